Context: an optimization exercise on an open-source flow, tuned for a short achievable clock period and few clock cycles. The choices shown serve that exercise and are no tape-out recipe.
In this exercise RTL edits were held to simulation tests only and were not proved equivalent to the original.
The runs stand in the order in which they began. Some may have run side by side, so a run need not build on the results above it, and the first need not be the original design.
The series may have gaps, and a smaller design here may also do less where the tests do not look.

## flow/config.mk

```make
export PLATFORM = sky130hd
export DESIGN_NAME = cpu
export DESIGN_NICKNAME = cpu
export VERILOG_FILES = /design/flow/design.v
export SDC_FILE = /design/flow/constraint.sdc
export NUM_CORES = 4
export LEC_CHECK = 0
export CAP_MARGIN = 20
export CORE_MARGIN = 2
export CORE_UTILIZATION = 40
export SLEW_MARGIN = 20
```

## flow/constraint.sdc

```tcl
create_clock -name core_clock -period 13.0 [get_ports {clk}]
set_input_delay 2.6000 -clock core_clock [delete_from_list [all_inputs] [get_ports {clk}]]
set_output_delay 2.6000 -clock core_clock [all_outputs]
set_load 0.01 [all_outputs]
```

## flow/design.v

```verilog
package rv32i_types;
  typedef enum logic [6:0] {
    op_lui       = 7'b0110111,  
    op_auipc     = 7'b0010111,  
    op_jal       = 7'b1101111,  
    op_jalr      = 7'b1100111,  
    op_br        = 7'b1100011,  
    op_load      = 7'b0000011,  
    op_store     = 7'b0100011,  
    op_imm       = 7'b0010011,  
    op_reg       = 7'b0110011   
  } rv32i_opcode;
  typedef enum logic [2:0] {
    beq  = 3'b000,
    bne  = 3'b001,
    blt  = 3'b100,
    bge  = 3'b101,
    bltu = 3'b110,
    bgeu = 3'b111
  } branch_funct3_t;
  typedef enum logic [2:0] {
    lb  = 3'b000,
    lh  = 3'b001,
    lw  = 3'b010,
    lbu = 3'b100,
    lhu = 3'b101
  } load_funct3_t;
  typedef enum logic [2:0] {
    sb = 3'b000,
    sh = 3'b001,
    sw = 3'b010
  } store_funct3_t;
  typedef enum logic [2:0] {
    add  = 3'b000,  
    sll  = 3'b001,
    slt  = 3'b010,
    sltu = 3'b011,
    axor = 3'b100,
    sr   = 3'b101,  
    aor  = 3'b110,
    aand = 3'b111
  } arith_funct3_t;
  typedef enum logic [2:0] {
    alu_add = 3'b000,
    alu_sll = 3'b001,
    alu_sra = 3'b010,
    alu_sub = 3'b011,
    alu_xor = 3'b100,
    alu_srl = 3'b101,
    alu_or  = 3'b110,
    alu_and = 3'b111
  } alu_ops;
  typedef enum logic {
    rs1_out = 1'b0,
    pc_out  = 1'b1
  } alu_m1_sel_t;
  typedef struct packed {
    logic valid;
    logic [31:0] pc;
    logic [31:0] pc_next;
    logic [31:0] inst;
  } if_id_t;
  typedef struct packed {
    logic valid;
    logic regf_we;        
    logic mem_we;        
    logic mem_rd;        
    logic [31:0] pc;
    logic  [31:0] pc_next;
    logic  [6:0]  opcode;
    logic  [2:0]  funct3;
    logic  [4:0]  rd_s;
    logic  [6:0]  funct7;
    logic  [31:0] i_imm;
    logic  [31:0] s_imm;
    logic  [31:0] b_imm;
    logic  [31:0] u_imm;
    logic  [31:0] j_imm;
    logic  [31:0] rs1_v, rs2_v;
    logic [4:0]  rs1_s, rs2_s;
    logic [31:0] inst;
  } id_ex_t;
  typedef struct packed {
    logic valid;
    logic [31:0] rd_v;
    logic [2:0] funct3;
    logic [4:0]  rd_s;
    logic regf_we;        
    logic mem_we;        
    logic mem_rd;        
    logic [31:0] inst;
    logic [31:0] pc;
    logic [31:0] pc_next;
    logic  [31:0] rs1_v, rs2_v;
    logic [4:0]  rs1_s, rs2_s;
    logic [3:0] load_mask;  
    logic load_half_s;  
    logic load_byte_s;
    logic load_half_u;
    logic load_byte_u;
    logic [3:0] dmem_wmask;
    logic [3:0] dmem_rmask;
    logic [31:0] dmem_wdata;
    logic [31:0] dmem_addr;
  } ex_mem_t;
  typedef struct packed {
    logic valid;
    logic [4:0]  rd_s;
    logic [31:0] rd_v;
    logic regf_we;       
    logic [31:0] inst;
    logic [31:0] pc;
    logic [31:0] pc_next;
    logic  [31:0] rs1_v, rs2_v;
    logic [4:0]  rs1_s, rs2_s;
    logic [3:0] dmem_wmask;
    logic [3:0] dmem_rmask;
    logic [31:0] dmem_rdata;
    logic [31:0] dmem_wdata;
    logic [31:0] dmem_addr;
  } mem_wb_t;
  typedef struct packed {
    logic [4:0] rd_s;
    logic [31:0] rd_v;
    logic regf_we;
  } fwd_t;
endpackage
import rv32i_types::*;
module alu
(
  input logic [2:0]   aluop,
  input logic [31:0]  a, b,
  output logic [31:0] aluout
);
  logic signed   [31:0] as;
  logic signed   [31:0] bs;
  logic unsigned [31:0] au;
  logic unsigned [31:0] bu;
  assign as =   signed'(a);
  assign bs =   signed'(b);
  assign au = unsigned'(a);
  assign bu = unsigned'(b);
  always_comb begin
    unique case (aluop)
      alu_add: aluout = au +   bu;
      alu_sll: aluout = au <<  bu[4:0];
      alu_sra: aluout = unsigned'(as >>> bu[4:0]);
      alu_sub: aluout = au -   bu;
      alu_xor: aluout = au ^   bu;
      alu_srl: aluout = au >>  bu[4:0];
      alu_or:  aluout = au |   bu;
      alu_and: aluout = au &   bu;
      default: aluout = 'x;
    endcase
  end
endmodule
import rv32i_types::*;
module cmp
(
  input logic [2:0]  cmpop,
  input logic [31:0] a,
  input logic [31:0] b,
  output logic       cmpout
);
  logic signed   [31:0] as;
  logic signed   [31:0] bs;
  logic unsigned [31:0] au;
  logic unsigned [31:0] bu;
  assign as =   signed'(a);
  assign bs =   signed'(b);
  assign au = unsigned'(a);
  assign bu = unsigned'(b);
  always_comb begin
    unique case (cmpop)
      beq:  cmpout = (au == bu);
      bne:  cmpout = (au != bu);
      blt:  cmpout = (as <  bs);
      bge:  cmpout = (as >=  bs);
      bltu: cmpout = (au <  bu);
      bgeu: cmpout = (au >=  bu);
      default: cmpout = 1'bx;
    endcase
  end
endmodule
module regfile
(
  input logic         clk,
  input logic         rst,
  input logic         regf_we,
  input logic [31:0]  rd_v,
  input logic [4:0]   rs1_s, rs2_s, rd_s,
  output logic [31:0] rs1_v, rs2_v
);
  logic   [31:0]  data [32];
  always_ff @(posedge clk) begin
      if (rst) begin
          for (int i = 0; i < 32; i++) begin
              data[i] <= '0;
          end
      end else if (regf_we && (rd_s != 5'd0)) begin
          data[rd_s] <= rd_v;
      end
  end
  always_comb begin
      if (rst) begin
          rs1_v = '0;
      end
      else begin
          if (rs1_s == 0) begin
            rs1_v = '0;
          end else if (rd_s == rs1_s && regf_we) begin
            rs1_v = rd_v;
          end else begin
            rs1_v = data[rs1_s];
          end
      end
      if (rst) begin
          rs2_v = '0;
      end
      else begin
          if (rs2_s == 0) begin
            rs2_v = '0;
          end else if (rd_s == rs2_s && regf_we) begin
            rs2_v = rd_v;
          end else begin
            rs2_v = data[rs2_s];
          end
      end
  end
endmodule
import rv32i_types::*;
module if_stage
(
  input   logic   [31:0]  pc, pc_next,
  input   logic           imem_resp,
  input   logic   [31:0]  imem_rdata,
  input   logic   load_hazard,
  input   logic   global_stall,
  output  logic   [31:0]  imem_addr,
  output  logic   [3:0]   imem_mask,
  output  logic           imem_stall,
  output  rv32i_types::if_id_t         if_id_reg_next
);
  always_comb begin
      if_id_reg_next = '0;
      imem_stall = ~imem_resp;
      imem_mask       = 4'b1111;  
      if (~global_stall && ~load_hazard) begin
        imem_addr = pc_next;
      end else begin
        imem_addr = pc;
      end
      if_id_reg_next = '0;
      if (imem_resp) begin
        if_id_reg_next.pc       = pc;
        if_id_reg_next.pc_next  = pc_next;
        if_id_reg_next.valid = '1;
        if_id_reg_next.inst = imem_rdata;
      end else begin
        if_id_reg_next.valid = '0;
      end
  end
endmodule
import rv32i_types::*;
module id_stage
(
  output logic [4:0] rs1_s,
  output logic [4:0] rs2_s,
  input logic [31:0] rs1_v,
  input logic [31:0] rs2_v,
  input rv32i_types::if_id_t      if_id_reg,
  output rv32i_types::id_ex_t     id_ex_reg_next
);
  logic   [6:0]   opcode;
  assign opcode = if_id_reg.inst[6:0];
  logic [31:0] i_imm, j_imm, s_imm, u_imm, b_imm;
  assign i_imm = {{21{if_id_reg.inst[31]}}, if_id_reg.inst[30:20]};
  assign j_imm = {{12{if_id_reg.inst[31]}}, if_id_reg.inst[19:12], if_id_reg.inst[20], if_id_reg.inst[30:21], 1'b0};
  assign s_imm = {{21{if_id_reg.inst[31]}}, if_id_reg.inst[30:25], if_id_reg.inst[11:7]};
  assign u_imm = {if_id_reg.inst[31:12], 12'h000};
  assign b_imm = {{20{if_id_reg.inst[31]}}, if_id_reg.inst[7], if_id_reg.inst[30:25], if_id_reg.inst[11:8], 1'b0};
  always_comb begin
    id_ex_reg_next = '0;
    id_ex_reg_next.mem_rd = 1'b0;
    id_ex_reg_next.mem_we = 1'b0;
    id_ex_reg_next.regf_we = 1'b0;
    id_ex_reg_next.funct3 = if_id_reg.inst[14:12];
    id_ex_reg_next.funct7 = if_id_reg.inst[31:25];
    id_ex_reg_next.opcode = opcode;
    id_ex_reg_next.rd_s   = if_id_reg.inst[11:7];
    id_ex_reg_next.i_imm  = i_imm;
    id_ex_reg_next.s_imm  = s_imm;
    id_ex_reg_next.b_imm  = b_imm;
    id_ex_reg_next.u_imm  = u_imm;
    id_ex_reg_next.j_imm  = j_imm;
    rs1_s  = if_id_reg.inst[19:15];
    rs2_s  = if_id_reg.inst[24:20];
    id_ex_reg_next.pc = if_id_reg.pc;
    id_ex_reg_next.pc_next = if_id_reg.pc_next;
    id_ex_reg_next.inst = if_id_reg.inst;
    id_ex_reg_next.valid = if_id_reg.valid;
    id_ex_reg_next.rs1_v = rs1_v;
    id_ex_reg_next.rs2_v = rs2_v;
    case(opcode)
      op_lui: begin  
        id_ex_reg_next.regf_we = 1'b1;
        rs1_s = '0;
        rs2_s = '0;
      end
      op_auipc: begin  
        id_ex_reg_next.regf_we = 1'b1;
        rs1_s = '0;
        rs2_s = '0;
      end
      op_jal: begin  
        id_ex_reg_next.regf_we = 1'b1;
        rs1_s = '0;
        rs2_s = '0;
      end
      op_jalr: begin  
        id_ex_reg_next.regf_we = 1'b1;
        rs2_s = '0;
      end
      op_br: begin  
        id_ex_reg_next.regf_we = 1'b0;
        rs2_s = rs2_s;
      end
      op_load: begin  
        id_ex_reg_next.regf_we = 1'b1;
        id_ex_reg_next.mem_rd = 1'b1;
        rs2_s = '0;
      end
      op_store: begin  
        id_ex_reg_next.mem_we = 1'b1;
      end
      op_imm: begin  
        id_ex_reg_next.regf_we = 1'b1;
        rs2_s = '0;
      end
      op_reg: begin  
        id_ex_reg_next.regf_we = 1'b1;
      end
      default: begin
        id_ex_reg_next.valid      = 1'b0;
      end
    endcase
    id_ex_reg_next.rs1_s = rs1_s;
    id_ex_reg_next.rs2_s = rs2_s;
  end
endmodule
import rv32i_types::*;
module ex_stage
(
  input   rv32i_types::id_ex_t         id_ex_reg,
  output  rv32i_types::ex_mem_t        ex_mem_reg_next,
  output  logic   [3:0]   dmem_rmask,
  output  logic   [3:0]   dmem_wmask,
  output  logic   [31:0]  dmem_wdata,
  output  logic   [31:0]  dmem_addr,   
  output logic [31:0] pc_next,
  output logic jmp,
  output logic br_taken,
  output logic br_not_taken,
  input rv32i_types::fwd_t mem_fwd, wb_fwd
);
  logic   [31:0]  a;
  logic   [31:0]  b;
  logic   [2:0]   aluop;
  logic   [2:0]   cmpop;
  logic   [31:0]  aluout;
  logic           cmpout;
  cmp cmp_i (
    .a      (a),
    .b      (b),
    .cmpop  (cmpop),
    .cmpout (cmpout)
  );
  alu alu(
    .a      (a),
    .b      (b),
    .aluop  (aluop),
    .aluout (aluout)
  );
  logic [1:0] byte_align;
  logic [31:0] fwd_rs1, fwd_rs2;
  always_comb begin
    ex_mem_reg_next = '0;
    a = id_ex_reg.rs1_v;
    b = id_ex_reg.rs2_v;
    if(id_ex_reg.rs1_s != 0 && id_ex_reg.rs1_s == mem_fwd.rd_s && mem_fwd.regf_we) begin
      fwd_rs1 = mem_fwd.rd_v;
    end else if (id_ex_reg.rs1_s != 0 && id_ex_reg.rs1_s == wb_fwd.rd_s && wb_fwd.regf_we) begin
      fwd_rs1 = wb_fwd.rd_v;
    end else begin
      fwd_rs1 = id_ex_reg.rs1_v;
    end
    if(id_ex_reg.rs2_s != 0 && id_ex_reg.rs2_s == mem_fwd.rd_s && mem_fwd.regf_we) begin
      fwd_rs2 = mem_fwd.rd_v;
    end else if (id_ex_reg.rs2_s != 0 && id_ex_reg.rs2_s == wb_fwd.rd_s && wb_fwd.regf_we) begin
      fwd_rs2 = wb_fwd.rd_v;
    end else begin
      fwd_rs2 = id_ex_reg.rs2_v;
    end
    ex_mem_reg_next.mem_rd = id_ex_reg.mem_rd;
    ex_mem_reg_next.mem_we = id_ex_reg.mem_we;
    ex_mem_reg_next.rd_s     = id_ex_reg.rd_s;
    ex_mem_reg_next.regf_we = id_ex_reg.regf_we;
    ex_mem_reg_next.rd_v = 32'd0;
    aluop = alu_add;  
    cmpop = beq;  
    ex_mem_reg_next.valid = id_ex_reg.valid;
    byte_align = 2'b0;
    ex_mem_reg_next.pc = id_ex_reg.pc;
    ex_mem_reg_next.pc_next = id_ex_reg.pc_next;
    ex_mem_reg_next.inst = id_ex_reg.inst;
    ex_mem_reg_next.rs1_v = fwd_rs1;
    ex_mem_reg_next.rs2_v = fwd_rs2;
    ex_mem_reg_next.rs1_s = id_ex_reg.rs1_s;
    ex_mem_reg_next.rs2_s = id_ex_reg.rs2_s;
    ex_mem_reg_next.load_mask = 4'h0;
    ex_mem_reg_next.funct3 = id_ex_reg.funct3;
    dmem_rmask = 4'b0000;
    dmem_wmask = 4'b0000;
    dmem_addr  = 32'd0;
    dmem_wdata = 32'd0;
    ex_mem_reg_next.dmem_addr = dmem_addr;
    ex_mem_reg_next.dmem_rmask = dmem_rmask;
    jmp = '0;
    br_taken = '0;
    br_not_taken = '0;
    pc_next = id_ex_reg.pc_next;
    ex_mem_reg_next.dmem_wdata = dmem_wdata;  
    ex_mem_reg_next.dmem_wmask = dmem_wmask;
    case(id_ex_reg.opcode)
      op_imm: begin
        a = fwd_rs1;
        b = id_ex_reg.i_imm;
        ex_mem_reg_next.rs1_v = fwd_rs1;
        ex_mem_reg_next.rs2_v = '0;
        ex_mem_reg_next.rs2_s = '0;
        case(id_ex_reg.funct3)
          3'b000: begin  
            case(id_ex_reg.funct7[5])
              1'b0: begin
                aluop = alu_add;
              end
              1'b1: begin
                aluop = alu_add;  
              end
            endcase
            ex_mem_reg_next.rd_v = aluout;
          end
          3'b010: begin  
            cmpop = blt;
            case(cmpout)
              1'b1: begin
                ex_mem_reg_next.rd_v = 32'd1;
              end
              1'b0: begin
                ex_mem_reg_next.rd_v = 32'd0;
              end
            endcase
          end
          3'b011: begin  
            cmpop = bltu;
            case(cmpout)
              1'b1: begin
                ex_mem_reg_next.rd_v = 32'd1;
              end
              1'b0: begin
                ex_mem_reg_next.rd_v = 32'd0;
              end
            endcase
          end
          3'b100: begin  
            aluop = alu_xor;
            ex_mem_reg_next.rd_v = aluout;
          end
          3'b110: begin  
            aluop = alu_or;
            ex_mem_reg_next.rd_v = aluout;
          end
          3'b111: begin  
            aluop = alu_and;
            ex_mem_reg_next.rd_v = aluout;
          end
          3'b001: begin  
            aluop = alu_sll;
            ex_mem_reg_next.rd_v = aluout;
          end
          3'b101: begin  
            if (id_ex_reg.funct7[5]) begin  
              aluop = alu_sra;
            end else begin  
              aluop = alu_srl;
            end
            ex_mem_reg_next.rd_v = aluout;
          end
          default: begin
            aluop = alu_add;  
            b     = 0;
            ex_mem_reg_next.rd_v = aluout;
            ex_mem_reg_next.valid = 1'b0;
          end
        endcase
      end
      op_reg: begin
        a = fwd_rs1;
        b = fwd_rs2;
        ex_mem_reg_next.rs1_v = fwd_rs1;
        ex_mem_reg_next.rs2_v = fwd_rs2;
        case(id_ex_reg.funct3)
          3'b000: begin  
            if (id_ex_reg.funct7[5]) begin  
              aluop = alu_sub;
            end else begin  
              aluop = alu_add;
            end
            ex_mem_reg_next.rd_v = aluout;
          end
          3'b001: begin  
            aluop = alu_sll;
            ex_mem_reg_next.rd_v = aluout;
          end
          3'b010: begin  
            cmpop = blt;
            case(cmpout)
              1'b1: begin
                ex_mem_reg_next.rd_v = 32'd1;
              end
              1'b0: begin
                ex_mem_reg_next.rd_v = 32'd0;
              end
            endcase
          end
          3'b011: begin  
            cmpop = bltu;
            case(cmpout)
              1'b1: begin
                ex_mem_reg_next.rd_v = 32'd1;
              end
              1'b0: begin
                ex_mem_reg_next.rd_v = 32'd0;
              end
            endcase
          end
          3'b100: begin  
            aluop = alu_xor;
            ex_mem_reg_next.rd_v = aluout;
          end
          3'b110: begin  
            aluop = alu_or;
            ex_mem_reg_next.rd_v = aluout;
          end
          3'b111: begin  
            aluop = alu_and;
            ex_mem_reg_next.rd_v = aluout;
          end
          3'b101: begin  
            if (id_ex_reg.funct7[5]) begin  
              aluop = alu_sra;
            end else begin  
              aluop = alu_srl;
            end
            ex_mem_reg_next.rd_v = aluout;
          end
          default: begin
            aluop = alu_add;  
            b     = 0;
            ex_mem_reg_next.rd_v = aluout;
            ex_mem_reg_next.valid = 1'b0;
          end
        endcase
      end
      op_load: begin
        a = fwd_rs1;
        ex_mem_reg_next.rs1_v = fwd_rs1;
        ex_mem_reg_next.rs2_s = '0;
        ex_mem_reg_next.dmem_wmask = '0;
        aluop = alu_add;  
        b     = id_ex_reg.i_imm;
        ex_mem_reg_next.rd_v = {aluout[31:2], 2'b00};
        dmem_addr = {aluout[31:2], 2'b00};  
        ex_mem_reg_next.dmem_addr = {aluout[31:2], 2'b00};
        byte_align = aluout[1:0];
        case(id_ex_reg.funct3)
          lb: begin
            dmem_rmask = 4'b0001 << byte_align;
            ex_mem_reg_next.load_mask[0] = 1'b1;
            ex_mem_reg_next.dmem_rmask = 4'b0001 << byte_align;
          end
          lh: begin
            dmem_rmask = 4'b0011 << {byte_align[1], 1'b0};
            ex_mem_reg_next.load_mask[1] = 1'b1;
            ex_mem_reg_next.dmem_rmask = 4'b0011 << {byte_align[1], 1'b0};
          end
          lw: begin
            dmem_rmask = 4'b1111;
            ex_mem_reg_next.dmem_rmask = 4'b1111;
          end
          lbu: begin
            dmem_rmask = 4'b0001 << byte_align;
            ex_mem_reg_next.load_mask[2] = 1'b1;
            ex_mem_reg_next.dmem_rmask = 4'b0001 << byte_align;
          end
          lhu: begin
            dmem_rmask = 4'b0011 << {byte_align[1], 1'b0};
            ex_mem_reg_next.load_mask[3] = 1'b1;
            ex_mem_reg_next.dmem_rmask = 4'b0011 << {byte_align[1], 1'b0};
          end
          default: begin
            dmem_rmask = 4'b0000;
            ex_mem_reg_next.valid = 1'b0;
            ex_mem_reg_next.dmem_rmask =  4'b0000;
          end
        endcase
      end
      op_store: begin
        a = fwd_rs1;
        ex_mem_reg_next.rs1_v = fwd_rs1;
        ex_mem_reg_next.dmem_rmask = '0;
        ex_mem_reg_next.rd_s = '0;
        aluop = alu_add;  
        b     = id_ex_reg.s_imm;
        ex_mem_reg_next.rs2_v = fwd_rs2;
        ex_mem_reg_next.rd_v = aluout;
        dmem_addr = {aluout[31:2], 2'b00};  
        ex_mem_reg_next.dmem_addr = {aluout[31:2], 2'b00};
        byte_align = aluout[1:0];
        dmem_wdata = fwd_rs2;
        case(id_ex_reg.funct3)
          sb: begin
            case (byte_align)
            2'b00: begin 
              dmem_wmask = 4'b0001; 
              dmem_wdata = {24'h000000, dmem_wdata[7:0]};
              ex_mem_reg_next.dmem_wmask = dmem_wmask;
              ex_mem_reg_next.dmem_wdata = dmem_wdata;
            end
            2'b01: begin 
              dmem_wmask = 4'b0010; 
              dmem_wdata = {16'h0000, dmem_wdata[7:0], 8'h00};
              ex_mem_reg_next.dmem_wmask = dmem_wmask;
              ex_mem_reg_next.dmem_wdata = dmem_wdata;
            end
            2'b10: begin 
              dmem_wmask = 4'b0100; 
              dmem_wdata = {8'h00, dmem_wdata[7:0], 16'h0000};
              ex_mem_reg_next.dmem_wmask = dmem_wmask;
              ex_mem_reg_next.dmem_wdata = dmem_wdata;
            end
            2'b11: begin 
              dmem_wmask = 4'b1000; 
              dmem_wdata = {dmem_wdata[7:0], 24'h000000};
              ex_mem_reg_next.dmem_wmask = dmem_wmask;
              ex_mem_reg_next.dmem_wdata = dmem_wdata;
            end
            endcase
          end
          sh: begin
            case(byte_align)
            2'b00: begin
              dmem_wmask = 4'b0011;
              dmem_wdata = {16'h0, dmem_wdata[15:0]};
              ex_mem_reg_next.dmem_wmask = dmem_wmask;
              ex_mem_reg_next.dmem_wdata = dmem_wdata;
            end
            2'b10: begin
              dmem_wmask = 4'b1100;
              dmem_wdata = {dmem_wdata[15:0], 16'h0};
              ex_mem_reg_next.dmem_wmask = dmem_wmask;
              ex_mem_reg_next.dmem_wdata = dmem_wdata;
            end
            default:begin
              dmem_wmask = 4'b0000;
              ex_mem_reg_next.dmem_wmask = 4'h0;
              ex_mem_reg_next.valid = 1'b0;
            end
            endcase
          end
          sw: begin
            dmem_wmask = 4'b1111;
            ex_mem_reg_next.dmem_wmask = dmem_wmask;
            ex_mem_reg_next.dmem_wdata = dmem_wdata;
          end
          default: begin
            dmem_wmask = 4'b0000;
            ex_mem_reg_next.dmem_wmask = 4'h0;
            ex_mem_reg_next.valid = 1'b0;
          end
        endcase
      end
      op_lui: begin
        ex_mem_reg_next.rd_v = id_ex_reg.u_imm;
        ex_mem_reg_next.rs2_v = '0;
        ex_mem_reg_next.rs2_s = '0;
        ex_mem_reg_next.rs1_v = '0;
        ex_mem_reg_next.rs1_s = '0;
      end
      op_auipc: begin
        aluop = alu_add;
        a     = id_ex_reg.pc;
        b     = id_ex_reg.u_imm;
        ex_mem_reg_next.rd_v = aluout;
        ex_mem_reg_next.rs1_v = '0;
        ex_mem_reg_next.rs1_s = '0;
        ex_mem_reg_next.rs2_v = '0;
        ex_mem_reg_next.rs2_s = '0;
      end
      op_jal: begin
        aluop = alu_add;
        a = id_ex_reg.pc;
        b     = id_ex_reg.j_imm;
        pc_next = aluout;  
        ex_mem_reg_next.pc_next = pc_next;
        ex_mem_reg_next.rd_v = id_ex_reg.pc + 'd4;  
        ex_mem_reg_next.rs2_v = '0;
        ex_mem_reg_next.rs2_s = '0;
        jmp = '1 & id_ex_reg.valid;
      end
      op_jalr: begin
        a = fwd_rs1;
        ex_mem_reg_next.rs1_v = fwd_rs1;
        ex_mem_reg_next.rs2_v = '0;
        ex_mem_reg_next.rs2_s = '0;
        aluop = alu_add;
        b     = id_ex_reg.i_imm;
        pc_next = aluout & ~32'd1;  
        ex_mem_reg_next.pc_next = pc_next;
        ex_mem_reg_next.rd_v = id_ex_reg.pc + 'd4;  
        jmp = '1 & id_ex_reg.valid;
      end
      op_br: begin
        a = fwd_rs1;
        b = fwd_rs2;
        ex_mem_reg_next.rs1_v = fwd_rs1;
        ex_mem_reg_next.rs2_v = fwd_rs2;
        ex_mem_reg_next.rd_s = '0;
        case(id_ex_reg.funct3)
          beq: begin  
            cmpop = beq;
          end
          bne: begin  
            cmpop = bne;
          end
          blt: begin  
            cmpop = blt;
          end
          bge: begin  
            cmpop = bge;
          end
          bltu: begin  
            cmpop = bltu;
          end
          bgeu: begin  
            cmpop = bgeu;
          end
          default: begin
            cmpop = beq;  
            b     = 0;
            ex_mem_reg_next.valid = 1'b0;
          end
        endcase
        if (cmpout) begin
          pc_next = id_ex_reg.pc + id_ex_reg.b_imm;  
          br_taken = '1 & id_ex_reg.valid;
          jmp = '1 & id_ex_reg.valid;
        end else begin
          ex_mem_reg_next.pc_next = id_ex_reg.pc_next;  
          br_not_taken = '1 & id_ex_reg.valid;
        end
        ex_mem_reg_next.pc_next = pc_next;
      end
      default: begin
        ex_mem_reg_next.rs2_v = '0;
        ex_mem_reg_next.rs2_s = '0;
        aluop = alu_add;  
        b     = 0;
        ex_mem_reg_next.rd_v = aluout;
        ex_mem_reg_next.valid = 1'b0;
      end
    endcase
  end
endmodule
import rv32i_types::*;
module mem_stage
(
  input rv32i_types::ex_mem_t      ex_mem_reg,
  output rv32i_types::mem_wb_t     mem_wb_reg_next,
  input logic [31:0]  dmem_rdata
);
  logic read_req;
  logic write_req;
  logic request;
  assign read_req = |ex_mem_reg.dmem_rmask;
  assign write_req = |ex_mem_reg.dmem_wmask;
  assign request = read_req | write_req;
  always_comb begin
    mem_wb_reg_next = '0;
    mem_wb_reg_next.valid     = ex_mem_reg.valid;
    mem_wb_reg_next.rd_v = ex_mem_reg.rd_v;
    mem_wb_reg_next.rd_s         = ex_mem_reg.rd_s;
    mem_wb_reg_next.regf_we    = ex_mem_reg.regf_we;
    mem_wb_reg_next.valid      = ex_mem_reg.valid;
    mem_wb_reg_next.pc_next    = ex_mem_reg.pc_next;
    mem_wb_reg_next.pc         = ex_mem_reg.pc;
    mem_wb_reg_next.inst       = ex_mem_reg.inst;
    mem_wb_reg_next.rs1_v     = ex_mem_reg.rs1_v;
    mem_wb_reg_next.rs2_v     = ex_mem_reg.rs2_v;
    mem_wb_reg_next.rs1_s     = ex_mem_reg.rs1_s;
    mem_wb_reg_next.rs2_s     = ex_mem_reg.rs2_s;
    mem_wb_reg_next.dmem_wdata = ex_mem_reg.dmem_wdata;
    mem_wb_reg_next.dmem_addr  = ex_mem_reg.dmem_addr;
    mem_wb_reg_next.dmem_wmask = ex_mem_reg.dmem_wmask;
    mem_wb_reg_next.dmem_rmask = ex_mem_reg.dmem_rmask;
    mem_wb_reg_next.dmem_rdata = '0;  
    if (ex_mem_reg.mem_rd & ex_mem_reg.valid) begin  
      mem_wb_reg_next.rd_v = dmem_rdata;  
      mem_wb_reg_next.dmem_rdata = dmem_rdata;
      if(ex_mem_reg.load_mask[0]) begin  
        case(ex_mem_reg.dmem_rmask)
          4'b0001: mem_wb_reg_next.rd_v = {{24{dmem_rdata[7]}}, dmem_rdata[7:0]};
          4'b0010: mem_wb_reg_next.rd_v = {{24{dmem_rdata[15]}}, dmem_rdata[15:8]};
          4'b0100: mem_wb_reg_next.rd_v = {{24{dmem_rdata[23]}}, dmem_rdata[23:16]};
          4'b1000: mem_wb_reg_next.rd_v = {{24{dmem_rdata[31]}}, dmem_rdata[31:24]};
          default: mem_wb_reg_next.valid = 1'b0;
        endcase
      end else if(ex_mem_reg.load_mask[1]) begin  
        case (ex_mem_reg.dmem_rmask)
          4'b0011: mem_wb_reg_next.rd_v = {{16{dmem_rdata[15]}}, dmem_rdata[15:0]};
          4'b1100: mem_wb_reg_next.rd_v = {{16{dmem_rdata[31]}}, dmem_rdata[31:16]};
          default: mem_wb_reg_next.valid = 1'b0;
        endcase
      end else if(ex_mem_reg.load_mask[2]) begin  
        case(ex_mem_reg.dmem_rmask)
          4'b0001: mem_wb_reg_next.rd_v = {{24'h0}, dmem_rdata[7:0]};
          4'b0010: mem_wb_reg_next.rd_v = {{24'h0}, dmem_rdata[15:8]};
          4'b0100: mem_wb_reg_next.rd_v = {{24'h0}, dmem_rdata[23:16]};
          4'b1000: mem_wb_reg_next.rd_v = {{24'h0}, dmem_rdata[31:24]};
          default: mem_wb_reg_next.valid = 1'b0;
        endcase
      end else if(ex_mem_reg.load_mask[3]) begin  
        case (ex_mem_reg.dmem_rmask)
          4'b0011: mem_wb_reg_next.rd_v = {{16'h0}, dmem_rdata[15:0]};
          4'b1100: mem_wb_reg_next.rd_v = {{16'h0}, dmem_rdata[31:16]};
          default: mem_wb_reg_next.valid = 1'b0;
        endcase
      end
    end else if (ex_mem_reg.regf_we & ex_mem_reg.valid) begin
      mem_wb_reg_next.rd_v = ex_mem_reg.rd_v;  
    end else begin
      mem_wb_reg_next.rd_v = '0; 
    end
    if (ex_mem_reg.mem_we & ex_mem_reg.valid) begin
      mem_wb_reg_next.rd_v = '0;  
    end
  end
endmodule
import rv32i_types::*;
module wb_stage
(
  input rv32i_types::mem_wb_t      mem_wb_reg,
  output logic [31:0] wb_rd_v,
  output logic [4:0]  wb_rd_s,
  output logic        wb_regf_we
);
  logic [4:0] rd_addr;
  assign rd_addr = wb_rd_s;
  always_comb begin
    if (mem_wb_reg.regf_we & mem_wb_reg.valid) begin
      wb_rd_v     = mem_wb_reg.rd_v;
      wb_rd_s     = mem_wb_reg.rd_s;
      wb_regf_we  = 1'b1;
    end else begin
      wb_rd_v     = 32'b0;
      wb_rd_s     = 5'b0;
      wb_regf_we  = 1'b0;
    end
  end
endmodule
import rv32i_types::*;
module cpu
(
    input logic         clk,
    input logic         rst,
    output logic [31:0] imem_addr,
    output logic [3:0]  imem_rmask,
    input logic [31:0]  imem_rdata,
    input logic         imem_resp,
    output logic [31:0] dmem_addr,
    output logic [3:0]  dmem_rmask,
    output logic [3:0]  dmem_wmask,
    input logic [31:0]  dmem_rdata,
    output logic [31:0] dmem_wdata,
    input logic         dmem_resp
);
  logic           global_stall;
  logic           imem_stall;
  logic           dmem_stall;
  logic rvfi_valid;
  logic [31:0]    pc, pc_next, pc_jmp;
  logic [4:0]     rs1_s, rs2_s, wb_rd_s;
  logic           wb_regf_we;
  logic [31:0]    rs1_v, rs2_v, wb_rd_v;
  rv32i_types::if_id_t  if_id_reg,  if_id_reg_next;
  rv32i_types::id_ex_t  id_ex_reg,  id_ex_reg_next;
  rv32i_types::ex_mem_t ex_mem_reg, ex_mem_reg_next;
  rv32i_types::mem_wb_t mem_wb_reg, mem_wb_reg_next;
  rv32i_types::fwd_t mem_fwd, wb_fwd;
  assign mem_fwd.rd_v = ex_mem_reg.rd_v; 
  assign mem_fwd.rd_s = ex_mem_reg.rd_s;
  assign mem_fwd.regf_we = ex_mem_reg.valid & ex_mem_reg.regf_we & (~ex_mem_reg.mem_rd);
  assign wb_fwd.rd_v = mem_wb_reg.rd_v;
  assign wb_fwd.rd_s = mem_wb_reg.rd_s;
  assign wb_fwd.regf_we = mem_wb_reg.valid & mem_wb_reg.regf_we;
  logic load_hazard;
  assign load_hazard = (id_ex_reg.mem_rd & ((rs1_s == id_ex_reg.rd_s) | (rs2_s == id_ex_reg.rd_s)) & (|id_ex_reg.rd_s));
  logic inst_latched;
  logic jmp, br_taken, br_not_taken;
  logic [31:0] inst_latch;
  logic if_id_st, pc_st, id_ex_st;
  logic if_id_clr, id_ex_clr;
  always_comb begin
    if_id_st = '0;
    if_id_clr = '0;
    id_ex_clr = '0;
    id_ex_st = '0;
    pc_st = '0;
    if (jmp) begin
      if_id_clr = '1;
      id_ex_clr = '1;
    end 
    if (load_hazard) begin
      id_ex_clr = '1;
      if_id_st = '1;
      pc_st = '1;
    end
  end
  logic [63:0] rvfi_order;
  logic dmem_req;
  assign dmem_req = (|ex_mem_reg.dmem_rmask) | (|ex_mem_reg.dmem_wmask);
  logic [3:0] dmem_rmask_ex;
  logic [3:0] dmem_wmask_ex;
  logic [31:0] dmem_addr_ex, dmem_wdata_ex;
  assign dmem_stall = ex_mem_reg.valid & dmem_req & ~dmem_resp;
  always_comb begin
    if (!global_stall) begin
      dmem_rmask = dmem_rmask_ex;
      dmem_wmask = dmem_wmask_ex;
      dmem_wdata = dmem_wdata_ex;
      dmem_addr = dmem_addr_ex;
    end else begin
      dmem_rmask = ex_mem_reg.dmem_rmask;
      dmem_wmask = ex_mem_reg.dmem_wmask;
      dmem_wdata = ex_mem_reg.dmem_wdata;
      dmem_addr = ex_mem_reg.dmem_addr;
    end
  end
  assign global_stall = imem_stall || dmem_stall;
  assign pc_next = jmp ? pc_jmp : pc + 'd4;
  always_ff @(posedge clk) begin
    if (rst) begin
      pc <= 32'haaaa_a000;
      if_id_reg <= '0;
      id_ex_reg <= '0;
      ex_mem_reg <= '0;
      mem_wb_reg <= '0;
    end else if (!global_stall) begin
      ex_mem_reg <= ex_mem_reg_next;
      mem_wb_reg <= mem_wb_reg_next;
      if(if_id_clr) begin
        if_id_reg <= '0;
      end else if(if_id_st) begin 
        if_id_reg <= if_id_reg;
      end else begin
        if_id_reg <= if_id_reg_next;
      end
      if (id_ex_clr) begin 
        id_ex_reg <= '0;
      end else if (id_ex_st) begin
        id_ex_reg <= id_ex_reg;
      end else begin
        id_ex_reg <= id_ex_reg_next;
      end
      if(pc_st) begin 
        pc <= pc;
      end else begin
        pc        <= pc_next;
      end
    end else begin
      pc        <= pc;
      if_id_reg  <= if_id_reg;
      id_ex_reg  <= id_ex_reg;
      ex_mem_reg <= ex_mem_reg;
      mem_wb_reg <= mem_wb_reg;
    end
  end
  regfile regfile_i (
    .clk     (clk),
    .rst     (rst),
    .regf_we (wb_regf_we),
    .rd_s    (wb_rd_s),
    .rd_v    (wb_rd_v),
    .rs1_s   (rs1_s),
    .rs2_s   (rs2_s),
    .rs1_v   (rs1_v),
    .rs2_v   (rs2_v)
  );
  if_stage if_stage_i (
    .imem_addr      (imem_addr),
    .imem_mask      (imem_rmask),
    .imem_stall     (imem_stall),
    .imem_resp      (imem_resp),
    .pc             (pc),
    .pc_next        (pc_next),
    .if_id_reg_next (if_id_reg_next),
    .imem_rdata     (imem_rdata),
    .load_hazard    (load_hazard),
    .global_stall   (global_stall)
  );
  id_stage id_stage_i (
    .if_id_reg      (if_id_reg),
    .id_ex_reg_next (id_ex_reg_next),
    .rs1_s          (rs1_s),
    .rs2_s          (rs2_s),
    .rs1_v          (rs1_v),
    .rs2_v          (rs2_v)
  );
  ex_stage ex_stage_i (
    .id_ex_reg       (id_ex_reg),
    .ex_mem_reg_next (ex_mem_reg_next),
    .dmem_rmask      (dmem_rmask_ex),
    .dmem_wmask      (dmem_wmask_ex),
    .dmem_wdata      (dmem_wdata_ex),
    .dmem_addr       (dmem_addr_ex),
    .pc_next        (pc_jmp),
    .jmp            (jmp),
    .br_taken       (br_taken),
    .br_not_taken   (br_not_taken),
    .mem_fwd         (mem_fwd),
    .wb_fwd          (wb_fwd)
  );
  mem_stage mem_stage_i (
    .ex_mem_reg      (ex_mem_reg),
    .mem_wb_reg_next (mem_wb_reg_next),
    .dmem_rdata      (dmem_rdata)
  );
  wb_stage wb_stage_i (
    .mem_wb_reg     (mem_wb_reg),
    .wb_rd_v        (wb_rd_v),
    .wb_rd_s        (wb_rd_s),
    .wb_regf_we     (wb_regf_we)
  );
  logic [31:0] rvfi_pc;
  logic [31:0] rvfi_pc_next;
  logic [31:0] rvfi_inst;
  logic [3:0] rvfi_dmem_rmask;
  logic [3:0]  rvfi_dmem_wmask;
  logic [31:0] rvfi_dmem_addr;
  logic [31:0] rvfi_dmem_wdata;
  logic [31:0] rvfi_dmem_rdata;
  assign rvfi_dmem_rmask = mem_wb_reg.dmem_rmask;
  assign rvfi_dmem_wmask = mem_wb_reg.dmem_wmask;
  assign rvfi_dmem_addr  = mem_wb_reg.dmem_addr;
  assign rvfi_dmem_wdata = mem_wb_reg.dmem_wdata;
  assign rvfi_dmem_rdata = mem_wb_reg.dmem_rdata;
  assign rvfi_pc = mem_wb_reg.pc;
  assign rvfi_pc_next = mem_wb_reg.pc_next;
  assign rvfi_inst = mem_wb_reg.inst;
  assign rvfi_valid = mem_wb_reg.valid & !global_stall;
  always_ff @ (posedge clk) begin
    if (rst) begin
      rvfi_order <= 64'd0;
    end else if (rvfi_valid) begin
      rvfi_order <= rvfi_order + 64'd1;
    end
  end
endmodule
```

## flow/run.sh

```bash
#!/bin/bash
# synth_recipe.tcl (not shown) runs the flow's synth.tcl, then flattens the netlist and writes it again
# the make line also repeats each setting of config.mk as NAME=value (left out here)
make -C /OpenROAD-flow-scripts/flow DESIGN_CONFIG=/design/flow/config.mk WORK_HOME=/design/flow/orfs CLKGATE_MAP_FILE= SYNTH_SCRIPT=/design/flow/synth_recipe.tcl finish
```

==> results of run 1 <==
==> cells by family (layout without fill, tap and decap cells) <==
| kind of cell | Yosys count | after routing | synth area share, % |
|---|---|---|---|
| AOI/OAI and AO/OA | 2660 | 2660 | 21.4 |
| xor gates and xnor gates | 135 | 135 | 1.33 |
| adders and majority gates | 132 | 132 | 1.88 |
| buffers and inverters | 1167 | 979 | 5.20 |
| DFF | 1473 | 1473 | 44.7 |
| muxes | 421 | 421 | 4.89 |
| other | 2 | 60 | 0.00845 |
| and+or+nand+nor | 4349 | 4349 | 20.6 |
==> area by class of cell <==
| type | instances | area, µm² | area share (%) |
|---|---|---|---|
| tap | 2975 | 3720 | 3.74 |
| sequential | 1473 | 39800 | 40.0 |
| clock inverter | 91 | 1060 | 1.07 |
| multi-input combinational | 7735 | 45200 | 45.5 |
| inverter | 150 | 571 | 0.573 |
| timing repair buffer | 514 | 4460 | 4.48 |
| antenna | 22 | 55.1 | 0.0553 |
| clock buffer | 224 | 4620 | 4.64 |
==> worst reg2reg max path: stages (launching register included) <==
cell and delay [ns]:
dfxtp_1 0.72, xor2_1 0.21, nor4_1 0.50, and3_1 0.59
buf_4 0.34, mux2i_1 0.13, o21ai_0 0.47, a21boi_0 0.36
ha_1 0.56, nand3_1 0.37, nor4_1 0.88, nand3_1 0.34
o22ai_1 0.24, a21oi_1 0.09, mux2_2 0.32, a21boi_4 0.30
buf_4 0.32, a21oi_2 0.11, buf_4 0.23, nor2_4 0.43
buf_4 0.66, buf_4 0.81, a22oi_1 0.24, nor2_1 0.13
==> worst max-delay path by stage <==
stage	from	endpoint	slack [ns]	depth (start not counted)
floorplan	mem_wb_reg[309]	imem_addr[3]	3.69	25
global placement	mem_wb_reg[307]	imem_addr[22]	1.83	22
detailed placement	mem_wb_reg[307]	imem_addr[25]	1.92	23
CTS	mem_wb_reg[307]	imem_addr[25]	0.98	23
global route	mem_wb_reg[307]	imem_addr[22]	0.44	22
finish	mem_wb_reg[307]	dmem_addr[25]	0.79	21
==> routing by layer <==
layer,routed length [µm],vias up,global-route usage [%]
met1,172000,43140,50.2
met3,51900,1407,9.36
li1,-,37012,-
met2,199000,6406,59.6
met5,117,-,0.0426
met4,41800,18,29.5
==> per-stage QoR <==
step           instance area, µm²  instances  hold slack (ns)  utilization, %
4_1_cts                     99400      13161            0.442            44.8
3_5_place_dp                93700      12846            0.443            42.3
6_report                    99500      13184            0.450            44.9
3_3_place_gp                93600      12845            0.433            42.2
2_1_floorplan               89000      10375            0.425               -
5_1_grt                     99400      13165            0.462            44.9
==> layout by cell type (no fill, tap or decap), types with 214 or more instances in the layout <==
master,instances
nand2_1,1629
nor2_1,1610
edfxtp_1,1024
a21oi_1,639
nand3_1,497
dfxtp_1,445
o21ai_0,380
mux2i_1,331
buf_4,330
a22oi_1,316
a221oi_1,214
==> synthesized netlist by cell type, drive strengths merged, types with 38 or more instances <==
| library cell | count |
|---|---|
| nand3 | 505 |
| mux2 | 88 |
| o21ai | 402 |
| a311o | 69 |
| a221o | 92 |
| o211ai | 72 |
| a21o | 41 |
| a311oi | 141 |
| and2 | 60 |
| a22oi | 318 |
| a21oi | 648 |
| nor3 | 74 |
| and3 | 200 |
| xnor2 | 90 |
| mux2i | 333 |
| xor2 | 45 |
| ha | 129 |
| inv | 149 |
| a31oi | 66 |
| o21a | 55 |
| a211oi | 111 |
| dfxtp | 449 |
| a22o | 73 |
| o311ai | 38 |
| clkbuf | 871 |
| nand2 | 1687 |
| nor4 | 48 |
| buf | 146 |
| edfxtp | 1024 |
| nor2 | 1622 |
| a221oi | 243 |
==> summary.md, run 1 <==
| Metric | Value |
|---|---|
| All-layer global routing usage | 39.9% |
| Register area share after synthesis | 44.7% |
| Post-synthesis cell count | 10,339 |
| CTS buffer count | 170 |
| Post-Route Skew | 0.0832 ns |
| Synth Register Bits | 1,473 |
| Final setup margin | 0.790 ns |
| Setup TNS | 0 ns |
| Crit-path cells | xor2_1 -> nor4_1 -> and3_1 -> buf_4 -> mux2i_1 -> o21ai_0 -> a21boi_0 -> inv_1 -> ha_1 -> nor3_1 -> buf_4 -> nand2_1 -> o21ai_0 -> o21ai_0 -> a311o_1 -> a311oi_1 -> o21ai_0 -> a311oi_2 -> nand2_1 -> o21ai_0 -> clkdlybuf4s50_1 |
| H-tree Lvls | 4 |
| Via Count | 87,983 |
| Share of layout cells above drive strength 1 | 8.87% |
| Reg2reg path depth | 23 |
| Nets@finish | 10,244 |
| Antenna-violating nets left | 0 |
| # fillers | 21,497 |
| Area growth, synth to finish | 11.9% |
| IO Port Bufs | 169 |
| Wire length per cell | 35.3 µm |
| Global route total overflow | 0 |
| Insertion delay to the later sink of the worst-skew pair | 0.88 ns |
| Number of synthesis warnings | 9 |
| Die area | 0.226 mm² |
| Reg2Reg Setup Slack | 3.52 ns |
| Vias/cell | 6.67 |
| Synthesized area | 0.0889 mm² |
| Tmin final | 12.21 ns |
| Post-CTS sizing | 0 |
| Number of antenna violations at the first check in global routing | 36 |
| RePlAce Congestion | 1.05 |
| Critical Path Fanout Max | 13 |
| WHS Endpoint | ex_mem_reg[251] |
| Unrepaired setup endpoints after global routing | false |
| Height of the die | 475 µm |
| Arr. time, crit path | 9.61 ns |
| Hold buffers post-CTS | 0 |
| Max_slew headroom | 13.7% |
| Terminus of the critical flop-to-flop path | if_id_reg[20] |
| DRT iter0 DRCs | 13,532 |
| Outcome | timing/DRC/antenna clean |
| Min-delay src | id_ex_reg[353] |
| CTS tree | built |
| Top cell type's share of synthesized area | 34.6% |
| Slew Viols, Final | 0 |
| Hold Crit Class | reg -> reg |
| CP endpoint kind | primary output |
| Max Cap Viol | 0 |
| Post-CTS setup buffers | 0 |
| Buf/Inv on CP | 4 |
| Sink Count | 1,473 |
| Slowest CP cell | a311oi_2 |
| Fmax | 0.0819 GHz |
| Largest net degree at the start of global routing | 155 |
| Final Hold Viols | 0 |
| Post-synthesis area per instance | 8.60 µm² |
| First-pass GRT wire length | 641,000 µm |
| EDFF count, synth | 1,024 |
| Synth async-reset ratio | 0% |
| Yosys cell types | 111 |
| Drt total wl | 465,000 µm |
| Critical path's largest stage delay | 1.14 ns |
| DRC viols | 0 |
| Count of final setup violators | 0 |
| Pre-CTS setup slack | 1.92 ns |
| Worst Setup Path Type | reg -> out |
| DP HPWL | 313,000 µm |
| RR Startpoint | mem_wb_reg[307] |
| Num ports | 176 |
| Vias in the first global route | 80,512 |
| CTS clk-pin slew, worst paths | 0.07 ns |
| Synth Flop Type | edfxtp_1 |
| CTS max path bufs | 3 |
| Worst hold stages | 2 |
| Synth area leaders | edfxtp_1 (35%), dfxtp_1 (10%), nand2_1 (7.1%) |
| CP Launch Type | flip-flop |
| Most frequent CP cell | o21ai_0 |
| Tightest Pin Transition | 1.28 ns |
| Router iterations before antenna repair | 7 |
| Cell family with most CP delay | compound AO/OA/AOI/OAI gates |
| Root buffer cell | clkbuf_16 |
| Max reg flops | 1,024 |
| Cell Rows | 173 |
| Die span in x | 475 µm |
| Core footprint | 0.222 mm² |
| Leading area contributor after synthesis | edfxtp_1 |
| Final period utilization | 93.9% |
| Initial Util | 40.1% |
| Critical Path RT | 10.40 ns |
Testbench counts, summed over its fixed seeds: cycles 76,797.
Power of run 1 is not shown: the default activity estimate is doubtful for this run.
==> run 2, diff against run 1 <==
==> flow/design.v (replaced) <==
module cpu
(
    input logic         clk,
    input logic         rst,
    output logic [31:0] imem_addr,
    output logic [3:0]  imem_rmask,
    input logic [31:0]  imem_rdata,
    input logic         imem_resp,
    output logic [31:0] dmem_addr,
    output logic [3:0]  dmem_rmask,
    output logic [3:0]  dmem_wmask,
    input logic [31:0]  dmem_rdata,
    output logic [31:0] dmem_wdata,
    input logic         dmem_resp
);
  localparam logic [31:0] RESET_PC = 32'haaaa_a000;
  logic        global_stall;
  logic        redir_e, redir_m, redir;
  logic [31:0] redir_tgt;
  logic [31:0] fpc;
  logic        can_issue, ibusy, ikill;
  logic [31:0] opc, opnpc;
  logic        optk;
  logic [31:0] q_inst [4];
  logic [31:0] q_pc   [4];
  logic [31:0] q_pnpc [4];
  logic        q_ptk  [4];
  logic [1:0]  q_rptr, q_wptr;
  logic [2:0]  q_cnt;
  logic        btb_v   [16];
  logic [7:0]  btb_tag [16];
  logic [29:0] btb_tgt [16];
  logic [1:0]  btb_ctr [16];
  logic [31:0] rf [32];
  logic        e_valid, e_redone;
  logic [31:0] e_pc, e_a, e_b, e_sd, e_pre, e_tgt, e_pc4, e_pnpc;
  logic        e_fa_m, e_fa_w, e_fa_x, e_fb_m, e_fb_w, e_fb_x, e_fs_m, e_fs_w, e_fs_x;
  logic        e_add, e_sub, e_sll, e_srl, e_sra, e_slt, e_sltu, e_xor, e_or, e_and, e_pres;
  logic        e_br, e_jal, e_jalr, e_load, e_store, e_wr;
  logic [2:0]  e_f3;
  logic [4:0]  e_rd;
  logic        e_ptk, e_tok;
  logic        m_valid, m_redone, m_upd;
  logic [31:0] m_res, m_addr, m_pnpc, m_pc, m_tgt, m_wdata;
  logic [3:0]  m_rmask, m_wmask;
  logic        m_load, m_wr, m_jalr, m_ctrl, m_taken, m_isbr;
  logic [2:0]  m_f3;
  logic [4:0]  m_rd;
  logic        w_valid, w_load, w_wr;
  logic [31:0] w_res;
  logic [2:0]  w_f3;
  logic [1:0]  w_off;
  logic [4:0]  w_rd;
  logic        x_valid, x_wr;
  logic [31:0] x_res;
  logic [4:0]  x_rd;
  logic        dbusy;
  assign imem_addr  = fpc;
  assign imem_rmask = can_issue ? 4'hf : 4'h0;
  logic        ifree, iacc, ipush;
  assign ifree = ~ibusy | imem_resp;
  assign iacc  = can_issue & ifree;
  assign ipush = imem_resp & ibusy & ~ikill;
  logic [3:0]  bidx;
  logic        bhit, bptk;
  logic [31:0] fpc4, pnpc;
  assign bidx = fpc[5:2];
  assign bhit = btb_v[bidx] & (btb_tag[bidx] == fpc[13:6]);
  assign bptk = bhit & btb_ctr[bidx][1];
  assign fpc4 = fpc + 32'd4;
  assign pnpc = bptk ? {btb_tgt[bidx], 2'b00} : fpc4;
  logic        d_valid, d_fire, d_stall;
  logic        qpush, qpop;
  logic [2:0]  q_cnt_n;
  logic        ibusy_n;
  assign qpush = ipush & ~redir;
  assign qpop  = d_fire;
  assign q_cnt_n = redir ? 3'd0 : (q_cnt + {2'b0, qpush} - {2'b0, qpop});
  assign ibusy_n = iacc | (ibusy & ~imem_resp);
  always_ff @(posedge clk) begin
    if (rst) begin
      fpc       <= RESET_PC;
      can_issue <= 1'b1;
      ibusy     <= 1'b0;
      ikill     <= 1'b0;
      q_rptr    <= '0;
      q_wptr    <= '0;
      q_cnt     <= '0;
    end else begin
      ibusy     <= ibusy_n;
      can_issue <= ({1'b0, q_cnt_n} + {3'b0, ibusy_n}) <= 4'd3;
      if (redir)                 ikill <= ibusy_n;
      else if (iacc | imem_resp) ikill <= 1'b0;
      if (redir)     fpc <= redir_tgt;
      else if (iacc) fpc <= pnpc;
      q_cnt <= q_cnt_n;
      if (redir) begin
        q_rptr <= q_wptr;
      end else begin
        if (qpush) q_wptr <= q_wptr + 2'd1;
        if (qpop)  q_rptr <= q_rptr + 2'd1;
      end
    end
  end
  always_ff @(posedge clk) begin
    if (iacc) begin
      opc   <= fpc;
      opnpc <= pnpc;
      optk  <= bptk;
    end
    if (q_cnt != 3'd4) begin
      q_inst[q_wptr] <= imem_rdata;
      q_pc[q_wptr]   <= opc;
      q_pnpc[q_wptr] <= opnpc;
      q_ptk[q_wptr]  <= optk;
    end
  end
  logic [31:0] d_inst, d_pc, d_pnpc;
  logic        d_ptk;
  assign d_valid = (q_cnt != 3'd0);
  assign d_inst  = q_inst[q_rptr];
  assign d_pc    = q_pc[q_rptr];
  assign d_pnpc  = q_pnpc[q_rptr];
  assign d_ptk   = q_ptk[q_rptr];
  logic [6:0] op;
  logic [2:0] f3;
  logic [4:0] rs1, rs2, rd;
  assign op  = d_inst[6:0];
  assign f3  = d_inst[14:12];
  assign rd  = d_inst[11:7];
  assign rs1 = d_inst[19:15];
  assign rs2 = d_inst[24:20];
  logic is_lui, is_auipc, is_jal, is_jalr, is_br, is_load, is_store, is_opimm, is_op;
  assign is_lui   = (op == 7'b0110111);
  assign is_auipc = (op == 7'b0010111);
  assign is_jal   = (op == 7'b1101111);
  assign is_jalr  = (op == 7'b1100111);
  assign is_br    = (op == 7'b1100011);
  assign is_load  = (op == 7'b0000011);
  assign is_store = (op == 7'b0100011);
  assign is_opimm = (op == 7'b0010011);
  assign is_op    = (op == 7'b0110011);
  logic use1, use2, d_wr, alu_rr;
  assign use1   = (is_jalr | is_br | is_load | is_store | is_opimm | is_op) & (rs1 != 5'd0);
  assign use2   = (is_br | is_store | is_op) & (rs2 != 5'd0);
  assign d_wr   = (is_lui | is_auipc | is_jal | is_jalr | is_load | is_opimm | is_op) & (rd != 5'd0);
  assign alu_rr = is_op | is_br;
  logic [31:0] imm_i, imm_s, imm_b, imm_u, imm_j;
  assign imm_i = {{20{d_inst[31]}}, d_inst[31:20]};
  assign imm_s = {{20{d_inst[31]}}, d_inst[31:25], d_inst[11:7]};
  assign imm_b = {{19{d_inst[31]}}, d_inst[31], d_inst[7], d_inst[30:25], d_inst[11:8], 1'b0};
  assign imm_u = {d_inst[31:12], 12'h000};
  assign imm_j = {{11{d_inst[31]}}, d_inst[31], d_inst[19:12], d_inst[20], d_inst[30:21], 1'b0};
  logic [31:0] d_imm, d_tgt, d_pc4, d_pre;
  assign d_imm = is_store ? imm_s : imm_i;
  assign d_tgt = d_pc + (is_auipc ? imm_u : is_jal ? imm_j : imm_b);
  assign d_pc4 = d_pc + 32'd4;
  assign d_pre = is_lui ? imm_u : is_auipc ? d_tgt : d_pc4;
  logic [31:0] rv1, rv2;
  assign rv1 = (x_valid & x_wr & (x_rd == rs1)) ? x_res : rf[rs1];
  assign rv2 = (x_valid & x_wr & (x_rd == rs2)) ? x_res : rf[rs2];
  logic s1m, s1w, s1x, s2m, s2w, s2x;
  assign s1m = use1 & e_valid & e_wr & (e_rd == rs1);
  assign s1w = use1 & ~s1m & m_valid & m_wr & (m_rd == rs1);
  assign s1x = use1 & ~s1m & ~s1w & w_valid & w_wr & (w_rd == rs1);
  assign s2m = use2 & e_valid & e_wr & (e_rd == rs2);
  assign s2w = use2 & ~s2m & m_valid & m_wr & (m_rd == rs2);
  assign s2x = use2 & ~s2m & ~s2w & w_valid & w_wr & (w_rd == rs2);
  assign d_stall = (e_valid & e_load & e_wr & ((use1 & (e_rd == rs1)) | (use2 & (e_rd == rs2)))) |
                   (m_valid & m_load & m_wr & ((use1 & (m_rd == rs1)) | (use2 & (m_rd == rs2))));
  assign d_fire = d_valid & ~d_stall & ~global_stall & ~redir;
  always_ff @(posedge clk) begin
    if (rst) begin
      e_valid  <= 1'b0;
      e_redone <= 1'b0;
    end else begin
      if (redir_m)            e_valid <= 1'b0;
      else if (!global_stall) e_valid <= d_fire;
      e_redone <= global_stall & (redir_e | e_redone);
    end
  end
  always_ff @(posedge clk) begin
    if (!global_stall) begin
      e_pc   <= d_pc;
      e_a    <= rv1;
      e_b    <= alu_rr ? rv2 : d_imm;
      e_sd   <= rv2;
      e_pre  <= d_pre;
      e_tgt  <= d_tgt;
      e_pc4  <= d_pc4;
      e_pnpc <= d_pnpc;
      e_fa_m <= s1m; e_fa_w <= s1w; e_fa_x <= s1x;
      e_fb_m <= s2m & alu_rr; e_fb_w <= s2w & alu_rr; e_fb_x <= s2x & alu_rr;
      e_fs_m <= s2m; e_fs_w <= s2w; e_fs_x <= s2x;
      e_add  <= ((is_opimm | is_op) & (f3 == 3'd0) & ~(is_op & d_inst[30])) | is_load | is_store;
      e_sub  <= is_op & (f3 == 3'd0) & d_inst[30];
      e_sll  <= (is_opimm | is_op) & (f3 == 3'd1);
      e_slt  <= (is_opimm | is_op) & (f3 == 3'd2);
      e_sltu <= (is_opimm | is_op) & (f3 == 3'd3);
      e_xor  <= (is_opimm | is_op) & (f3 == 3'd4);
      e_srl  <= (is_opimm | is_op) & (f3 == 3'd5) & ~d_inst[30];
      e_sra  <= (is_opimm | is_op) & (f3 == 3'd5) & d_inst[30];
      e_or   <= (is_opimm | is_op) & (f3 == 3'd6);
      e_and  <= (is_opimm | is_op) & (f3 == 3'd7);
      e_pres <= is_lui | is_auipc | is_jal | is_jalr;
      e_br   <= is_br;
      e_jal  <= is_jal;
      e_jalr <= is_jalr;
      e_load <= is_load;
      e_store <= is_store;
      e_wr   <= d_wr;
      e_f3   <= f3;
      e_rd   <= rd;
      e_ptk  <= d_ptk;
      e_tok  <= d_ptk & (d_pnpc == d_tgt);
    end
  end
  logic [31:0] fa, fb, fs;
  assign fa = ({32{e_fa_m}} & m_res) | ({32{e_fa_w}} & w_res) | ({32{e_fa_x}} & x_res) |
              ({32{~(e_fa_m | e_fa_w | e_fa_x)}} & e_a);
  assign fb = ({32{e_fb_m}} & m_res) | ({32{e_fb_w}} & w_res) | ({32{e_fb_x}} & x_res) |
              ({32{~(e_fb_m | e_fb_w | e_fb_x)}} & e_b);
  assign fs = ({32{e_fs_m}} & m_res) | ({32{e_fs_w}} & w_res) | ({32{e_fs_x}} & x_res) |
              ({32{~(e_fs_m | e_fs_w | e_fs_x)}} & e_sd);
  logic [31:0] sum, dif, shl, shr, res;
  logic        lt, ltu, eq;
  assign sum = fa + fb;
  assign dif = fa - fb;
  assign shl = fa << fb[4:0];
  assign shr = 32'(signed'({e_sra & fa[31], fa}) >>> fb[4:0]);
  assign lt  = signed'(fa) < signed'(fb);
  assign ltu = fa < fb;
  assign eq  = fa == fb;
  assign res = ({32{e_add}} & sum) | ({32{e_sub}} & dif) | ({32{e_sll}} & shl) |
               ({32{e_srl | e_sra}} & shr) | ({32{e_xor}} & (fa ^ fb)) |
               ({32{e_or}} & (fa | fb)) | ({32{e_and}} & (fa & fb)) |
               {31'b0, (e_slt & lt) | (e_sltu & ltu)} | ({32{e_pres}} & e_pre);
  logic taken;
  always_comb begin
    case (e_f3)
      3'b000:  taken = eq;
      3'b001:  taken = ~eq;
      3'b100:  taken = lt;
      3'b101:  taken = ~lt;
      3'b110:  taken = ltu;
      default: taken = ~ltu;
    endcase
  end
  logic e_mis;
  logic [31:0] e_rtgt;
  always_comb begin
    if (e_br) begin
      e_mis  = taken ? ~e_tok : e_ptk;
      e_rtgt = taken ? e_tgt : e_pc4;
    end else if (e_jal) begin
      e_mis  = ~e_tok;
      e_rtgt = e_tgt;
    end else begin
      e_mis  = e_ptk & ~e_jalr;
      e_rtgt = e_pc4;
    end
  end
  assign redir_e = e_valid & ~e_redone & e_mis;
  logic [3:0] rmask_e, wmask_e;
  logic [31:0] wdata_e;
  always_comb begin
    case (e_f3[1:0])
      2'b00:   rmask_e = 4'b0001 << sum[1:0];
      2'b01:   rmask_e = sum[1] ? 4'b1100 : 4'b0011;
      default: rmask_e = 4'b1111;
    endcase
    wmask_e = rmask_e;
    case (e_f3[1:0])
      2'b00:   wdata_e = {4{fs[7:0]}};
      2'b01:   wdata_e = {2{fs[15:0]}};
      default: wdata_e = fs;
    endcase
  end
  logic e_go;
  assign e_go = e_valid & ~redir_m;
  always_ff @(posedge clk) begin
    if (rst) begin
      m_valid  <= 1'b0;
      m_rmask  <= 4'b0;
      m_wmask  <= 4'b0;
      m_redone <= 1'b0;
      m_upd    <= 1'b0;
    end else begin
      if (!global_stall) begin
        m_valid <= e_go;
        m_rmask <= (e_go & e_load) ? rmask_e : 4'b0;
        m_wmask <= (e_go & e_store) ? wmask_e : 4'b0;
      end
      m_upd    <= ~global_stall & e_go & (e_br | e_jal | e_jalr);
      m_redone <= global_stall & (redir_m | m_redone);
    end
  end
  always_ff @(posedge clk) begin
    if (!global_stall) begin
      m_res   <= res;
      m_addr  <= sum;
      m_wdata <= wdata_e;
      m_pnpc  <= e_pnpc;
      m_pc    <= e_pc;
      m_tgt   <= e_jalr ? {sum[31:1], 1'b0} : e_tgt;
      m_taken <= e_jal | e_jalr | (e_br & taken);
      m_isbr  <= e_br;
      m_load  <= e_load;
      m_wr    <= e_wr;
      m_jalr  <= e_jalr;
      m_f3    <= e_f3;
      m_rd    <= e_rd;
    end
  end
  assign dmem_addr  = m_addr;
  assign dmem_rmask = m_rmask;
  assign dmem_wmask = m_wmask;
  assign dmem_wdata = m_wdata;
  logic m_req, dfree, stall_m, stall_w;
  assign m_req   = (m_rmask != 4'b0) | (m_wmask != 4'b0);
  assign dfree   = ~dbusy | dmem_resp;
  assign stall_m = m_req & ~dfree;
  assign stall_w = w_valid & w_load & ~dmem_resp;
  assign global_stall = stall_m | stall_w;
  always_ff @(posedge clk) begin
    if (rst) dbusy <= 1'b0;
    else     dbusy <= (m_req & dfree) | (dbusy & ~dmem_resp);
  end
  assign redir_m = m_valid & ~m_redone & m_jalr & (m_tgt != m_pnpc);
  assign redir     = redir_m | redir_e;
  assign redir_tgt = redir_m ? m_tgt : e_rtgt;
  logic [3:0] uidx;
  logic       uhit;
  assign uidx = m_pc[5:2];
  assign uhit = btb_v[uidx] & (btb_tag[uidx] == m_pc[13:6]);
  always_ff @(posedge clk) begin
    if (rst) begin
      for (int i = 0; i < 16; i++) begin
        btb_v[i]   <= 1'b0;
        btb_ctr[i] <= 2'b0;
      end
    end else if (m_upd) begin
      if (!m_isbr) begin
        btb_v[uidx]   <= 1'b1;
        btb_tag[uidx] <= m_pc[13:6];
        btb_tgt[uidx] <= m_tgt[31:2];
        btb_ctr[uidx] <= 2'b11;
      end else if (uhit) begin
        if (m_taken) begin
          btb_tgt[uidx] <= m_tgt[31:2];
          if (btb_ctr[uidx] != 2'b11) btb_ctr[uidx] <= btb_ctr[uidx] + 2'b01;
        end else begin
          if (btb_ctr[uidx] != 2'b00) btb_ctr[uidx] <= btb_ctr[uidx] - 2'b01;
        end
      end else if (m_taken) begin
        btb_v[uidx]   <= 1'b1;
        btb_tag[uidx] <= m_pc[13:6];
        btb_tgt[uidx] <= m_tgt[31:2];
        btb_ctr[uidx] <= 2'b10;
      end
    end
  end
  always_ff @(posedge clk) begin
    if (rst) begin
      w_valid <= 1'b0;
    end else if (!global_stall) begin
      w_valid <= m_valid;
    end
  end
  always_ff @(posedge clk) begin
    if (!global_stall) begin
      w_res  <= m_res;
      w_load <= m_rmask != 4'b0;
      w_wr   <= m_wr;
      w_f3   <= m_f3;
      w_off  <= m_addr[1:0];
      w_rd   <= m_rd;
    end
  end
  logic [31:0] lshift, ldata;
  assign lshift = dmem_rdata >> {w_off, 3'b000};
  always_comb begin
    case (w_f3)
      3'b000:  ldata = {{24{lshift[7]}}, lshift[7:0]};
      3'b001:  ldata = {{16{lshift[15]}}, lshift[15:0]};
      3'b100:  ldata = {24'b0, lshift[7:0]};
      3'b101:  ldata = {16'b0, lshift[15:0]};
      default: ldata = dmem_rdata;
    endcase
  end
  always_ff @(posedge clk) begin
    if (rst) begin
      x_valid <= 1'b0;
    end else if (!global_stall) begin
      x_valid <= w_valid;
    end
  end
  always_ff @(posedge clk) begin
    if (!global_stall) begin
      x_res <= w_load ? ldata : w_res;
      x_wr  <= w_wr;
      x_rd  <= w_rd;
    end
  end
  always_ff @(posedge clk) begin
    if (rst) begin
      for (int i = 0; i < 32; i++) rf[i] <= 32'b0;
    end else if (x_valid & x_wr) begin
      rf[x_rd] <= x_res;
    end
  end
endmodule
==> summary.md, run 2 <==
| Metric | Value |
|---|---|
| Outcome | timing/DRC/antenna clean |
| Most frequent cells in the layout | edfxtp_1 (2,655), and2_1 (1,054), mux4_2 (751), nand2_1 (609), mux2i_1 (431) |
| Most frequent cell after synthesis | edfxtp_1 |
| Post-CTS setup buffers | 0 |
| Insertion delay to the later sink of the worst-skew pair | 0.95 ns |
| Arr. time, crit path | 8.38 ns |
| Number of antenna violations at the first check in global routing | 52 |
| Reg with most FFs | rf |
| Yosys cell types | 95 |
| Critical Path RT | 13.80 ns |
| Reg2reg path depth | 23 |
| Post-synthesis cell count | 9,483 |
| CTS clk-pin slew, worst paths | 0.06 ns |
| Area growth, synth to finish | 12.3% |
| Share of layout cells above drive strength 1 | 17.4% |
| Post-CTS sizing | 0 |
| Synth Flop Type | edfxtp_1 |
| Max reg flops | 1,024 |
| Critical Path Fanout Max | 33 |
| Buf/Inv on CP | 4 |
| CP Launch Type | flip-flop |
| Slew Viols, Final | 0 |
| Core footprint | 0.337 mm² |
| Area of the multi-input gates | 0.0507 mm² |
| Die span in x | 586 µm |
| Initial Util | 40.2% |
| Critical path's largest stage delay | 0.78 ns |
| Synth Register Bits | 2,739 |
| Max_slew headroom | 19.0% |
| Count of final setup violators | 0 |
| Crit-path cells | buf_4 -> nor3_2 -> buf_4 -> a221o_1 -> ha_1 -> nor2b_1 -> o311ai_1 -> a31o_1 -> a31o_1 -> and3_1 -> a21boi_1 -> or3_1 -> nor4b_2 -> o31a_1 -> buf_4 -> nand2_1 -> ha_1 -> inv_1 -> ha_1 -> fa_1 -> xnor2_1 -> o21ai_0 -> nand2_1 |
| Top cell type's share of synthesized area | 58.8% |
| Wire length per cell | 34.0 µm |
| Cell family with most CP delay | simple AND/OR/NAND/NOR gates |
| Number of synthesis warnings | 1 |
| Terminus of the critical flop-to-flop path | can_issue |
| IO Port Bufs | 175 |
| Synth area leaders | edfxtp_1 (59%), mux4_2 (13%), and2_1 (4.9%) |
| Max Cap Viol | 0 |
| CTS buffer count | 304 |
| Post-synthesis area per instance | 14.3 µm² |
| Fmax | 0.132 GHz |
| Synthesized area | 0.136 mm² |
| First-pass GRT wire length | 669,000 µm |
| Final period utilization | 58.3% |
| Tightest Pin Transition | 1.20 ns |
| Drt total wl | 484,000 µm |
| Reg2Reg Setup Slack | 5.42 ns |
| Die area | 0.344 mm² |
| Pre-CTS setup slack | 5.67 ns |
| CTS max path bufs | 4 |
| RePlAce Congestion | 0.971 |
| DRC viols | 0 |
| Most frequent cells after synthesis | edfxtp_1 (2,655), and2_1 (1,057), mux4_2 (753), nand2_1 (610), clkbuf_1 (600) |
| Num ports | 176 |
| Vias/cell | 6.23 |
| Worst Setup Path Type | reg -> reg |
| Synth async-reset ratio | 0% |
| Sink Count | 2,739 |
| Tmin final | 7.58 ns |
| # fillers | 29,651 |
| Min-delay src | e_pnpc[30] |
| All-layer global routing usage | 27.6% |
| Global route total overflow | 0 |
| H-tree Lvls | 5 |
| Final setup margin | 5.42 ns |
| RR Startpoint | e_fa_m |
| WHS Endpoint | m_pnpc[30] |
| Final Hold Viols | 0 |
| Final design utilization | 45.2% |
| Vias in the first global route | 85,888 |
| Hold Worst Slack | 0.408 ns |
| FF/Latch Area | 0.0814 mm² |
| CP endpoint kind | flip-flop |
| Height of the die | 586 µm |
| CTS tree | built |
| Setup TNS | 0 ns |
| Unrepaired setup endpoints after global routing | false |
| Cell Rows | 213 |
| Root buffer cell | clkbuf_16 |
| Slowest CP cell | nor4b_2 |
| Post-Route Skew | 0.0922 ns |
| Router iterations before antenna repair | 9 |
| DP HPWL | 311,000 µm |
| EDFF count, synth | 2,655 |
| Hold Crit Class | reg -> reg |
| Nets@finish | 9,655 |
| Hold buffers post-CTS | 0 |
| Register area share after synthesis | 60.1% |
| Antenna-violating nets left | 0 |
| Leading area contributor after synthesis | edfxtp_1 |
| DRT iter0 DRCs | 13,045 |
| Commonest non-fill, non-tap cell in the layout | edfxtp_1 |
| Via Count | 88,661 |
| Worst hold stages | 0 |
| Largest net degree at the start of global routing | 183 |
==> run 2: area by class of cell <==
cell class / instances / share of cell area, %
flip-flops and latches: 2739 / 53.5
multi-input cells: 5772 / 33.3
clock buffers: 383 / 5.31
well taps: 4515 / 3.71
repair buffers: 448 / 2.57
clock inverters: 170 / 1.16
inverters: 181 / 0.449
diodes: 15 / 0.0247
==> run 2: worst max path at each step <==
stage / start / to / slack, ns / depth (start not counted)
final: e_fa_m / can_issue / 5.42 / 23
after global routing: e_fa_m / can_issue / 5.08 / 24
after floorplan: dmem_resp / can_issue / 0.22 / 11
after detailed placement: e_fa_m / can_issue / 5.67 / 22
after global placement: e_fa_m / can_issue / 5.66 / 22
after CTS: e_fa_m / can_issue / 5.66 / 22
==> run 2: metal layers <==
metal	wire length, µm	GRT usage (%)	up-vias
met2	217000	41.9	5226
met1	193000	38.5	45830
met3	48100	4.98	923
li1	-	-	36662
met4	25100	12.8	20
met5	126	0	-
==> run 2: logic make-up after synthesis <==
group           Yosys count  share of synthesized area, %
flops                  2739                          60.1
simple gates           2598                          9.91
compound gates         1518                          7.63
mux                    1257                          16.5
buf+inv                 972                          2.88
xor+xnor                258                          1.68
fa+ha+maj               141                          1.32
==> run 2: stage by stage <==
stage                     instances  cell area [µm²]
after floorplan                9483           136000
after global placement        13648           142000
after detailed placement      13652           142000
after CTS                     14205           152000
after global routing          14215           152000
final                         14223           152000
Testbench counts for the RTL of run 2, summed over its fixed seeds: cycles 64,227.
Power of run 2 is not shown: the default activity estimate is doubtful for this run.
==> run 3, diff against run 2 <==
--- a/flow/design.v
+++ b/flow/design.v
@@ -15,7 +15,7 @@
 );
   localparam logic [31:0] RESET_PC = 32'haaaa_a000;
   logic        global_stall;
-  logic        redir_e, redir_m, redir;
+  logic        redir;
   logic [31:0] redir_tgt;
   logic [31:0] fpc;
   logic        can_issue, ibusy, ikill;
@@ -32,18 +32,19 @@
   logic [29:0] btb_tgt [16];
   logic [1:0]  btb_ctr [16];
   logic [31:0] rf [32];
-  logic        e_valid, e_redone;
+  logic        e_valid;
   logic [31:0] e_pc, e_a, e_b, e_sd, e_pre, e_tgt, e_pc4, e_pnpc;
   logic        e_fa_m, e_fa_w, e_fa_x, e_fb_m, e_fb_w, e_fb_x, e_fs_m, e_fs_w, e_fs_x;
   logic        e_add, e_sub, e_sll, e_srl, e_sra, e_slt, e_sltu, e_xor, e_or, e_and, e_pres;
   logic        e_br, e_jal, e_jalr, e_load, e_store, e_wr;
   logic [2:0]  e_f3;
   logic [4:0]  e_rd;
-  logic        e_ptk, e_tok;
+  logic        e_ptk;
   logic        m_valid, m_redone, m_upd;
   logic [31:0] m_res, m_addr, m_pnpc, m_pc, m_tgt, m_wdata;
   logic [3:0]  m_rmask, m_wmask;
-  logic        m_load, m_wr, m_jalr, m_ctrl, m_taken, m_isbr;
+  logic        m_load, m_wr, m_jalr, m_taken, m_isbr, m_mis;
+  logic [31:0] m_rtgt;
   logic [2:0]  m_f3;
   logic [4:0]  m_rd;
   logic        w_valid, w_load, w_wr;
@@ -88,7 +89,7 @@
       q_cnt     <= '0;
     end else begin
       ibusy     <= ibusy_n;
-      can_issue <= ({1'b0, q_cnt_n} + {3'b0, ibusy_n}) <= 4'd3;
+      can_issue <= redir | (({1'b0, q_cnt} + {3'b0, ipush} + {3'b0, ibusy_n}) <= 4'd3);
       if (redir)                 ikill <= ibusy_n;
       else if (iacc | imem_resp) ikill <= 1'b0;
       if (redir)     fpc <= redir_tgt;
@@ -172,11 +173,9 @@
   always_ff @(posedge clk) begin
     if (rst) begin
       e_valid  <= 1'b0;
-      e_redone <= 1'b0;
     end else begin
-      if (redir_m)            e_valid <= 1'b0;
+      if (redir)              e_valid <= 1'b0;
       else if (!global_stall) e_valid <= d_fire;
-      e_redone <= global_stall & (redir_e | e_redone);
     end
   end
   always_ff @(posedge clk) begin
@@ -212,7 +211,6 @@
       e_f3   <= f3;
       e_rd   <= rd;
       e_ptk  <= d_ptk;
-      e_tok  <= d_ptk & (d_pnpc == d_tgt);
     end
   end
   logic [31:0] fa, fb, fs;
@@ -246,8 +244,9 @@
       default: taken = ~ltu;
     endcase
   end
-  logic e_mis;
+  logic e_mis, e_tok;
   logic [31:0] e_rtgt;
+  assign e_tok = e_ptk & (e_pnpc == e_tgt);
   always_comb begin
     if (e_br) begin
       e_mis  = taken ? ~e_tok : e_ptk;
@@ -255,12 +254,14 @@
     end else if (e_jal) begin
       e_mis  = ~e_tok;
       e_rtgt = e_tgt;
+    end else if (e_jalr) begin
+      e_mis  = 1'b0;
+      e_rtgt = {sum[31:1], 1'b0};
     end else begin
-      e_mis  = e_ptk & ~e_jalr;
+      e_mis  = e_ptk;
       e_rtgt = e_pc4;
     end
   end
-  assign redir_e = e_valid & ~e_redone & e_mis;
   logic [3:0] rmask_e, wmask_e;
   logic [31:0] wdata_e;
   always_comb begin
@@ -277,7 +278,7 @@
     endcase
   end
   logic e_go;
-  assign e_go = e_valid & ~redir_m;
+  assign e_go = e_valid & ~redir;
   always_ff @(posedge clk) begin
     if (rst) begin
       m_valid  <= 1'b0;
@@ -292,7 +293,7 @@
         m_wmask <= (e_go & e_store) ? wmask_e : 4'b0;
       end
       m_upd    <= ~global_stall & e_go & (e_br | e_jal | e_jalr);
-      m_redone <= global_stall & (redir_m | m_redone);
+      m_redone <= global_stall & (redir | m_redone);
     end
   end
   always_ff @(posedge clk) begin
@@ -305,6 +306,8 @@
       m_tgt   <= e_jalr ? {sum[31:1], 1'b0} : e_tgt;
       m_taken <= e_jal | e_jalr | (e_br & taken);
       m_isbr  <= e_br;
+      m_mis   <= e_mis;
+      m_rtgt  <= e_rtgt;
       m_load  <= e_load;
       m_wr    <= e_wr;
       m_jalr  <= e_jalr;
@@ -326,9 +329,8 @@
     if (rst) dbusy <= 1'b0;
     else     dbusy <= (m_req & dfree) | (dbusy & ~dmem_resp);
   end
-  assign redir_m = m_valid & ~m_redone & m_jalr & (m_tgt != m_pnpc);
-  assign redir     = redir_m | redir_e;
-  assign redir_tgt = redir_m ? m_tgt : e_rtgt;
+  assign redir     = m_valid & ~m_redone & (m_mis | (m_jalr & (m_rtgt[31:1] != m_pnpc[31:1])));
+  assign redir_tgt = m_rtgt;
   logic [3:0] uidx;
   logic       uhit;
   assign uidx = m_pc[5:2];
==> flow/flow/run.sh (new file) <==
#!/bin/bash
# The standard layout (standard synthesis, floorplan, placement, CTS, routing), with the
# timing repair steps asked to leave extra setup slack so that the layout runs faster than the
# clock period requires. The SDC (clock period, I/O delays, loads) is the design's, unchanged.
set -euo pipefail
export SETUP_SLACK_MARGIN=${REPAIR_MARGIN:-8.5}
export TNS_END_PERCENT=100
bash standard.sh > standard_flow.log 2>&1
==> flow/standard.sh (new file) <==
#!/bin/bash
# synth_recipe.tcl (not shown) runs the flow's synth.tcl, then flattens the netlist and writes it again
# the make line also repeats each setting of config.mk as NAME=value (left out here)
make -C /OpenROAD-flow-scripts/flow DESIGN_CONFIG=/design/flow/config.mk WORK_HOME=/design/flow/orfs CLKGATE_MAP_FILE= SYNTH_SCRIPT=/design/flow/synth_recipe.tcl "${@:-finish}"
--- a/flow/config.mk
+++ b/flow/config.mk
@@ -5,6 +5,7 @@
 export SDC_FILE = /design/flow/constraint.sdc
 export NUM_CORES = 4
 export LEC_CHECK = 0
+export ABC_CLOCK_PERIOD_IN_PS = 3000
 export CAP_MARGIN = 20
 export CORE_MARGIN = 2
 export CORE_UTILIZATION = 40
removed: flow/run.sh
==> summary.md, run 3 <==
| Metric | Value |
|---|---|
| Outcome | timing/DRC/antenna clean |
| Post-synthesis area per instance | 15.2 µm² |
| Commonest non-fill, non-tap cell in the layout | edfxtp_1 |
| CP endpoint kind | flip-flop |
| EDFF count, synth | 2,684 |
| Vias/cell | 6.34 |
| Most frequent cells in the layout | edfxtp_1 (2,684), and2_1 (1,053), mux4_2 (971), nand2_1 (538), buf_4 (371) |
| Worst Setup Path Type | reg -> reg |
| CTS clk-pin slew, worst paths | 0.06 ns |
| RePlAce Congestion | 0.973 |
| Share of layout cells above drive strength 1 | 26.2% |
| Vias in the first global route | 85,334 |
| DRT iter0 DRCs | 14,622 |
| Max Cap Viol | 0 |
| Worst hold stages | 0 |
| Synthesized area | 0.136 mm² |
| DRC viols | 0 |
| Tightest Pin Transition | 1.23 ns |
| Root buffer cell | clkbuf_16 |
| Reg2reg path depth | 18 |
| Hold Crit Class | reg -> reg |
| Initial Util | 40.3% |
| Die area | 0.344 mm² |
| # fillers | 28,772 |
| Fmax | 0.214 GHz |
| Insertion delay to the later sink of the worst-skew pair | 0.95 ns |
| Number of synthesis warnings | 1 |
| CTS buffer count | 304 |
| Synth Flop Type | edfxtp_1 |
| Drt total wl | 490,000 µm |
| DP HPWL | 308,000 µm |
| Global route total overflow | 0 |
| Critical Path Fanout Max | 10 |
| Post-Route Skew | 0.0909 ns |
| Leading area contributor after synthesis | edfxtp_1 |
| Synth Register Bits | 2,767 |
| Wire length per cell | 35.1 µm |
| Number of antenna violations at the first check in global routing | 62 |
| Die span in x | 587 µm |
| Core footprint | 0.337 mm² |
| Max_slew headroom | 15.8% |
| H-tree Lvls | 5 |
| Register area share after synthesis | 60.6% |
| Arr. time, crit path | 5.29 ns |
| Antenna-violating nets left | 0 |
| Tmin final | 4.68 ns |
| IO Port Bufs | 175 |
| Max reg flops | 1,024 |
| FF/Latch Area | 0.0824 mm² |
| Yosys cell types | 99 |
| All-layer global routing usage | 27.6% |
| Nets@finish | 9,408 |
| Area growth, synth to finish | 16.8% |
| Synth async-reset ratio | 0% |
| Reg with most FFs | rf |
| Final period utilization | 36.0% |
| Num ports | 176 |
| Most frequent cell after synthesis | edfxtp_1 |
| CP Launch Type | flip-flop |
| Router iterations before antenna repair | 12 |
| Unrepaired setup endpoints after global routing | true |
| Height of the die | 587 µm |
| Cell Rows | 213 |
| CTS tree | built |
| Most frequent cells after synthesis | edfxtp_1 (2,684), and2_1 (1,055), mux4_2 (976), nand2_1 (566), clkbuf_1 (519) |
| Sink Count | 2,767 |
| Top cell type's share of synthesized area | 59.3% |
| Hold buffers post-CTS | 0 |
| First-pass GRT wire length | 675,000 µm |
| Largest net degree at the start of global routing | 174 |
| Count of final setup violators | 0 |
| Post-synthesis cell count | 8,929 |
| Synth area leaders | edfxtp_1 (59%), mux4_2 (16%), and2_1 (4.9%) |
| Area of the multi-input gates | 0.0528 mm² |
| CTS max path bufs | 4 |
| Setup TNS | 0 ns |
| Critical Path RT | 13.61 ns |
| Final Hold Viols | 0 |
| Slew Viols, Final | 0 |
| Via Count | 88,668 |
==> run 3: cell count changes in the layout (fill, tap and decap cells not counted), sizes merged, moves of 37 or more <==
cell / before / now
clkdlybuf4s50: 174 / 91
nor3: 105 / 54
nand2: 611 / 567
nor2: 453 / 409
mux4: 772 / 982
o221ai: 150 / 22
buf: 273 / 501
a21oi: 389 / 257
dlygate4sd2: 0 / 79
o22ai: 110 / 12
inv: 194 / 157
mux2i: 433 / 249
==> run 3: area by class of cell <==
type                       count  area share (%)
timing repair inverter         2         0.00631
timing repair buffer         695            4.47
inverter                     155           0.392
sequential                  2767            51.9
clock inverter               166            1.20
multi-input combinational   5271            33.3
antenna                       27          0.0426
tap                         4515            3.56
clock buffer                 379            5.12
==> run 3: layer usage <==
layer	vias to the layer above	GRT usage (%)	routed length [µm]
li1	35464	-	-
met3	984	7.96	61000
met4	46	10.9	22600
met5	-	0	277
met2	5920	40.2	212000
met1	46254	39.0	194000
==> run 3: worst paths after layout <==
check | start | end | slack, ns
max | e_fa_x | m_rtgt[30] | 8.32
max reg2reg | e_fa_x | m_rtgt[30] | 8.32
min reg2reg | m_f3[1] | w_f3[1] | 0.42
min | m_f3[1] | w_f3[1] | 0.42
==> run 3: worst max-delay path: stages, from the launching register on <==
cell and delay (ns):
edfxtp_1 0.42, buf_6 0.15, buf_12 0.14, nor3_4 0.25, buf_6 0.15, buf_4 0.11
buf_4 0.11, a221o_1 0.55, ha_4 0.36, nor4_2 0.59, nand4_1 0.25, nor3_1 0.19
o31ai_1 0.12, o21ai_2 0.11, nor3_4 0.08, buf_6 0.15, buf_16 0.14, and3_1 0.18
o32a_4 0.35
==> run 3: per-stage QoR <==
step / setup WS [ns] / hold slack (ns) / util (%) / instance area [µm²] / cells
3_5_place_dp: 5.53 / 0.406 / 42.3 / 143000 / 13125
6_report: 8.32 / 0.419 / 47.0 / 159000 / 13977
4_1_cts: 8.38 / 0.420 / 46.5 / 157000 / 13873
3_3_place_gp: 5.60 / 0.405 / 42.3 / 143000 / 13125
2_1_floorplan: 0.923 / 0.400 / - / 136000 / 8929
5_1_grt: 8.18 / 0.433 / 47.0 / 159000 / 13963
==> run 3: repair_timing <==
item	in CTS	in global routing
endpoints found under the setup margin	1961	418
pin swaps	105	73
gates resized for setup	585	173
buffers inserted	174	68
gates cloned	29	7
==> run 3: logic make-up after synthesis <==
group | Yosys count | synth area share [%]
AO/OA/AOI/OAI | 1155 | 5.85
XOR/XNOR | 251 | 1.62
adder cells (fa/ha/maj) | 144 | 1.34
buffers and inverters | 898 | 2.66
flip-flops | 2767 | 60.6
multiplexers | 1299 | 18.6
AND/OR/NAND/NOR | 2415 | 9.31
Testbench counts for the RTL of run 3, summed over its fixed seeds: cycles 65,921.
Power of run 3 is not shown: the default activity estimate is doubtful for this run.
==> run 4, diff against run 3 <==
--- a/flow/design.v
+++ b/flow/design.v
@@ -27,24 +27,31 @@
   logic        q_ptk  [4];
   logic [1:0]  q_rptr, q_wptr;
   logic [2:0]  q_cnt;
-  logic        btb_v   [16];
-  logic [7:0]  btb_tag [16];
-  logic [29:0] btb_tgt [16];
-  logic [1:0]  btb_ctr [16];
+  logic        dv, d_redone;
+  logic [31:0] d_inst, d_pc, d_pnpc;
+  logic        d_ptk;
+  logic        ras_v;
+  logic [31:0] ras;
+  localparam int NB = 16;
+  localparam int BI = 4;
+  logic        btb_v   [NB];
+  logic [7:0]  btb_tag [NB];
+  logic [29:0] btb_tgt [NB];
+  logic [1:0]  btb_ctr [NB];
   logic [31:0] rf [32];
   logic        e_valid;
   logic [31:0] e_pc, e_a, e_b, e_sd, e_pre, e_tgt, e_pc4, e_pnpc;
   logic        e_fa_m, e_fa_w, e_fa_x, e_fb_m, e_fb_w, e_fb_x, e_fs_m, e_fs_w, e_fs_x;
   logic        e_add, e_sub, e_sll, e_srl, e_sra, e_slt, e_sltu, e_xor, e_or, e_and, e_pres;
-  logic        e_br, e_jal, e_jalr, e_load, e_store, e_wr;
+  logic        e_br, e_jal, e_jalr, e_ret, e_load, e_store, e_wr;
   logic [2:0]  e_f3;
   logic [4:0]  e_rd;
   logic        e_ptk;
   logic        m_valid, m_redone, m_upd;
   logic [31:0] m_res, m_addr, m_pnpc, m_pc, m_tgt, m_wdata;
   logic [3:0]  m_rmask, m_wmask;
-  logic        m_load, m_wr, m_jalr, m_taken, m_isbr, m_mis;
-  logic [31:0] m_rtgt;
+  logic        m_load, m_wr, m_jalr, m_taken, m_isbr, m_mis, m_ret;
+  logic [31:0] m_pc4;
   logic [2:0]  m_f3;
   logic [4:0]  m_rd;
   logic        w_valid, w_load, w_wr;
@@ -62,22 +69,33 @@
   assign ifree = ~ibusy | imem_resp;
   assign iacc  = can_issue & ifree;
   assign ipush = imem_resp & ibusy & ~ikill;
-  logic [3:0]  bidx;
+  logic [BI-1:0] bidx;
   logic        bhit, bptk;
   logic [31:0] fpc4, pnpc;
-  assign bidx = fpc[5:2];
-  assign bhit = btb_v[bidx] & (btb_tag[bidx] == fpc[13:6]);
+  assign bidx = fpc[BI+1:2];
+  assign bhit = btb_v[bidx] & (btb_tag[bidx] == fpc[BI+9:BI+2]);
   assign bptk = bhit & btb_ctr[bidx][1];
   assign fpc4 = fpc + 32'd4;
   assign pnpc = bptk ? {btb_tgt[bidx], 2'b00} : fpc4;
-  logic        d_valid, d_fire, d_stall;
-  logic        qpush, qpop;
-  logic [2:0]  q_cnt_n;
+  logic [6:0] op;
+  logic [2:0] f3;
+  logic [4:0] rs1, rs2, rd;
+  assign op  = d_inst[6:0];
+  assign f3  = d_inst[14:12];
+  assign rd  = d_inst[11:7];
+  assign rs1 = d_inst[19:15];
+  assign rs2 = d_inst[24:20];
+  logic        d_fire, d_stall, dpred, dredir, flush;
+  logic [31:0] dtgt, d_tgt, d_pc4;
+  logic        qpush, qpop, d_take, d_from_q, d_from_in;
   logic        ibusy_n;
-  assign qpush = ipush & ~redir;
-  assign qpop  = d_fire;
-  assign q_cnt_n = redir ? 3'd0 : (q_cnt + {2'b0, qpush} - {2'b0, qpop});
   assign ibusy_n = iacc | (ibusy & ~imem_resp);
+  assign flush   = redir | dredir;
+  assign d_take  = ~dv | d_fire;
+  assign d_from_q  = d_take & (q_cnt != 3'd0);
+  assign d_from_in = d_take & (q_cnt == 3'd0) & ipush;
+  assign qpop  = d_from_q;
+  assign qpush = ipush & ~d_from_in;
   always_ff @(posedge clk) begin
     if (rst) begin
       fpc       <= RESET_PC;
@@ -87,20 +105,34 @@
       q_rptr    <= '0;
       q_wptr    <= '0;
       q_cnt     <= '0;
+      dv        <= 1'b0;
+      d_redone  <= 1'b0;
+      ras_v     <= 1'b0;
     end else begin
       ibusy     <= ibusy_n;
-      can_issue <= redir | (({1'b0, q_cnt} + {3'b0, ipush} + {3'b0, ibusy_n}) <= 4'd3);
-      if (redir)                 ikill <= ibusy_n;
+      can_issue <= flush | (({1'b0, q_cnt} + {3'b0, dv} + {3'b0, ipush} + {3'b0, ibusy_n}) <= 4'd4);
+      if (flush)                 ikill <= ibusy_n;
       else if (iacc | imem_resp) ikill <= 1'b0;
-      if (redir)     fpc <= redir_tgt;
-      else if (iacc) fpc <= pnpc;
-      q_cnt <= q_cnt_n;
-      if (redir) begin
+      if (redir)       fpc <= redir_tgt;
+      else if (dredir) fpc <= dtgt;
+      else if (iacc)   fpc <= pnpc;
+      if (flush) begin
+        q_cnt  <= '0;
         q_rptr <= q_wptr;
       end else begin
+        q_cnt <= q_cnt + {2'b0, qpush} - {2'b0, qpop};
         if (qpush) q_wptr <= q_wptr + 2'd1;
         if (qpop)  q_rptr <= q_rptr + 2'd1;
       end
+      if (redir)                  dv <= 1'b0;
+      else if (dredir)            dv <= ~d_fire;
+      else if (d_take)            dv <= d_from_q | d_from_in;
+      if (redir | d_take)         d_redone <= 1'b0;
+      else if (dredir)            d_redone <= 1'b1;
+      if (d_fire && (op == 7'b1101111 || op == 7'b1100111) && rd != 5'd0) begin
+        ras_v <= 1'b1;
+        ras   <= d_pc4;
+      end
     end
   end
   always_ff @(posedge clk) begin
@@ -115,22 +147,18 @@
       q_pnpc[q_wptr] <= opnpc;
       q_ptk[q_wptr]  <= optk;
     end
+    if (d_from_q) begin
+      d_inst <= q_inst[q_rptr];
+      d_pc   <= q_pc[q_rptr];
+      d_pnpc <= q_pnpc[q_rptr];
+      d_ptk  <= q_ptk[q_rptr];
+    end else if (d_from_in) begin
+      d_inst <= imem_rdata;
+      d_pc   <= opc;
+      d_pnpc <= opnpc;
+      d_ptk  <= optk;
+    end
   end
-  logic [31:0] d_inst, d_pc, d_pnpc;
-  logic        d_ptk;
-  assign d_valid = (q_cnt != 3'd0);
-  assign d_inst  = q_inst[q_rptr];
-  assign d_pc    = q_pc[q_rptr];
-  assign d_pnpc  = q_pnpc[q_rptr];
-  assign d_ptk   = q_ptk[q_rptr];
-  logic [6:0] op;
-  logic [2:0] f3;
-  logic [4:0] rs1, rs2, rd;
-  assign op  = d_inst[6:0];
-  assign f3  = d_inst[14:12];
-  assign rd  = d_inst[11:7];
-  assign rs1 = d_inst[19:15];
-  assign rs2 = d_inst[24:20];
   logic is_lui, is_auipc, is_jal, is_jalr, is_br, is_load, is_store, is_opimm, is_op;
   assign is_lui   = (op == 7'b0110111);
   assign is_auipc = (op == 7'b0010111);
@@ -152,7 +180,9 @@
   assign imm_b = {{19{d_inst[31]}}, d_inst[31], d_inst[7], d_inst[30:25], d_inst[11:8], 1'b0};
   assign imm_u = {d_inst[31:12], 12'h000};
   assign imm_j = {{11{d_inst[31]}}, d_inst[31], d_inst[19:12], d_inst[20], d_inst[30:21], 1'b0};
-  logic [31:0] d_imm, d_tgt, d_pc4, d_pre;
+  logic [31:0] d_imm, d_pre;
+  logic        is_ret;
+  assign is_ret = is_jalr & (rd == 5'd0) & (d_inst[31:20] == 12'd0);
   assign d_imm = is_store ? imm_s : imm_i;
   assign d_tgt = d_pc + (is_auipc ? imm_u : is_jal ? imm_j : imm_b);
   assign d_pc4 = d_pc + 32'd4;
@@ -169,7 +199,10 @@
   assign s2x = use2 & ~s2m & ~s2w & w_valid & w_wr & (w_rd == rs2);
   assign d_stall = (e_valid & e_load & e_wr & ((use1 & (e_rd == rs1)) | (use2 & (e_rd == rs2)))) |
                    (m_valid & m_load & m_wr & ((use1 & (m_rd == rs1)) | (use2 & (m_rd == rs2))));
-  assign d_fire = d_valid & ~d_stall & ~global_stall & ~redir;
+  assign d_fire = dv & ~d_stall & ~global_stall & ~redir;
+  assign dpred  = dv & ~d_ptk & (is_jal | (is_br & d_inst[31]) | (is_ret & ras_v));
+  assign dredir = dpred & ~d_redone & ~redir;
+  assign dtgt   = is_ret ? ras : d_tgt;
   always_ff @(posedge clk) begin
     if (rst) begin
       e_valid  <= 1'b0;
@@ -187,7 +220,7 @@
       e_pre  <= d_pre;
       e_tgt  <= d_tgt;
       e_pc4  <= d_pc4;
-      e_pnpc <= d_pnpc;
+      e_pnpc <= dpred ? dtgt : d_pnpc;
       e_fa_m <= s1m; e_fa_w <= s1w; e_fa_x <= s1x;
       e_fb_m <= s2m & alu_rr; e_fb_w <= s2w & alu_rr; e_fb_x <= s2x & alu_rr;
       e_fs_m <= s2m; e_fs_w <= s2w; e_fs_x <= s2x;
@@ -205,12 +238,13 @@
       e_br   <= is_br;
       e_jal  <= is_jal;
       e_jalr <= is_jalr;
+      e_ret  <= is_ret;
       e_load <= is_load;
       e_store <= is_store;
       e_wr   <= d_wr;
       e_f3   <= f3;
       e_rd   <= rd;
-      e_ptk  <= d_ptk;
+      e_ptk  <= d_ptk | dpred;
     end
   end
   logic [31:0] fa, fb, fs;
@@ -245,22 +279,12 @@
     endcase
   end
   logic e_mis, e_tok;
-  logic [31:0] e_rtgt;
   assign e_tok = e_ptk & (e_pnpc == e_tgt);
   always_comb begin
-    if (e_br) begin
-      e_mis  = taken ? ~e_tok : e_ptk;
-      e_rtgt = taken ? e_tgt : e_pc4;
-    end else if (e_jal) begin
-      e_mis  = ~e_tok;
-      e_rtgt = e_tgt;
-    end else if (e_jalr) begin
-      e_mis  = 1'b0;
-      e_rtgt = {sum[31:1], 1'b0};
-    end else begin
-      e_mis  = e_ptk;
-      e_rtgt = e_pc4;
-    end
+    if (e_br)        e_mis = taken ? ~e_tok : e_ptk;
+    else if (e_jal)  e_mis = ~e_tok;
+    else if (e_jalr) e_mis = 1'b0;
+    else             e_mis = e_ptk;
   end
   logic [3:0] rmask_e, wmask_e;
   logic [31:0] wdata_e;
@@ -307,7 +331,8 @@
       m_taken <= e_jal | e_jalr | (e_br & taken);
       m_isbr  <= e_br;
       m_mis   <= e_mis;
-      m_rtgt  <= e_rtgt;
+      m_pc4   <= e_pc4;
+      m_ret   <= e_ret;
       m_load  <= e_load;
       m_wr    <= e_wr;
       m_jalr  <= e_jalr;
@@ -329,22 +354,24 @@
     if (rst) dbusy <= 1'b0;
     else     dbusy <= (m_req & dfree) | (dbusy & ~dmem_resp);
   end
-  assign redir     = m_valid & ~m_redone & (m_mis | (m_jalr & (m_rtgt[31:1] != m_pnpc[31:1])));
-  assign redir_tgt = m_rtgt;
-  logic [3:0] uidx;
-  logic       uhit;
-  assign uidx = m_pc[5:2];
-  assign uhit = btb_v[uidx] & (btb_tag[uidx] == m_pc[13:6]);
+  assign redir     = m_valid & ~m_redone & (m_mis | (m_jalr & (m_tgt[31:1] != m_pnpc[31:1])));
+  assign redir_tgt = m_taken ? m_tgt : m_pc4;
+  logic [BI-1:0] uidx;
+  logic [7:0]    utag;
+  logic          uhit;
+  assign uidx = m_pc[BI+1:2];
+  assign utag = m_pc[BI+9:BI+2];
+  assign uhit = btb_v[uidx] & (btb_tag[uidx] == utag);
   always_ff @(posedge clk) begin
     if (rst) begin
-      for (int i = 0; i < 16; i++) begin
+      for (int i = 0; i < NB; i++) begin
         btb_v[i]   <= 1'b0;
         btb_ctr[i] <= 2'b0;
       end
-    end else if (m_upd) begin
+    end else if (m_upd & ~m_ret) begin
       if (!m_isbr) begin
         btb_v[uidx]   <= 1'b1;
-        btb_tag[uidx] <= m_pc[13:6];
+        btb_tag[uidx] <= utag;
         btb_tgt[uidx] <= m_tgt[31:2];
         btb_ctr[uidx] <= 2'b11;
       end else if (uhit) begin
@@ -356,7 +383,7 @@
         end
       end else if (m_taken) begin
         btb_v[uidx]   <= 1'b1;
-        btb_tag[uidx] <= m_pc[13:6];
+        btb_tag[uidx] <= utag;
         btb_tgt[uidx] <= m_tgt[31:2];
         btb_ctr[uidx] <= 2'b10;
       end
==> summary.md, run 4 <==
| Metric | Value |
|---|---|
| Outcome | timing/DRC/antenna clean |
| CTS max path bufs | 4 |
| Reg2Reg Setup Slack | 8.42 ns |
| Worst Setup Path Type | reg -> reg |
| Vias/cell | 6.14 |
| Die area | 0.359 mm² |
| Core footprint | 0.353 mm² |
| Most frequent cells in the layout | edfxtp_1 (2,817), and2_1 (1,039), mux4_2 (967), nor2_1 (448), nand2_1 (422) |
| CTS clk-pin slew, worst paths | 0.06 ns |
| Reg with most FFs | rf |
| Post-synthesis cell count | 9,320 |
| Router iterations before antenna repair | 14 |
| Most frequent cell after synthesis | edfxtp_1 |
| Min-delay src | e_pc4[13] |
| Slew Viols, Final | 0 |
| DP HPWL | 319,000 µm |
| WHS Endpoint | m_pc4[13] |
| Leading area contributor after synthesis | edfxtp_1 |
| Arr. time, crit path | 5.22 ns |
| CTS tree | built |
| CP Launch Type | flip-flop |
| Max reg flops | 1,024 |
| Nets@finish | 9,732 |
| Post-synthesis area per instance | 15.2 µm² |
| Most frequent cells after synthesis | edfxtp_1 (2,817), and2_1 (1,042), mux4_2 (967), clkbuf_1 (590), nor2_1 (512) |
| DRT iter0 DRCs | 13,625 |
| EDFF count, synth | 2,817 |
| Placed Cells | 13,744 |
| Sink Count | 2,913 |
| Register area share after synthesis | 61.0% |
| Initial Util | 40.2% |
| Unrepaired setup endpoints after global routing | true |
| Number of antenna violations at the first check in global routing | 53 |
| Tmin final | 4.58 ns |
| Num ports | 176 |
| Max_slew headroom | 23.7% |
| Tightest Pin Transition | 1.13 ns |
| DRC viols | 0 |
| Post-Route Skew | 0.101 ns |
| Vias in the first global route | 87,893 |
| Global route total overflow | 0 |
| Final period utilization | 35.2% |
| Critical Path RT | 13.65 ns |
| Synth Flop Type | edfxtp_1 |
| Share of layout cells above drive strength 1 | 25.6% |
| Number of synthesis warnings | 1 |
| First-pass GRT wire length | 684,000 µm |
| Synthesized area | 0.142 mm² |
| CTS buffer count | 323 |
| Height of the die | 599 µm |
| Hold Crit Class | reg -> reg |
| Final Hold Viols | 0 |
| Die span in x | 599 µm |
| Max Cap Viol | 0 |
| Cell Rows | 218 |
| Root buffer cell | clkbuf_16 |
| Wire length per cell | 33.9 µm |
| Count of final setup violators | 0 |
| Fin cells | 14,530 |
| Via Count | 89,262 |
| Synth area leaders | edfxtp_1 (60%), mux4_2 (15%), and2_1 (4.6%) |
| Area growth, synth to finish | 15.6% |
| Reg2reg path depth | 15 |
| H-tree Lvls | 5 |
| Terminus of the critical flop-to-flop path | m_res[28] |
| Top cell type's share of synthesized area | 59.7% |
| Fmax | 0.218 GHz |
| Largest net degree at the start of global routing | 92 |
| Critical Path Fanout Max | 6 |
| Antenna-violating nets left | 0 |
| Synth async-reset ratio | 0% |
| Final design utilization | 46.5% |
| Drt total wl | 493,000 µm |
| Commonest non-fill, non-tap cell in the layout | edfxtp_1 |
| RR Startpoint | e_fa_w |
| All-layer global routing usage | 26.9% |
| CP endpoint kind | flip-flop |
| IO Port Bufs | 175 |
| Worst hold stages | 0 |
| Hold Worst Slack | 0.388 ns |
| Yosys cell types | 102 |
| Insertion delay to the later sink of the worst-skew pair | 0.95 ns |
| RePlAce Congestion | 0.984 |
| Synth Register Bits | 2,913 |
-- run 4: changes by cell type in the layout (fill, tap and decap cells not counted), sizes merged, moves of 23 or more --
cell	before	now
mux2	74	196
inv	157	210
a21oi	257	361
clkbuf	386	423
nor2	409	513
edfxtp	2684	2817
xnor2	162	185
buf	501	444
nand2	567	444
-- run 4: critical path, stage by stage (launching register included) --
cell      delay, ns
edfxtp_1       0.37
buf_6          0.16
buf_4          0.16
a222oi_1       0.51
nand2_4        0.16
ha_4           0.26
or4_4          0.54
nor3_4         0.25
nand3_2        0.11
buf_4          0.15
buf_6          0.12
or4_4          0.50
o211ai_1       0.22
a211oi_2       0.18
a221o_1        0.33
a221o_1        0.33
-- run 4: timing repair --
item	in CTS	in global routing
gates resized for setup	367	172
setup buffers	89	70
pin swaps	29	63
setup endpoints to repair	1318	254
hold buffers	0	0
gates cloned	14	8
-- run 4: area by class of cell --
| class | count | area [µm²] |
|---|---|---|
| fillers | 30430 | 189000 |
| flip-flops and latches | 2913 | 86600 |
| multi-input cells | 5447 | 53700 |
| clock buffers | 415 | 8660 |
| repair buffers | 636 | 6330 |
| well taps | 4730 | 5920 |
| clock inverters | 178 | 1900 |
| inverters | 200 | 801 |
| diodes | 11 | 27.5 |
-- run 4: how the worst max path moves through the flow --
stage / cells past startpoint / from / endpoint
4_1_cts: 16 / e_fb_x / m_tgt[30]
3_3_place_gp: 10 / dmem_resp / d_pc[2]
5_1_grt: 15 / e_fa_w / m_res[30]
2_1_floorplan: 15 / dmem_resp / q_cnt[2]
6_report: 15 / e_fa_w / m_res[28]
3_5_place_dp: 10 / dmem_resp / d_pc[2]
-- run 4: kinds of logic after synthesis --
| kind of cell | after synthesis | synth area share, % |
|---|---|---|
| fa+ha+maj | 143 | 1.28 |
| flops | 2913 | 61.0 |
| xor+xnor | 260 | 1.61 |
| mux | 1412 | 18.7 |
| simple gates | 2412 | 8.93 |
| compound gates | 1219 | 5.75 |
| buf+inv | 961 | 2.67 |
-- run 4: through the flow --
| stage | setup WS [ns] | area, µm² | setup TNS, ns |
|---|---|---|---|
| CTS | 8.43 | 162000 | 0 |
| global placement | 6.34 | 149000 | 0 |
| global route | 8.33 | 164000 | 0 |
| finish | 8.42 | 164000 | 0 |
| detailed placement | 6.33 | 150000 | 0 |
| floorplan | -0.142 | 142000 | -0.155 |
-- run 4: layer usage --
metal	routed length, µm	share of wire, %	track usage, %	vias up
met4	28000	5.7	12.6	10
met5	71	0.014	0	-
met2	237000	48	44.3	4786
li1	-	-	-	36727
met3	41400	8.4	4.01	994
met1	187000	38	35.1	46745
Testbench counts for the RTL of run 4, summed over its fixed seeds: cycles 63,886.
Power of run 4 is not shown: the default activity estimate is doubtful for this run.
==> run 5, diff against run 4 <==
--- a/flow/design.v
+++ b/flow/design.v
@@ -39,9 +39,11 @@
   logic [29:0] btb_tgt [NB];
   logic [1:0]  btb_ctr [NB];
   logic [31:0] rf [32];
+  logic [31:0] rf_v;       
   logic        e_valid;
   logic [31:0] e_pc, e_a, e_b, e_sd, e_pre, e_tgt, e_pc4, e_pnpc;
   logic        e_fa_m, e_fa_w, e_fa_x, e_fb_m, e_fb_w, e_fb_x, e_fs_m, e_fs_w, e_fs_x;
+  logic        e_fa_r, e_fb_r, e_fs_r;
   logic        e_add, e_sub, e_sll, e_srl, e_sra, e_slt, e_sltu, e_xor, e_or, e_and, e_pres;
   logic        e_br, e_jal, e_jalr, e_ret, e_load, e_store, e_wr;
   logic [2:0]  e_f3;
@@ -184,12 +186,12 @@
   logic        is_ret;
   assign is_ret = is_jalr & (rd == 5'd0) & (d_inst[31:20] == 12'd0);
   assign d_imm = is_store ? imm_s : imm_i;
-  assign d_tgt = d_pc + (is_auipc ? imm_u : is_jal ? imm_j : imm_b);
+  assign d_tgt = d_pc + (d_inst[3] ? imm_j : imm_b);
   assign d_pc4 = d_pc + 32'd4;
-  assign d_pre = is_lui ? imm_u : is_auipc ? d_tgt : d_pc4;
+  assign d_pre = is_lui ? imm_u : is_auipc ? {d_pc[31:12] + d_inst[31:12], d_pc[11:0]} : d_pc4;
   logic [31:0] rv1, rv2;
-  assign rv1 = (x_valid & x_wr & (x_rd == rs1)) ? x_res : rf[rs1];
-  assign rv2 = (x_valid & x_wr & (x_rd == rs2)) ? x_res : rf[rs2];
+  assign rv1 = (x_valid & x_wr & (x_rd == rs1)) ? x_res : (rf[rs1] & {32{rf_v[rs1]}});
+  assign rv2 = (x_valid & x_wr & (x_rd == rs2)) ? x_res : (rf[rs2] & {32{rf_v[rs2]}});
   logic s1m, s1w, s1x, s2m, s2w, s2x;
   assign s1m = use1 & e_valid & e_wr & (e_rd == rs1);
   assign s1w = use1 & ~s1m & m_valid & m_wr & (m_rd == rs1);
@@ -200,7 +202,13 @@
   assign d_stall = (e_valid & e_load & e_wr & ((use1 & (e_rd == rs1)) | (use2 & (e_rd == rs2)))) |
                    (m_valid & m_load & m_wr & ((use1 & (m_rd == rs1)) | (use2 & (m_rd == rs2))));
   assign d_fire = dv & ~d_stall & ~global_stall & ~redir;
-  assign dpred  = dv & ~d_ptk & (is_jal | (is_br & d_inst[31]) | (is_ret & ras_v));
+  logic br_guess;
+  always_comb begin
+    if (d_inst[31])       br_guess = 1'b1;
+    else if (rs1 == rs2)  br_guess = (f3 == 3'b000) | (f3 == 3'b101) | (f3 == 3'b111);
+    else                  br_guess = 1'b0;
+  end
+  assign dpred  = dv & ~d_ptk & (is_jal | (is_br & br_guess) | (is_ret & ras_v));
   assign dredir = dpred & ~d_redone & ~redir;
   assign dtgt   = is_ret ? ras : d_tgt;
   always_ff @(posedge clk) begin
@@ -224,6 +232,9 @@
       e_fa_m <= s1m; e_fa_w <= s1w; e_fa_x <= s1x;
       e_fb_m <= s2m & alu_rr; e_fb_w <= s2w & alu_rr; e_fb_x <= s2x & alu_rr;
       e_fs_m <= s2m; e_fs_w <= s2w; e_fs_x <= s2x;
+      e_fa_r <= ~(s1m | s1w | s1x);
+      e_fb_r <= ~((s2m | s2w | s2x) & alu_rr);
+      e_fs_r <= ~(s2m | s2w | s2x);
       e_add  <= ((is_opimm | is_op) & (f3 == 3'd0) & ~(is_op & d_inst[30])) | is_load | is_store;
       e_sub  <= is_op & (f3 == 3'd0) & d_inst[30];
       e_sll  <= (is_opimm | is_op) & (f3 == 3'd1);
@@ -249,11 +260,11 @@
   end
   logic [31:0] fa, fb, fs;
   assign fa = ({32{e_fa_m}} & m_res) | ({32{e_fa_w}} & w_res) | ({32{e_fa_x}} & x_res) |
-              ({32{~(e_fa_m | e_fa_w | e_fa_x)}} & e_a);
+              ({32{e_fa_r}} & e_a);
   assign fb = ({32{e_fb_m}} & m_res) | ({32{e_fb_w}} & w_res) | ({32{e_fb_x}} & x_res) |
-              ({32{~(e_fb_m | e_fb_w | e_fb_x)}} & e_b);
+              ({32{e_fb_r}} & e_b);
   assign fs = ({32{e_fs_m}} & m_res) | ({32{e_fs_w}} & w_res) | ({32{e_fs_x}} & x_res) |
-              ({32{~(e_fs_m | e_fs_w | e_fs_x)}} & e_sd);
+              ({32{e_fs_r}} & e_sd);
   logic [31:0] sum, dif, shl, shr, res;
   logic        lt, ltu, eq;
   assign sum = fa + fb;
@@ -433,9 +444,12 @@
   end
   always_ff @(posedge clk) begin
     if (rst) begin
-      for (int i = 0; i < 32; i++) rf[i] <= 32'b0;
+      rf_v <= 32'b0;
     end else if (x_valid & x_wr) begin
-      rf[x_rd] <= x_res;
+      rf_v[x_rd] <= 1'b1;
     end
   end
+  always_ff @(posedge clk) begin
+    if (x_valid & x_wr) rf[x_rd] <= x_res;
+  end
 endmodule
==> flow/flow/run.sh (replaced) <==
#!/bin/bash
# The standard layout (standard synthesis, floorplan, placement, CTS, routing), with
#  - the timing repair steps asked to leave extra setup slack, so that the layout runs faster
#    than the clock period requires;
#  - port buffers of a plain buffer cell (buf_4) rather than the delay cell buffer_ports picks.
# The SDC (clock period, I/O delays, loads) is the design's, unchanged.
set -euo pipefail
export SETUP_SLACK_MARGIN=${REPAIR_MARGIN:-9.0}
export TNS_END_PERCENT=100
export BUFFER_PORTS_ARGS="-buffer_cell sky130_fd_sc_hd__buf_4"
bash standard.sh > standard_flow.log 2>&1
==> summary.md, run 5 <==
| Metric | Value |
|---|---|
| Die span in x | 588 µm |
| Critical path's largest stage delay | 0.35 ns |
| CTS max path bufs | 4 |
| Critical Path RT | 13.79 ns |
| Max reg flops | 1,024 |
| H-tree Lvls | 5 |
| Core footprint | 0.340 mm² |
| Wire length per cell | 34.3 µm |
| DRC viols | 0 |
| CP endpoint kind | flip-flop |
| Global route total overflow | 0 |
| Unrepaired setup endpoints after global routing | true |
| FF/Latch Area | 0.0874 mm² |
| Tmin final | 4.29 ns |
| Final period utilization | 33.0% |
| Register area share after synthesis | 63.8% |
| Hold buffers post-CTS | 0 |
| Cell Rows | 214 |
| Synth async-reset ratio | 0% |
| Vias in the first global route | 82,804 |
| Synth area leaders | edfxtp_1 (62%), mux4_2 (16%), mux2i_1 (2.2%) |
| Critical Path Fanout Max | 3 |
| Largest net degree at the start of global routing | 84 |
| Final Hold Viols | 0 |
| Drt total wl | 467,000 µm |
| Tightest Pin Transition | 1.26 ns |
| First-pass GRT wire length | 643,000 µm |
| Max_slew headroom | 15.1% |
| EDFF count, synth | 2,820 |
| Fin cells | 13,601 |
| Synth Flop Type | edfxtp_1 |
| RePlAce Congestion | 0.966 |
| Yosys cell types | 89 |
| CP Launch Type | input port |
| DRT iter0 DRCs | 10,724 |
| CTS buffer count | 318 |
| Most frequent cells in the layout | edfxtp_1 (2,820), mux4_2 (984), buf_4 (463), nand2_1 (461), nor2_1 (406) |
| Post-Route Skew | 0.0917 ns |
| Commonest non-fill, non-tap cell in the layout | edfxtp_1 |
| Leading area contributor after synthesis | edfxtp_1 |
| CTS clk-pin slew, worst paths | 0.06 ns |
| Fmax | 0.233 GHz |
| RR Startpoint | e_fa_x |
| DP HPWL | 289,000 µm |
| All-layer global routing usage | 26.2% |
| Crit path launch | dmem_resp |
| Height of the die | 588 µm |
| Synthesized area | 0.137 mm² |
| Initial Util | 40.2% |
| Cell family with most CP delay | compound AO/OA/AOI/OAI gates |
| Nets@finish | 9,036 |
| Placed Cells | 12,676 |
| Min-delay src | e_pc4[4] |
| Top cell type's share of synthesized area | 62.0% |
| Most frequent cells after synthesis | edfxtp_1 (2,820), mux4_2 (984), nand2_1 (517), nor2_1 (479), clkbuf_1 (364) |
| Max Cap Viol | 0 |
| Outcome | timing/DRC/antenna clean |
| Number of antenna violations at the first check in global routing | 41 |
| Hold Worst Slack | 0.402 ns |
| Area of the multi-input gates | 0.0493 mm² |
| Reg with most FFs | rf |
| Area growth, synth to finish | 17.9% |
| Synth Register Bits | 2,948 |
| Number of synthesis warnings | 1 |
| Most frequent cell after synthesis | edfxtp_1 |
| Post-synthesis area per instance | 16.5 µm² |
| Buf/Inv on CP | 5 |
| IO Port Bufs | 175 |
| Vias/cell | 6.23 |
| Arr. time, crit path | 5.08 ns |
| Router iterations before antenna repair | 9 |
| Count of final setup violators | 0 |
| Setup TNS | 0 ns |
| # fillers | 28,580 |
| Insertion delay to the later sink of the worst-skew pair | 0.94 ns |
| Final design utilization | 47.4% |
| Die area | 0.346 mm² |
| Num ports | 176 |
| Slowest CP cell | fa_2 |
| Share of layout cells above drive strength 1 | 31.2% |
| CTS tree | built |
| Via Count | 84,753 |
| Post-synthesis cell count | 8,274 |
| Root buffer cell | clkbuf_16 |
| Hold Crit Class | reg -> reg |
| Worst Setup Path Type | in -> reg |
| Slew Viols, Final | 0 |
| Crit-path cells | buf_12 -> a21oi_4 -> buf_12 -> clkinv_16 -> nand2_4 -> a211o_4 -> o21a_4 -> o41ai_4 -> ha_4 -> inv_2 -> ha_4 -> inv_2 -> fa_2 -> xor2_2 -> xnor2_1 -> nor2_1 |
| Sink Count | 2,948 |
| Antenna-violating nets left | 0 |
[run 5: final cells by class]
cell class,count,area share (%)
Sequential cell,2948,54.3
Multi-Input combinational cell,4617,30.6
Clock buffer,392,5.23
Timing Repair Buffer,730,4.74
Tap cell,4536,3.52
Clock inverter,180,1.12
Inverter,182,0.492
Timing Repair inverter,4,0.0404
Antenna cell,12,0.0186
[run 5: routing by layer]
layer	wire, µm	GRT usage, %	vias to the layer above
met4	28200	13.4	22
met3	41400	5.09	999
met5	151	0	-
met2	221000	42.0	4653
met1	176000	33.9	44508
li1	-	-	34571
[run 5: timing repair]
item                       4_1_cts  5_1_grt
gates cloned                    24       11
setup endpoints to repair     1337      588
pin swaps                       63      121
gates resized for setup        592      242
buffers inserted               187      119
[run 5: cells by family after synthesis]
family | count (synthesis) | synth area share [%]
AOI/OAI and AO/OA | 1299 | 6.17
adders and majority gates | 167 | 1.56
buffers and inverters | 709 | 2.03
muxes | 1479 | 20.1
DFF | 2948 | 63.8
xor gates and xnor gates | 269 | 1.72
and+or+nand+nor | 1403 | 4.53
[run 5: worst reg2reg max path: cells and delay by family (launching register included)]
kind / cells / cell delay [ns]
AO/OA/AOI/OAI: 8 / 2.04
buffers and inverters: 3 / 0.49
flip-flops: 1 / 0.47
AND/OR/NAND/NOR: 3 / 0.39
adder cells (fa/ha/maj): 1 / 0.30
XOR/XNOR: 1 / 0.20
[run 5: path summary, 6_finish.rpt]
path / to / slack (ns) / cells after the start
max: q_cnt[2] / 8.71 / 16
min: m_pc4[4] / 0.40 / 0
max reg2reg: m_res[17] / 8.88 / 16
min reg2reg: m_pc4[4] / 0.40 / 0
[run 5: stage by stage]
stage / worst slack (ns) / cell area, µm²
finish: 8.71 / 161000
CTS: 8.69 / 159000
floorplan: 6.93 / 137000
global placement: 5.78 / 144000
global route: 8.63 / 161000
detailed placement: 5.65 / 144000
Testbench counts for the RTL of run 5, summed over its fixed seeds: cycles 63,724.
Power of run 5 is not shown: the default activity estimate is doubtful for this run.
==> run 6, diff against run 5 <==
--- a/flow/design.v
+++ b/flow/design.v
@@ -92,6 +92,9 @@
   logic        qpush, qpop, d_take, d_from_q, d_from_in;
   logic        ibusy_n;
   assign ibusy_n = iacc | (ibusy & ~imem_resp);
+  logic [2:0]  q_cnt_inc, q_cnt_dec;
+  assign q_cnt_inc = q_cnt + 3'd1;
+  assign q_cnt_dec = q_cnt - 3'd1;
   assign flush   = redir | dredir;
   assign d_take  = ~dv | d_fire;
   assign d_from_q  = d_take & (q_cnt != 3'd0);
@@ -122,7 +125,8 @@
         q_cnt  <= '0;
         q_rptr <= q_wptr;
       end else begin
-        q_cnt <= q_cnt + {2'b0, qpush} - {2'b0, qpop};
+        if (qpush & ~qpop)      q_cnt <= q_cnt_inc;
+        else if (qpop & ~qpush) q_cnt <= q_cnt_dec;
         if (qpush) q_wptr <= q_wptr + 2'd1;
         if (qpop)  q_rptr <= q_rptr + 2'd1;
       end
@@ -319,6 +323,8 @@
       m_valid  <= 1'b0;
       m_rmask  <= 4'b0;
       m_wmask  <= 4'b0;
+      m_addr   <= 32'b0;
+      m_wdata  <= 32'b0;
       m_redone <= 1'b0;
       m_upd    <= 1'b0;
     end else begin
@@ -326,6 +332,8 @@
         m_valid <= e_go;
         m_rmask <= (e_go & e_load) ? rmask_e : 4'b0;
         m_wmask <= (e_go & e_store) ? wmask_e : 4'b0;
+        m_addr  <= sum;
+        m_wdata <= wdata_e;
       end
       m_upd    <= ~global_stall & e_go & (e_br | e_jal | e_jalr);
       m_redone <= global_stall & (redir | m_redone);
@@ -334,8 +342,6 @@
   always_ff @(posedge clk) begin
     if (!global_stall) begin
       m_res   <= res;
-      m_addr  <= sum;
-      m_wdata <= wdata_e;
       m_pnpc  <= e_pnpc;
       m_pc    <= e_pc;
       m_tgt   <= e_jalr ? {sum[31:1], 1'b0} : e_tgt;
--- a/flow/flow/run.sh
+++ b/flow/flow/run.sh
@@ -5,7 +5,7 @@
 #  - port buffers of a plain buffer cell (buf_4) rather than the delay cell buffer_ports picks.
 # The SDC (clock period, I/O delays, loads) is the design's, unchanged.
 set -euo pipefail
-export SETUP_SLACK_MARGIN=${REPAIR_MARGIN:-9.0}
+export SETUP_SLACK_MARGIN=${REPAIR_MARGIN:-9.5}
 export TNS_END_PERCENT=100
 export BUFFER_PORTS_ARGS="-buffer_cell sky130_fd_sc_hd__buf_4"
 bash standard.sh > standard_flow.log 2>&1
==> summary.md, run 6 <==
| Metric | Value |
|---|---|
| Root buffer cell | clkbuf_16 |
| DP HPWL | 297,000 µm |
| Die span in x | 589 µm |
| Leading area contributor after synthesis | edfxtp_1 |
| DRT iter0 DRCs | 11,649 |
| Crit-path cells | buf_6 -> buf_16 -> a22oi_2 -> nand2_4 -> ha_4 -> or3_4 -> a211o_1 -> a211oi_4 -> o31a_1 -> a21o_1 -> a211oi_2 -> or4_4 -> nand4b_1 -> buf_6 -> mux2i_1 -> a21oi_1 |
| Most frequent cell after synthesis | edfxtp_1 |
| Global route total overflow | 0 |
| Router iterations before antenna repair | 6 |
| Slowest CP cell | or4_4 |
| Via Count | 88,693 |
| CTS clk-pin slew, worst paths | 0.06 ns |
| DRC viols | 0 |
| Cell Rows | 214 |
| Max_slew headroom | 16.4% |
| Final period utilization | 32.7% |
| Reg with most FFs | rf |
| Number of synthesis warnings | 1 |
| Nets@finish | 9,516 |
| Count of final setup violators | 0 |
| Register area share after synthesis | 63.2% |
| Cell family with most CP delay | compound AO/OA/AOI/OAI gates |
| Synthesized area | 0.137 mm² |
| Hold Worst Slack | 0.413 ns |
| Core footprint | 0.341 mm² |
| IO Port Bufs | 175 |
| Share of layout cells above drive strength 1 | 35.7% |
| Synth Flop Type | edfxtp_1 |
| Height of the die | 589 µm |
| CP endpoint kind | flip-flop |
| Sink Count | 2,948 |
| Post-Route Skew | 0.0723 ns |
| Die area | 0.347 mm² |
| Post-synthesis cell count | 8,545 |
| Drt total wl | 496,000 µm |
| Setup TNS | 0 ns |
| Tightest Pin Transition | 1.25 ns |
| H-tree Lvls | 5 |
| Post-synthesis area per instance | 16.0 µm² |
| CP Launch Type | flip-flop |
| Outcome | timing/DRC/antenna clean |
| # fillers | 28,182 |
| Top cell type's share of synthesized area | 60.4% |
| Max reg flops | 1,024 |
| Tmin final | 4.26 ns |
| Insertion delay to the later sink of the worst-skew pair | 0.94 ns |
| RePlAce Congestion | 0.964 |
| Most frequent CP cell | buf_6 |
| Worst Setup Path Type | reg -> reg |
| First-pass GRT wire length | 678,000 µm |
| Hold Crit Class | reg -> reg |
| CTS max path bufs | 4 |
| Wire length per cell | 35.2 µm |
| Final Hold Viols | 0 |
| Most frequent cells after synthesis | edfxtp_1 (2,756), mux4_2 (987), nand2_1 (619), nor2_1 (543), clkbuf_1 (390) |
| Area post-placement | 0.144 mm² |
| Critical Path RT | 13.65 ns |
| Most frequent cells in the layout | edfxtp_1 (2,756), mux4_2 (987), nand2_1 (567), buf_4 (561), nor2_1 (452) |
| Fmax | 0.235 GHz |
| Critical Path Fanout Max | 4 |
| Commonest non-fill, non-tap cell in the layout | edfxtp_1 |
| Antenna-violating nets left | 0 |
| Critical path's largest stage delay | 0.53 ns |
| Largest net degree at the start of global routing | 86 |
| Cell area after layout | 0.167 mm² |
| Buf/Inv on CP | 3 |
| Area growth, synth to finish | 22.0% |
| Vias/cell | 6.29 |
| Synth async-reset ratio | 0% |
| Unrepaired setup endpoints after global routing | true |
| Initial Util | 40.3% |
| Vias in the first global route | 86,471 |
| Number of antenna violations at the first check in global routing | 41 |
| Synth area leaders | edfxtp_1 (60%), mux4_2 (16%), dfxtp_1 (2.8%) |
| All-layer global routing usage | 27.6% |
| Num ports | 176 |
| Hold buffers post-CTS | 0 |
| Yosys cell types | 85 |
| Synth Register Bits | 2,948 |
| Max Cap Viol | 0 |
| CTS tree | built |
| EDFF count, synth | 2,756 |
| Slew Viols, Final | 0 |
| Arr. time, crit path | 4.90 ns |
| CTS buffer count | 319 |
==> run 6: cell count changes after synthesis, moves of 20 or more <==
cell / change
nand2_1: +102
dfxtp_1: +64
edfxtp_1: -64
nor2_1: +64
o21ai_0: +35
a211oi_1: +34
mux2i_1: -30
clkbuf_1: +26
nand3_1: +26
xnor2_1: +26
xor2_1: -23
inv_1: -20
==> run 6: kinds of logic after synthesis <==
family	after synthesis	share of synthesized area [%]
AOI/OAI and AO/OA	1374	6.52
muxes	1452	19.8
DFF	2948	63.2
buffers and inverters	709	2.02
xor gates and xnor gates	272	1.74
and+or+nand+nor	1624	5.22
adders and majority gates	166	1.54
==> run 6: what timing repair did <==
action | 4_1_cts | 5_1_grt
setup buffers | 367 | 115
gates resized for setup | 1222 | 377
endpoints found under the setup margin | 2162 | 1291
pin swaps | 154 | 161
cloned | 59 | 24
==> run 6: cell type report <==
type	count	area, µm²	area share [%]
Inverter	157	698	0.417
Tap cell	4536	5680	3.39
Clock buffer	403	8500	5.09
Timing Repair Buffer	942	10600	6.35
Antenna cell	11	27.5	0.0165
Multi-Input combinational cell	4907	52800	31.6
Clock inverter	184	1850	1.11
Timing Repair inverter	7	61.3	0.0367
Sequential cell	2948	87000	52.0
==> run 6: worst register-to-register path, stage by stage (launching register included) <==
cell and delay [ns]:
edfxtp_1 0.41, buf_6 0.17, buf_16 0.15, a22oi_2 0.24
nand2_4 0.14, ha_4 0.27, or3_4 0.40, a211o_1 0.28
a211oi_4 0.36, o31a_1 0.26, a21o_1 0.20, a211oi_2 0.08
or4_4 0.53, nand4b_1 0.12, buf_6 0.13, mux2i_1 0.18
a21oi_1 0.10
==> run 6: path summary, 6_finish.rpt <==
path | from | to | slack (ns) | cells past startpoint
max | e_fa_x | m_mis | 8.74 | 16
min | e_pc4[28] | m_pc4[28] | 0.41 | 0
max reg2reg | e_fa_x | m_mis | 8.74 | 16
min reg2reg | e_pc4[28] | m_pc4[28] | 0.41 | 0
==> run 6: metal layers <==
metal  up-vias  global-route usage [%]  routed length (µm)
li1      35906                       -                   -
met4        14                    14.6               32800
met3      1131                    4.93               44800
met5         -                       0                 100
met2      5131                    44.2              233000
met1     46511                    35.9              185000
==> run 6: stage by stage <==
step                      std cells  setup WS, ns  util, %
after floorplan                8545          8.26        -
after global placement        12929          6.17     42.3
after global routing          14085          8.68     49.1
final                         14095          8.74     49.1
after CTS                     13945          8.81     48.2
after detailed placement      12932          6.08     42.4
Testbench counts for the RTL of run 6, summed over its fixed seeds: cycles 63,724.
Power of run 6 is not shown: the default activity estimate is doubtful for this run.
==> run 7, diff against run 6 <==
--- a/flow/design.v
+++ b/flow/design.v
@@ -32,11 +32,11 @@
   logic        d_ptk;
   logic        ras_v;
   logic [31:0] ras;
-  localparam int NB = 16;
-  localparam int BI = 4;
+  localparam int NB = 32;
+  localparam int BI = 5;
   logic        btb_v   [NB];
   logic [7:0]  btb_tag [NB];
-  logic [29:0] btb_tgt [NB];
+  logic [13:0] btb_tgt [NB];    
   logic [1:0]  btb_ctr [NB];
   logic [31:0] rf [32];
   logic [31:0] rf_v;       
@@ -78,7 +78,7 @@
   assign bhit = btb_v[bidx] & (btb_tag[bidx] == fpc[BI+9:BI+2]);
   assign bptk = bhit & btb_ctr[bidx][1];
   assign fpc4 = fpc + 32'd4;
-  assign pnpc = bptk ? {btb_tgt[bidx], 2'b00} : fpc4;
+  assign pnpc = bptk ? {fpc[31:16], btb_tgt[bidx], 2'b00} : fpc4;
   logic [6:0] op;
   logic [2:0] f3;
   logic [4:0] rs1, rs2, rd;
@@ -389,11 +389,11 @@
       if (!m_isbr) begin
         btb_v[uidx]   <= 1'b1;
         btb_tag[uidx] <= utag;
-        btb_tgt[uidx] <= m_tgt[31:2];
+        btb_tgt[uidx] <= m_tgt[15:2];
         btb_ctr[uidx] <= 2'b11;
       end else if (uhit) begin
         if (m_taken) begin
-          btb_tgt[uidx] <= m_tgt[31:2];
+          btb_tgt[uidx] <= m_tgt[15:2];
           if (btb_ctr[uidx] != 2'b11) btb_ctr[uidx] <= btb_ctr[uidx] + 2'b01;
         end else begin
           if (btb_ctr[uidx] != 2'b00) btb_ctr[uidx] <= btb_ctr[uidx] - 2'b01;
@@ -401,7 +401,7 @@
       end else if (m_taken) begin
         btb_v[uidx]   <= 1'b1;
         btb_tag[uidx] <= utag;
-        btb_tgt[uidx] <= m_tgt[31:2];
+        btb_tgt[uidx] <= m_tgt[15:2];
         btb_ctr[uidx] <= 2'b10;
       end
     end
==> summary.md, run 7 <==
| Metric | Value |
|---|---|
| Post-synthesis area per instance | 16.1 µm² |
| Num ports | 176 |
| Tightest Pin Transition | 1.36 ns |
| CTS buffer count | 336 |
| Tmin final | 4.43 ns |
| Reg2Reg Setup Slack | 8.57 ns |
| Critical Path Fanout Max | 32 |
| Leading area contributor after synthesis | edfxtp_1 |
| IO Port Bufs | 175 |
| Critical Path RT | 13.78 ns |
| Most frequent cells after synthesis | edfxtp_1 (2,886), mux4_2 (1,056), nand2_1 (659), nor2_1 (533), clkbuf_1 (425) |
| Die area | 0.365 mm² |
| Cell area after layout | 0.178 mm² |
| Count of final setup violators | 0 |
| DRC viols | 0 |
| Synth area leaders | edfxtp_1 (60%), mux4_2 (16%), dfxtp_1 (2.9%) |
| Met3 WL | 54,800 µm |
| Max Cap Viol | 0 |
| Outcome | timing/DRC/antenna clean |
| Final period utilization | 34.0% |
| Terminus of the critical flop-to-flop path | m_mis |
| Placed Cells | 13,577 |
| Max_slew headroom | 8.71% |
| First-pass GRT wire length | 726,000 µm |
| Largest net degree at the start of global routing | 113 |
| Router iterations before antenna repair | 8 |
| Register area share after synthesis | 63.0% |
| All-layer global routing usage | 28.1% |
| DP HPWL | 315,000 µm |
| Nets@finish | 10,052 |
| Core footprint | 0.359 mm² |
| Fmax | 0.226 GHz |
| Vias in the first global route | 92,838 |
| Wire length per cell | 35.5 µm |
| Unrepaired setup endpoints after global routing | true |
| CTS tree | built |
| Top cell type's share of synthesized area | 60.1% |
| CP endpoint kind | flip-flop |
| Hold Crit Class | reg -> reg |
| Synth Register Bits | 3,096 |
| Synth async-reset ratio | 0% |
| Synth Flop Type | edfxtp_1 |
| DRT iter0 DRCs | 14,273 |
| H-tree Lvls | 5 |
| Crit path launch | e_fb_x |
| RR Startpoint | e_fb_x |
| Fin cells | 14,895 |
| Antenna-violating nets left | 0 |
| FF/Latch Area | 0.0912 mm² |
| Height of the die | 605 µm |
| Via Count | 94,771 |
| Pre-CTS setup slack | 6.27 ns |
| Share of layout cells above drive strength 1 | 37.1% |
| Setup TNS | 0 ns |
| Drt total wl | 528,000 µm |
| Reg2reg path depth | 15 |
| Yosys cell types | 88 |
| Vias/cell | 6.36 |
| CP Launch Type | flip-flop |
| Root buffer cell | clkbuf_16 |
| Final Hold Viols | 0 |
| CTS clk-pin slew, worst paths | 0.07 ns |
| DR top layer | met5 |
| Post-Route Skew | 0.113 ns |
| Worst Setup Path Type | reg -> reg |
| Cell Rows | 220 |
| Max reg flops | 1,024 |
| Most frequent cell after synthesis | edfxtp_1 |
| Post-synthesis cell count | 8,976 |
| Number of antenna violations at the first check in global routing | 52 |
| Area growth, synth to finish | 23.6% |
| Arr. time, crit path | 5.20 ns |
| Die span in x | 605 µm |
| Slew Viols, Final | 0 |
| RePlAce Congestion | 0.977 |
| # fillers | 29,476 |
| Global route total overflow | 0 |
| WL met1 | 202,000 µm |
| Area of the multi-input gates | 0.0568 mm² |
| Insertion delay to the later sink of the worst-skew pair | 0.98 ns |
| Sink Count | 3,096 |
| Reg with most FFs | rf |
| Commonest non-fill, non-tap cell in the layout | edfxtp_1 |
| Number of synthesis warnings | 1 |
| DR WL met2 | 238,000 µm |
| EDFF count, synth | 2,886 |
| Synthesized area | 0.144 mm² |
| Initial Util | 40.2% |
| Most frequent cells in the layout | edfxtp_1 (2,886), mux4_2 (1,056), nand2_1 (572), buf_4 (539), nor2_1 (367) |
| CTS max path bufs | 4 |
| CP endpoint | m_mis |
| Final setup margin | 8.57 ns |
| Area post-placement | 0.152 mm² |
run 7: worst max-delay path, stage by stage, from the launching register on:
cell and delay [ns]:
edfxtp_1 0.42, buf_12 0.21, a22oi_1 0.27, nand2_2 0.18
ha_4 0.28, nor4_4 0.34, a21oi_2 0.14, a2111oi_4 0.46
buf_4 0.19, a211oi_2 0.05, o31a_1 0.35, or4_4 0.44
a21oi_4 0.27, o211ai_1 0.22, or3_1 0.39, o211ai_1 0.10
run 7: cell type report:
class | instances | area share [%]
antenna | 32 | 0.0449
clock buffer | 417 | 5.00
clock inverter | 195 | 1.06
inverter | 166 | 0.391
multi-input combinational | 5160 | 31.8
sequential | 3096 | 51.1
tap | 4773 | 3.35
timing repair buffer | 1053 | 7.17
timing repair inverter | 3 | 0.0147
run 7: logic make-up after synthesis:
group                      synth area share [%]
DFF                                        63.0
and+or+nand+nor                            5.33
muxes                                      20.2
AOI/OAI and AO/OA                          6.29
buffers and inverters                      2.08
xor gates and xnor gates                   1.64
adders and majority gates                  1.48
run 7: repair_timing:
action	CTS	global route
setup buffers	390	162
hold buffers	0	0
gates cloned	113	8
setup endpoints to repair	2219	1231
gates resized for setup	1399	445
pin swaps	253	228
run 7: routing by layer:
metal	GRT usage [%]	vias to the layer above
li1	-	37927
met1	38.2	49635
met2	42.9	6005
met3	5.45	1196
met4	14.7	8
met5	0	-
run 7: worst min path at each step:
stage / start / slack (ns) / to / cells past startpoint
2_1_floorplan: e_pc4[10] / 0.40 / m_pc4[10] / 0
3_3_place_gp: e_pc4[25] / 0.40 / m_pc4[25] / 0
3_5_place_dp: e_pc4[12] / 0.41 / m_pc4[12] / 0
4_1_cts: e_pc[13] / 0.34 / m_pc[13] / 0
5_1_grt: e_pc[13] / 0.34 / m_pc[13] / 0
6_report: e_pc4[28] / 0.34 / m_pc4[28] / 0
run 7: through the flow:
stage	util [%]	hold slack, ns
after floorplan	-	0.400
after global placement	42.3	0.403
after detailed placement	42.3	0.405
after CTS	48.6	0.341
after global routing	49.7	0.343
final	49.7	0.336
Testbench counts for the RTL of run 7, summed over its fixed seeds: cycles 63,028.
Power of run 7 is not shown: the default activity estimate is doubtful for this run.
==> run 8, diff against run 7 <==
--- a/flow/design.v
+++ b/flow/design.v
@@ -21,12 +21,12 @@
   logic        can_issue, ibusy, ikill;
   logic [31:0] opc, opnpc;
   logic        optk;
-  logic [31:0] q_inst [4];
-  logic [31:0] q_pc   [4];
-  logic [31:0] q_pnpc [4];
-  logic        q_ptk  [4];
-  logic [1:0]  q_rptr, q_wptr;
-  logic [2:0]  q_cnt;
+  logic [31:0] q_inst [8];
+  logic [31:0] q_pc   [8];
+  logic [31:0] q_pnpc [8];
+  logic        q_ptk  [8];
+  logic [2:0]  q_rptr, q_wptr;
+  logic [3:0]  q_cnt;
   logic        dv, d_redone;
   logic [31:0] d_inst, d_pc, d_pnpc;
   logic        d_ptk;
@@ -52,7 +52,10 @@
   logic        m_valid, m_redone, m_upd;
   logic [31:0] m_res, m_addr, m_pnpc, m_pc, m_tgt, m_wdata;
   logic [3:0]  m_rmask, m_wmask;
-  logic        m_load, m_wr, m_jalr, m_taken, m_isbr, m_mis, m_ret;
+  logic        m_load, m_wr, m_jalr, m_isbr, m_mis_nb, m_ret, m_uncond, m_tok, m_ptk;
+  logic        m_eq, m_lt, m_ltu;
+  logic [2:0]  m_bf3;
+  logic        m_taken;
   logic [31:0] m_pc4;
   logic [2:0]  m_f3;
   logic [4:0]  m_rd;
@@ -92,13 +95,13 @@
   logic        qpush, qpop, d_take, d_from_q, d_from_in;
   logic        ibusy_n;
   assign ibusy_n = iacc | (ibusy & ~imem_resp);
-  logic [2:0]  q_cnt_inc, q_cnt_dec;
-  assign q_cnt_inc = q_cnt + 3'd1;
-  assign q_cnt_dec = q_cnt - 3'd1;
+  logic [3:0]  q_cnt_inc, q_cnt_dec;
+  assign q_cnt_inc = q_cnt + 4'd1;
+  assign q_cnt_dec = q_cnt - 4'd1;
   assign flush   = redir | dredir;
   assign d_take  = ~dv | d_fire;
-  assign d_from_q  = d_take & (q_cnt != 3'd0);
-  assign d_from_in = d_take & (q_cnt == 3'd0) & ipush;
+  assign d_from_q  = d_take & (q_cnt != 4'd0);
+  assign d_from_in = d_take & (q_cnt == 4'd0) & ipush;
   assign qpop  = d_from_q;
   assign qpush = ipush & ~d_from_in;
   always_ff @(posedge clk) begin
@@ -115,7 +118,7 @@
       ras_v     <= 1'b0;
     end else begin
       ibusy     <= ibusy_n;
-      can_issue <= flush | (({1'b0, q_cnt} + {3'b0, dv} + {3'b0, ipush} + {3'b0, ibusy_n}) <= 4'd4);
+      can_issue <= flush | (({1'b0, q_cnt} + {4'b0, dv} + {4'b0, ipush} + {4'b0, ibusy_n}) <= 5'd8);
       if (flush)                 ikill <= ibusy_n;
       else if (iacc | imem_resp) ikill <= 1'b0;
       if (redir)       fpc <= redir_tgt;
@@ -127,8 +130,8 @@
       end else begin
         if (qpush & ~qpop)      q_cnt <= q_cnt_inc;
         else if (qpop & ~qpush) q_cnt <= q_cnt_dec;
-        if (qpush) q_wptr <= q_wptr + 2'd1;
-        if (qpop)  q_rptr <= q_rptr + 2'd1;
+        if (qpush) q_wptr <= q_wptr + 3'd1;
+        if (qpop)  q_rptr <= q_rptr + 3'd1;
       end
       if (redir)                  dv <= 1'b0;
       else if (dredir)            dv <= ~d_fire;
@@ -147,7 +150,7 @@
       opnpc <= pnpc;
       optk  <= bptk;
     end
-    if (q_cnt != 3'd4) begin
+    if (q_cnt != 4'd8) begin
       q_inst[q_wptr] <= imem_rdata;
       q_pc[q_wptr]   <= opc;
       q_pnpc[q_wptr] <= opnpc;
@@ -282,25 +285,8 @@
                ({32{e_srl | e_sra}} & shr) | ({32{e_xor}} & (fa ^ fb)) |
                ({32{e_or}} & (fa | fb)) | ({32{e_and}} & (fa & fb)) |
                {31'b0, (e_slt & lt) | (e_sltu & ltu)} | ({32{e_pres}} & e_pre);
-  logic taken;
-  always_comb begin
-    case (e_f3)
-      3'b000:  taken = eq;
-      3'b001:  taken = ~eq;
-      3'b100:  taken = lt;
-      3'b101:  taken = ~lt;
-      3'b110:  taken = ltu;
-      default: taken = ~ltu;
-    endcase
-  end
-  logic e_mis, e_tok;
+  logic e_tok;
   assign e_tok = e_ptk & (e_pnpc == e_tgt);
-  always_comb begin
-    if (e_br)        e_mis = taken ? ~e_tok : e_ptk;
-    else if (e_jal)  e_mis = ~e_tok;
-    else if (e_jalr) e_mis = 1'b0;
-    else             e_mis = e_ptk;
-  end
   logic [3:0] rmask_e, wmask_e;
   logic [31:0] wdata_e;
   always_comb begin
@@ -345,9 +331,15 @@
       m_pnpc  <= e_pnpc;
       m_pc    <= e_pc;
       m_tgt   <= e_jalr ? {sum[31:1], 1'b0} : e_tgt;
-      m_taken <= e_jal | e_jalr | (e_br & taken);
+      m_uncond <= e_jal | e_jalr;
+      m_eq    <= eq;
+      m_lt    <= lt;
+      m_ltu   <= ltu;
+      m_bf3   <= e_f3;
+      m_tok   <= e_tok;
+      m_ptk   <= e_ptk;
       m_isbr  <= e_br;
-      m_mis   <= e_mis;
+      m_mis_nb <= e_jal ? ~e_tok : (~e_br & ~e_jalr & e_ptk);
       m_pc4   <= e_pc4;
       m_ret   <= e_ret;
       m_load  <= e_load;
@@ -371,6 +363,19 @@
     if (rst) dbusy <= 1'b0;
     else     dbusy <= (m_req & dfree) | (dbusy & ~dmem_resp);
   end
+  logic m_brt, m_mis;
+  always_comb begin
+    case (m_bf3)
+      3'b000:  m_brt = m_eq;
+      3'b001:  m_brt = ~m_eq;
+      3'b100:  m_brt = m_lt;
+      3'b101:  m_brt = ~m_lt;
+      3'b110:  m_brt = m_ltu;
+      default: m_brt = ~m_ltu;
+    endcase
+  end
+  assign m_taken = m_uncond | (m_isbr & m_brt);
+  assign m_mis   = m_mis_nb | (m_isbr & (m_brt ? ~m_tok : m_ptk));
   assign redir     = m_valid & ~m_redone & (m_mis | (m_jalr & (m_tgt[31:1] != m_pnpc[31:1])));
   assign redir_tgt = m_taken ? m_tgt : m_pc4;
   logic [BI-1:0] uidx;
==> summary.md, run 8 <==
| Metric | Value |
|---|---|
| Register area share after synthesis | 64.4% |
| Number of antenna violations at the first check in global routing | 35 |
| Number of synthesis warnings | 1 |
| Leading area contributor after synthesis | edfxtp_1 |
| Synth async-reset ratio | 0% |
| Arr. time, crit path | 1.58 ns |
| Critical Path Fanout Max | 2 |
| Max Cap Viol | 0 |
| Critical Path RT | 10.40 ns |
| Die span in x | 635 µm |
| Cell family with most CP delay | flip-flops |
| Synthesized area | 0.159 mm² |
| CTS buffer count | 372 |
| Critical path's largest stage delay | 0.50 ns |
| Area growth, synth to finish | 24.6% |
| Drt total wl | 570,000 µm |
| Most frequent cell after synthesis | edfxtp_1 |
| Slowest CP cell | dfxtp_4 |
| Fmax | 0.239 GHz |
| Hold Crit Class | reg -> reg |
| CP Launch Type | flip-flop |
| Top cell type's share of synthesized area | 61.7% |
| Global route total overflow | 0 |
| CP endpoint kind | primary output |
| Most frequent cells after synthesis | edfxtp_1 (3,279), mux4_2 (1,167), nor2_1 (652), nand2_1 (603), mux2i_1 (457) |
| DRC viols | 0 |
| Synth Register Bits | 3,493 |
| Hold buffers post-CTS | 0 |
| Post-synthesis cell count | 9,673 |
| Tmin final | 4.18 ns |
| RePlAce Congestion | 1.02 |
| Cell Rows | 231 |
| Synth area leaders | edfxtp_1 (62%), mux4_2 (16%), mux2i_1 (2.9%) |
| Die area | 0.404 mm² |
| Wire length per cell | 35.1 µm |
| All-layer global routing usage | 27.0% |
| Most frequent cells in the layout | edfxtp_1 (3,279), mux4_2 (1,167), buf_4 (610), nand2_1 (530), clkbuf_16 (396) |
| Unrepaired setup endpoints after global routing | true |
| Crit-path cells | buf_6 |
| Root buffer cell | clkbuf_16 |
| Vias/cell | 6.30 |
| CTS max path bufs | 4 |
| Router iterations before antenna repair | 8 |
| Setup TNS | 0 ns |
| Share of layout cells above drive strength 1 | 39.0% |
| DRT iter0 DRCs | 13,477 |
| WHS Endpoint | m_pc4[20] |
| DP HPWL | 332,000 µm |
| CTS clk-pin slew, worst paths | 0.06 ns |
| Vias in the first global route | 100,007 |
| Height of the die | 635 µm |
| Worst Setup Path Type | reg -> out |
| Core footprint | 0.397 mm² |
| RR Startpoint | e_fb_r |
| Slew Viols, Final | 0 |
| Final period utilization | 32.1% |
| Outcome | timing/DRC/antenna clean |
| Nets@finish | 10,912 |
| Largest net degree at the start of global routing | 140 |
| Reg with most FFs | rf |
| Commonest non-fill, non-tap cell in the layout | edfxtp_1 |
| Via Count | 102,292 |
| CTS tree | built |
| Num ports | 176 |
| Post-Route Skew | 0.121 ns |
| Initial Util | 40.2% |
| Reg2reg path depth | 17 |
| H-tree Lvls | 5 |
| Tightest Pin Transition | 1.22 ns |
| EDFF count, synth | 3,279 |
| Synth Flop Type | edfxtp_1 |
| Terminus of the critical flop-to-flop path | m_res[30] |
| Min-delay src | e_pc4[20] |
| Max reg flops | 1,024 |
| IO Port Bufs | 175 |
| Buf/Inv on CP | 1 |
| Post-synthesis area per instance | 16.5 µm² |
| First-pass GRT wire length | 780,000 µm |
| Worst hold stages | 0 |
| Count of final setup violators | 0 |
| Yosys cell types | 84 |
| Insertion delay to the later sink of the worst-skew pair | 1.01 ns |
| Max_slew headroom | 18.3% |
| Reg2Reg Setup Slack | 8.83 ns |
| Antenna-violating nets left | 0 |
| Sink Count | 3,493 |
| Final Hold Viols | 0 |
[run 8: changes by cell type in the layout (fill, tap and decap cells not counted), sizes merged, moves of 47 or more]
cell	previous run	this run
edfxtp	2886	3279
nand2	667	603
nor2	566	683
a21oi	348	450
mux4	1056	1167
nand3	154	107
mux2i	336	457
buf	1025	1170
mux2	177	113
clkbuf	425	503
[run 8: how the worst max path moves through the flow]
stage	from	endpoint	slack [ns]	cells after the start
2_1_floorplan	dmem_resp	q_cnt[3]	8.39	11
3_3_place_gp	dmem_resp	flip-flop	6.86	9
3_5_place_dp	dmem_resp	flip-flop	6.79	9
4_1_cts	m_addr[29]	dmem_addr[29]	8.79	1
5_1_grt	m_addr[23]	dmem_addr[23]	8.77	1
6_report	m_addr[23]	dmem_addr[23]	8.82	1
[run 8: layer usage]
metal  vias up  track usage, %  part of all wire [%]
li1      41151               -                     -
met1     53267            33.2                    35
met2      6273            44.0                    48
met3      1597            4.63                   8.6
met4         4            18.1                   8.1
met5         -               0                0.0039
[run 8: cells by family after synthesis]
family | after synthesis | synth area share (%)
xor+xnor | 268 | 1.47
compound gates | 1449 | 5.80
simple gates | 1751 | 4.81
buf+inv | 808 | 2.01
fa+ha+maj | 167 | 1.34
mux | 1737 | 20.1
flops | 3493 | 64.4
[run 8: metrics by stage]
step	utilization (%)	cells	cell area (µm²)	hold WS, ns	worst slack [ns]
2_1_floorplan	-	9673	160000	0.400	8.39
3_3_place_gp	42.2	14711	167000	0.401	6.86
3_5_place_dp	42.2	14714	168000	0.405	6.79
4_1_cts	48.6	15969	193000	0.399	8.79
5_1_grt	50.1	16228	199000	0.401	8.77
6_report	50.1	16239	199000	0.387	8.82
[run 8: cell type report]
class,count,area [µm²]
multi-input combinational,5417,61500
clock buffer,481,9980
clock inverter,201,2120
antenna,12,30.0
fill,31970,198000
sequential,3493,103000
inverter,174,772
tap,5242,6560
timing repair inverter,7,126
timing repair buffer,1212,14500
[run 8: what timing repair did]
item,CTS,global route
gates cloned,95,41
endpoints found under the setup margin,1796,1280
setup buffers,478,216
resized for setup,1610,775
pin swaps,218,310
Testbench counts for the RTL of run 8, summed over its fixed seeds: cycles 62,198.
Power of run 8 is not shown: the default activity estimate is doubtful for this run.
==> run 9, diff against run 8 <==
--- a/flow/design.v
+++ b/flow/design.v
@@ -68,6 +68,11 @@
   logic [31:0] x_res;
   logic [4:0]  x_rd;
   logic        dbusy;
+  logic        p_valid, p_ready, p_wr;
+  logic [4:0]  p_rd;
+  logic [2:0]  p_f3;
+  logic [1:0]  p_off;
+  logic [31:0] p_data;
   assign imem_addr  = fpc;
   assign imem_rmask = can_issue ? 4'hf : 4'h0;
   logic        ifree, iacc, ipush;
@@ -196,9 +201,26 @@
   assign d_tgt = d_pc + (d_inst[3] ? imm_j : imm_b);
   assign d_pc4 = d_pc + 32'd4;
   assign d_pre = is_lui ? imm_u : is_auipc ? {d_pc[31:12] + d_inst[31:12], d_pc[11:0]} : d_pc4;
+  logic [31:0] pshift, pdata_n;
+  assign pshift = dmem_rdata >> {p_off, 3'b000};
+  always_comb begin
+    case (p_f3)
+      3'b000:  pdata_n = {{24{pshift[7]}}, pshift[7:0]};
+      3'b001:  pdata_n = {{16{pshift[15]}}, pshift[15:0]};
+      3'b100:  pdata_n = {24'b0, pshift[7:0]};
+      3'b101:  pdata_n = {16'b0, pshift[15:0]};
+      default: pdata_n = dmem_rdata;
+    endcase
+  end
   logic [31:0] rv1, rv2;
-  assign rv1 = (x_valid & x_wr & (x_rd == rs1)) ? x_res : (rf[rs1] & {32{rf_v[rs1]}});
-  assign rv2 = (x_valid & x_wr & (x_rd == rs2)) ? x_res : (rf[rs2] & {32{rf_v[rs2]}});
+  logic [31:0] pv;
+  logic        p_byp;
+  assign pv    = p_ready ? p_data : pdata_n;
+  assign p_byp = p_valid & p_wr;
+  assign rv1 = (x_valid & x_wr & (x_rd == rs1)) ? x_res :
+               (p_byp & (p_rd == rs1)) ? pv : (rf[rs1] & {32{rf_v[rs1]}});
+  assign rv2 = (x_valid & x_wr & (x_rd == rs2)) ? x_res :
+               (p_byp & (p_rd == rs2)) ? pv : (rf[rs2] & {32{rf_v[rs2]}});
   logic s1m, s1w, s1x, s2m, s2w, s2x;
   assign s1m = use1 & e_valid & e_wr & (e_rd == rs1);
   assign s1w = use1 & ~s1m & m_valid & m_wr & (m_rd == rs1);
@@ -207,7 +229,11 @@
   assign s2w = use2 & ~s2m & m_valid & m_wr & (m_rd == rs2);
   assign s2x = use2 & ~s2m & ~s2w & w_valid & w_wr & (w_rd == rs2);
   assign d_stall = (e_valid & e_load & e_wr & ((use1 & (e_rd == rs1)) | (use2 & (e_rd == rs2)))) |
-                   (m_valid & m_load & m_wr & ((use1 & (m_rd == rs1)) | (use2 & (m_rd == rs2))));
+                   (m_valid & m_load & m_wr & ((use1 & (m_rd == rs1)) | (use2 & (m_rd == rs2)))) |
+                   (w_valid & w_load & w_wr & ~dmem_resp &
+                    ((use1 & (w_rd == rs1)) | (use2 & (w_rd == rs2)))) |
+                   (p_valid & p_wr & ~p_ready & ~dmem_resp &
+                    ((use1 & (p_rd == rs1)) | (use2 & (p_rd == rs2))));
   assign d_fire = dv & ~d_stall & ~global_stall & ~redir;
   logic br_guess;
   always_comb begin
@@ -357,7 +383,9 @@
   assign m_req   = (m_rmask != 4'b0) | (m_wmask != 4'b0);
   assign dfree   = ~dbusy | dmem_resp;
   assign stall_m = m_req & ~dfree;
-  assign stall_w = w_valid & w_load & ~dmem_resp;
+  logic w_late;    
+  assign w_late  = w_valid & w_load & ~dmem_resp;
+  assign stall_w = w_late & p_valid & ~p_ready;
   assign global_stall = stall_m | stall_w;
   always_ff @(posedge clk) begin
     if (rst) dbusy <= 1'b0;
@@ -443,7 +471,32 @@
     if (rst) begin
       x_valid <= 1'b0;
     end else if (!global_stall) begin
-      x_valid <= w_valid;
+      x_valid <= w_valid & ~w_late;
+    end
+  end
+  always_ff @(posedge clk) begin
+    if (rst) begin
+      p_valid <= 1'b0;
+      p_ready <= 1'b0;
+      p_wr    <= 1'b0;
+    end else begin
+      if (w_late & ~stall_w) begin
+        p_valid <= 1'b1;
+        p_ready <= 1'b0;
+        p_wr    <= w_wr;
+        p_rd    <= w_rd;
+        p_f3    <= w_f3;
+        p_off   <= w_off;
+      end else if (p_valid & p_ready) begin
+        p_valid <= 1'b0;
+        p_ready <= 1'b0;
+      end else if (p_valid & dmem_resp) begin
+        p_ready <= 1'b1;
+        p_data  <= pdata_n;
+        if (x_valid & x_wr & (x_rd == p_rd)) p_wr <= 1'b0;
+      end else if (p_valid & x_valid & x_wr & (x_rd == p_rd)) begin
+        p_wr <= 1'b0;
+      end
     end
   end
   always_ff @(posedge clk) begin
@@ -456,11 +509,13 @@
   always_ff @(posedge clk) begin
     if (rst) begin
       rf_v <= 32'b0;
-    end else if (x_valid & x_wr) begin
-      rf_v[x_rd] <= 1'b1;
+    end else begin
+      if (p_valid & p_ready & p_wr) rf_v[p_rd] <= 1'b1;
+      if (x_valid & x_wr)           rf_v[x_rd] <= 1'b1;
     end
   end
   always_ff @(posedge clk) begin
-    if (x_valid & x_wr) rf[x_rd] <= x_res;
+    if (p_valid & p_ready & p_wr) rf[p_rd] <= p_data;
+    if (x_valid & x_wr)           rf[x_rd] <= x_res;
   end
 endmodule
==> summary.md, run 9 <==
| Metric | Value |
|---|---|
| DRC viols | 0 |
| IO Port Bufs | 175 |
| Yosys cell types | 94 |
| CP endpoint kind | primary output |
| Vias/cell | 6.55 |
| Core footprint | 0.437 mm² |
| First-pass GRT wire length | 920,000 µm |
| Largest net degree at the start of global routing | 125 |
| Count of final setup violators | 0 |
| Synth async-reset ratio | 0% |
| Most frequent cells in the layout | edfxtp_1 (3,321), mux4_2 (1,162), mux2_2 (1,056), buf_4 (665), nand2_1 (528) |
| Post-synthesis xor/xnor area fraction | 1.51% |
| Post-Route Skew | 0.122 ns |
| Vias in the first global route | 116,112 |
| Mux contribution to synthesized area | 24.6% |
| EDFF count, synth | 3,321 |
| Main combinational cell family by area after synthesis | multiplexers |
| Sink Count | 3,538 |
| Global route total overflow | 0 |
| Nets@finish | 12,308 |
| Synth area leaders | edfxtp_1 (57%), mux4_2 (15%), mux2_2 (7.1%) |
| Area growth, synth to finish | 23.9% |
| Post-synthesis simple-gate area fraction | 4.24% |
| Critical Path RT | 10.40 ns |
| Most frequent cells after synthesis | edfxtp_1 (3,321), mux4_2 (1,162), mux2_2 (1,100), clkbuf_1 (728), nand2_1 (669) |
| Wire length per cell | 37.3 µm |
| Synth Register Bits | 3,538 |
| Leading area contributor after synthesis | edfxtp_1 |
| Synth Flop Type | edfxtp_1 |
| Number of synthesis warnings | 1 |
| Arr. time, crit path | 1.69 ns |
| DRT iter0 DRCs | 17,087 |
| CP Launch Type | flip-flop |
| Max reg flops | 1,024 |
| Initial Util | 40.1% |
| Synth Area in Compound Gates | 6.48% |
| DP HPWL | 380,000 µm |
| Outcome | timing/DRC/antenna clean |
| Tightest Pin Transition | 1.39 ns |
| CTS clk-pin slew, worst paths | 0.06 ns |
| Post-synthesis cell count | 11,271 |
| CTS tree | built |
| Drt total wl | 677,000 µm |
| Final period utilization | 33.0% |
| Synthesized area | 0.175 mm² |
| Reg with most FFs | rf |
| Die area | 0.444 mm² |
| Via Count | 119,040 |
| Share of layout cells above drive strength 1 | 44.0% |
| Post-synthesis area per instance | 15.6 µm² |
| Most frequent cell after synthesis | edfxtp_1 |
| Slew Viols, Final | 0 |
| Die span in x | 666 µm |
| Max_slew headroom | 7.20% |
| Unrepaired setup endpoints after global routing | true |
| Top cell type's share of synthesized area | 56.9% |
| H-tree Lvls | 5 |
| CTS buffer count | 383 |
| Number of antenna violations at the first check in global routing | 44 |
| Num ports | 176 |
| Adder-cell share of the synthesized area | 1.23% |
| Worst Setup Path Type | reg -> out |
| Register area share after synthesis | 59.3% |
| Antenna-violating nets left | 0 |
| All-layer global routing usage | 29.3% |
| Max Cap Viol | 0 |
| Fmax | 0.233 GHz |
| Commonest non-fill, non-tap cell in the layout | edfxtp_1 |
| Cell Rows | 243 |
| # fillers | 35,732 |
| Root buffer cell | clkbuf_16 |
| Hold Crit Class | reg -> reg |
| Insertion delay to the later sink of the worst-skew pair | 1.07 ns |
| Tmin final | 4.29 ns |
| Setup TNS | 0 ns |
| RePlAce Congestion | 0.943 |
| Final Hold Viols | 0 |
| Critical Path Fanout Max | 2 |
| Height of the die | 666 µm |
| CTS max path bufs | 4 |
| Router iterations before antenna repair | 9 |
run 9: changes by cell type in the layout (fill, tap and decap cells not counted), moves of 35 or more:
| cell | before | now |
|---|---|---|
| a21oi_2 | 132 | 57 |
| a221oi_1 | 9 | 44 |
| buf_4 | 610 | 665 |
| buf_6 | 299 | 347 |
| edfxtp_1 | 3279 | 3321 |
| mux2_2 | 80 | 1056 |
| nand2_2 | 39 | 85 |
| nor2_2 | 82 | 20 |
| nor2_4 | 220 | 161 |
| o21a_1 | 20 | 65 |
| o21ai_2 | 24 | 94 |
| xor2_1 | 70 | 109 |
run 9: path summary, 6_finish.rpt:
path / endpoint / depth (start not counted) / slack (ns) / startpoint
max: imem_addr[9] / 2 / 8.71 / fpc[9]
min: m_pc4[24] / 0 / 0.42 / e_pc4[24]
max reg2reg: m_res[27] / 18 / 8.75 / e_fb_x
min reg2reg: m_pc4[24] / 0 / 0.42 / e_pc4[24]
run 9: logic make-up after synthesis:
family,count (synthesis)
flip-flops,3538
buffers and inverters,1155
XOR/XNOR,303
AO/OA/AOI/OAI,1698
AND/OR/NAND/NOR,1683
adder cells (fa/ha/maj),169
multiplexers,2725
run 9: cell type report:
cell class / instances / area [µm²] / area share (%)
repair buffers: 1367 / 16900 / 7.78
multi-input cells: 6607 / 75300 / 34.6
repair inverters: 8 / 148 / 0.0679
inverters: 166 / 739 / 0.340
clock buffers: 488 / 10400 / 4.78
diodes: 28 / 70.1 / 0.0322
clock inverters: 210 / 2210 / 1.02
flip-flops and latches: 3538 / 104000 / 48.0
well taps: 5757 / 7200 / 3.31
run 9: critical path: stages (launching register included):
cell and delay [ns]:
dfxtp_4 0.36, buf_12 0.14, buf_6 0.12
run 9: per-layer routing:
layer | GRT usage [%] | vias to the layer above | share of wire (%)
met5 | 0.304 | - | 0.032
met4 | 16.7 | 24 | 7.1
met3 | 5.76 | 2034 | 10
met2 | 46.3 | 7968 | 46
met1 | 37.9 | 62128 | 37
li1 | - | 46886 | -
run 9: what timing repair did:
action                                  in CTS  in global routing
endpoints found under the setup margin    1884               1709
pin swaps                                  387                317
hold buffers                                 0                  0
gates resized for setup                   1876                682
gates cloned                               142                 18
buffers inserted                           547                183
run 9: metrics by stage:
step                utilization, %  instance area [µm²]  cells  setup slack, ns  hold WS [ns]
finish                        49.7               217000  18169             8.71         0.419
detailed placement            42.0               184000  16540             6.06         0.405
floorplan                        -               176000  11271             7.89         0.400
global placement              42.0               183000  16537             6.03         0.402
global route                  49.7               217000  18148             8.69         0.424
CTS                           48.5               212000  17927             8.68         0.419
Testbench counts for the RTL of run 9, summed over its fixed seeds: cycles 61,982.
Power of run 9 is not shown: the default activity estimate is doubtful for this run.
==> run 10, diff against run 9 <==
--- a/flow/design.v
+++ b/flow/design.v
@@ -255,30 +255,10 @@
   always_ff @(posedge clk) begin
     if (!global_stall) begin
       e_pc   <= d_pc;
-      e_a    <= rv1;
-      e_b    <= alu_rr ? rv2 : d_imm;
-      e_sd   <= rv2;
       e_pre  <= d_pre;
       e_tgt  <= d_tgt;
       e_pc4  <= d_pc4;
       e_pnpc <= dpred ? dtgt : d_pnpc;
-      e_fa_m <= s1m; e_fa_w <= s1w; e_fa_x <= s1x;
-      e_fb_m <= s2m & alu_rr; e_fb_w <= s2w & alu_rr; e_fb_x <= s2x & alu_rr;
-      e_fs_m <= s2m; e_fs_w <= s2w; e_fs_x <= s2x;
-      e_fa_r <= ~(s1m | s1w | s1x);
-      e_fb_r <= ~((s2m | s2w | s2x) & alu_rr);
-      e_fs_r <= ~(s2m | s2w | s2x);
-      e_add  <= ((is_opimm | is_op) & (f3 == 3'd0) & ~(is_op & d_inst[30])) | is_load | is_store;
-      e_sub  <= is_op & (f3 == 3'd0) & d_inst[30];
-      e_sll  <= (is_opimm | is_op) & (f3 == 3'd1);
-      e_slt  <= (is_opimm | is_op) & (f3 == 3'd2);
-      e_sltu <= (is_opimm | is_op) & (f3 == 3'd3);
-      e_xor  <= (is_opimm | is_op) & (f3 == 3'd4);
-      e_srl  <= (is_opimm | is_op) & (f3 == 3'd5) & ~d_inst[30];
-      e_sra  <= (is_opimm | is_op) & (f3 == 3'd5) & d_inst[30];
-      e_or   <= (is_opimm | is_op) & (f3 == 3'd6);
-      e_and  <= (is_opimm | is_op) & (f3 == 3'd7);
-      e_pres <= is_lui | is_auipc | is_jal | is_jalr;
       e_br   <= is_br;
       e_jal  <= is_jal;
       e_jalr <= is_jalr;
@@ -291,6 +271,57 @@
       e_ptk  <= d_ptk | dpred;
     end
   end
+  always_ff @(posedge clk) begin
+    if (rst) begin
+      e_a <= '0;
+      e_b <= '0;
+      e_sd <= '0;
+      e_fa_m <= '0;
+      e_fa_w <= '0;
+      e_fa_x <= '0;
+      e_fb_m <= '0;
+      e_fb_w <= '0;
+      e_fb_x <= '0;
+      e_fs_m <= '0;
+      e_fs_w <= '0;
+      e_fs_x <= '0;
+      e_fa_r <= '0;
+      e_fb_r <= '0;
+      e_fs_r <= '0;
+      e_add <= '0;
+      e_sub <= '0;
+      e_sll <= '0;
+      e_slt <= '0;
+      e_sltu <= '0;
+      e_xor <= '0;
+      e_srl <= '0;
+      e_sra <= '0;
+      e_or <= '0;
+      e_and <= '0;
+      e_pres <= '0;
+    end else if (!global_stall) begin
+        e_a    <= rv1;
+        e_b    <= alu_rr ? rv2 : d_imm;
+        e_sd   <= rv2;
+        e_fa_m <= s1m; e_fa_w <= s1w; e_fa_x <= s1x;
+        e_fb_m <= s2m & alu_rr; e_fb_w <= s2w & alu_rr; e_fb_x <= s2x & alu_rr;
+        e_fs_m <= s2m; e_fs_w <= s2w; e_fs_x <= s2x;
+        e_fa_r <= ~(s1m | s1w | s1x);
+        e_fb_r <= ~((s2m | s2w | s2x) & alu_rr);
+        e_fs_r <= ~(s2m | s2w | s2x);
+        e_add  <= ((is_opimm | is_op) & (f3 == 3'd0) & ~(is_op & d_inst[30])) | is_load | is_store;
+        e_sub  <= is_op & (f3 == 3'd0) & d_inst[30];
+        e_sll  <= (is_opimm | is_op) & (f3 == 3'd1);
+        e_slt  <= (is_opimm | is_op) & (f3 == 3'd2);
+        e_sltu <= (is_opimm | is_op) & (f3 == 3'd3);
+        e_xor  <= (is_opimm | is_op) & (f3 == 3'd4);
+        e_srl  <= (is_opimm | is_op) & (f3 == 3'd5) & ~d_inst[30];
+        e_sra  <= (is_opimm | is_op) & (f3 == 3'd5) & d_inst[30];
+        e_or   <= (is_opimm | is_op) & (f3 == 3'd6);
+        e_and  <= (is_opimm | is_op) & (f3 == 3'd7);
+        e_pres <= is_lui | is_auipc | is_jal | is_jalr;
+    end
+  end
   logic [31:0] fa, fb, fs;
   assign fa = ({32{e_fa_m}} & m_res) | ({32{e_fa_w}} & w_res) | ({32{e_fa_x}} & x_res) |
               ({32{e_fa_r}} & e_a);
==> summary.md, run 10 <==
| Metric | Value |
|---|---|
| Final period utilization | 33.0% |
| H-tree Lvls | 5 |
| Cell family with most CP delay | buffers and inverters |
| Final Hold Viols | 0 |
| Final setup margin | 8.71 ns |
| Area growth, synth to finish | 24.2% |
| Wire length per cell | 37.9 µm |
| Die area | 0.445 mm² |
| Initial Util | 40.2% |
| Synth area leaders | edfxtp_1 (55%), mux4_2 (15%), mux2_2 (7.0%) |
| Number of antenna violations at the first check in global routing | 42 |
| Vias/cell | 6.55 |
| CTS buffer count | 387 |
| Unrepaired setup endpoints after global routing | true |
| Number of synthesis warnings | 1 |
| Cell Rows | 243 |
| Root buffer cell | clkbuf_16 |
| Antenna-violating nets left | 0 |
| Post-synthesis area per instance | 15.0 µm² |
| Synth Flop Type | edfxtp_1 |
| Drt total wl | 709,000 µm |
| Leading area contributor after synthesis | edfxtp_1 |
| CP Launch Type | flip-flop |
| Outcome | timing/DRC/antenna clean |
| Num ports | 176 |
| Via Count | 122,618 |
| Max Cap Viol | 0 |
| Worst Setup Path Type | reg -> reg |
| Max_slew headroom | 12.4% |
| Reg with most FFs | rf |
| Commonest non-fill, non-tap cell in the layout | edfxtp_1 |
| IO Port Bufs | 175 |
| Hold Crit Class | reg -> reg |
| Most frequent CP cell | buf_6 |
| Die span in x | 667 µm |
| Count of final setup violators | 0 |
| Yosys cell types | 86 |
| Sink Count | 3,538 |
| Synth Register Bits | 3,538 |
| Synthesized area | 0.176 mm² |
| Core footprint | 0.438 mm² |
| Buf/Inv on CP | 11 |
| Synth async-reset ratio | 0% |
| DRT iter0 DRCs | 18,942 |
| Nets@finish | 12,740 |
| DRC viols | 0 |
| Tmin final | 4.29 ns |
| Crit-path cells | buf_12 -> buf_12 -> mux4_2 -> mux4_2 -> mux2i_1 -> nor4_2 -> nand4_1 -> buf_6 -> o21bai_4 -> buf_6 -> buf_6 -> buf_6 -> buf_6 -> buf_6 -> buf_16 -> buf_6 -> buf_6 -> nor2_4 |
| Pre-CTS setup slack | 5.80 ns |
| CP endpoint kind | flip-flop |
| Share of layout cells above drive strength 1 | 43.2% |
| Critical Path Fanout Max | 13 |
| Global route total overflow | 0 |
| Top cell type's share of synthesized area | 54.7% |
| Most frequent cell after synthesis | edfxtp_1 |
| Post-Route Skew | 0.104 ns |
| CTS max path bufs | 4 |
| Arr. time, crit path | 4.93 ns |
| DP HPWL | 403,000 µm |
| Most frequent cells in the layout | edfxtp_1 (3,202), mux4_2 (1,162), mux2_2 (1,065), buf_4 (652), nand2_1 (616) |
| Fmax | 0.233 GHz |
| Hold buffers post-CTS | 0 |
| Slowest CP cell | mux4_2 |
| Post-synthesis cell count | 11,698 |
| Register area share after synthesis | 58.5% |
| All-layer global routing usage | 30.7% |
| Tightest Pin Transition | 1.31 ns |
| CTS clk-pin slew, worst paths | 0.07 ns |
| Router iterations before antenna repair | 7 |
| CTS tree | built |
| Most frequent cells after synthesis | edfxtp_1 (3,202), mux4_2 (1,162), mux2_2 (1,096), nand2_1 (787), clkbuf_1 (780) |
| Largest net degree at the start of global routing | 119 |
| Max reg flops | 1,024 |
| First-pass GRT wire length | 959,000 µm |
| Height of the die | 667 µm |
| Critical Path RT | 13.64 ns |
| RePlAce Congestion | 0.961 |
| Vias in the first global route | 118,934 |
| Setup TNS | 0 ns |
| Slew Viols, Final | 0 |
| Critical path's largest stage delay | 0.61 ns |
| Insertion delay to the later sink of the worst-skew pair | 1.04 ns |
| EDFF count, synth | 3,202 |
==> run 10: cells by family after synthesis <==
family	count (synthesis)	share of synthesized area, %
AOI/OAI and AO/OA	1788	6.71
and+or+nand+nor	2006	5.06
adders and majority gates	169	1.22
xor gates and xnor gates	299	1.49
DFF	3538	58.5
buffers and inverters	1200	2.64
muxes	2698	24.4
==> run 10: layout make-up <==
| type | count | area (µm²) |
|---|---|---|
| well taps | 5880 | 7360 |
| clock inverters | 211 | 2010 |
| repair inverters | 10 | 161 |
| diodes | 12 | 30.0 |
| flip-flops and latches | 3538 | 103000 |
| repair buffers | 1402 | 17700 |
| inverters | 164 | 693 |
| multi-input cells | 7000 | 76800 |
| fillers | 35880 | 220000 |
| clock buffers | 511 | 10500 |
==> run 10: path summary, 6_finish.rpt <==
kind                            depth (start not counted)        endpoint  slack, ns  startpoint
worst min-delay path                                    0       m_pc4[12]       0.41   e_pc4[12]
worst max register to register                         18  btb_tag[13][5]       8.71   flip-flop
worst max-delay path                                   18  btb_tag[13][5]       8.71   flip-flop
worst min register to register                          0       m_pc4[12]       0.41   e_pc4[12]
==> run 10: what timing repair did <==
action / in CTS / in global routing
gates cloned: 161 / 19
endpoints found under the setup margin: 2803 / 1539
pin swaps: 405 / 311
buffers inserted: 565 / 158
gates resized for setup: 2056 / 728
==> run 10: metal layers <==
metal / share of wire (%) / vias up / track usage, %
met4: 7.3 / 33 / 17.8
li1: - / 48236 / -
met2: 44 / 8531 / 46.5
met5: 0.11 / - / 0.0543
met3: 12 / 2070 / 7.83
met1: 37 / 63748 / 39.9
==> run 10: through the flow <==
step | util (%) | std cells | hold slack, ns | instance area [µm²]
floorplan | - | 11698 | 0.400 | 176000
global placement | 42.1 | 17069 | 0.402 | 184000
detailed placement | 42.1 | 17077 | 0.405 | 185000
CTS | 48.7 | 18525 | 0.414 | 213000
global route | 49.9 | 18719 | 0.422 | 219000
finish | 49.9 | 18728 | 0.411 | 219000
Testbench counts for the RTL of run 10, summed over its fixed seeds: cycles 61,982.
Power of run 10 is not shown: the default activity estimate is doubtful for this run.
==> run 11, diff against run 10 <==
--- a/flow/design.v
+++ b/flow/design.v
@@ -1,3 +1,35 @@
+module add32
+(
+  input  logic [31:0] a,
+  input  logic [31:0] b,
+  input  logic        cin,
+  output logic [31:0] s,
+  output logic        cout
+);
+  logic [31:0] g [6];
+  logic [31:0] p [6];
+  logic [32:0] c;
+  assign g[0] = a & b;
+  assign p[0] = a ^ b;
+  genvar l, i;
+  generate
+    for (l = 1; l < 6; l++) begin : lvl
+      for (i = 0; i < 32; i++) begin : bit_
+        if (i >= (1 << (l - 1))) begin : op
+          assign g[l][i] = g[l-1][i] | (p[l-1][i] & g[l-1][i - (1 << (l - 1))]);
+          assign p[l][i] = p[l-1][i] & p[l-1][i - (1 << (l - 1))];
+        end else begin : pass
+          assign g[l][i] = g[l-1][i];
+          assign p[l][i] = p[l-1][i];
+        end
+      end
+    end
+  endgenerate
+  assign c[0]    = cin;
+  assign c[32:1] = g[5] | (p[5] & {32{cin}});
+  assign s       = p[0] ^ c[31:0];
+  assign cout    = c[32];
+endmodule
 module cpu
 (
     input logic         clk,
@@ -42,8 +74,7 @@
   logic [31:0] rf_v;       
   logic        e_valid;
   logic [31:0] e_pc, e_a, e_b, e_sd, e_pre, e_tgt, e_pc4, e_pnpc;
-  logic        e_fa_m, e_fa_w, e_fa_x, e_fb_m, e_fb_w, e_fb_x, e_fs_m, e_fs_w, e_fs_x;
-  logic        e_fa_r, e_fb_r, e_fs_r;
+  logic        e_fa_m, e_fb_m, e_fs_m;    
   logic        e_add, e_sub, e_sll, e_srl, e_sra, e_slt, e_sltu, e_xor, e_or, e_and, e_pres;
   logic        e_br, e_jal, e_jalr, e_ret, e_load, e_store, e_wr;
   logic [2:0]  e_f3;
@@ -73,7 +104,8 @@
   logic [2:0]  p_f3;
   logic [1:0]  p_off;
   logic [31:0] p_data;
-  assign imem_addr  = fpc;
+  logic [31:0] fpc_o;
+  assign imem_addr  = fpc_o;
   assign imem_rmask = can_issue ? 4'hf : 4'h0;
   logic        ifree, iacc, ipush;
   assign ifree = ~ibusy | imem_resp;
@@ -112,6 +144,7 @@
   always_ff @(posedge clk) begin
     if (rst) begin
       fpc       <= RESET_PC;
+      fpc_o     <= RESET_PC;
       can_issue <= 1'b1;
       ibusy     <= 1'b0;
       ikill     <= 1'b0;
@@ -129,6 +162,10 @@
       if (redir)       fpc <= redir_tgt;
       else if (dredir) fpc <= dtgt;
       else if (iacc)   fpc <= pnpc;
+      if (redir)       fpc_o <= redir_tgt;
+      else if (dredir) fpc_o <= dtgt;
+      else if (iacc)   fpc_o <= pnpc;
+      else             fpc_o <= fpc;
       if (flush) begin
         q_cnt  <= '0;
         q_rptr <= q_wptr;
@@ -212,6 +249,17 @@
       default: pdata_n = dmem_rdata;
     endcase
   end
+  logic [31:0] lshift, ldata;
+  assign lshift = dmem_rdata >> {w_off, 3'b000};
+  always_comb begin
+    case (w_f3)
+      3'b000:  ldata = {{24{lshift[7]}}, lshift[7:0]};
+      3'b001:  ldata = {{16{lshift[15]}}, lshift[15:0]};
+      3'b100:  ldata = {24'b0, lshift[7:0]};
+      3'b101:  ldata = {16'b0, lshift[15:0]};
+      default: ldata = dmem_rdata;
+    endcase
+  end
   logic [31:0] rv1, rv2;
   logic [31:0] pv;
   logic        p_byp;
@@ -228,6 +276,10 @@
   assign s2m = use2 & e_valid & e_wr & (e_rd == rs2);
   assign s2w = use2 & ~s2m & m_valid & m_wr & (m_rd == rs2);
   assign s2x = use2 & ~s2m & ~s2w & w_valid & w_wr & (w_rd == rs2);
+  logic [31:0] wv, op1, op2;
+  assign wv  = w_load ? ldata : w_res;
+  assign op1 = s1w ? m_res : s1x ? wv : rv1;
+  assign op2 = s2w ? m_res : s2x ? wv : rv2;
   assign d_stall = (e_valid & e_load & e_wr & ((use1 & (e_rd == rs1)) | (use2 & (e_rd == rs2)))) |
                    (m_valid & m_load & m_wr & ((use1 & (m_rd == rs1)) | (use2 & (m_rd == rs2)))) |
                    (w_valid & w_load & w_wr & ~dmem_resp &
@@ -277,17 +329,8 @@
       e_b <= '0;
       e_sd <= '0;
       e_fa_m <= '0;
-      e_fa_w <= '0;
-      e_fa_x <= '0;
       e_fb_m <= '0;
-      e_fb_w <= '0;
-      e_fb_x <= '0;
       e_fs_m <= '0;
-      e_fs_w <= '0;
-      e_fs_x <= '0;
-      e_fa_r <= '0;
-      e_fb_r <= '0;
-      e_fs_r <= '0;
       e_add <= '0;
       e_sub <= '0;
       e_sll <= '0;
@@ -300,15 +343,12 @@
       e_and <= '0;
       e_pres <= '0;
     end else if (!global_stall) begin
-        e_a    <= rv1;
-        e_b    <= alu_rr ? rv2 : d_imm;
-        e_sd   <= rv2;
-        e_fa_m <= s1m; e_fa_w <= s1w; e_fa_x <= s1x;
-        e_fb_m <= s2m & alu_rr; e_fb_w <= s2w & alu_rr; e_fb_x <= s2x & alu_rr;
-        e_fs_m <= s2m; e_fs_w <= s2w; e_fs_x <= s2x;
-        e_fa_r <= ~(s1m | s1w | s1x);
-        e_fb_r <= ~((s2m | s2w | s2x) & alu_rr);
-        e_fs_r <= ~(s2m | s2w | s2x);
+        e_a    <= op1;
+        e_b    <= alu_rr ? op2 : d_imm;
+        e_sd   <= op2;
+        e_fa_m <= s1m;
+        e_fb_m <= s2m & alu_rr;
+        e_fs_m <= s2m;
         e_add  <= ((is_opimm | is_op) & (f3 == 3'd0) & ~(is_op & d_inst[30])) | is_load | is_store;
         e_sub  <= is_op & (f3 == 3'd0) & d_inst[30];
         e_sll  <= (is_opimm | is_op) & (f3 == 3'd1);
@@ -323,20 +363,18 @@
     end
   end
   logic [31:0] fa, fb, fs;
-  assign fa = ({32{e_fa_m}} & m_res) | ({32{e_fa_w}} & w_res) | ({32{e_fa_x}} & x_res) |
-              ({32{e_fa_r}} & e_a);
-  assign fb = ({32{e_fb_m}} & m_res) | ({32{e_fb_w}} & w_res) | ({32{e_fb_x}} & x_res) |
-              ({32{e_fb_r}} & e_b);
-  assign fs = ({32{e_fs_m}} & m_res) | ({32{e_fs_w}} & w_res) | ({32{e_fs_x}} & x_res) |
-              ({32{e_fs_r}} & e_sd);
+  assign fa = e_fa_m ? m_res : e_a;
+  assign fb = e_fb_m ? m_res : e_b;
+  assign fs = e_fs_m ? m_res : e_sd;
   logic [31:0] sum, dif, shl, shr, res;
   logic        lt, ltu, eq;
-  assign sum = fa + fb;
-  assign dif = fa - fb;
+  logic        sum_co, dif_co;
+  add32 add_i (.a(fa), .b(fb),  .cin(1'b0), .s(sum), .cout(sum_co));
+  add32 sub_i (.a(fa), .b(~fb), .cin(1'b1), .s(dif), .cout(dif_co));
   assign shl = fa << fb[4:0];
   assign shr = 32'(signed'({e_sra & fa[31], fa}) >>> fb[4:0]);
-  assign lt  = signed'(fa) < signed'(fb);
-  assign ltu = fa < fb;
+  assign ltu = ~dif_co;
+  assign lt  = (fa[31] ^ fb[31]) ? fa[31] : ltu;
   assign eq  = fa == fb;
   assign res = ({32{e_add}} & sum) | ({32{e_sub}} & dif) | ({32{e_sll}} & shl) |
                ({32{e_srl | e_sra}} & shr) | ({32{e_xor}} & (fa ^ fb)) |
@@ -487,17 +525,6 @@
       w_rd   <= m_rd;
     end
   end
-  logic [31:0] lshift, ldata;
-  assign lshift = dmem_rdata >> {w_off, 3'b000};
-  always_comb begin
-    case (w_f3)
-      3'b000:  ldata = {{24{lshift[7]}}, lshift[7:0]};
-      3'b001:  ldata = {{16{lshift[15]}}, lshift[15:0]};
-      3'b100:  ldata = {24'b0, lshift[7:0]};
-      3'b101:  ldata = {16'b0, lshift[15:0]};
-      default: ldata = dmem_rdata;
-    endcase
-  end
   always_ff @(posedge clk) begin
     if (rst) begin
       x_valid <= 1'b0;
==> summary.md, run 11 <==
| Metric | Value |
|---|---|
| Outcome | timing/DRC/antenna clean |
| Vias/cell | 6.62 |
| Synth async-reset ratio | 0% |
| All-layer global routing usage | 29.8% |
| Most frequent cells in the layout | edfxtp_1 (3,202), mux4_2 (1,191), mux2_2 (1,070), buf_4 (674), nand2_1 (452) |
| Initial Util | 40.2% |
| Most frequent CP cell | buf_6 |
| Router iterations before antenna repair | 8 |
| Largest net degree at the start of global routing | 98 |
| CP endpoint kind | flip-flop |
| Die span in x | 664 µm |
| Synthesized area | 0.174 mm² |
| Critical Path Fanout Max | 8 |
| DRC viols | 0 |
| Unrepaired setup endpoints after global routing | true |
| Via Count | 122,013 |
| H-tree Lvls | 5 |
| Final period utilization | 32.8% |
| Post-synthesis cell count | 11,370 |
| CTS max path bufs | 4 |
| Arr. time, crit path | 5.19 ns |
| Synth area leaders | edfxtp_1 (55%), mux4_2 (15%), mux2_2 (7.1%) |
| CTS clk-pin slew, worst paths | 0.06 ns |
| Worst Setup Path Type | in -> reg |
| Register area share after synthesis | 58.9% |
| Share of layout cells above drive strength 1 | 46.5% |
| Synth Flop Type | edfxtp_1 |
| Most frequent cells after synthesis | edfxtp_1 (3,202), mux4_2 (1,191), mux2_2 (1,106), clkbuf_1 (744), nand2_1 (656) |
| Hold Crit Class | reg -> reg |
| Tmin final | 4.26 ns |
| EDFF count, synth | 3,202 |
| Sink Count | 3,529 |
| Leading area contributor after synthesis | edfxtp_1 |
| Number of antenna violations at the first check in global routing | 34 |
| Cell Rows | 242 |
| Nets@finish | 12,610 |
| Post-Route Skew | 0.0778 ns |
| Crit-path cells | buf_12 -> inv_12 -> nand3_4 -> o22ai_4 -> buf_12 -> inv_16 -> buf_6 -> buf_6 -> buf_6 -> buf_6 -> buf_6 -> buf_12 -> buf_6 -> buf_12 -> nor2_4 -> buf_6 -> buf_12 -> clkbuf_16 -> nand2_2 -> o21ai_1 |
| Area growth, synth to finish | 26.6% |
| Top cell type's share of synthesized area | 55.1% |
| CP Launch Type | input port |
| Global route total overflow | 0 |
| Synth Register Bits | 3,529 |
| Number of synthesis warnings | 4 |
| Max reg flops | 1,024 |
| Core footprint | 0.434 mm² |
| Tightest Pin Transition | 1.35 ns |
| Slew Viols, Final | 0 |
| Die area | 0.441 mm² |
| DRT iter0 DRCs | 18,542 |
| Drt total wl | 695,000 µm |
| First-pass GRT wire length | 933,000 µm |
| CTS tree | built |
| Vias in the first global route | 117,289 |
| Post-synthesis area per instance | 15.3 µm² |
| Most frequent cell after synthesis | edfxtp_1 |
| Fmax | 0.235 GHz |
| Reg2Reg Setup Slack | 8.74 ns |
| Critical Path RT | 13.93 ns |
| Final Hold Viols | 0 |
| DP HPWL | 383,000 µm |
| Insertion delay to the later sink of the worst-skew pair | 1.05 ns |
| Yosys cell types | 90 |
| Max_slew headroom | 8.78% |
| Wire length per cell | 37.7 µm |
| Antenna-violating nets left | 0 |
| Count of final setup violators | 0 |
| Setup TNS | 0 ns |
| Num ports | 176 |
| Max Cap Viol | 0 |
| Reg with most FFs | rf |
| Critical path's largest stage delay | 0.29 ns |
| CTS buffer count | 374 |
| Height of the die | 664 µm |
| # fillers | 35,055 |
| Commonest non-fill, non-tap cell in the layout | edfxtp_1 |
| IO Port Bufs | 175 |
| Root buffer cell | clkbuf_16 |
| RePlAce Congestion | 0.960 |
| Slowest CP cell | nor2_4 |
## run 11: final cells by class
| class | instances | area (µm²) | area share [%] |
|---|---|---|---|
| multi-input combinational | 6756 | 77400 | 35.1 |
| timing repair buffer | 1544 | 20000 | 9.08 |
| clock buffer | 490 | 10100 | 4.57 |
| tap | 5734 | 7170 | 3.25 |
| antenna | 15 | 37.5 | 0.0170 |
| sequential | 3529 | 103000 | 46.7 |
| clock inverter | 200 | 2110 | 0.955 |
| timing repair inverter | 6 | 57.6 | 0.0261 |
| inverter | 161 | 761 | 0.345 |
## run 11: worst paths after layout
path,start,endpoint,depth (start not counted)
max,dmem_resp,m_wdata[26],20
min,e_pc4[25],m_pc4[25],0
max reg2reg,flip-flop,fpc_o[31],15
min reg2reg,e_pc4[25],m_pc4[25],0
## run 11: per-stage QoR
step                cell area [µm²]  std cells  utilization [%]  setup slack [ns]  hold WS, ns
floorplan                    175000      11370                -              8.04        0.400
global placement             183000      16601             42.0              5.80        0.402
detailed placement           183000      16606             42.0              5.69        0.405
CTS                          212000      18040             48.9              8.72        0.401
global route                 221000      18422             50.8              8.66        0.414
finish                       221000      18435             50.9              8.74        0.411
## run 11: per-layer routing
layer	routed length, µm	up-vias	global-route usage [%]
li1	-	47613	-
met4	50600	22	16.9
met2	311000	8753	45.7
met1	253000	63440	39.1
met5	147	-	0
met3	80500	2185	7.04
## run 11: critical path, delay by kind of cell
family | cells | cell delay (ns)
and+or+nand+nor | 3 | 0.43
AOI/OAI and AO/OA | 2 | 0.32
buffers and inverters | 15 | 1.77
## run 11: cells by family (layout without fill, tap and decap cells)
| kind of cell | Yosys count | after routing | synth area share [%] |
|---|---|---|---|
| AO/OA/AOI/OAI | 1696 | 1710 | 6.30 |
| XOR/XNOR | 295 | 295 | 1.48 |
| adder cells (fa/ha/maj) | 170 | 170 | 1.25 |
| buffers and inverters | 1137 | 2401 | 2.52 |
| flip-flops | 3529 | 3529 | 58.9 |
| multiplexers | 2724 | 2724 | 25.0 |
| other | 0 | 15 | 0 |
| AND/OR/NAND/NOR | 1819 | 1857 | 4.62 |
## run 11: repair_timing
item | 4_1_cts | 5_1_grt
buffers inserted | 569 | 271
resized for setup | 2215 | 1004
hold buffers | 0 | 0
gates cloned | 175 | 88
endpoints found under the hold margin | 0 | 0
pin swaps | 451 | 401
endpoints found under the setup margin | 3115 | 2569
Testbench counts for the RTL of run 11, summed over its fixed seeds: cycles 61,982.
Power of run 11 is not shown: the default activity estimate is doubtful for this run.
==> run 12, diff against run 11 <==
--- a/flow/design.v
+++ b/flow/design.v
@@ -87,6 +87,8 @@
   logic        m_eq, m_lt, m_ltu;
   logic [2:0]  m_bf3;
   logic        m_taken;
+  logic        m_uhit;      
+  logic [1:0]  m_uctr;      
   logic [31:0] m_pc4;
   logic [2:0]  m_f3;
   logic [4:0]  m_rd;
@@ -380,6 +382,10 @@
                ({32{e_srl | e_sra}} & shr) | ({32{e_xor}} & (fa ^ fb)) |
                ({32{e_or}} & (fa | fb)) | ({32{e_and}} & (fa & fb)) |
                {31'b0, (e_slt & lt) | (e_sltu & ltu)} | ({32{e_pres}} & e_pre);
+  logic [BI-1:0] eidx;
+  logic          e_uhit;
+  assign eidx   = e_pc[BI+1:2];
+  assign e_uhit = btb_v[eidx] & (btb_tag[eidx] == e_pc[BI+9:BI+2]);
   logic e_tok;
   assign e_tok = e_ptk & (e_pnpc == e_tgt);
   logic [3:0] rmask_e, wmask_e;
@@ -427,6 +433,8 @@
       m_pc    <= e_pc;
       m_tgt   <= e_jalr ? {sum[31:1], 1'b0} : e_tgt;
       m_uncond <= e_jal | e_jalr;
+      m_uhit  <= e_uhit;
+      m_uctr  <= btb_ctr[eidx];
       m_eq    <= eq;
       m_lt    <= lt;
       m_ltu   <= ltu;
@@ -477,35 +485,28 @@
   assign redir_tgt = m_taken ? m_tgt : m_pc4;
   logic [BI-1:0] uidx;
   logic [7:0]    utag;
-  logic          uhit;
+  logic [1:0]    uctr_n;
+  logic          uwrite;
   assign uidx = m_pc[BI+1:2];
   assign utag = m_pc[BI+9:BI+2];
-  assign uhit = btb_v[uidx] & (btb_tag[uidx] == utag);
+  always_comb begin
+    if (!m_isbr)      uctr_n = 2'b11;
+    else if (!m_uhit) uctr_n = 2'b10;
+    else if (m_taken) uctr_n = (m_uctr == 2'b11) ? 2'b11 : m_uctr + 2'b01;
+    else              uctr_n = (m_uctr == 2'b00) ? 2'b00 : m_uctr - 2'b01;
+  end
+  assign uwrite = m_upd & ~m_ret & (~m_isbr | m_uhit | m_taken);
   always_ff @(posedge clk) begin
     if (rst) begin
       for (int i = 0; i < NB; i++) begin
         btb_v[i]   <= 1'b0;
         btb_ctr[i] <= 2'b0;
       end
-    end else if (m_upd & ~m_ret) begin
-      if (!m_isbr) begin
-        btb_v[uidx]   <= 1'b1;
-        btb_tag[uidx] <= utag;
-        btb_tgt[uidx] <= m_tgt[15:2];
-        btb_ctr[uidx] <= 2'b11;
-      end else if (uhit) begin
-        if (m_taken) begin
-          btb_tgt[uidx] <= m_tgt[15:2];
-          if (btb_ctr[uidx] != 2'b11) btb_ctr[uidx] <= btb_ctr[uidx] + 2'b01;
-        end else begin
-          if (btb_ctr[uidx] != 2'b00) btb_ctr[uidx] <= btb_ctr[uidx] - 2'b01;
-        end
-      end else if (m_taken) begin
-        btb_v[uidx]   <= 1'b1;
-        btb_tag[uidx] <= utag;
-        btb_tgt[uidx] <= m_tgt[15:2];
-        btb_ctr[uidx] <= 2'b10;
-      end
+    end else if (uwrite) begin
+      btb_v[uidx]   <= 1'b1;
+      btb_tag[uidx] <= utag;
+      btb_ctr[uidx] <= uctr_n;
+      if (m_taken) btb_tgt[uidx] <= m_tgt[15:2];
     end
   end
   always_ff @(posedge clk) begin
==> summary.md, run 12 <==
| Metric | Value |
|---|---|
| Sink Count | 3,532 |
| Post-synthesis cell count | 11,504 |
| IO Port Bufs | 175 |
| Root buffer cell | clkbuf_16 |
| First-pass GRT wire length | 913,000 µm |
| Max reg flops | 1,024 |
| Max Cap Viol | 0 |
| Synthesized area | 0.175 mm² |
| Vias in the first global route | 116,010 |
| Fmax | 0.234 GHz |
| EDFF count, synth | 3,205 |
| Die span in x | 665 µm |
| Critical Path Fanout Max | 4 |
| Final period utilization | 32.9% |
| Area growth, synth to finish | 23.9% |
| RePlAce Congestion | 0.979 |
| Die area | 0.442 mm² |
| Cell Rows | 242 |
| Setup TNS | 0 ns |
| Antenna-violating nets left | 0 |
| Drt total wl | 669,000 µm |
| Arr. time, crit path | 5.10 ns |
| Register area share after synthesis | 58.8% |
| Most frequent cells in the layout | edfxtp_1 (3,205), mux4_2 (1,166), mux2_2 (1,091), buf_4 (713), nor2_1 (562) |
| DRC viols | 0 |
| Crit path launch | dmem_rdata[31] |
| DRT iter0 DRCs | 16,663 |
| Max_slew headroom | 18.4% |
| Largest net degree at the start of global routing | 98 |
| CTS tree | built |
| Hold buffers post-CTS | 0 |
| Num ports | 176 |
| Min-delay src | e_pc4[23] |
| Adder-cell share of the synthesized area | 1.24% |
| H-tree Lvls | 5 |
| Reg with most FFs | rf |
| Critical path's largest stage delay | 0.51 ns |
| Router iterations before antenna repair | 6 |
| Most frequent cells after synthesis | edfxtp_1 (3,205), mux4_2 (1,166), mux2_2 (1,126), clkbuf_1 (738), nor2_1 (708) |
| Post-synthesis area per instance | 15.2 µm² |
| Post-synthesis xor/xnor area fraction | 1.49% |
| CTS clk-pin slew, worst paths | 0.06 ns |
| Global route total overflow | 0 |
| Synth Flop Type | edfxtp_1 |
| Mux contribution to synthesized area | 24.8% |
| CP endpoint kind | flip-flop |
| Most frequent cell after synthesis | edfxtp_1 |
| Synth Register Bits | 3,532 |
| All-layer global routing usage | 29.1% |
| Number of antenna violations at the first check in global routing | 26 |
| Critical Path RT | 13.82 ns |
| Post-synthesis simple-gate area fraction | 4.88% |
| Slew Viols, Final | 0 |
| Wire length per cell | 36.4 µm |
| Hold Crit Class | reg -> reg |
| Commonest non-fill, non-tap cell in the layout | edfxtp_1 |
| Synth async-reset ratio | 0% |
| Crit-path cells | buf_12 -> mux4_2 -> nand2_4 -> buf_6 -> buf_6 -> buf_6 -> o211ai_1 -> mux2i_1 -> o221ai_1 -> o21ai_2 -> nor2_1 -> a221oi_4 -> buf_12 -> nor2_1 -> o22ai_1 -> nor2_1 |
| CTS max path bufs | 4 |
| Outcome | timing/DRC/antenna clean |
| RR Startpoint | e_fb_m |
| Yosys cell types | 93 |
| Vias/cell | 6.49 |
| CP Launch Type | input port |
| Slowest CP cell | mux4_2 |
| Initial Util | 40.2% |
| Count of final setup violators | 0 |
| Unrepaired setup endpoints after global routing | true |
| Synth area leaders | edfxtp_1 (55%), mux4_2 (15%), mux2_2 (7.3%) |
| Nets@finish | 12,570 |
| Core footprint | 0.435 mm² |
| Height of the die | 665 µm |
| Insertion delay to the later sink of the worst-skew pair | 1.03 ns |
| Final Hold Viols | 0 |
| # fillers | 35,734 |
| Worst Setup Path Type | in -> reg |
| Leading area contributor after synthesis | edfxtp_1 |
| Tightest Pin Transition | 1.22 ns |
| Top cell type's share of synthesized area | 55.1% |
| CTS buffer count | 374 |
| Post-Route Skew | 0.0834 ns |
| Number of synthesis warnings | 4 |
| Via Count | 119,235 |
| Share of layout cells above drive strength 1 | 44.1% |
| DP HPWL | 374,000 µm |
| Synth Area in Compound Gates | 6.15% |
| Main combinational cell family by area after synthesis | multiplexers |
| Tmin final | 4.28 ns |
run 12: cell count changes in the layout (fill, tap and decap cells not counted), sizes merged, moves of 23 or more:
cell / previous run / this run
mux2i: 425 / 448
mux4: 1191 / 1166
a21boi: 42 / 10
nand2b: 31 / 55
a21oi: 351 / 427
a211oi: 74 / 47
clkinvlp: 20 / 58
nor2: 654 / 710
clkbuf: 543 / 515
a221oi: 96 / 57
o21ai: 526 / 473
buf: 1460 / 1358
o31ai: 9 / 38
run 12: final timing paths:
check               to  slack [ns]  cells past startpoint
min reg2reg  m_pc4[23]        0.41                      0
max            e_b[11]        8.72                     16
min          m_pc4[23]        0.41                      0
max reg2reg  m_res[31]        8.90                     18
run 12: kinds of logic (layout without fill, tap and decap cells):
family                     Yosys count  in the layout
adders and majority gates          170            170
xor gates and xnor gates           297            297
buffers and inverters             1167           2297
DFF                               3532           3532
and+or+nand+nor                   1928           1937
muxes                             2741           2741
other                                0              9
AOI/OAI and AO/OA                 1669           1669
run 12: metal layers:
layer / track usage, % / part of all wire, % / vias up
li1: - / - / 47406
met1: 38.1 / 37 / 61898
met2: 44.6 / 45 / 8014
met3: 7.06 / 11 / 1901
met4: 15.9 / 6.8 / 16
met5: 0 / 0.034 / -
run 12: layout make-up:
class / instances / area (µm²) / share of cell area (%)
sequential: 3532 / 103000 / 47.7
clock buffer: 496 / 10200 / 4.70
timing repair buffer: 1410 / 17400 / 8.03
timing repair inverter: 11 / 141 / 0.0653
clock inverter: 189 / 1790 / 0.826
antenna: 9 / 22.5 / 0.0104
tap: 5734 / 7170 / 3.31
multi-input combinational: 6814 / 75700 / 35.0
inverter: 191 / 977 / 0.451
run 12: critical path: cells and delay by family:
kind	cells	cell delay (ns)
and+or+nand+nor	4	0.35
muxes	2	0.74
AOI/OAI and AO/OA	5	0.85
buffers and inverters	5	0.56
run 12: through the flow:
step / hold slack, ns / worst slack, ns / util [%] / cell area, µm² / std cells
5_1_grt: 0.422 / 8.68 / 49.8 / 217000 / 18380
4_1_cts: 0.419 / 8.73 / 48.6 / 211000 / 18131
2_1_floorplan: 0.400 / 7.97 / - / 175000 / 11504
6_report: 0.407 / 8.72 / 49.8 / 217000 / 18386
3_3_place_gp: 0.402 / 6.01 / 42.0 / 183000 / 16707
3_5_place_dp: 0.406 / 5.95 / 42.0 / 183000 / 16708
run 12: what timing repair did:
item | 4_1_cts | 5_1_grt
setup endpoints to repair | 2100 | 1901
gates resized for setup | 1956 | 657
buffers inserted | 638 | 205
pin swaps | 419 | 302
gates cloned | 100 | 23
Testbench counts for the RTL of run 12, summed over its fixed seeds: cycles 61,982.
Power of run 12 is not shown: the default activity estimate is doubtful for this run.
==> run 13, diff against run 12 <==
--- a/flow/design.v
+++ b/flow/design.v
@@ -74,7 +74,8 @@
   logic [31:0] rf_v;       
   logic        e_valid;
   logic [31:0] e_pc, e_a, e_b, e_sd, e_pre, e_tgt, e_pc4, e_pnpc;
-  logic        e_fa_m, e_fb_m, e_fs_m;    
+  logic        e_fa_m, e_fa_w, e_fa_x, e_fb_m, e_fb_w, e_fb_x, e_fs_m, e_fs_w, e_fs_x;
+  logic        e_fa_r, e_fb_r, e_fs_r;
   logic        e_add, e_sub, e_sll, e_srl, e_sra, e_slt, e_sltu, e_xor, e_or, e_and, e_pres;
   logic        e_br, e_jal, e_jalr, e_ret, e_load, e_store, e_wr;
   logic [2:0]  e_f3;
@@ -101,11 +102,6 @@
   logic [31:0] x_res;
   logic [4:0]  x_rd;
   logic        dbusy;
-  logic        p_valid, p_ready, p_wr;
-  logic [4:0]  p_rd;
-  logic [2:0]  p_f3;
-  logic [1:0]  p_off;
-  logic [31:0] p_data;
   logic [31:0] fpc_o;
   assign imem_addr  = fpc_o;
   assign imem_rmask = can_issue ? 4'hf : 4'h0;
@@ -240,37 +236,9 @@
   assign d_tgt = d_pc + (d_inst[3] ? imm_j : imm_b);
   assign d_pc4 = d_pc + 32'd4;
   assign d_pre = is_lui ? imm_u : is_auipc ? {d_pc[31:12] + d_inst[31:12], d_pc[11:0]} : d_pc4;
-  logic [31:0] pshift, pdata_n;
-  assign pshift = dmem_rdata >> {p_off, 3'b000};
-  always_comb begin
-    case (p_f3)
-      3'b000:  pdata_n = {{24{pshift[7]}}, pshift[7:0]};
-      3'b001:  pdata_n = {{16{pshift[15]}}, pshift[15:0]};
-      3'b100:  pdata_n = {24'b0, pshift[7:0]};
-      3'b101:  pdata_n = {16'b0, pshift[15:0]};
-      default: pdata_n = dmem_rdata;
-    endcase
-  end
-  logic [31:0] lshift, ldata;
-  assign lshift = dmem_rdata >> {w_off, 3'b000};
-  always_comb begin
-    case (w_f3)
-      3'b000:  ldata = {{24{lshift[7]}}, lshift[7:0]};
-      3'b001:  ldata = {{16{lshift[15]}}, lshift[15:0]};
-      3'b100:  ldata = {24'b0, lshift[7:0]};
-      3'b101:  ldata = {16'b0, lshift[15:0]};
-      default: ldata = dmem_rdata;
-    endcase
-  end
   logic [31:0] rv1, rv2;
-  logic [31:0] pv;
-  logic        p_byp;
-  assign pv    = p_ready ? p_data : pdata_n;
-  assign p_byp = p_valid & p_wr;
-  assign rv1 = (x_valid & x_wr & (x_rd == rs1)) ? x_res :
-               (p_byp & (p_rd == rs1)) ? pv : (rf[rs1] & {32{rf_v[rs1]}});
-  assign rv2 = (x_valid & x_wr & (x_rd == rs2)) ? x_res :
-               (p_byp & (p_rd == rs2)) ? pv : (rf[rs2] & {32{rf_v[rs2]}});
+  assign rv1 = (x_valid & x_wr & (x_rd == rs1)) ? x_res : (rf[rs1] & {32{rf_v[rs1]}});
+  assign rv2 = (x_valid & x_wr & (x_rd == rs2)) ? x_res : (rf[rs2] & {32{rf_v[rs2]}});
   logic s1m, s1w, s1x, s2m, s2w, s2x;
   assign s1m = use1 & e_valid & e_wr & (e_rd == rs1);
   assign s1w = use1 & ~s1m & m_valid & m_wr & (m_rd == rs1);
@@ -278,16 +246,8 @@
   assign s2m = use2 & e_valid & e_wr & (e_rd == rs2);
   assign s2w = use2 & ~s2m & m_valid & m_wr & (m_rd == rs2);
   assign s2x = use2 & ~s2m & ~s2w & w_valid & w_wr & (w_rd == rs2);
-  logic [31:0] wv, op1, op2;
-  assign wv  = w_load ? ldata : w_res;
-  assign op1 = s1w ? m_res : s1x ? wv : rv1;
-  assign op2 = s2w ? m_res : s2x ? wv : rv2;
   assign d_stall = (e_valid & e_load & e_wr & ((use1 & (e_rd == rs1)) | (use2 & (e_rd == rs2)))) |
-                   (m_valid & m_load & m_wr & ((use1 & (m_rd == rs1)) | (use2 & (m_rd == rs2)))) |
-                   (w_valid & w_load & w_wr & ~dmem_resp &
-                    ((use1 & (w_rd == rs1)) | (use2 & (w_rd == rs2)))) |
-                   (p_valid & p_wr & ~p_ready & ~dmem_resp &
-                    ((use1 & (p_rd == rs1)) | (use2 & (p_rd == rs2))));
+                   (m_valid & m_load & m_wr & ((use1 & (m_rd == rs1)) | (use2 & (m_rd == rs2))));
   assign d_fire = dv & ~d_stall & ~global_stall & ~redir;
   logic br_guess;
   always_comb begin
@@ -309,10 +269,30 @@
   always_ff @(posedge clk) begin
     if (!global_stall) begin
       e_pc   <= d_pc;
+      e_a    <= rv1;
+      e_b    <= alu_rr ? rv2 : d_imm;
+      e_sd   <= rv2;
       e_pre  <= d_pre;
       e_tgt  <= d_tgt;
       e_pc4  <= d_pc4;
       e_pnpc <= dpred ? dtgt : d_pnpc;
+      e_fa_m <= s1m; e_fa_w <= s1w; e_fa_x <= s1x;
+      e_fb_m <= s2m & alu_rr; e_fb_w <= s2w & alu_rr; e_fb_x <= s2x & alu_rr;
+      e_fs_m <= s2m; e_fs_w <= s2w; e_fs_x <= s2x;
+      e_fa_r <= ~(s1m | s1w | s1x);
+      e_fb_r <= ~((s2m | s2w | s2x) & alu_rr);
+      e_fs_r <= ~(s2m | s2w | s2x);
+      e_add  <= ((is_opimm | is_op) & (f3 == 3'd0) & ~(is_op & d_inst[30])) | is_load | is_store;
+      e_sub  <= is_op & (f3 == 3'd0) & d_inst[30];
+      e_sll  <= (is_opimm | is_op) & (f3 == 3'd1);
+      e_slt  <= (is_opimm | is_op) & (f3 == 3'd2);
+      e_sltu <= (is_opimm | is_op) & (f3 == 3'd3);
+      e_xor  <= (is_opimm | is_op) & (f3 == 3'd4);
+      e_srl  <= (is_opimm | is_op) & (f3 == 3'd5) & ~d_inst[30];
+      e_sra  <= (is_opimm | is_op) & (f3 == 3'd5) & d_inst[30];
+      e_or   <= (is_opimm | is_op) & (f3 == 3'd6);
+      e_and  <= (is_opimm | is_op) & (f3 == 3'd7);
+      e_pres <= is_lui | is_auipc | is_jal | is_jalr;
       e_br   <= is_br;
       e_jal  <= is_jal;
       e_jalr <= is_jalr;
@@ -325,49 +305,13 @@
       e_ptk  <= d_ptk | dpred;
     end
   end
-  always_ff @(posedge clk) begin
-    if (rst) begin
-      e_a <= '0;
-      e_b <= '0;
-      e_sd <= '0;
-      e_fa_m <= '0;
-      e_fb_m <= '0;
-      e_fs_m <= '0;
-      e_add <= '0;
-      e_sub <= '0;
-      e_sll <= '0;
-      e_slt <= '0;
-      e_sltu <= '0;
-      e_xor <= '0;
-      e_srl <= '0;
-      e_sra <= '0;
-      e_or <= '0;
-      e_and <= '0;
-      e_pres <= '0;
-    end else if (!global_stall) begin
-        e_a    <= op1;
-        e_b    <= alu_rr ? op2 : d_imm;
-        e_sd   <= op2;
-        e_fa_m <= s1m;
-        e_fb_m <= s2m & alu_rr;
-        e_fs_m <= s2m;
-        e_add  <= ((is_opimm | is_op) & (f3 == 3'd0) & ~(is_op & d_inst[30])) | is_load | is_store;
-        e_sub  <= is_op & (f3 == 3'd0) & d_inst[30];
-        e_sll  <= (is_opimm | is_op) & (f3 == 3'd1);
-        e_slt  <= (is_opimm | is_op) & (f3 == 3'd2);
-        e_sltu <= (is_opimm | is_op) & (f3 == 3'd3);
-        e_xor  <= (is_opimm | is_op) & (f3 == 3'd4);
-        e_srl  <= (is_opimm | is_op) & (f3 == 3'd5) & ~d_inst[30];
-        e_sra  <= (is_opimm | is_op) & (f3 == 3'd5) & d_inst[30];
-        e_or   <= (is_opimm | is_op) & (f3 == 3'd6);
-        e_and  <= (is_opimm | is_op) & (f3 == 3'd7);
-        e_pres <= is_lui | is_auipc | is_jal | is_jalr;
-    end
-  end
   logic [31:0] fa, fb, fs;
-  assign fa = e_fa_m ? m_res : e_a;
-  assign fb = e_fb_m ? m_res : e_b;
-  assign fs = e_fs_m ? m_res : e_sd;
+  assign fa = ({32{e_fa_m}} & m_res) | ({32{e_fa_w}} & w_res) | ({32{e_fa_x}} & x_res) |
+              ({32{e_fa_r}} & e_a);
+  assign fb = ({32{e_fb_m}} & m_res) | ({32{e_fb_w}} & w_res) | ({32{e_fb_x}} & x_res) |
+              ({32{e_fb_r}} & e_b);
+  assign fs = ({32{e_fs_m}} & m_res) | ({32{e_fs_w}} & w_res) | ({32{e_fs_x}} & x_res) |
+              ({32{e_fs_r}} & e_sd);
   logic [31:0] sum, dif, shl, shr, res;
   logic        lt, ltu, eq;
   logic        sum_co, dif_co;
@@ -460,9 +404,7 @@
   assign m_req   = (m_rmask != 4'b0) | (m_wmask != 4'b0);
   assign dfree   = ~dbusy | dmem_resp;
   assign stall_m = m_req & ~dfree;
-  logic w_late;    
-  assign w_late  = w_valid & w_load & ~dmem_resp;
-  assign stall_w = w_late & p_valid & ~p_ready;
+  assign stall_w = w_valid & w_load & ~dmem_resp;
   assign global_stall = stall_m | stall_w;
   always_ff @(posedge clk) begin
     if (rst) dbusy <= 1'b0;
@@ -526,36 +468,22 @@
       w_rd   <= m_rd;
     end
   end
+  logic [31:0] lshift, ldata;
+  assign lshift = dmem_rdata >> {w_off, 3'b000};
+  always_comb begin
+    case (w_f3)
+      3'b000:  ldata = {{24{lshift[7]}}, lshift[7:0]};
+      3'b001:  ldata = {{16{lshift[15]}}, lshift[15:0]};
+      3'b100:  ldata = {24'b0, lshift[7:0]};
+      3'b101:  ldata = {16'b0, lshift[15:0]};
+      default: ldata = dmem_rdata;
+    endcase
+  end
   always_ff @(posedge clk) begin
     if (rst) begin
       x_valid <= 1'b0;
     end else if (!global_stall) begin
-      x_valid <= w_valid & ~w_late;
-    end
-  end
-  always_ff @(posedge clk) begin
-    if (rst) begin
-      p_valid <= 1'b0;
-      p_ready <= 1'b0;
-      p_wr    <= 1'b0;
-    end else begin
-      if (w_late & ~stall_w) begin
-        p_valid <= 1'b1;
-        p_ready <= 1'b0;
-        p_wr    <= w_wr;
-        p_rd    <= w_rd;
-        p_f3    <= w_f3;
-        p_off   <= w_off;
-      end else if (p_valid & p_ready) begin
-        p_valid <= 1'b0;
-        p_ready <= 1'b0;
-      end else if (p_valid & dmem_resp) begin
-        p_ready <= 1'b1;
-        p_data  <= pdata_n;
-        if (x_valid & x_wr & (x_rd == p_rd)) p_wr <= 1'b0;
-      end else if (p_valid & x_valid & x_wr & (x_rd == p_rd)) begin
-        p_wr <= 1'b0;
-      end
+      x_valid <= w_valid;
     end
   end
   always_ff @(posedge clk) begin
@@ -568,13 +496,11 @@
   always_ff @(posedge clk) begin
     if (rst) begin
       rf_v <= 32'b0;
-    end else begin
-      if (p_valid & p_ready & p_wr) rf_v[p_rd] <= 1'b1;
-      if (x_valid & x_wr)           rf_v[x_rd] <= 1'b1;
+    end else if (x_valid & x_wr) begin
+      rf_v[x_rd] <= 1'b1;
     end
   end
   always_ff @(posedge clk) begin
-    if (p_valid & p_ready & p_wr) rf[p_rd] <= p_data;
-    if (x_valid & x_wr)           rf[x_rd] <= x_res;
+    if (x_valid & x_wr) rf[x_rd] <= x_res;
   end
 endmodule
--- a/flow/config.mk
+++ b/flow/config.mk
@@ -8,5 +8,5 @@
 export ABC_CLOCK_PERIOD_IN_PS = 3000
 export CAP_MARGIN = 20
 export CORE_MARGIN = 2
-export CORE_UTILIZATION = 40
+export CORE_UTILIZATION = 60
 export SLEW_MARGIN = 20
==> summary.md, run 13 <==
| Metric | Value |
|---|---|
| Share of layout cells above drive strength 1 | 35.6% |
| H-tree Lvls | 5 |
| Min-delay src | e_pc4[5] |
| Final period utilization | 32.5% |
| Vias/cell | 7.16 |
| Drt total wl | 549,000 µm |
| Most frequent cell after synthesis | edfxtp_1 |
| Number of synthesis warnings | 4 |
| Synthesized area | 0.159 mm² |
| WHS Endpoint | m_pc4[5] |
| Worst hold stages | 0 |
| Sink Count | 3,496 |
| WL met1 | 195,000 µm |
| Num ports | 176 |
| Leading area contributor after synthesis | edfxtp_1 |
| Tightest Pin Transition | 1.86 ns |
| Area growth, synth to finish | 21.2% |
| Synth async-reset ratio | 0% |
| Tmin final | 4.22 ns |
| Reg2Reg Setup Slack | 8.78 ns |
| CTS tree | built |
| Most frequent cells after synthesis | edfxtp_1 (3,282), mux4_2 (1,151), nand2_1 (752), nor2_1 (573), clkbuf_1 (440) |
| Number of antenna violations at the first check in global routing | 23 |
| Synth area leaders | edfxtp_1 (62%), mux4_2 (16%), mux2i_1 (2.7%) |
| DRT iter0 DRCs | 15,823 |
| Max_slew headroom | -24.3% |
| All-layer global routing usage | 39.8% |
| Post-Route Skew | 0.0649 ns |
| Reg2reg path depth | 16 |
| Count of final setup violators | 0 |
| CTS max path bufs | 4 |
| Met3 WL | 69,000 µm |
| Largest net degree at the start of global routing | 160 |
| DP HPWL | 315,000 µm |
| Layout Check Failures | capacitance limit, slew limit |
| Height of the die | 519 µm |
| Arr. time, crit path | 4.87 ns |
| Vias in the first global route | 99,973 |
| Insertion delay to the later sink of the worst-skew pair | 0.97 ns |
| Die area | 0.269 mm² |
| Crit path launch | e_fa_r |
| First-pass GRT wire length | 755,000 µm |
| Top cell type's share of synthesized area | 61.9% |
| FF/Latch Area | 0.103 mm² |
| Register area share after synthesis | 64.6% |
| Hold Crit Class | reg -> reg |
| Root buffer cell | clkbuf_16 |
| IO Port Bufs | 175 |
| Initial Util | 60.2% |
| Outcome | finished with violations |
| CP endpoint kind | flip-flop |
| Most frequent cells in the layout | edfxtp_1 (3,282), mux4_2 (1,151), buf_4 (640), nand2_1 (616), nor2_1 (482) |
| Core footprint | 0.265 mm² |
| Critical Path Fanout Max | 6 |
| RePlAce Congestion | 1.04 |
| DRC viols | 0 |
| Synth Register Bits | 3,496 |
| Cell Rows | 189 |
| DR WL met2 | 245,000 µm |
| Max reg flops | 1,024 |
| Die span in x | 519 µm |
| DR top layer | met5 |
| CTS buffer count | 355 |
| # fillers | 15,881 |
| Fmax | 0.237 GHz |
| Post-synthesis cell count | 9,720 |
| Wire length per cell | 37.9 µm |
| Critical Path RT | 13.65 ns |
| Max Cap Viol | 1 |
| Final Hold Viols | 0 |
| Synth Flop Type | edfxtp_1 |
| Setup TNS | 0 ns |
| Worst Setup Path Type | reg -> reg |
| Commonest non-fill, non-tap cell in the layout | edfxtp_1 |
| Antenna-violating nets left | 0 |
| Via Count | 103,574 |
| Unrepaired setup endpoints after global routing | true |
| Router iterations before antenna repair | 10 |
| Global route total overflow | 0 |
| Slew Viols, Final | 14 |
| Post-synthesis area per instance | 16.4 µm² |
| RR Startpoint | e_fa_r |
| Terminus of the critical flop-to-flop path | m_res[23] |
| EDFF count, synth | 3,282 |
| Yosys cell types | 85 |
| Nets@finish | 10,870 |
| Reg with most FFs | rf |
| CTS clk-pin slew, worst paths | 0.06 ns |
| Area of the multi-input gates | 0.0590 mm² |
| CP Launch Type | flip-flop |
-- run 13: cell types whose count changed after synthesis, sizes merged, moves of 34 or more --
cell | before | now
o22ai | 56 | 20
o221ai | 97 | 18
a221oi | 57 | 23
a22oi | 44 | 250
clkbuf | 739 | 440
nand2 | 664 | 752
mux2 | 1127 | 76
o21ai | 473 | 364
nor2 | 708 | 573
dfxtp | 327 | 214
buf | 237 | 191
edfxtp | 3205 | 3282
a21oi | 427 | 369
-- run 13: cell families (layout without fill, tap and decap cells) --
family          after synthesis  count (layout)  synth area share, %
flops                      3496            3496                 64.6
simple gates               1826            1839                 5.03
mux                        1660            1660                 19.5
compound gates             1483            1483                 5.99
buf+inv                     813            2009                 1.98
xor+xnor                    277             277                 1.52
fa+ha+maj                   165             165                 1.32
other cells                   0               7                    0
-- run 13: how the worst max path moves through the flow --
| stage | end | slack, ns |
|---|---|---|
| 3_5_place_dp | flip-flop | 6.35 |
| 3_3_place_gp | flip-flop | 6.46 |
| 2_1_floorplan | e_a[0] | 8.34 |
| 5_1_grt | m_res[23] | 8.77 |
| 4_1_cts | imem_addr[13] | 8.80 |
| 6_report | m_res[23] | 8.78 |
-- run 13: final cells by class --
cell class / instances / area share, %
tap: 3533 / 2.29
timing repair inverter: 10 / 0.0629
clock buffer: 472 / 5.10
antenna: 7 / 0.00908
timing repair buffer: 1169 / 7.10
inverter: 182 / 0.465
sequential: 3496 / 53.5
multi-input combinational: 5424 / 30.6
clock inverter: 176 / 0.913
-- run 13: layer usage --
layer | up-vias | track usage (%)
li1 | 40926 | -
met1 | 53470 | 54.8
met2 | 7637 | 58.5
met3 | 1531 | 9.91
met4 | 10 | 23.0
met5 | - | 0
-- run 13: critical path, stage by stage, from the launching register on --
cell and delay, ns:
edfxtp_1 0.43, buf_12 0.17, buf_12 0.13, a22oi_2 0.24, nand2_4 0.16, ha_4 0.29
and3_4 0.15, a221o_1 0.30, a21o_1 0.16, a41o_2 0.27, a2111oi_4 0.44, o31ai_4 0.24
buf_12 0.20, a31oi_4 0.23, nand2b_4 0.17, a32oi_2 0.07, a211o_1 0.24
-- run 13: per-stage QoR --
stage | worst slack [ns] | instances | hold WS [ns] | cell area, µm² | util [%]
final | 8.78 | 14469 | 0.414 | 193000 | 72.9
after global routing | 8.77 | 14465 | 0.424 | 193000 | 72.9
after CTS | 8.80 | 14273 | 0.410 | 189000 | 71.4
after detailed placement | 6.35 | 13065 | 0.405 | 165000 | 62.4
after global placement | 6.46 | 13063 | 0.402 | 165000 | 62.4
after floorplan | 8.34 | 9720 | 0.400 | 159000 | -
-- run 13: repair_timing --
action                     in CTS  in global routing
cloned                         77                 24
hold endpoints to repair        0                  0
pin swaps                     304                233
setup endpoints to repair    2083               1147
gates resized for setup      1430                463
setup buffers                 483                164
hold buffers                    0                  0
Testbench counts for the RTL of run 13, summed over its fixed seeds: cycles 62,198.
Power of run 13 is not shown: the default activity estimate is doubtful for this run.
==> run 14, diff against run 13 <==
--- a/flow/config.mk
+++ b/flow/config.mk
@@ -8,5 +8,5 @@
 export ABC_CLOCK_PERIOD_IN_PS = 3000
 export CAP_MARGIN = 20
 export CORE_MARGIN = 2
-export CORE_UTILIZATION = 60
+export CORE_UTILIZATION = 50
 export SLEW_MARGIN = 20
==> summary.md, run 14 <==
| Metric | Value |
|---|---|
| Area growth, synth to finish | 22.4% |
| CP Launch Type | flip-flop |
| Die area | 0.323 mm² |
| Vias in the first global route | 99,713 |
| Cell Rows | 207 |
| Synth Register Bits | 3,496 |
| CTS max path bufs | 4 |
| Wire length per cell | 36.7 µm |
| DRT iter0 DRCs | 14,024 |
| Final design utilization | 61.4% |
| CTS clk-pin slew, worst paths | 0.06 ns |
| Outcome | timing/DRC/antenna clean |
| Setup TNS | 0 ns |
| Number of antenna violations at the first check in global routing | 26 |
| Global route total overflow | 0 |
| Most frequent cell after synthesis | edfxtp_1 |
| Core footprint | 0.317 mm² |
| Count of final setup violators | 0 |
| Most frequent cells after synthesis | edfxtp_1 (3,282), mux4_2 (1,151), nand2_1 (752), nor2_1 (573), clkbuf_1 (440) |
| Post-Route Skew | 0.0723 ns |
| Unrepaired setup endpoints after global routing | true |
| CP endpoint kind | primary output |
| RePlAce Congestion | 1.00 |
| Yosys cell types | 85 |
| Placed Cells | 13,720 |
| Drt total wl | 557,000 µm |
| Synth Flop Type | edfxtp_1 |
| Tightest Pin Transition | 1.20 ns |
| Max reg flops | 1,024 |
| Post-synthesis cell count | 9,720 |
| H-tree Lvls | 5 |
| Synthesized area | 0.159 mm² |
| Leading area contributor after synthesis | edfxtp_1 |
| Initial Util | 50.2% |
| Most frequent cells in the layout | edfxtp_1 (3,282), mux4_2 (1,151), buf_4 (610), nand2_1 (596), nor2_1 (480) |
| Final Hold Viols | 0 |
| EDFF count, synth | 3,282 |
| Number of synthesis warnings | 4 |
| DP HPWL | 335,000 µm |
| Die span in x | 568 µm |
| Register area share after synthesis | 64.6% |
| Top cell type's share of synthesized area | 61.9% |
| Synth async-reset ratio | 0% |
| Max Cap Viol | 0 |
| Tmin final | 4.16 ns |
| Num ports | 176 |
| Slew Viols, Final | 0 |
| Root buffer cell | clkbuf_16 |
| Share of layout cells above drive strength 1 | 36.1% |
| Hold Crit Class | reg -> reg |
| Insertion delay to the later sink of the worst-skew pair | 0.96 ns |
| Vias/cell | 6.69 |
| Largest net degree at the start of global routing | 98 |
| Final period utilization | 32.0% |
| Synth area leaders | edfxtp_1 (62%), mux4_2 (16%), mux2i_1 (2.7%) |
| First-pass GRT wire length | 769,000 µm |
| IO Port Bufs | 175 |
| # fillers | 22,829 |
| Post-synthesis area per instance | 16.4 µm² |
| Arr. time, crit path | 1.56 ns |
| DRC viols | 0 |
| CTS buffer count | 374 |
| Reg with most FFs | rf |
| Hold Worst Slack | 0.419 ns |
| All-layer global routing usage | 33.9% |
| Critical Path RT | 10.40 ns |
| CTS tree | built |
| Max_slew headroom | 19.1% |
| Fin cells | 15,184 |
| Via Count | 101,513 |
| Router iterations before antenna repair | 7 |
| Commonest non-fill, non-tap cell in the layout | edfxtp_1 |
| Height of the die | 568 µm |
| Sink Count | 3,496 |
| Antenna-violating nets left | 0 |
| Critical Path Fanout Max | 2 |
| Nets@finish | 10,911 |
| Fmax | 0.240 GHz |
| Worst Setup Path Type | reg -> out |
## run 14: cell counts after synthesis
Identical to the previous run, type by type.
## run 14: stage by stage
stage	setup WS [ns]	cell area, µm²
2_1_floorplan	8.34	159000
3_3_place_gp	6.56	166000
3_5_place_dp	6.41	166000
4_1_cts	8.79	191000
5_1_grt	8.78	195000
6_report	8.84	195000
## run 14: metal layers
layer | routed length [µm] | track usage [%]
met2 | 256000 | 52.3
met1 | 211000 | 46.1
met5 | 67 | 0
met4 | 33800 | 16.7
met3 | 56200 | 7.01
## run 14: cells by family (layout without fill, tap and decap cells)
family          Yosys count  count (layout)  synth area share (%)
xor+xnor                277             277                  1.52
mux                    1660            1660                  19.5
flops                  3496            3496                  64.6
other cells               0              12                     0
fa+ha+maj               165             165                  1.32
buf+inv                 813            2075                  1.98
simple gates           1826            1836                  5.03
compound gates         1483            1483                  5.99
## run 14: final timing paths
path / start / cells past startpoint / slack [ns] / end
setup / recovery: fpc_o[13] / 2 / 8.84 / imem_addr[13]
hold / removal: e_pc4[24] / 0 / 0.42 / m_pc4[24]
setup reg to reg: flip-flop / 15 / 8.84 / fpc_o[17]
hold reg to reg: e_pc4[24] / 0 / 0.42 / m_pc4[24]
## run 14: worst max-delay path, cell delays in order (launching register included)
cell and delay (ns):
dfxtp_4 0.35, buf_8 0.13, buf_6 0.12
## run 14: final cells by class
class	instances	area, µm²	area share (%)
Sequential cell	3496	103000	53.0
Antenna cell	12	30.0	0.0154
Multi-Input combinational cell	5421	58800	30.2
Clock buffer	484	10200	5.23
Inverter	182	891	0.457
Timing Repair inverter	18	188	0.0963
Clock inverter	205	2340	1.20
Timing Repair Buffer	1186	13900	7.15
Tap cell	4180	5230	2.68
## run 14: timing repair
item,in CTS,in global routing
pin swaps,305,231
gates cloned,84,16
hold buffers,0,0
buffers inserted,486,172
endpoints found under the hold margin,0,0
gates resized for setup,1517,476
setup endpoints to repair,2062,1232
Power of run 14 is not shown: the default activity estimate is doubtful for this run.
==> run 15, diff against run 14 <==
--- a/flow/config.mk
+++ b/flow/config.mk
@@ -8,5 +8,5 @@
 export ABC_CLOCK_PERIOD_IN_PS = 3000
 export CAP_MARGIN = 20
 export CORE_MARGIN = 2
-export CORE_UTILIZATION = 50
+export CORE_UTILIZATION = 40
 export SLEW_MARGIN = 20
==> summary.md, run 15 <==
| Metric | Value |
|---|---|
| RR Startpoint | e_fa_x |
| Reg2reg path depth | 13 |
| Antenna-violating nets left | 0 |
| Commonest non-fill, non-tap cell in the layout | edfxtp_1 |
| WHS Endpoint | m_pc[1] |
| DRC viols | 0 |
| H-tree Lvls | 5 |
| Number of antenna violations at the first check in global routing | 29 |
| Root buffer cell | clkbuf_16 |
| Final period utilization | 32.4% |
| Final Hold Viols | 0 |
| Reg with most FFs | rf |
| Worst Setup Path Type | reg -> out |
| Critical Path Fanout Max | 2 |
| Number of synthesis warnings | 4 |
| Height of the die | 635 µm |
| Synth async-reset ratio | 0% |
| Synthesized area | 0.159 mm² |
| Buf/Inv on CP | 1 |
| Vias/cell | 6.31 |
| Max reg flops | 1,024 |
| Largest net degree at the start of global routing | 131 |
| Max Cap Viol | 1 |
| Nets@finish | 10,901 |
| CP endpoint kind | primary output |
| Tmin final | 4.21 ns |
| Reg2Reg Setup Slack | 8.89 ns |
| RePlAce Congestion | 0.962 |
| Via Count | 102,419 |
| EDFF count, synth | 3,282 |
| All-layer global routing usage | 26.8% |
| DP HPWL | 333,000 µm |
| Layout Check Failures | capacitance limit, slew limit |
| CTS buffer count | 369 |
| DRT iter0 DRCs | 14,440 |
| CTS tree | built |
| Initial Util | 40.2% |
| Unrepaired setup endpoints after global routing | true |
| Count of final setup violators | 0 |
| Area growth, synth to finish | 23.2% |
| Post-synthesis area per instance | 16.4 µm² |
| Critical path's largest stage delay | 0.44 ns |
| CTS clk-pin slew, worst paths | 0.06 ns |
| FF/Latch Area | 0.103 mm² |
| Most frequent cells after synthesis | edfxtp_1 (3,282), mux4_2 (1,151), nand2_1 (752), nor2_1 (573), clkbuf_1 (440) |
| Wire length per cell | 34.8 µm |
| Post-Route Skew | 0.106 ns |
| Vias in the first global route | 99,605 |
| Max_slew headroom | -12.5% |
| Sink Count | 3,496 |
| Setup TNS | 0 ns |
| Synth Register Bits | 3,496 |
| Most frequent cells in the layout | edfxtp_1 (3,282), mux4_2 (1,151), buf_4 (647), nand2_1 (609), nor2_1 (468) |
| Critical Path RT | 10.40 ns |
| Post-synthesis cell count | 9,720 |
| Insertion delay to the later sink of the worst-skew pair | 1.00 ns |
| Hold Crit Class | reg -> reg |
| Terminus of the critical flop-to-flop path | m_res[31] |
| Area of the multi-input gates | 0.0594 mm² |
| Arr. time, crit path | 1.61 ns |
| Top cell type's share of synthesized area | 61.9% |
| # fillers | 32,440 |
| Synth area leaders | edfxtp_1 (62%), mux4_2 (16%), mux2i_1 (2.7%) |
| CP Launch Type | flip-flop |
| Min-delay src | e_pc[1] |
| Slew Viols, Final | 12 |
| Cell family with most CP delay | flip-flops |
| Most frequent cell after synthesis | edfxtp_1 |
| Share of layout cells above drive strength 1 | 36.5% |
| Worst hold stages | 0 |
| Crit-path cells | buf_8 |
| Die span in x | 635 µm |
| Leading area contributor after synthesis | edfxtp_1 |
| Register area share after synthesis | 64.6% |
| First-pass GRT wire length | 774,000 µm |
| Die area | 0.403 mm² |
| Router iterations before antenna repair | 8 |
| Num ports | 176 |
| Drt total wl | 564,000 µm |
| IO Port Bufs | 175 |
| Yosys cell types | 85 |
| Slowest CP cell | dfxtp_4 |
| Core footprint | 0.396 mm² |
| Tightest Pin Transition | 1.69 ns |
| Synth Flop Type | edfxtp_1 |
| Cell Rows | 231 |
| Fmax | 0.237 GHz |
| CTS max path bufs | 4 |
| Global route total overflow | 0 |
| Outcome | finished with violations |
-- run 15: cell counts after synthesis --
Identical to the previous run, type by type.
-- run 15: how the worst max path moves through the flow --
stage	startpoint	cells past startpoint	end	slack [ns]
after floorplan	dmem_resp	4	e_a[0]	8.34
after global placement	dmem_resp	10	flip-flop	6.29
after detailed placement	dmem_resp	10	flip-flop	6.24
after CTS	m_wdata[22]	1	dmem_wdata[22]	8.76
after global routing	e_fb_x	15	m_res[31]	8.80
final	m_wdata[22]	1	dmem_wdata[22]	8.79
-- run 15: layer usage --
metal  vias up  share of wire (%)  GRT usage, %
li1      41070                  -             -
met1     53781                 39          37.1
met2      6357                 45          41.4
met3      1191                 10          4.57
met4        20                6.0          12.8
met5         -              0.022             0
-- run 15: cells by family after synthesis --
| family | after synthesis | synth area share (%) |
|---|---|---|
| DFF | 3496 | 64.6 |
| and+or+nand+nor | 1826 | 5.03 |
| muxes | 1660 | 19.5 |
| AOI/OAI and AO/OA | 1483 | 5.99 |
| buffers and inverters | 813 | 1.98 |
| xor gates and xnor gates | 277 | 1.52 |
| adders and majority gates | 165 | 1.32 |
-- run 15: metrics by stage --
stage          hold slack [ns]  util [%]  worst slack (ns)  instance area [µm²]  std cells
2_1_floorplan            0.400         -              8.34               159000       9720
3_3_place_gp             0.400      42.3              6.29               167000      14767
3_5_place_dp             0.405      42.3              6.24               167000      14769
4_1_cts                  0.417      48.3              8.76               191000      15990
5_1_grt                  0.423      49.5              8.80               196000      16214
6_report                 0.416      49.5              8.79               196000      16222
-- run 15: area by class of cell --
cell class                      instances  share of cell area [%]
Multi-Input combinational cell       5421                    30.3
Tap cell                             5242                    3.34
Timing Repair Buffer                 1193                    7.17
Inverter                              182                   0.470
Timing Repair inverter                  6                  0.0357
Clock inverter                        211                    1.05
Clock buffer                          462                    5.05
Sequential cell                      3496                    52.6
Antenna cell                            9                  0.0115
-- run 15: repair_timing --
| item | in CTS | in global routing |
|---|---|---|
| buffers inserted | 485 | 195 |
| endpoints found under the setup margin | 2281 | 1027 |
| pin swaps | 250 | 244 |
| cloned | 63 | 26 |
| gates resized for setup | 1411 | 628 |
| hold buffers | 0 | 0 |
Power of run 15 is not shown: the default activity estimate is doubtful for this run.
==> run 16, diff against run 15 <==
--- a/flow/design.v
+++ b/flow/design.v
@@ -102,8 +102,7 @@
   logic [31:0] x_res;
   logic [4:0]  x_rd;
   logic        dbusy;
-  logic [31:0] fpc_o;
-  assign imem_addr  = fpc_o;
+  assign imem_addr  = fpc;
   assign imem_rmask = can_issue ? 4'hf : 4'h0;
   logic        ifree, iacc, ipush;
   assign ifree = ~ibusy | imem_resp;
@@ -142,7 +141,6 @@
   always_ff @(posedge clk) begin
     if (rst) begin
       fpc       <= RESET_PC;
-      fpc_o     <= RESET_PC;
       can_issue <= 1'b1;
       ibusy     <= 1'b0;
       ikill     <= 1'b0;
@@ -160,10 +158,6 @@
       if (redir)       fpc <= redir_tgt;
       else if (dredir) fpc <= dtgt;
       else if (iacc)   fpc <= pnpc;
-      if (redir)       fpc_o <= redir_tgt;
-      else if (dredir) fpc_o <= dtgt;
-      else if (iacc)   fpc_o <= pnpc;
-      else             fpc_o <= fpc;
       if (flush) begin
         q_cnt  <= '0;
         q_rptr <= q_wptr;
--- a/flow/config.mk
+++ b/flow/config.mk
@@ -8,5 +8,5 @@
 export ABC_CLOCK_PERIOD_IN_PS = 3000
 export CAP_MARGIN = 20
 export CORE_MARGIN = 2
-export CORE_UTILIZATION = 40
+export CORE_UTILIZATION = 50
 export SLEW_MARGIN = 20
==> summary.md, run 16 <==
| Metric | Value |
|---|---|
| Worst hold stages | 0 |
| Max Cap Viol | 0 |
| Hold Crit Class | reg -> reg |
| CP Launch Type | flip-flop |
| Drt total wl | 554,000 µm |
| Setup TNS | 0 ns |
| Commonest non-fill, non-tap cell in the layout | edfxtp_1 |
| Cell family with most CP delay | compound AO/OA/AOI/OAI gates |
| Critical Path Fanout Max | 37 |
| Synth Flop Type | edfxtp_1 |
| Most frequent cell after synthesis | edfxtp_1 |
| Slew Viols, Final | 0 |
| Terminus of the critical flop-to-flop path | m_res[30] |
| Initial Util | 50.2% |
| Synth area leaders | edfxtp_1 (62%), mux4_2 (16%), mux2i_1 (2.7%) |
| Antenna-violating nets left | 0 |
| Post-Route Skew | 0.0798 ns |
| CTS tree | built |
| Fmax | 0.236 GHz |
| Largest net degree at the start of global routing | 91 |
| Post-synthesis cell count | 9,738 |
| Critical Path RT | 13.69 ns |
| Buf/Inv on CP | 1 |
| Die span in x | 569 µm |
| Most frequent cells in the layout | edfxtp_1 (3,282), mux4_2 (1,151), buf_4 (631), nand2_1 (614), nor2_1 (493) |
| Area growth, synth to finish | 22.7% |
| Router iterations before antenna repair | 6 |
| Synthesized area | 0.159 mm² |
| Synth Register Bits | 3,496 |
| Insertion delay to the later sink of the worst-skew pair | 0.99 ns |
| Reg2Reg Setup Slack | 8.76 ns |
| Top cell type's share of synthesized area | 61.8% |
| Critical path's largest stage delay | 0.74 ns |
| H-tree Lvls | 5 |
| RR Startpoint | x_res[20] |
| Max_slew headroom | 25.2% |
| Final period utilization | 32.7% |
| CP endpoint kind | flip-flop |
| Tmin final | 4.24 ns |
| Synth async-reset ratio | 0% |
| Register area share after synthesis | 64.5% |
| Post-synthesis area per instance | 16.4 µm² |
| Sink Count | 3,496 |
| Hold buffers post-CTS | 0 |
| Root buffer cell | clkbuf_16 |
| Count of final setup violators | 0 |
| Crit path launch | x_res[20] |
| DRT iter0 DRCs | 13,126 |
| CTS max path bufs | 4 |
| Via Count | 101,294 |
| Leading area contributor after synthesis | edfxtp_1 |
| # fillers | 23,009 |
| CTS clk-pin slew, worst paths | 0.06 ns |
| Nets@finish | 10,888 |
| Worst path depth | 13 |
| DP HPWL | 331,000 µm |
| Pre-CTS setup slack | 6.45 ns |
| Die area | 0.323 mm² |
| DRC viols | 0 |
| Max reg flops | 1,024 |
| First-pass GRT wire length | 764,000 µm |
| Core footprint | 0.318 mm² |
| Reg with most FFs | rf |
| Number of synthesis warnings | 4 |
| IO Port Bufs | 175 |
| Height of the die | 569 µm |
| Global route total overflow | 0 |
| Arr. time, crit path | 4.94 ns |
| Outcome | timing/DRC/antenna clean |
| Yosys cell types | 96 |
| All-layer global routing usage | 33.5% |
| Most frequent cells after synthesis | edfxtp_1 (3,282), mux4_2 (1,151), nand2_1 (767), nor2_1 (581), mux2i_1 (435) |
| Num ports | 176 |
| Final Hold Viols | 0 |
| CTS buffer count | 370 |
| Crit-path cells | buf_4 -> a22oi_1 -> nand2_2 -> ha_2 -> nor2_1 -> nand2_1 -> o31ai_1 -> or4_4 -> o21ai_4 -> o22ai_4 -> o31ai_2 -> mux2_2 -> a221o_1 |
| Worst Setup Path Type | reg -> reg |
| Reg2reg path depth | 13 |
| Share of layout cells above drive strength 1 | 37.1% |
| Unrepaired setup endpoints after global routing | true |
| Cell Rows | 207 |
| RePlAce Congestion | 0.977 |
| Vias/cell | 6.69 |
| Wire length per cell | 36.6 µm |
| Final setup margin | 8.76 ns |
| Tightest Pin Transition | 1.12 ns |
| Slowest CP cell | o31ai_1 |
| Vias in the first global route | 98,958 |
| EDFF count, synth | 3,282 |
| Number of antenna violations at the first check in global routing | 25 |
| CP endpoint | m_res[30] |
| Hold Worst Slack | 0.410 ns |
==> run 16: cell count changes in the layout (fill, tap and decap cells not counted), sizes merged, moves of 20 or more <==
cell / before / now
a21oi: 369 / 349
o21ai: 364 / 337
xnor2: 198 / 159
buf: 1156 / 1100
a22oi: 250 / 226
xor2: 79 / 111
==> run 16: logic make-up after synthesis <==
kind of cell	Yosys count	synth area share, %
DFF	3496	64.5
and+or+nand+nor	1893	5.26
muxes	1661	19.5
AOI/OAI and AO/OA	1436	5.86
buffers and inverters	816	2.02
xor gates and xnor gates	270	1.48
adders and majority gates	166	1.32
==> run 16: repair_timing <==
action,in CTS,in global routing
gates cloned,73,28
pin swaps,245,303
endpoints found under the setup margin,2131,1345
hold endpoints to repair,0,0
setup buffers,416,203
gates resized for setup,1510,584
==> run 16: cell type report <==
class / instances / area, µm² / share of cell area (%)
Timing Repair inverter: 12 / 189 / 0.0966
Antenna cell: 6 / 15.0 / 0.00768
Clock inverter: 230 / 2610 / 1.33
Timing Repair Buffer: 1146 / 13700 / 7.00
Multi-Input combinational cell: 5438 / 60100 / 30.7
Inverter: 192 / 967 / 0.494
Clock buffer: 451 / 9710 / 4.96
Tap cell: 4180 / 5230 / 2.67
Sequential cell: 3496 / 103000 / 52.7
==> run 16: metrics by stage <==
stage	util [%]	area, µm²	std cells
floorplan	-	160000	9738
global placement	52.4	166000	13735
detailed placement	52.4	166000	13738
CTS	60.0	190000	14908
global route	61.6	196000	15146
finish	61.6	196000	15151
==> run 16: worst min-delay path by stage <==
| stage | slack (ns) | endpoint | startpoint |
|---|---|---|---|
| floorplan | 0.40 | m_f3[2] | e_f3[2] |
| global placement | 0.40 | m_pc4[20] | e_pc4[20] |
| detailed placement | 0.40 | m_pc4[5] | e_pc4[5] |
| CTS | 0.40 | m_pc4[8] | e_pc4[8] |
| global route | 0.41 | m_pc4[8] | e_pc4[8] |
| finish | 0.41 | m_pc4[8] | e_pc4[8] |
==> run 16: routing by layer <==
layer	global-route usage (%)	routed length [µm]	up-vias
li1	-	-	41007
met1	45.3	208000	52937
met5	0	146	-
met3	5.59	50700	1312
met2	52.7	259000	6016
met4	17.3	36600	22
Testbench counts for the RTL of run 16, summed over its fixed seeds: cycles 62,198.
Power of run 16 is not shown: the default activity estimate is doubtful for this run.
==> run 17, diff against run 16 <==
--- a/flow/design.v
+++ b/flow/design.v
@@ -74,7 +74,7 @@
   logic [31:0] rf_v;       
   logic        e_valid;
   logic [31:0] e_pc, e_a, e_b, e_sd, e_pre, e_tgt, e_pc4, e_pnpc;
-  logic        e_fa_m, e_fa_w, e_fa_x, e_fb_m, e_fb_w, e_fb_x, e_fs_m, e_fs_w, e_fs_x;
+  logic        e_fa_m, e_fa_x, e_fb_m, e_fb_x, e_fs_m, e_fs_x;
   logic        e_fa_r, e_fb_r, e_fs_r;
   logic        e_add, e_sub, e_sll, e_srl, e_sra, e_slt, e_sltu, e_xor, e_or, e_and, e_pres;
   logic        e_br, e_jal, e_jalr, e_ret, e_load, e_store, e_wr;
@@ -240,6 +240,9 @@
   assign s2m = use2 & e_valid & e_wr & (e_rd == rs2);
   assign s2w = use2 & ~s2m & m_valid & m_wr & (m_rd == rs2);
   assign s2x = use2 & ~s2m & ~s2w & w_valid & w_wr & (w_rd == rs2);
+  logic [31:0] op1, op2;
+  assign op1 = s1w ? m_res : (s1x & ~w_load) ? w_res : rv1;
+  assign op2 = s2w ? m_res : (s2x & ~w_load) ? w_res : rv2;
   assign d_stall = (e_valid & e_load & e_wr & ((use1 & (e_rd == rs1)) | (use2 & (e_rd == rs2)))) |
                    (m_valid & m_load & m_wr & ((use1 & (m_rd == rs1)) | (use2 & (m_rd == rs2))));
   assign d_fire = dv & ~d_stall & ~global_stall & ~redir;
@@ -263,19 +266,19 @@
   always_ff @(posedge clk) begin
     if (!global_stall) begin
       e_pc   <= d_pc;
-      e_a    <= rv1;
-      e_b    <= alu_rr ? rv2 : d_imm;
-      e_sd   <= rv2;
+      e_a    <= op1;
+      e_b    <= alu_rr ? op2 : d_imm;
+      e_sd   <= op2;
       e_pre  <= d_pre;
       e_tgt  <= d_tgt;
       e_pc4  <= d_pc4;
       e_pnpc <= dpred ? dtgt : d_pnpc;
-      e_fa_m <= s1m; e_fa_w <= s1w; e_fa_x <= s1x;
-      e_fb_m <= s2m & alu_rr; e_fb_w <= s2w & alu_rr; e_fb_x <= s2x & alu_rr;
-      e_fs_m <= s2m; e_fs_w <= s2w; e_fs_x <= s2x;
-      e_fa_r <= ~(s1m | s1w | s1x);
-      e_fb_r <= ~((s2m | s2w | s2x) & alu_rr);
-      e_fs_r <= ~(s2m | s2w | s2x);
+      e_fa_m <= s1m; e_fa_x <= s1x & w_load;
+      e_fb_m <= s2m & alu_rr; e_fb_x <= s2x & w_load & alu_rr;
+      e_fs_m <= s2m; e_fs_x <= s2x & w_load;
+      e_fa_r <= ~(s1m | (s1x & w_load));
+      e_fb_r <= ~((s2m | (s2x & w_load)) & alu_rr);
+      e_fs_r <= ~(s2m | (s2x & w_load));
       e_add  <= ((is_opimm | is_op) & (f3 == 3'd0) & ~(is_op & d_inst[30])) | is_load | is_store;
       e_sub  <= is_op & (f3 == 3'd0) & d_inst[30];
       e_sll  <= (is_opimm | is_op) & (f3 == 3'd1);
@@ -300,12 +303,9 @@
     end
   end
   logic [31:0] fa, fb, fs;
-  assign fa = ({32{e_fa_m}} & m_res) | ({32{e_fa_w}} & w_res) | ({32{e_fa_x}} & x_res) |
-              ({32{e_fa_r}} & e_a);
-  assign fb = ({32{e_fb_m}} & m_res) | ({32{e_fb_w}} & w_res) | ({32{e_fb_x}} & x_res) |
-              ({32{e_fb_r}} & e_b);
-  assign fs = ({32{e_fs_m}} & m_res) | ({32{e_fs_w}} & w_res) | ({32{e_fs_x}} & x_res) |
-              ({32{e_fs_r}} & e_sd);
+  assign fa = ({32{e_fa_m}} & m_res) | ({32{e_fa_x}} & x_res) | ({32{e_fa_r}} & e_a);
+  assign fb = ({32{e_fb_m}} & m_res) | ({32{e_fb_x}} & x_res) | ({32{e_fb_r}} & e_b);
+  assign fs = ({32{e_fs_m}} & m_res) | ({32{e_fs_x}} & x_res) | ({32{e_fs_r}} & e_sd);
   logic [31:0] sum, dif, shl, shr, res;
   logic        lt, ltu, eq;
   logic        sum_co, dif_co;
==> summary.md, run 17 <==
| Metric | Value |
|---|---|
| Tmin final | 4.48 ns |
| Cell area after layout | 0.197 mm² |
| H-tree Lvls | 5 |
| CTS buffer count | 370 |
| Crit-path cells | buf_12 -> buf_6 -> buf_4 -> a222oi_1 -> buf_4 -> inv_1 -> ha_4 -> clkinvlp_4 -> a21oi_1 -> o21bai_1 -> a21oi_2 -> o311ai_4 -> a21o_4 -> a211o_4 -> a311oi_4 -> o31ai_2 -> mux2_4 -> a211o_1 |
| CP Launch Type | flip-flop |
| Outcome | timing/DRC/antenna clean |
| Fmax | 0.223 GHz |
| FF/Latch Area | 0.103 mm² |
| Insertion delay to the later sink of the worst-skew pair | 0.99 ns |
| EDFF count, synth | 3,279 |
| Height of the die | 569 µm |
| Cell family with most CP delay | compound AO/OA/AOI/OAI gates |
| Wire length per cell | 38.4 µm |
| DRC viols | 0 |
| Number of antenna violations at the first check in global routing | 37 |
| Max_slew headroom | 17.5% |
| Critical Path RT | 13.69 ns |
| Reg with most FFs | rf |
| Drt total wl | 587,000 µm |
| Most frequent cells in the layout | edfxtp_1 (3,279), mux4_2 (1,171), buf_4 (687), nor2_1 (591), nand2_1 (578) |
| Arr. time, crit path | 5.18 ns |
| DP HPWL | 338,000 µm |
| Synth Flop Type | edfxtp_1 |
| Initial Util | 50.2% |
| First-pass GRT wire length | 797,000 µm |
| Slowest CP cell | edfxtp_1 |
| Area post-placement | 0.167 mm² |
| Root buffer cell | clkbuf_16 |
| IO Port Bufs | 175 |
| Die area | 0.323 mm² |
| Slew Viols, Final | 0 |
| Yosys cell types | 95 |
| Final Hold Viols | 0 |
| Commonest non-fill, non-tap cell in the layout | edfxtp_1 |
| All-layer global routing usage | 35.3% |
| Number of synthesis warnings | 4 |
| CTS clk-pin slew, worst paths | 0.06 ns |
| Register area share after synthesis | 64.5% |
| Vias in the first global route | 101,621 |
| Top cell type's share of synthesized area | 61.8% |
| Antenna-violating nets left | 0 |
| Leading area contributor after synthesis | edfxtp_1 |
| Share of layout cells above drive strength 1 | 38.4% |
| Final period utilization | 34.5% |
| Router iterations before antenna repair | 11 |
| Max reg flops | 1,024 |
| Post-synthesis area per instance | 16.3 µm² |
| DRT iter0 DRCs | 16,524 |
| CP endpoint kind | flip-flop |
| Most frequent cells after synthesis | edfxtp_1 (3,279), mux4_2 (1,170), nor2_1 (768), nand2_1 (649), a21oi_1 (552) |
| Area of the multi-input gates | 0.0601 mm² |
| Synth area leaders | edfxtp_1 (62%), mux4_2 (17%), dfxtp_1 (2.7%) |
| Tightest Pin Transition | 1.24 ns |
| Core footprint | 0.318 mm² |
| Synth async-reset ratio | 0% |
| RePlAce Congestion | 0.974 |
| CTS max path bufs | 4 |
| Post-Route Skew | 0.0623 ns |
| Area growth, synth to finish | 23.7% |
| # fillers | 22,744 |
| CTS tree | built |
| Synthesized area | 0.159 mm² |
| Critical Path Fanout Max | 7 |
| Post-synthesis cell count | 9,765 |
| Num ports | 176 |
| Cell Rows | 207 |
| Sink Count | 3,493 |
| Nets@finish | 11,049 |
| Buf/Inv on CP | 6 |
| Most frequent CP cell | buf_4 |
| Fin cells | 15,315 |
| Most frequent cell after synthesis | edfxtp_1 |
| Setup TNS | 0 ns |
| Synth Register Bits | 3,493 |
| Critical path's largest stage delay | 0.43 ns |
| Count of final setup violators | 0 |
| Vias/cell | 6.86 |
| Worst Setup Path Type | reg -> reg |
| Largest net degree at the start of global routing | 149 |
| Placed Cells | 13,787 |
| Hold Crit Class | reg -> reg |
| Via Count | 105,088 |
| Die span in x | 569 µm |
| Max Cap Viol | 0 |
| Unrepaired setup endpoints after global routing | true |
| Global route total overflow | 0 |
## run 17: final cells by class
| class | instances | share of cell area [%] |
|---|---|---|
| Timing Repair inverter | 9 | 0.0761 |
| Timing Repair Buffer | 1311 | 8.10 |
| Sequential cell | 3493 | 52.3 |
| Clock buffer | 473 | 5.06 |
| Clock inverter | 198 | 0.891 |
| Tap cell | 4180 | 2.65 |
| Multi-Input combinational cell | 5448 | 30.5 |
| Antenna cell | 19 | 0.0241 |
| Inverter | 184 | 0.454 |
## run 17: layer usage
metal	track usage (%)	share of wire [%]	wire length [µm]
met5	0	0.023	136
met4	20.0	6.9	40700
met3	6.83	11	62900
met2	54.8	46	272000
met1	47.0	36	212000
## run 17: per-stage QoR
stage | utilization, % | setup WS, ns | hold slack (ns)
after global placement | 52.5 | 6.65 | 0.400
after global routing | 62.1 | 8.42 | 0.414
final | 62.1 | 8.52 | 0.399
after floorplan | - | 8.31 | 0.400
after detailed placement | 52.5 | 6.54 | 0.405
after CTS | 60.5 | 8.58 | 0.400
## run 17: what timing repair did
action,CTS,global route
setup endpoints to repair,2279,1093
hold buffers,0,0
buffers inserted,481,217
resized for setup,1548,617
gates cloned,108,28
pin swaps,232,218
## run 17: final timing paths
check | start | to | slack (ns) | cells after the start
worst max-delay path | e_fb_m | m_res[29] | 8.52 | 18
worst min-delay path | e_pc4[8] | m_pc4[8] | 0.40 | 0
worst max register to register | e_fb_m | m_res[29] | 8.52 | 18
worst min register to register | e_pc4[8] | m_pc4[8] | 0.40 | 0
## run 17: cell families (layout without fill, tap and decap cells)
family          count (synthesis)  count (layout)  synth area share (%)
flops                        3493            3493                  64.5
simple gates                 1897            1898                  5.19
mux                          1592            1592                  19.3
compound gates               1521            1521                  6.20
buf+inv                       825            2175                  2.04
xor+xnor                      271             271                  1.49
fa+ha+maj                     166             166                  1.32
other cells                     0              19                     0
Testbench counts for the RTL of run 17, summed over its fixed seeds: cycles 62,198.
Power of run 17 is not shown: the default activity estimate is doubtful for this run.

## static timing again, ports no longer ideal
The results above use ideal ports. As a check the final layouts listed here were re-extracted and re-timed, cells and wires unchanged. Step 1, drivers: a clkbuf_16 drives clk and a buf_2 each remaining input, both assumed. Step 2 also shifts input and output timing later by t, the mid clock arrival at the registers, as if the neighbouring blocks saw the same clock. Three values: ideal, step 1, step 2; two values: the first two.
| run | shift t [ns] | setup WS [ns] | clock arrival spread, ns | pins driven straight from the clock port |
|---|---|---|---|---|
| run 1 | 0.944 | 0.790 / 0.690 / 1.634 | 0.084 / 0.085 | 1 |
| run 2 | 0.998 | 5.423 / 5.423 / 5.423 | 0.092 / 0.092 | 1 |
| run 3 | 1.003 | 8.322 / 8.322 / 7.697 | 0.092 / 0.092 | 1 |
| run 4 | 1.010 | 8.423 / 8.423 / 7.615 | 0.100 / 0.101 | 1 |
| run 5 | 1.000 | 8.713 / 8.681 / 7.740 | 0.093 / 0.093 | 1 |
| run 6 | 1.008 | 8.743 / 8.743 / 8.104 | 0.080 / 0.079 | 1 |
| run 7 | 1.025 | 8.574 / 8.574 / 7.924 | 0.114 / 0.114 | 1 |
| run 8 | 1.052 | 8.823 / 8.714 / 8.019 | 0.142 / 0.142 | 1 |
| run 9 | 1.131 | 8.715 / 8.595 / 7.691 | 0.133 / 0.133 | 1 |
| run 10 | 1.122 | 8.711 / 8.533 / 7.412 | 0.104 / 0.103 | 1 |
| run 11 | 1.131 | 8.736 / 8.657 / 7.585 | 0.086 / 0.086 | 1 |
| run 12 | 1.094 | 8.721 / 8.657 / 7.637 | 0.103 / 0.104 | 1 |
| run 13 | 1.049 | 8.779 / 8.723 / 8.002 | 0.065 / 0.064 | 1 |
| run 14 | 1.034 | 8.839 / 8.732 / 7.922 | 0.073 / 0.073 | 1 |
| run 15 | 1.053 | 8.789 / 8.679 / 8.073 | 0.108 / 0.108 | 1 |
| run 16 | 1.067 | 8.755 / 8.653 / 8.171 | 0.089 / 0.089 | 1 |
| run 17 | 1.073 | 8.517 / 8.517 / 8.078 | 0.066 / 0.066 | 1 |
For run 10, which loses most, drivers alone change the setup slack by -0.178 ns; drivers and shift together by -1.299 ns.
